Background: an optimization exercise with open tools, aiming at small area and a short achievable clock period. Do not read the settings as production practice. At most, simulation tests tie the RTL to the original design; equivalence was not proved. The runs stand in the order in which they began. Some may have run side by side, so a run need not build on the results above it, and the first need not be the original design. The series may have gaps, and a smaller design here may also do less where the tests do not look. For runs 1, 2, 4, 6, 10, 11 and 16 to 18, only the layout was checked, not whether the RTL still works.

===== flow/run.sh =====
#!/bin/bash
# synth_recipe.tcl (not shown) runs the flow's synth.tcl, then flattens the netlist and writes it again
# the make line also repeats each setting of config.mk as NAME=value (left out here)
make -C /OpenROAD-flow-scripts/flow DESIGN_CONFIG=/design/flow/config.mk WORK_HOME=/design/flow/orfs CLKGATE_MAP_FILE= SYNTH_SCRIPT=/design/flow/synth_recipe.tcl finish

===== flow/config.mk =====
export PLATFORM = sky130hd
export DESIGN_NAME = simon_for
export DESIGN_NICKNAME = simon_for
export VERILOG_FILES = /design/flow/design.v
export SDC_FILE = /design/flow/constraint.sdc
export NUM_CORES = 4
export LEC_CHECK = 0
export CAP_MARGIN = 20
export CORE_MARGIN = 2
export CORE_UTILIZATION = 40
export PLACE_DENSITY = 0.6
export SLEW_MARGIN = 20

===== flow/constraint.sdc =====
create_clock -name core_clock -period 34.0 [get_ports {clk}]
set_input_delay 6.8000 -clock core_clock [delete_from_list [all_inputs] [get_ports {clk}]]
set_output_delay 6.8000 -clock core_clock [all_outputs]
set_load 0.01 [all_outputs]

===== flow/design.v =====
module simon_key_for(
    input[63:0] keytext,
    input clk,
    output [511:0] key_total
);
    reg [15:0] key [0:31];
    wire [15:0] c;
    wire [61:0] z;
    reg [15:0] temp0;
    reg [15:0] temp1;
    reg [15:0] temp2;
    reg [15:0] temp3;
    reg [15:0] temp4;
    reg [15:0] temp5;
    reg [15:0] temp_out;
    integer i;
    assign c  = 16'hfffc;
    assign z  = 62'b01100111000011010100100010111110110011100001101010010001011111;
    assign key_total[15:0]    = key[0];
    assign key_total[31:16]   = key[1];
    assign key_total[47:32]   = key[2];
    assign key_total[63:48]   = key[3];
    assign key_total[79:64]   = key[4];
    assign key_total[95:80]   = key[5];
    assign key_total[111:96]  = key[6];
    assign key_total[127:112] = key[7];
    assign key_total[143:128] = key[8];
    assign key_total[159:144] = key[9];
    assign key_total[175:160] = key[10];
    assign key_total[191:176] = key[11];
    assign key_total[207:192] = key[12];
    assign key_total[223:208] = key[13];
    assign key_total[239:224] = key[14];
    assign key_total[255:240] = key[15];
    assign key_total[271:256] = key[16];
    assign key_total[287:272] = key[17];
    assign key_total[303:288] = key[18];
    assign key_total[319:304] = key[19];
    assign key_total[335:320] = key[20];
    assign key_total[351:336] = key[21];
    assign key_total[367:352] = key[22];
    assign key_total[383:368] = key[23];
    assign key_total[399:384] = key[24];
    assign key_total[415:400] = key[25];
    assign key_total[431:416] = key[26];
    assign key_total[447:432] = key[27];
    assign key_total[463:448] = key[28];
    assign key_total[479:464] = key[29];
    assign key_total[495:480] = key[30];
    assign key_total[511:496] = key[31];
    always @(*)
    begin
        temp0  = keytext[15:0];
        temp1  = keytext[31:16];
        temp2  = keytext[47:32];
        temp3  = keytext[63:48];
        key[0]  = keytext[15:0];
        key[1]  = keytext[31:16];
        key[2]  = keytext[47:32];
        key[3]  = keytext[63:48];
        for(i = 4; i <= 31; i = i+1)
        begin
            temp4  = {temp3[2:0],temp3[15:3]};
            temp4  = temp4 ^ temp1;
            temp5  = temp4 ^ {temp4[0],temp4[15:1]};
            temp_out  = temp0 ^ temp5 ^ (c ^ z[i-4]);
            key[i]  = temp_out;
            temp0  = temp1;
            temp1  = temp2;
            temp2  = temp3;
            temp3  = temp_out;
        end
    end
endmodule
module simon_for(
    input[31:0] plaintext,
    input[63:0] keytext,
    input clk,
    output reg [31:0] ciphertext
);
    wire [511:0] key_total;
    reg [15:0] temp1;
    reg [15:0] temp2;
    reg [15:0] in_low;
    reg [15:0] in_high;
    wire [15:0] key [0:31];
    integer i;
    simon_key_for key_generate(
        .keytext(keytext),
        .clk(clk),
        .key_total(key_total)
    );
    assign key[0] = key_total[15:0];
    assign key[1] = key_total[31:16];
    assign key[2] = key_total[47:32];
    assign key[3] = key_total[63:48];
    assign key[4] = key_total[79:64];
    assign key[5] = key_total[95:80];
    assign key[6] = key_total[111:96];
    assign key[7] = key_total[127:112];
    assign key[8] = key_total[143:128];
    assign key[9] = key_total[159:144];
    assign key[10]= key_total[175:160];
    assign key[11]=key_total[191:176];
    assign key[12]=key_total[207:192];
    assign key[13]=key_total[223:208];
    assign key[14]=key_total[239:224];
    assign key[15]=key_total[255:240];
    assign key[16]=key_total[271:256];
    assign key[17]=key_total[287:272];
    assign key[18]=key_total[303:288];
    assign key[19]=key_total[319:304];
    assign key[20]=key_total[335:320];
    assign key[21]=key_total[351:336];
    assign key[22]=key_total[367:352];
    assign key[23]=key_total[383:368];
    assign key[24]=key_total[399:384];
    assign key[25]=key_total[415:400];
    assign key[26]=key_total[431:416];
    assign key[27]=key_total[447:432];
    assign key[28]=key_total[463:448];
    assign key[29]=key_total[479:464];
    assign key[30]=key_total[495:480];
    assign key[31]=key_total[511:496];
    always @(posedge clk)
    begin
        in_low = plaintext[15:0];
        in_high = plaintext[31:16];
        for(i=0;i<=31;i=i+1)
        begin
            temp1 = {in_high[14:0],in_high[15]}&{in_high[7:0],in_high[15:8]};
            temp2 = temp1 ^ in_low ^ {in_high[13:0],in_high[15:14]};
            in_low = in_high;
            in_high = temp2 ^ key[i];
        end
        ciphertext[15:0] = in_low;
        ciphertext[31:16] = in_high;
    end
endmodule

==> summary.md, run 1 <==
| Metric | Value |
|---|---|
| Fraction of registers with async set/reset | `0` |
| Fmax | `31.9 MHz` |
| Non-Filler Instances | `6748` |
| Max reg flops | `32` |
| Worst setup margin | `2.70 ns` |
| Number of port buffers | `128` |
| Total number of placement rows | `126` |
| Fin nets | `5309` |
| Worst slack at placement | `2.98 ns` |
| Share of layout cells above drive strength 1 | `0.102` |
| CTS Root Cell | `clkbuf_16` |
| Mux contribution to synthesized area | `0.00541` |
| EDFF count, synth | `0` |
| Register area | `641 sq um` |
| Full die area | `121000 sq um` |
| Post-synthesis compound-gate area fraction | `0.0938` |
| First-pass GRT wire length | `264000 um` |
| CP max stage delay | `0.89 ns` |
| Die height | `348 um` |
| Crit-path max FO | `12` |
| Initial antenna violation count | `0` |
| Vias | `38200` |
| Final wirelength | `183000 um` |
| Distinct cell type count after synthesis | `129` |
| Mapped Cells | `5034` |
| H-tree levels | `2` |
| Fin crit share | `0.921` |
| Detailed Routing Iterations Pass 1 | `8` |
| Setup TNS | `0 ns` |
| Final setup viols | `0` |
| Status | `complete, no violations` |
| Worst Path Required | `34.17 ns` |
| CTS clk-pin slew, worst paths | `0.05 ns` |
| Fraction of synthesized cell area in xor and xnor cells | `0.750` |
| Ranking of synthesized cells by area | `xnor2_1 35%, xnor3_1 15%, xor2_1 13%` |
| Crit path top cell by count | `xnor2_1` |
| DP Cell Count | `6741` |
| CP max stage cell | `xnor3_1` |
| WL/cell | `27.2 um` |
| DRC | `0` |
| Number of antenna-violating nets in the routed design | `0` |
| Cell taking the most area after synthesis | `xnor2_1` |
| Max-cap violations | `0` |
| Post-synthesis cell area | `47200 sq um` |
| GRT overflow | `0` |
| Initial Util | `0.402` |
| CP endpoint | `ciphertext[23]` |
| CTS Buffer Depth | `2` |
| Largest family of logic cells by synthesized area | `XOR/XNOR gates` |
| Fin crit period | `31.30 ns` |
| Fillers | `11600` |
| Crit path DAT | `31.47 ns` |
| Syn Nets | `5131` |
| Synthesis Warnings | `3` |
| Finished Core Util | `0.435` |
| Critical setup path kind | `in -> reg` |
| Simple-Gate Fraction of Synth Area | `0.127` |
| Most common cell in the synthesized netlist | `xnor2_1` |
| Mean area per synthesized cell | `9.38 sq um` |
| N_diodes | `0` |
| Seq/Total Area, Yosys | `0.0136` |
| Post-CTS setup buffers | `0` |
| Post-synthesis adder-cell area fraction | `0` |
| Num Clock Sinks | `32` |
| GR Util All Layers | `0.295` |
| Area of the multi-input gates | `46200 sq um` |
| Crit. Startpoint | `plaintext[29]` |
| Least-Margin Pin Slew | `1.21 ns` |
| Vias in the first global route | `37300` |
| #FFs+latches synth | `32` |
| Resized Gates After CTS | `0` |
| Final slew viol count | `0` |
| Pin count of the biggest net entering global routing | `16` |
| HPWL after detailed placement | `157000 um` |
| Startpoint Class | `input port` |
| Hold Path Class | `reg -> out` |
| Hold Vio Cnt, Final | `0` |
| Yosys top cell area share | `0.348` |
| Die X | `348 um` |
| Core ar. | `118000 sq um` |
| Max_slew headroom | `0.186` |
| I/O Pins | `129` |
| RSZ-0062 raised after global routing | `false` |
| CP Capture Type | `register` |
| CTS tree | `yes` |
| Primary FF master, synth | `dfxtp_1` |
| Area growth, synth to finish | `8.32%` |
| GPL Wtd Cong | `1.01` |
| Initial DRC Count | `3979` |
| Commonest cells in the synthesized netlist | `1875 x xnor2_1, 707 x xor2_1, 311 x xnor3_1, 250 x nor2_1, 175 x nand2_1` |
| Detail-routed via count per cell | `5.66` |
| CTS Buf Count | `5` |
| CTS Hold Buffers Added | `0` |
## cell usage in the layout (no fill, tap or decap), drive strengths merged, types with 19 or more instances in the layout
cell	Yosys	final
xor3	60	60
nand4	28	28
o22ai	19	19
nor2	259	259
o211ai	19	19
xnor3	335	335
nor3b	31	31
xor2	749	749
inv	47	47
a211oi	29	29
buf	40	109
and3	68	68
nand2	180	180
nor4	45	45
nand3	75	75
a21boi	21	21
a21o	31	31
nor2b	36	36
and2	79	79
a21oi	118	118
or3	33	33
o21a	21	21
o21ai	90	90
xnor2	2054	2054
or2	46	46
dfxtp	32	32
nand2b	26	26
nor3	75	75
clkdlybuf4s50	0	128
## logic make-up after synthesis
kind of cell    after synthesis
xor+xnor                   3198
simple gates               1082
mux                          24
buf+inv                     113
compound gates              585
flops                        32
## worst max-delay path, delay by kind of cell
kind / cells / cell delay, ns
AO/OA/AOI/OAI: 9 / 1.75
XOR/XNOR: 36 / 18.18
buffers and inverters: 2 / 0.67
AND/OR/NAND/NOR: 15 / 4.00
## area by class of cell
class | count | share of cell area
timing repair buffer | 237 | 0.0410
inverter | 47 | 0.00345
tap | 1536 | 0.0376
clock buffer | 7 | 0.00298
multi-input combinational | 4889 | 0.902
sequential | 32 | 0.0125
## metal layers
| layer | part of all wire | wire length (um) | vias to the layer above | track usage |
|---|---|---|---|---|
| met4 | 0.035 | 6430 | 0 | 0.0856 |
| met1 | 0.45 | 81800 | 18800 | 0.414 |
| met2 | 0.45 | 83200 | 1665 | 0.483 |
| met5 | 0 | 0 | - | 0 |
| li1 | - | - | 17400 | - |
| met3 | 0.065 | 11900 | 314 | 0.0222 |
## through the flow
| stage | hold WS [ns] | area [sq um] |
|---|---|---|
| 2_1_floorplan | 7.10 | 47200 |
| 3_3_place_gp | 7.54 | 50900 |
| 3_5_place_dp | 7.54 | 51000 |
| 4_1_cts | 7.84 | 51100 |
| 5_1_grt | 7.85 | 51100 |
| 6_report | 7.83 | 51100 |
## worst min path at each step
stage                        start              to  slack (ns)  depth (start not counted)
global route         ciphertext[7]   ciphertext[7]        7.85                          1
global placement     ciphertext[9]   ciphertext[9]        7.54                          1
floorplan            ciphertext[0]   ciphertext[0]        7.10                          0
CTS                 ciphertext[10]  ciphertext[10]        7.84                          1
detailed placement  ciphertext[12]  ciphertext[12]        7.54                          1
finish              ciphertext[29]  ciphertext[29]        7.83                          1
Power of run 1 is left out: the tool's default activity adds up to more than one toggle a clock period on the data nets, which glitch-free logic cannot reach.
==> inputs of run 2 (changes only) <==
==> flow/design.v (replaced) <==
module simon_key_for(
    input  [63:0]  keytext,
    output [511:0] key_total
);
    localparam [61:0] Z = 62'b01100111000011010100100010111110110011100001101010010001011111;
    wire [15:0] k [0:31];
    wire [15:0] m [0:31];
    assign k[0] = keytext[15:0];
    assign k[1] = keytext[31:16];
    assign k[2] = keytext[47:32];
    assign k[3] = keytext[63:48];
    genvar i;
    generate
        for (i = 0; i < 32; i = i + 1) begin : g_m
            assign m[i] = k[i] ^ {k[i][0], k[i][15:1]};
        end
        for (i = 0; i < 28; i = i + 1) begin : g_k
            wire [15:0] early = k[i] ^ m[i+1] ^ {15'h7ffe, Z[i]};
            assign k[i+4] = early ^ {m[i+3][2:0], m[i+3][15:3]};
        end
        for (i = 0; i < 32; i = i + 1) begin : g_out
            assign key_total[16*i +: 16] = k[i];
        end
    endgenerate
endmodule
module simon_for(
    input  [31:0] plaintext,
    input  [63:0] keytext,
    input         clk,
    output reg [31:0] ciphertext
);
    wire [511:0] key_total;
    simon_key_for key_generate(
        .keytext(keytext),
        .key_total(key_total)
    );
    wire [15:0] x [0:32];
    wire [15:0] y [0:32];
    assign x[0] = plaintext[31:16];
    assign y[0] = plaintext[15:0];
    genvar i;
    generate
        for (i = 0; i < 32; i = i + 1) begin : g_round
            wire [15:0] a  = {x[i][14:0], x[i][15]};
            wire [15:0] b  = {x[i][7:0], x[i][15:8]};
            wire [15:0] c  = {x[i][13:0], x[i][15:14]};
            wire [15:0] yk = y[i] ^ key_total[16*i +: 16];
            assign x[i+1] = (yk ^ c) ^ (a & b);
            assign y[i+1] = x[i];
        end
    endgenerate
    always @(posedge clk)
        ciphertext <= {x[32], y[32]};
endmodule
==> run 2 against run 1 <==
Effect of this change: worst setup slack got worse by 0.45 ns; synthesized cell count decreased by 3.7%; flip-flop and latch count unchanged; critical path depth decreased by 4; non-clock buffer count decreased by 16; wire length about the same; clock-buffer cell count decreased by 1; global-route usage increased by 1.2 points; fmax decreased by 1.4%.
==> summary.md, run 2 <==
| Metric | Value |
|---|---|
| Status | `complete, no violations` |
| Hold Vio Cnt, Final | `0` |
| Hold Crit Start | `ciphertext[8]` |
| Total number of placement rows | `123` |
| Mean area per synthesized cell | `9.37 sq um` |
| Number of antenna-violating nets in the routed design | `0` |
| Hold Path Class | `reg -> out` |
| Commonest cells after routing, fill and taps aside | `1840 x xnor2_1, 698 x xor2_1, 281 x xnor3_1` |
| Fillers | `11100` |
| RSZ-0062 raised after global routing | `false` |
| #FFs+latches synth | `32` |
| Register area | `641 sq um` |
| Distinct cell type count after synthesis | `142` |
| WL/cell | `28.2 um` |
| Commonest cells in the synthesized netlist | `1847 x xnor2_1, 700 x xor2_1, 281 x xnor3_1, 199 x nand2_1, 192 x nor2_1` |
| CTS Root Cell | `clkbuf_16` |
| Initial Util | `0.404` |
| Commonest non-fill, non-tap cell in the layout | `xnor2_1` |
| GRT overflow | `0` |
| Crit path top cell by count | `xnor2_1` |
| Worst Path Required | `34.15 ns` |
| Critical setup path kind | `in -> reg` |
| Fin crit share | `0.934` |
| I/O Pins | `129` |
| Syn Nets | `4944` |
| Pin count of the biggest net entering global routing | `14` |
| Yosys top cell area share | `0.356` |
| Area of the multi-input gates | `44400 sq um` |
| CTS tree | `yes` |
| Initial antenna violation count | `1` |
| Initial DRC Count | `4036` |
| Final wirelength | `183000 um` |
| Cell taking the most area after synthesis | `xnor2_1` |
| CTS Buffer Depth | `2` |
| Ranking of synthesized cells by area | `xnor2_1 36%, xnor3_1 14%, xor2_1 14%` |
| Fraction of registers with async set/reset | `0` |
| H-tree levels | `2` |
| Fin crit period | `31.75 ns` |
| Core ar. | `112000 sq um` |
| Detail-routed via count per cell | `5.68` |
| HPWL after detailed placement | `158000 um` |
| Setup TNS | `0 ns` |
| CP max stage cell | `xnor2_1` |
| Crit-path max FO | `11` |
| CTS clk-pin slew, worst paths | `0.05 ns` |
| First-pass GRT wire length | `262000 um` |
| Dpl cell area | `49000 sq um` |
| Hold worst-path end | `ciphertext[8]` |
| Max reg flops | `32` |
| CP max stage delay | `0.95 ns` |
| Max-cap violations | `0` |
| GR Util All Layers | `0.307` |
| Max_slew headroom | `0.173` |
| Fin nets | `5109` |
| Seq/Total Area, Yosys | `0.0141` |
| CTS Hold Buffers Added | `0` |
| Final setup viols | `0` |
| Full die area | `116000 sq um` |
| Primary FF master, synth | `dfxtp_1` |
| Fmax | `31.5 MHz` |
| GPL Wtd Cong | `1.05` |
| EDFF count, synth | `0` |
| Least-Margin Pin Slew | `1.23 ns` |
| Crit. Startpoint | `plaintext[24]` |
| Most common cell in the synthesized netlist | `xnor2_1` |
| Vias | `37000` |
| Area growth, synth to finish | `8.24%` |
| Crit path DAT | `31.90 ns` |
| Post-synthesis cell area | `45400 sq um` |
| CTS Buf Count | `5` |
| DRC | `0` |
| Final slew viol count | `0` |
| Post-CTS setup buffers | `0` |
| Mapped Cells | `4847` |
| Startpoint Class | `input port` |
| Die height | `341 um` |
| Num Clock Sinks | `32` |
| Hold path depth | `1` |
| Number of port buffers | `128` |
| CP Capture Type | `register` |
| Hold slack final | `7.83 ns` |
| Finished Cell Area | `49100 sq um` |
| Die X | `341 um` |
| Vias in the first global route | `35500` |
| Share of layout cells above drive strength 1 | `0.100` |
| Detailed Routing Iterations Pass 1 | `5` |
| Resized Gates After CTS | `0` |
| Synthesis Warnings | `2` |
-- run 2: cell count changes after synthesis, moves of 24 or more --
cell / change
nand2_1: +24
xnor3_1: -30
nand3_1: +27
nor2_1: -58
o21ai_0: -31
xnor2_1: -28
-- run 2: layer usage --
layer | global-route usage | vias to the layer above | routed length (um)
li1 | - | 16700 | -
met1 | 0.431 | 18100 | 80200
met2 | 0.485 | 1786 | 81200
met3 | 0.0324 | 354 | 13800
met4 | 0.112 | 0 | 8100
met5 | 0 | - | 0
-- run 2: how the worst max path moves through the flow --
stage,slack (ns),to
5_1_grt,1.42,ciphertext[20]
3_5_place_dp,2.55,ciphertext[20]
6_report,2.25,ciphertext[20]
2_1_floorplan,9.04,ciphertext[31]
3_3_place_gp,2.28,ciphertext[30]
4_1_cts,2.69,ciphertext[20]
-- run 2: logic make-up (layout without fill, tap and decap cells) --
kind of cell,Yosys count,count (layout),synth area share
buf+inv,99,264,0.0100
other cells,0,1,0
simple gates,1011,1011,0.121
compound gates,546,546,0.0917
flops,32,32,0.0141
mux,24,24,0.00551
xor+xnor,3135,3135,0.758
-- run 2: stage by stage --
stage	util	std cells	worst slack, ns
after floorplan	-	4847	9.04
after global placement	0.435	6505	2.28
after detailed placement	0.435	6505	2.55
after CTS	0.436	6512	2.69
after global routing	0.437	6513	1.42
final	0.437	6513	2.25
-- run 2: layout make-up --
cell class | count | area share
Clock buffer | 6 | 0.00262
Tap cell | 1500 | 0.0382
Timing Repair Buffer | 221 | 0.0403
Clock inverter | 1 | 0.000102
Multi-Input combinational cell | 4716 | 0.903
Antenna cell | 1 | 0.0000509
Inverter | 36 | 0.00275
Sequential cell | 32 | 0.0130
-- run 2: critical path, delay by kind of cell --
| family | cells | cell delay, ns |
|---|---|---|
| AO/OA/AOI/OAI | 11 | 4.13 |
| buffers and inverters | 1 | 0.65 |
| XOR/XNOR | 35 | 17.22 |
| multiplexers | 1 | 0.29 |
| AND/OR/NAND/NOR | 10 | 2.75 |
Power of run 2 is left out for the same reason.
==> inputs of run 3 (changes only) <==
==> flow/design.v (replaced) <==
module simon_xor2(input a, input b, output y);
    assign y = a ^ b;
endmodule
module simon_xnor2(input a, input b, output y);
    assign y = ~(a ^ b);
endmodule
module simon_nand2(input a, input b, output y);
    assign y = ~(a & b);
endmodule
module simon_inv(input a, output y);
    assign y = ~a;
endmodule
module simon_key_for(
    input  [63:0]  keytext,
    output [447:0] key_total    
);
    localparam [61:0] Z = 62'b01100111000011010100100010111110110011100001101010010001011111;
    wire [511:0] k;    
    wire [511:0] m;    
    assign k[63:0] = keytext;
    genvar i, j;
    generate
        for (i = 1; i < 31; i = i + 1) begin : g_m
            for (j = 0; j < 16; j = j + 1) begin : g_b
                simon_xor2 u_m(.a(k[16*i+j]), .b(k[16*i+(j+1)%16]), .y(m[16*i+j]));
            end
        end
        for (i = 0; i < 28; i = i + 1) begin : g_k
            wire [15:0] early;
            for (j = 0; j < 16; j = j + 1) begin : g_b
                if (j >= 2 || (j == 0 && Z[i])) begin : g_inv
                    simon_xnor2 u_e(.a(k[16*i+j]), .b(m[16*(i+1)+j]), .y(early[j]));
                end else begin : g_keep
                    simon_xor2 u_e(.a(k[16*i+j]), .b(m[16*(i+1)+j]), .y(early[j]));
                end
                wire kn;
                simon_xnor2 u_k(.a(early[j]), .b(m[16*(i+3)+(j+3)%16]), .y(kn));
                simon_inv   u_d(.a(kn), .y(k[16*(i+4)+j]));
            end
        end
    endgenerate
    assign key_total = k[511:64];
endmodule
module simon_for(
    input  [31:0] plaintext,
    input  [63:0] keytext,
    input         clk,
    output reg [31:0] ciphertext
);
    wire [447:0] key_total;
    wire [511:0] rk = {key_total, keytext};    
    simon_key_for key_generate(
        .keytext(keytext),
        .key_total(key_total)
    );
    wire [16*33-1:0] x;    
    assign x[15:0] = plaintext[31:16];
    wire [16*33-1:0] y = {x[16*32-1:0], plaintext[15:0]};
    genvar i, j;
    generate
        for (i = 0; i < 32; i = i + 1) begin : g_round
            wire [15:0] yk, w, n, xn;
            for (j = 0; j < 16; j = j + 1) begin : g_b
                simon_xor2  u_yk(.a(y[16*i+j]), .b(rk[16*i + j]), .y(yk[j]));
                simon_xor2  u_w (.a(yk[j]), .b(x[16*i+(j+14)%16]), .y(w[j]));
                simon_nand2 u_n (.a(x[16*i+(j+15)%16]), .b(x[16*i+(j+8)%16]), .y(n[j]));
                simon_xor2  u_x (.a(w[j]), .b(n[j]), .y(xn[j]));
                simon_inv   u_d (.a(xn[j]), .y(x[16*(i+1)+j]));
            end
        end
    endgenerate
    always @(posedge clk)
        ciphertext <= x[16*31 +: 32];
endmodule
--- a/flow/config.mk
+++ b/flow/config.mk
@@ -10,3 +10,5 @@
 export CORE_UTILIZATION = 40
 export PLACE_DENSITY = 0.6
 export SLEW_MARGIN = 20
+export SYNTH_HIERARCHICAL = 1
+export SYNTH_MINIMUM_KEEP_SIZE = 0
==> run 3 against run 2 <==
Effect of this change: highest routed layer unchanged; utilization is 0.052 points higher; cell count down 14%; still clean on timing, DRC and antenna; sequential share of layout area rose by 0.56 points; first-iteration DRC count decreased by 47%.
==> summary.md, run 3 <==
| Metric | Value |
|---|---|
| Initial Util | `0.402` |
| Fin nets | `4648` |
| Pin count of the biggest net entering global routing | `11` |
| Hold path depth | `1` |
| Crit path top cell by count | `xor2_1` |
| DRC | `0` |
| Post-synthesis cell area | `31700 sq um` |
| Max_slew headroom | `0.608` |
| Fraction of synthesized cell area in xor and xnor cells | `0.805` |
| Commonest non-fill, non-tap cell in the layout | `xor2_1` |
| Largest family of logic cells by synthesized area | `XOR/XNOR gates` |
| Mapped Cells | `4416` |
| Share of layout cells above drive strength 1 | `0.00154` |
| Detail-routed via count per cell | `4.64` |
| Mux contribution to synthesized area | `0` |
| Die height | `285 um` |
| Setup TNS | `0 ns` |
| Vias in the first global route | `26800` |
| Die X | `285 um` |
| Dpl cell area | `34300 sq um` |
| Area growth, synth to finish | `8.72%` |
| Startpoint Class | `input port` |
| I/O Pins | `129` |
| CTS Root Cell | `clkbuf_16` |
| Initial antenna violation count | `1` |
| Hold Crit Start | `ciphertext[2]` |
| Worst Path Required | `34.17 ns` |
| Fin crit period | `27.27 ns` |
| CP max stage cell | `clkdlybuf4s50_1` |
| Commonest cells after routing, fill and taps aside | `2058 x xor2_1, 960 x inv_1, 854 x xnor2_1` |
| CP Capture Type | `register` |
| Primary FF master, synth | `dfxtp_1` |
| GPL Wtd Cong | `1.03` |
| Post-synthesis compound-gate area fraction | `0` |
| Critical setup path kind | `in -> reg` |
| Syn Nets | `4513` |
| CTS clk-pin slew, worst paths | `0.05 ns` |
| Fmax | `36.7 MHz` |
| Fraction of registers with async set/reset | `0` |
| Detailed Routing Iterations Pass 1 | `5` |
| Number of antenna-violating nets in the routed design | `0` |
| HPWL after detailed placement | `101000 um` |
| Commonest cells in the synthesized netlist | `2058 x xor2_1, 960 x inv_1, 854 x xnor2_1, 512 x nand2_1, 32 x dfxtp_1` |
| Hold worst-path end | `ciphertext[2]` |
| WL/cell | `20.5 um` |
| Mean area per synthesized cell | `7.17 sq um` |
| Seq/Total Area, Yosys | `0.0202` |
| Hold Vio Cnt, Final | `0` |
| CTS Buffer Depth | `2` |
| EDFF count, synth | `0` |
| Core ar. | `78700 sq um` |
| Number of port buffers | `128` |
| Final setup viols | `0` |
| Register area | `641 sq um` |
| Final slew viol count | `0` |
| Most common cell in the synthesized netlist | `xor2_1` |
| Post-synthesis adder-cell area fraction | `0` |
| Max-cap violations | `0` |
| CTS Hold Buffers Added | `0` |
| CTS tree | `yes` |
| Resized Gates After CTS | `0` |
| Max reg flops | `32` |
| Fillers | `8243` |
| CTS Buf Count | `5` |
| Simple-Gate Fraction of Synth Area | `0.0607` |
| Num Clock Sinks | `32` |
| Ranking of synthesized cells by area | `xor2_1 57%, xnor2_1 24%, inv_1 11%` |
| Yosys top cell area share | `0.569` |
| Hold Path Class | `reg -> out` |
| Synthesis Warnings | `7` |
| Area of the multi-input gates | `27400 sq um` |
| Fin crit share | `0.802` |
| Total number of placement rows | `103` |
| #FFs+latches synth | `32` |
| Crit-path max FO | `4` |
| First-pass GRT wire length | `169000 um` |
| Vias | `26000` |
| Least-Margin Pin Slew | `0.584 ns` |
| CP max stage delay | `0.54 ns` |
| Status | `complete, no violations` |
| Initial DRC Count | `2130` |
| Post-CTS setup buffers | `0` |
| Cell taking the most area after synthesis | `xor2_1` |
| GR Util All Layers | `0.272` |
| Finished Cell Area | `34400 sq um` |
| Final wirelength | `115000 um` |
| Crit path DAT | `27.45 ns` |
| Full die area | `81400 sq um` |
| H-tree levels | `2` |
| Distinct cell type count after synthesis | `5` |
| RSZ-0062 raised after global routing | `false` |
| GRT overflow | `0` |
-- run 3: how the worst max path moves through the flow --
stage / from / to / slack [ns] / cells after the start
finish: keytext[16] / ciphertext[25] / 6.73 / 90
global route: keytext[19] / ciphertext[19] / 6.10 / 90
CTS: keytext[16] / ciphertext[25] / 7.51 / 90
detailed placement: keytext[16] / ciphertext[25] / 7.31 / 90
global placement: keytext[31] / ciphertext[25] / 7.33 / 90
floorplan: keytext[20] / ciphertext[19] / 12.72 / 89
-- run 3: layout make-up --
cell class / instances / area share
clock inverter: 2 / 0.00102
tap: 1050 / 0.0382
inverter: 960 / 0.105
sequential: 32 / 0.0186
timing repair buffer: 128 / 0.0372
multi-input combinational: 3424 / 0.797
clock buffer: 6 / 0.00374
antenna: 1 / 0.0000727
-- run 3: logic make-up (layout without fill, tap and decap cells) --
family	count (synthesis)	count (layout)
buffers and inverters	960	1096
and+or+nand+nor	512	512
xor gates and xnor gates	2912	2912
DFF	32	32
other	0	1
-- run 3: worst max-delay path: cells and delay by family --
kind / cells / cell delay, ns
xor+xnor: 60 / 13.15
buf+inv: 30 / 7.47
-- run 3: routing by layer --
metal	vias to the layer above	share of wire	GRT usage
li1	12600	-	-
met1	12300	0.42	0.343
met5	-	0	0
met4	0	0.041	0.0982
met3	222	0.051	0.0187
met2	881	0.49	0.486
-- run 3: modules after synthesis, one instance, submodules excluded, excerpt --
| module | cell area (sq um) | cells inside | copies in the design |
|---|---|---|---|
| simon_nand2 | 3.75 | 1 | 512 |
| simon_xor2 | 8.76 | 1 | 2058 |
| simon_for | 641 | 32 | 1 |
| simon_inv | 3.75 | 1 | 960 |
| simon_xnor2 | 8.76 | 1 | 854 |
-- run 3: stage by stage --
stage / util / worst slack [ns] / hold WS [ns] / instances
after floorplan: - / 12.72 / 7.10 / 4416
after global placement: 0.435 / 7.33 / 7.54 / 5594
after detailed placement: 0.435 / 7.31 / 7.53 / 5594
after CTS: 0.437 / 7.51 / 7.83 / 5602
after global routing: 0.437 / 6.10 / 7.85 / 5603
final: 0.437 / 6.73 / 7.82 / 5603
Power of run 3 is left out for the same reason.
==> inputs of run 4 (changes only) <==
--- a/flow/design.v
+++ b/flow/design.v
@@ -15,14 +15,19 @@
     output [447:0] key_total    
 );
     localparam [61:0] Z = 62'b01100111000011010100100010111110110011100001101010010001011111;
-    wire [511:0] k;    
-    wire [511:0] m;    
+    wire [511:0] k;     
+    wire [511:64] kn;   
+    wire [511:0] m;     
     assign k[63:0] = keytext;
     genvar i, j;
     generate
         for (i = 1; i < 31; i = i + 1) begin : g_m
             for (j = 0; j < 16; j = j + 1) begin : g_b
-                simon_xor2 u_m(.a(k[16*i+j]), .b(k[16*i+(j+1)%16]), .y(m[16*i+j]));
+                if (i < 4) begin : g_in
+                    simon_xor2 u_m(.a(k[16*i+j]), .b(k[16*i+(j+1)%16]), .y(m[16*i+j]));
+                end else begin : g_kn
+                    simon_xor2 u_m(.a(kn[16*i+j]), .b(kn[16*i+(j+1)%16]), .y(m[16*i+j]));
+                end
             end
         end
         for (i = 0; i < 28; i = i + 1) begin : g_k
@@ -33,9 +38,8 @@
                 end else begin : g_keep
                     simon_xor2 u_e(.a(k[16*i+j]), .b(m[16*(i+1)+j]), .y(early[j]));
                 end
-                wire kn;
-                simon_xnor2 u_k(.a(early[j]), .b(m[16*(i+3)+(j+3)%16]), .y(kn));
-                simon_inv   u_d(.a(kn), .y(k[16*(i+4)+j]));
+                simon_xnor2 u_k(.a(early[j]), .b(m[16*(i+3)+(j+3)%16]), .y(kn[16*(i+4)+j]));
+                simon_inv   u_d(.a(kn[16*(i+4)+j]), .y(k[16*(i+4)+j]));
             end
         end
     endgenerate
@@ -53,19 +57,25 @@
         .keytext(keytext),
         .key_total(key_total)
     );
-    wire [16*33-1:0] x;    
+    wire [16*33-1:0] x;     
+    wire [16*33-1:16] xn;   
     assign x[15:0] = plaintext[31:16];
     wire [16*33-1:0] y = {x[16*32-1:0], plaintext[15:0]};
     genvar i, j;
     generate
         for (i = 0; i < 32; i = i + 1) begin : g_round
-            wire [15:0] yk, w, n, xn;
+            wire [15:0] yk, w, n;
             for (j = 0; j < 16; j = j + 1) begin : g_b
                 simon_xor2  u_yk(.a(y[16*i+j]), .b(rk[16*i + j]), .y(yk[j]));
-                simon_xor2  u_w (.a(yk[j]), .b(x[16*i+(j+14)%16]), .y(w[j]));
                 simon_nand2 u_n (.a(x[16*i+(j+15)%16]), .b(x[16*i+(j+8)%16]), .y(n[j]));
-                simon_xor2  u_x (.a(w[j]), .b(n[j]), .y(xn[j]));
-                simon_inv   u_d (.a(xn[j]), .y(x[16*(i+1)+j]));
+                if (i == 0) begin : g_first
+                    simon_xor2  u_w (.a(yk[j]), .b(x[16*i+(j+14)%16]), .y(w[j]));
+                    simon_xor2  u_x (.a(w[j]), .b(n[j]), .y(xn[16*(i+1)+j]));
+                end else begin : g_next
+                    simon_xor2  u_w (.a(yk[j]), .b(xn[16*i+(j+14)%16]), .y(w[j]));
+                    simon_xnor2 u_x (.a(w[j]), .b(n[j]), .y(xn[16*(i+1)+j]));
+                end
+                simon_inv   u_d (.a(xn[16*(i+1)+j]), .y(x[16*(i+1)+j]));
             end
         end
     endgenerate
==> run 4 against run 3 <==
Effect of this change: still clean on timing, DRC and antenna; worst setup slack lost 1.5 ns; area after synthesis stayed put; flip-flop and latch count is the same; non-clock buffer count unchanged; fmax fell by 5.2%; global-route usage is 0.55 points lower; wire length decreased by 1.8%; critical path type unchanged.
==> summary.md, run 4 <==
| Metric | Value |
|---|---|
| Status | `complete, no violations` |
| Syn Nets | `4513` |
| Max-cap violations | `0` |
| Detailed Routing Iterations Pass 1 | `5` |
| Post-synthesis cell area | `31700 sq um` |
| Setup TNS | `0 ns` |
| Final setup viols | `0` |
| RSZ-0062 raised after global routing | `false` |
| Worst Path Required | `34.17 ns` |
| CTS Buf Count | `5` |
| CP Capture Type | `register` |
| Hold Path Class | `reg -> out` |
| Area of the multi-input gates | `27400 sq um` |
| CTS Hold Buffers Added | `0` |
| Primary FF master, synth | `dfxtp_1` |
| Register area | `641 sq um` |
| Fillers | `8102` |
| Commonest cells in the synthesized netlist | `1562 x xor2_1, 1350 x xnor2_1, 960 x inv_1, 512 x nand2_1, 32 x dfxtp_1` |
| CTS clk-pin slew, worst paths | `0.05 ns` |
| Share of layout cells above drive strength 1 | `0.00176` |
| Dpl cell area | `34300 sq um` |
| Full die area | `81400 sq um` |
| Die X | `285 um` |
| Mean area per synthesized cell | `7.17 sq um` |
| Most common cell in the synthesized netlist | `xor2_1` |
| Final slew viol count | `0` |
| CTS tree | `yes` |
| First-pass GRT wire length | `165000 um` |
| #FFs+latches synth | `32` |
| Fmax | `34.8 MHz` |
| Num Clock Sinks | `32` |
| Fin nets | `4648` |
| Post-CTS setup buffers | `0` |
| CP max stage cell | `clkdlybuf4s50_1` |
| WL/cell | `20.1 um` |
| I/O Pins | `129` |
| Max_slew headroom | `0.473` |
| Cell taking the most area after synthesis | `xor2_1` |
| Commonest cells after routing, fill and taps aside | `1562 x xor2_1, 1350 x xnor2_1, 960 x inv_1` |
| GR Util All Layers | `0.267` |
| Detail-routed via count per cell | `4.70` |
| Yosys top cell area share | `0.432` |
| Final wirelength | `113000 um` |
| CP max stage delay | `0.69 ns` |
| Number of antenna-violating nets in the routed design | `0` |
| CTS Root Cell | `clkbuf_16` |
| Core ar. | `78700 sq um` |
| Die height | `285 um` |
| Total number of placement rows | `103` |
| GPL Wtd Cong | `1.06` |
| Commonest non-fill, non-tap cell in the layout | `xor2_1` |
| Fin crit period | `28.77 ns` |
| Finished Cell Area | `34400 sq um` |
| CTS Buffer Depth | `2` |
| Initial antenna violation count | `4` |
| HPWL after detailed placement | `103000 um` |
| H-tree levels | `2` |
| Initial Util | `0.402` |
| Crit-path max FO | `4` |
| Crit path top cell by count | `xnor2_1` |
| Initial DRC Count | `2926` |
| Pin count of the biggest net entering global routing | `11` |
| Startpoint Class | `input port` |
| Fraction of registers with async set/reset | `0` |
| Hold slack final | `7.82 ns` |
| Crit path DAT | `28.94 ns` |
| Synthesis Warnings | `7` |
| Fin crit share | `0.846` |
| Vias in the first global route | `27000` |
| Max reg flops | `32` |
| Mapped Cells | `4416` |
| Area growth, synth to finish | `8.70%` |
| Number of port buffers | `128` |
| Vias | `26400` |
| Hold Vio Cnt, Final | `0` |
| GRT overflow | `0` |
| Critical setup path kind | `in -> reg` |
| Seq/Total Area, Yosys | `0.0202` |
| Ranking of synthesized cells by area | `xor2_1 43%, xnor2_1 37%, inv_1 11%` |
| DRC | `0` |
| EDFF count, synth | `0` |
| Resized Gates After CTS | `0` |
| Least-Margin Pin Slew | `0.785 ns` |
| Distinct cell type count after synthesis | `5` |
-- run 4: cell count changes after synthesis, sizes merged --
| cell | change |
|---|---|
| xnor2 | +496 |
| xor2 | -496 |
-- run 4: layout make-up --
type | instances | area share
flip-flops and latches | 32 | 0.0186
repair buffers | 128 | 0.0372
multi-input cells | 3424 | 0.797
inverters | 960 | 0.105
diodes | 4 | 0.000291
well taps | 1050 | 0.0382
clock buffers | 6 | 0.00403
clock inverters | 2 | 0.000291
-- run 4: Yosys stat by module, one instance, submodules excluded, a selection --
module       cells  flops+latches  copies in the design
simon_for       32             32                     1
simon_xnor2      1              0                  1350
simon_xor2       1              0                  1562
simon_inv        1              0                   960
simon_nand2      1              0                   512
-- run 4: path summary, 6_finish.rpt --
kind,start,end,slack (ns),cells after the start
max,keytext[28],ciphertext[16],5.23,64
min,ciphertext[4],ciphertext[4],7.82,1
-- run 4: critical path, delay by kind of cell --
kind,cells,cell delay [ns]
XOR/XNOR,59,20.97
buffers and inverters,4,1.03
AND/OR/NAND/NOR,1,0.09
-- run 4: kinds of logic after synthesis --
group | share of synthesized area
XOR/XNOR | 0.805
buffers and inverters | 0.114
flip-flops | 0.0202
AND/OR/NAND/NOR | 0.0607
-- run 4: per-stage QoR --
stage                     std cells  setup WS, ns  utilization
final                          5606          5.23        0.437
after floorplan                4416         13.22            -
after global placement         5594          5.80        0.435
after detailed placement       5594          6.16        0.435
after global routing           5606          5.13        0.437
after CTS                      5602          6.37        0.437
-- run 4: per-layer routing --
| metal | track usage | routed length, um | up-vias | share of wire |
|---|---|---|---|---|
| met3 | 0.0409 | 9450 | 229 | 0.084 |
| met2 | 0.430 | 49500 | 1192 | 0.44 |
| met1 | 0.365 | 50100 | 12300 | 0.44 |
| met5 | 0 | 0 | - | 0 |
| met4 | 0.0775 | 3820 | 0 | 0.034 |
| li1 | - | - | 12600 | - |
Power of run 4 is left out for the same reason.
==> inputs of run 5 (changes only) <==
==> flow/design.v: back to that of run 3 <==
--- a/flow/config.mk
+++ b/flow/config.mk
@@ -7,8 +7,8 @@
 export LEC_CHECK = 0
 export CAP_MARGIN = 20
 export CORE_MARGIN = 2
-export CORE_UTILIZATION = 40
-export PLACE_DENSITY = 0.6
+export CORE_UTILIZATION = 70
+export PLACE_DENSITY = 0.8
 export SLEW_MARGIN = 20
 export SYNTH_HIERARCHICAL = 1
 export SYNTH_MINIMUM_KEEP_SIZE = 0
==> run 5 against run 4 <==
Effect of this change: still clean; critical path depth rose by 26; hold slack improved by 0.0038 ns; die area fell by 42%; design area fell by 1.7%; fmax rose by 2.3%; sequential share of layout area barely moved; via count rose by 7.7%; worst setup slack improved by 0.65 ns; non-clock buffer count did not move; critical endpoint is now ciphertext[28]; largest cell class unchanged.
==> summary.md, run 5 <==
| Metric | Value |
|---|---|
| Num Clock Sinks | `32` |
| Primary FF master, synth | `dfxtp_1` |
| Post-CTS setup buffers | `0` |
| Initial Util | `0.713` |
| Hold path depth | `1` |
| CTS Hold Buffers Added | `0` |
| Number of antenna-violating nets in the routed design | `0` |
| Core ar. | `44400 sq um` |
| Hold Vio Cnt, Final | `0` |
| Fin nets | `4648` |
| Startpoint Class | `input port` |
| Vias in the first global route | `29000` |
| Distinct cell type count after synthesis | `5` |
| CTS Buf Count | `5` |
| Worst setup margin | `5.88 ns` |
| Full die area | `47000 sq um` |
| Setup TNS | `0 ns` |
| Final slew viol count | `0` |
| Crit-path max FO | `4` |
| Register area | `641 sq um` |
| Final wirelength | `117000 um` |
| RSZ-0062 raised after global routing | `false` |
| Die height | `217 um` |
| GRT overflow | `0` |
| DRC | `0` |
| Mean area per synthesized cell | `7.17 sq um` |
| Fraction of synthesized cell area in xor and xnor cells | `0.805` |
| Vias | `28400` |
| Fmax | `35.6 MHz` |
| Seq/Total Area, Yosys | `0.0202` |
| Mux contribution to synthesized area | `0` |
| Synthesis Warnings | `7` |
| Resized Gates After CTS | `0` |
| Area of the multi-input gates | `27400 sq um` |
| CTS tree | `yes` |
| Dpl cell area | `33700 sq um` |
| WL/cell | `22.7 um` |
| First-pass GRT wire length | `173000 um` |
| H-tree levels | `2` |
| Bufs and invs on worst path | `30` |
| Number of port buffers | `128` |
| Most common cell in the synthesized netlist | `xor2_1` |
| Commonest non-fill, non-tap cell in the layout | `xor2_1` |
| Crit path top cell by count | `xor2_1` |
| Ranking of synthesized cells by area | `xor2_1 57%, xnor2_1 24%, inv_1 11%` |
| Worst Path Required | `34.16 ns` |
| Fraction of registers with async set/reset | `0` |
| Fin crit share | `0.827` |
| Max-cap violations | `0` |
| CP Capture Type | `register` |
| Yosys top cell area share | `0.569` |
| Worst slack at placement | `7.07 ns` |
| Simple-Gate Fraction of Synth Area | `0.0607` |
| Initial antenna violation count | `0` |
| Hold worst-path end | `ciphertext[21]` |
| Mapped Cells | `4416` |
| Max reg flops | `32` |
| Post-synthesis compound-gate area fraction | `0` |
| Detailed Routing Iterations Pass 1 | `6` |
| Status | `complete, no violations` |
| Share of layout cells above drive strength 1 | `0.00154` |
| Critical setup path kind | `in -> reg` |
| Post-synthesis cell area | `31700 sq um` |
| GR Util All Layers | `0.481` |
| Least-Margin Pin Slew | `1.13 ns` |
| CP top delay family | `XOR/XNOR gates` |
| Crit path DAT | `28.29 ns` |
| Syn Nets | `4513` |
| N_diodes | `0` |
| Detail-routed via count per cell | `5.52` |
| Area growth, synth to finish | `6.90%` |
| GPL Wtd Cong | `1.13` |
| #FFs+latches synth | `32` |
| I/O Pins | `129` |
| Fin crit period | `28.12 ns` |
| Largest family of logic cells by synthesized area | `XOR/XNOR gates` |
| Fillers | `3496` |
| Commonest cells in the synthesized netlist | `2058 x xor2_1, 960 x inv_1, 854 x xnor2_1, 512 x nand2_1, 32 x dfxtp_1` |
| Hold slack final | `7.83 ns` |
| Hold Path Class | `reg -> out` |
| HPWL after detailed placement | `100000 um` |
| Finished Cell Area | `33900 sq um` |
| Final setup viols | `0` |
| Commonest cells after routing, fill and taps aside | `2058 x xor2_1, 960 x inv_1, 854 x xnor2_1` |
| Die X | `217 um` |
| CP Depth | `90` |
| CTS Buffer Depth | `2` |
| Post-synthesis adder-cell area fraction | `0` |
| CTS clk-pin slew, worst paths | `0.05 ns` |
| Hold Crit Start | `ciphertext[21]` |
| Initial DRC Count | `3326` |
| Pin count of the biggest net entering global routing | `11` |
| CP max stage delay | `0.68 ns` |
| CTS Root Cell | `clkbuf_16` |
| EDFF count, synth | `0` |
| Cell taking the most area after synthesis | `xor2_1` |
| CP max stage cell | `clkdlybuf4s50_1` |
| Total number of placement rows | `77` |
| Max_slew headroom | `0.242` |
## run 5: modules after synthesis, one instance, submodules excluded, excerpt
module       cell area (sq um)  cells inside  copies in the design
simon_nand2               3.75             1                   512
simon_for                  641            32                     1
simon_inv                 3.75             1                   960
simon_xnor2               8.76             1                   854
simon_xor2                8.76             1                  2058
## run 5: cells by family (layout without fill, tap and decap cells)
logic type    Yosys count  after routing
flops                  32             32
xor+xnor             2912           2912
buf+inv               960           1096
simple gates          512            512
## run 5: worst max-delay path by stage
stage	end	start	slack [ns]
2_1_floorplan	ciphertext[19]	keytext[20]	12.72
3_3_place_gp	ciphertext[27]	keytext[16]	7.31
3_5_place_dp	ciphertext[28]	keytext[18]	7.07
4_1_cts	ciphertext[28]	keytext[18]	7.28
5_1_grt	ciphertext[28]	keytext[16]	5.34
6_report	ciphertext[28]	keytext[18]	5.88
## run 5: metrics by stage
stage | std cells | utilization
final | 5144 | 0.762
after global routing | 5144 | 0.762
after CTS | 5144 | 0.762
after detailed placement | 5136 | 0.759
after global placement | 5136 | 0.759
after floorplan | 4416 | -
## run 5: per-layer routing
| metal | global-route usage | wire, um | vias to the layer above |
|---|---|---|---|
| met2 | 0.816 | 53500 | 1937 |
| met5 | 0 | 0 | - |
| met4 | 0.348 | 10100 | 0 |
| met1 | 0.538 | 41500 | 13200 |
| met3 | 0.0933 | 11600 | 675 |
| li1 | - | - | 12600 |
## run 5: cell type report
cell class	count	area share
clock buffer	6	0.00381
clock inverter	2	0.00103
inverter	960	0.106
multi-input combinational	3424	0.810
sequential	32	0.0189
tap	592	0.0219
timing repair buffer	128	0.0378
Power of run 5 is left out for the same reason.
==> inputs of run 6 (changes only) <==
==> flow/design.v: back to that of run 4 <==
==> run 6 against run 5 <==
Effect of this change: wire length rose by 3.7%; critical path type unchanged; clock-buffer cell count did not move; via count fell by 1.0%; utilization barely moved; die area did not move; global-route usage rose by 2.4 points; largest cell class unchanged; design area barely moved; synthesized cell count did not move; critical endpoint is now ciphertext[30]; first-iteration DRC count fell by 1.6%; sequential share of layout area barely moved.
==> summary.md, run 6 <==
| Metric | Value |
|---|---|
| Post-synthesis adder-cell area fraction | `0` |
| Post-synthesis compound-gate area fraction | `0` |
| Max-cap violations | `0` |
| GRT overflow | `0` |
| Yosys top cell area share | `0.432` |
| Ranking of synthesized cells by area | `xor2_1 43%, xnor2_1 37%, inv_1 11%` |
| Number of antenna-violating nets in the routed design | `0` |
| Worst Path Required | `34.17 ns` |
| Full die area | `47000 sq um` |
| Commonest cells in the synthesized netlist | `1562 x xor2_1, 1350 x xnor2_1, 960 x inv_1, 512 x nand2_1, 32 x dfxtp_1` |
| CTS tree | `yes` |
| Status | `complete, no violations` |
| Largest family of logic cells by synthesized area | `XOR/XNOR gates` |
| Crit path DAT | `28.85 ns` |
| Fraction of synthesized cell area in xor and xnor cells | `0.805` |
| Pin count of the biggest net entering global routing | `10` |
| Mean area per synthesized cell | `7.17 sq um` |
| GPL Wtd Cong | `1.21` |
| Total number of placement rows | `77` |
| Startpoint Class | `input port` |
| H-tree levels | `2` |
| Syn Nets | `4513` |
| DRC | `0` |
| HPWL after detailed placement | `105000 um` |
| Seq/Total Area, Yosys | `0.0202` |
| Core ar. | `44400 sq um` |
| Share of layout cells above drive strength 1 | `0.00242` |
| CP max stage delay | `0.93 ns` |
| CTS Buf Count | `5` |
| Initial antenna violation count | `1` |
| Cell taking the most area after synthesis | `xor2_1` |
| WL/cell | `23.5 um` |
| Fraction of registers with async set/reset | `0` |
| CTS Root Cell | `clkbuf_16` |
| CTS Buffer Depth | `2` |
| First-pass GRT wire length | `178000 um` |
| Crit-path max FO | `4` |
| Synthesis Warnings | `7` |
| Mux contribution to synthesized area | `0` |
| Setup TNS | `0 ns` |
| CTS clk-pin slew, worst paths | `0.05 ns` |
| Critical setup path kind | `in -> reg` |
| EDFF count, synth | `0` |
| Commonest non-fill, non-tap cell in the layout | `xor2_1` |
| #FFs+latches synth | `32` |
| Final wirelength | `121000 um` |
| Fillers | `3508` |
| Die height | `217 um` |
| Detailed Routing Iterations Pass 1 | `5` |
| Fmax | `34.9 MHz` |
| Num Clock Sinks | `32` |
| Primary FF master, synth | `dfxtp_1` |
| Fin crit period | `28.69 ns` |
| Final slew viol count | `0` |
| Max reg flops | `32` |
| Hold Path Class | `reg -> out` |
| CP max stage cell | `xor2_1` |
| Post-synthesis cell area | `31700 sq um` |
| I/O Pins | `129` |
| Distinct cell type count after synthesis | `5` |
| Fin nets | `4649` |
| Fin crit share | `0.844` |
| Initial DRC Count | `3272` |
| Simple-Gate Fraction of Synth Area | `0.0607` |
| CTS Hold Buffers Added | `0` |
| Non-Filler Instances | `5145` |
| Vias | `28100` |
| Max_slew headroom | `0.107` |
| GR Util All Layers | `0.506` |
| Most common cell in the synthesized netlist | `xor2_1` |
| Least-Margin Pin Slew | `1.33 ns` |
| Finished Core Util | `0.763` |
| Area growth, synth to finish | `6.93%` |
| DP Cell Count | `5137` |
| Vias in the first global route | `29500` |
| Final setup viols | `0` |
| Detail-routed via count per cell | `5.46` |
| RSZ-0062 raised after global routing | `false` |
| Die X | `217 um` |
| Resized Gates After CTS | `0` |
| Number of port buffers | `128` |
| Hold Vio Cnt, Final | `0` |
| Mapped Cells | `4416` |
| CP Capture Type | `register` |
| Initial Util | `0.713` |
| Post-CTS setup buffers | `0` |
| Commonest cells after routing, fill and taps aside | `1562 x xor2_1, 1346 x xnor2_1, 960 x inv_1` |
-- run 6: cell types whose count changed in the layout (fill, tap and decap cells not counted), sizes merged --
cell    before   now
buf          0     1
xor2      2058  1562
bufinv       1     0
xnor2      854  1350
diode        0     1
-- run 6: area by class of cell --
cell class | count | area [sq um] | area share
repair buffers | 129 | 1290 | 0.0381
inverters | 960 | 3600 | 0.106
flip-flops and latches | 32 | 641 | 0.0189
diodes | 1 | 2.50 | 0.0000739
well taps | 592 | 741 | 0.0219
clock buffers | 6 | 129 | 0.00381
multi-input cells | 3424 | 27500 | 0.811
clock inverters | 1 | 5.00 | 0.000148
-- run 6: worst paths after layout --
| kind | slack (ns) | endpoint | cells past startpoint | from |
|---|---|---|---|---|
| min | 7.83 | ciphertext[2] | 1 | ciphertext[2] |
| max | 5.31 | ciphertext[30] | 64 | keytext[25] |
-- run 6: per-module statistics from Yosys, one instance, submodules excluded, a selection --
module       times used  flip-flops and latches  cells
simon_xnor2        1350                       0      1
simon_inv           960                       0      1
simon_xor2         1562                       0      1
simon_nand2         512                       0      1
simon_for             1                      32     32
-- run 6: through the flow --
step                instance area, sq um  setup WS, ns  hold slack [ns]
finish                             33900          5.31             7.83
global route                       33900          5.46             7.84
CTS                                33800          6.68             7.83
detailed placement                 33700          6.58             7.54
global placement                   33700          6.47             7.53
floorplan                          31700         13.22             7.10
-- run 6: metal layers --
layer,global-route usage,routed length (um)
met5,0.0156,88
met4,0.424,12500
met3,0.160,13600
met2,0.829,53800
met1,0.528,41000
-- run 6: logic make-up (layout without fill, tap and decap cells) --
family | after synthesis | count (layout)
XOR/XNOR | 2912 | 2912
other | 0 | 1
buffers and inverters | 960 | 1096
AND/OR/NAND/NOR | 512 | 512
flip-flops | 32 | 32
-- run 6: worst max-delay path, delay by kind of cell --
kind / cells / cell delay [ns]
XOR/XNOR: 58 / 20.55
buffers and inverters: 5 / 1.38
AND/OR/NAND/NOR: 1 / 0.08
Power of run 6 is left out for the same reason.
==> inputs of run 7 (changes only) <==
==> flow/design.v: back to that of run 3 <==
==> flow/flow/run.sh (new file) <==
#!/bin/bash
# The standard layout, except that the port buffers are buf_2 cells: the default pick
# (a clkdlybuf4s50_1 delay cell) is twice the area and slow on the input paths.
set -euo pipefail
bash standard.sh "BUFFER_PORTS_ARGS=-buffer_cell sky130_fd_sc_hd__buf_2" finish > make_finish.log 2>&1
==> flow/standard.sh (new file) <==
#!/bin/bash
# synth_recipe.tcl (not shown) runs the flow's synth.tcl, then flattens the netlist and writes it again
# the make line also repeats each setting of config.mk as NAME=value (left out here)
make -C /OpenROAD-flow-scripts/flow DESIGN_CONFIG=/design/flow/config.mk WORK_HOME=/design/flow/orfs CLKGATE_MAP_FILE= SYNTH_SCRIPT=/design/flow/synth_recipe.tcl "${@:-finish}"
--- a/flow/config.mk
+++ b/flow/config.mk
@@ -7,8 +7,8 @@
 export LEC_CHECK = 0
 export CAP_MARGIN = 20
 export CORE_MARGIN = 2
-export CORE_UTILIZATION = 70
-export PLACE_DENSITY = 0.8
+export CORE_UTILIZATION = 40
+export PLACE_DENSITY = 0.6
 export SLEW_MARGIN = 20
 export SYNTH_HIERARCHICAL = 1
 export SYNTH_MINIMUM_KEEP_SIZE = 0
removed: flow/run.sh
==> run 7 against run 6 <==
Effect of this change: critical path type unchanged; hold slack lost 0.34 ns; worst setup slack improved by 2.1 ns; highest routed layer is now met4; largest cell class unchanged; synthesized cell count stayed put; still clean on timing, DRC and antenna; fmax grew 7.7%; area after synthesis stayed put; sequential share of layout area is essentially flat; critical endpoint is now ciphertext[24]; flip-flop and latch count unchanged; critical path depth increased by 26.
==> summary.md, run 7 <==
| Metric | Value |
|---|---|
| Status | `complete, no violations` |
| Hold Vio Cnt, Final | `0` |
| Hold Path Class | `reg -> out` |
| Startpoint Class | `input port` |
| Primary FF master, synth | `dfxtp_1` |
| Ranking of synthesized cells by area | `xor2_1 57%, xnor2_1 24%, inv_1 11%` |
| Syn Nets | `4513` |
| Finished Core Util | `0.429` |
| Post-synthesis cell area | `31700 sq um` |
| Detailed Routing Iterations Pass 1 | `5` |
| Post-CTS setup buffers | `0` |
| Initial Util | `0.402` |
| Resized Gates After CTS | `0` |
| Cell taking the most area after synthesis | `xor2_1` |
| CTS Hold Buffers Added | `0` |
| Crit. Startpoint | `keytext[29]` |
| Detail-routed via count per cell | `4.68` |
| Final slew viol count | `0` |
| Fin crit period | `26.63 ns` |
| EDFF count, synth | `0` |
| Initial antenna violation count | `0` |
| Least-Margin Pin Slew | `0.546 ns` |
| Max-cap violations | `0` |
| Critical setup path kind | `in -> reg` |
| #FFs+latches synth | `32` |
| HPWL after detailed placement | `99100 um` |
| I/O Pins | `129` |
| Crit path DAT | `26.80 ns` |
| Most common cell in the synthesized netlist | `xor2_1` |
| Die height | `285 um` |
| Mean area per synthesized cell | `7.17 sq um` |
| N_diodes | `0` |
| CP endpoint | `ciphertext[24]` |
| H-tree levels | `2` |
| Die X | `285 um` |
| Crit-path max FO | `4` |
| Commonest cells in the synthesized netlist | `2058 x xor2_1, 960 x inv_1, 854 x xnor2_1, 512 x nand2_1, 32 x dfxtp_1` |
| GPL Wtd Cong | `1.03` |
| CTS clk-pin slew, worst paths | `0.05 ns` |
| Core ar. | `78700 sq um` |
| Worst Path Required | `34.17 ns` |
| CTS tree | `yes` |
| Yosys top cell area share | `0.569` |
| Fin crit share | `0.783` |
| CP max stage cell | `xor2_1` |
| Total number of placement rows | `103` |
| Dpl cell area | `33600 sq um` |
| Number of port buffers | `128` |
| Number of antenna-violating nets in the routed design | `0` |
| WL/cell | `20.2 um` |
| Pin count of the biggest net entering global routing | `13` |
| Max reg flops | `32` |
| GR Util All Layers | `0.269` |
| Vias in the first global route | `26700` |
| Commonest cells after routing, fill and taps aside | `2058 x xor2_1, 960 x inv_1, 854 x xnor2_1` |
| Vias | `26200` |
| DRC | `0` |
| Synthesis Warnings | `7` |
| Full die area | `81400 sq um` |
| Area growth, synth to finish | `6.64%` |
| Commonest non-fill, non-tap cell in the layout | `xor2_1` |
| Distinct cell type count after synthesis | `5` |
| Mapped Cells | `4416` |
| Initial DRC Count | `2135` |
| Fin nets | `4648` |
| CTS Buf Count | `5` |
| Max_slew headroom | `0.633` |
| Setup TNS | `0 ns` |
| GRT overflow | `0` |
| Final wirelength | `113000 um` |
| Fmax | `37.6 MHz` |
| Finished Cell Area | `33800 sq um` |
| CP Capture Type | `register` |
| Crit path top cell by count | `xor2_1` |
| CTS Buffer Depth | `2` |
| Fraction of registers with async set/reset | `0` |
| Num Clock Sinks | `32` |
| CP max stage delay | `0.46 ns` |
| Seq/Total Area, Yosys | `0.0202` |
| Final setup viols | `0` |
| RSZ-0062 raised after global routing | `false` |
| CTS Root Cell | `clkbuf_16` |
| First-pass GRT wire length | `168000 um` |
| Share of layout cells above drive strength 1 | `0.0299` |
-- run 7: changes by cell type in the layout (fill, tap and decap cells not counted), moves of 2 or more --
| cell | previous run | this run |
|---|---|---|
| buf_2 | 0 | 128 |
| clkdlybuf4s50_1 | 128 | 0 |
| clkinvlp_4 | 0 | 2 |
| xnor2_1 | 1346 | 854 |
| xnor2_2 | 4 | 0 |
| xor2_1 | 1562 | 2058 |
-- run 7: layout make-up --
class,count,area [sq um]
tap,1050,1310
fill,8350,45000
clock buffer,5,125
multi-input combinational,3424,27400
clock inverter,3,23.8
timing repair buffer,128,641
inverter,960,3600
sequential,32,641
-- run 7: kinds of logic (layout without fill, tap and decap cells) --
family,count (synthesis),in the layout,synth area share
flip-flops,32,32,0.0202
buffers and inverters,960,1096,0.114
AND/OR/NAND/NOR,512,512,0.0607
XOR/XNOR,2912,2912,0.805
-- run 7: metal layers --
layer | up-vias | global-route usage | share of wire
met3 | 260 | 0.0214 | 0.058
met1 | 12400 | 0.337 | 0.42
met5 | - | 0 | 0
met4 | 0 | 0.107 | 0.045
li1 | 12600 | - | -
met2 | 996 | 0.473 | 0.48
-- run 7: Yosys stat by module (local to each module, per instance), a selection --
module / cell area, sq um / copies in the design / flip-flops and latches
simon_for: 641 / 1 / 32
simon_xnor2: 8.76 / 854 / 0
simon_xor2: 8.76 / 2058 / 0
simon_inv: 3.75 / 960 / 0
simon_nand2: 3.75 / 512 / 0
-- run 7: worst min-delay path by stage --
stage / startpoint / endpoint / slack [ns] / cells past startpoint
global route: ciphertext[27] / ciphertext[27] / 7.51 / 1
finish: ciphertext[27] / ciphertext[27] / 7.49 / 1
detailed placement: ciphertext[27] / ciphertext[27] / 7.19 / 1
floorplan: ciphertext[0] / ciphertext[0] / 7.10 / 0
CTS: ciphertext[27] / ciphertext[27] / 7.50 / 1
global placement: ciphertext[2] / ciphertext[2] / 7.20 / 1
-- run 7: worst max-delay path, delay by kind of cell --
family    cells  cell delay [ns]
xor+xnor     60            12.80
buf+inv      30             7.14
-- run 7: through the flow --
step | instances | worst slack [ns] | hold slack, ns
after floorplan | 4416 | 12.72 | 7.10
after global placement | 5594 | 7.71 | 7.20
after detailed placement | 5594 | 7.88 | 7.19
after CTS | 5602 | 7.99 | 7.50
after global routing | 5602 | 6.52 | 7.51
final | 5602 | 7.37 | 7.49
Power of run 7 is left out for the same reason.
==> inputs of run 8 (changes only) <==
==> flow/flow/run.sh (replaced) <==
#!/bin/bash
# The standard layout with two changes of cell choice, not of the circuit:
#  - after the standard synthesis, every inv_1 becomes an inv_2 (same area, twice the
#    drive; the inverters drive the design's fanout-4 nets);
#  - the port buffers are buf_2 cells instead of the default clkdlybuf4s50_1 delay cell,
#    which is twice the area and slow on the input paths.
set -euo pipefail
here=$(pwd)
bash standard.sh synth > make_synth.log 2>&1
ODB=$here/orfs/results/$FLOW_PLATFORM/simon_for/base/1_synth.odb \
  openroad -no_init -exit flow/swap_inv.tcl > openroad_swap_inv.log 2>&1
bash standard.sh "BUFFER_PORTS_ARGS=-buffer_cell sky130_fd_sc_hd__buf_2" finish > make_finish.log 2>&1
==> flow/flow/swap_inv.tcl (new file) <==
# swap every inv_1 for inv_2 (same area, twice the drive)
read_db $::env(ODB)
set db [ord::get_db]
set to [$db findMaster sky130_fd_sc_hd__inv_2]
set n 0
foreach inst [[ord::get_db_block] getInsts] {
  if {[[$inst getMaster] getName] eq "sky130_fd_sc_hd__inv_1"} {
    $inst swapMaster $to
    incr n
  }
}
puts "swapped $n inv_1 to inv_2"
write_db $::env(ODB)
==> run 8 against run 7 <==
Effect of this change: utilization is essentially flat; synthesized cell count is the same; highest routed layer unchanged; cell count is essentially flat; die area stayed put; still clean on timing, DRC and antenna; non-clock buffer count unchanged; critical path type unchanged; first-iteration DRC count is 12% lower; area after synthesis did not move; sequential share of layout area about the same.
==> summary.md, run 8 <==
| Metric | Value |
|---|---|
| GPL Wtd Cong | `1.04` |
| Startpoint Class | `input port` |
| WL/cell | `19.9 um` |
| Detail-routed via count per cell | `4.60` |
| CP Capture Type | `register` |
| Commonest cells after routing, fill and taps aside | `2058 x xor2_1, 960 x inv_2, 854 x xnor2_1` |
| Max_slew headroom | `0.659` |
| Mapped Cells | `4416` |
| Worst Path Required | `34.18 ns` |
| Post-synthesis cell area | `31700 sq um` |
| Number of port buffers | `128` |
| Detailed Routing Iterations Pass 1 | `5` |
| Commonest cells in the synthesized netlist | `2058 x xor2_1, 960 x inv_1, 854 x xnor2_1, 512 x nand2_1, 32 x dfxtp_1` |
| Setup TNS | `0 ns` |
| I/O Pins | `129` |
| Worst setup margin | `9.62 ns` |
| Commonest non-fill, non-tap cell in the layout | `xor2_1` |
| DRC | `0` |
| First-pass GRT wire length | `165000 um` |
| Post-CTS setup buffers | `0` |
| Mean area per synthesized cell | `7.17 sq um` |
| Crit path DAT | `24.55 ns` |
| Die X | `285 um` |
| Final slew viol count | `0` |
| Initial DRC Count | `1886` |
| GR Util All Layers | `0.266` |
| Area growth, synth to finish | `6.71%` |
| Least-Margin Pin Slew | `0.507 ns` |
| Crit-path max FO | `4` |
| Vias in the first global route | `26600` |
| Fin crit share | `0.717` |
| Fmax | `41.0 MHz` |
| Status | `complete, no violations` |
| Core ar. | `78700 sq um` |
| Initial Util | `0.402` |
| Syn Nets | `4513` |
| Fin crit period | `24.38 ns` |
| Final setup viols | `0` |
| Hold Vio Cnt, Final | `0` |
| Primary FF master, synth | `dfxtp_1` |
| Fin nets | `4648` |
| Distinct cell type count after synthesis | `5` |
| Num Clock Sinks | `32` |
| Share of layout cells above drive strength 1 | `0.241` |
| Crit path top cell by count | `xor2_1` |
| CTS Root Cell | `clkbuf_16` |
| HPWL after detailed placement | `98200 um` |
| Yosys top cell area share | `0.569` |
| EDFF count, synth | `0` |
| CTS tree | `yes` |
| Max-cap violations | `0` |
| Full die area | `81400 sq um` |
| GRT overflow | `0` |
| CTS Buf Count | `5` |
| Seq/Total Area, Yosys | `0.0202` |
| Pin count of the biggest net entering global routing | `12` |
| Fraction of registers with async set/reset | `0` |
| Ranking of synthesized cells by area | `xor2_1 57%, xnor2_1 24%, inv_1 11%` |
| Total number of placement rows | `103` |
| RSZ-0062 raised after global routing | `false` |
| CTS Buffer Depth | `2` |
| Number of antenna-violating nets in the routed design | `0` |
| Hold Path Class | `reg -> out` |
| Final wirelength | `111000 um` |
| Synthesis Warnings | `7` |
| Cell taking the most area after synthesis | `xor2_1` |
| CTS clk-pin slew, worst paths | `0.05 ns` |
| Initial antenna violation count | `1` |
| #FFs+latches synth | `32` |
| Vias | `25700` |
| Die height | `285 um` |
| Critical setup path kind | `in -> reg` |
| Most common cell in the synthesized netlist | `xor2_1` |
| Resized Gates After CTS | `0` |
| CP max stage cell | `xor2_1` |
| CTS Hold Buffers Added | `0` |
| CP max stage delay | `0.42 ns` |
| H-tree levels | `2` |
| Worst slack at placement | `9.77 ns` |
| Max reg flops | `32` |
==> run 8: cell types whose count changed in the layout (fill, tap and decap cells not counted) <==
cell	before	now
inv_1	960	0
inv_2	0	960
bufinv_16	0	1
clkinv_2	0	1
clkinv_4	1	0
clkinvlp_4	2	1
diode_2	0	1
==> run 8: Yosys stat by module, one instance, submodules excluded, excerpt <==
module / cells / times used
simon_xor2: 1 / 2058
simon_inv: 1 / 960
simon_for: 32 / 1
simon_nand2: 1 / 512
simon_xnor2: 1 / 854
==> run 8: final cells by class <==
type	count	area (sq um)
Multi-Input combinational cell	3424	27400
Timing Repair Buffer	128	641
Fill cell	8295	44900
Clock inverter	3	42.5
Sequential cell	32	641
Antenna cell	1	2.50
Tap cell	1050	1310
Clock buffer	5	125
Inverter	960	3600
==> run 8: critical path: cells and delay by family <==
family / cells / cell delay, ns
xor gates and xnor gates: 59 / 13.64
buffers and inverters: 30 / 4.04
==> run 8: final timing paths <==
kind / from / to / slack (ns) / cells after the start
max: keytext[54] / ciphertext[22] / 9.62 / 89
min: ciphertext[3] / ciphertext[3] / 7.49 / 1
==> run 8: logic make-up after synthesis <==
family / count (synthesis) / share of synthesized area
xor gates and xnor gates: 2912 / 0.805
buffers and inverters: 960 / 0.114
DFF: 32 / 0.0202
and+or+nand+nor: 512 / 0.0607
==> run 8: stage by stage <==
| step | area (sq um) | cells | utilization | hold slack, ns |
|---|---|---|---|---|
| 2_1_floorplan | 31700 | 4416 | - | 7.10 |
| 3_3_place_gp | 33600 | 5594 | 0.427 | 7.20 |
| 3_5_place_dp | 33600 | 5594 | 0.427 | 7.20 |
| 4_1_cts | 33800 | 5602 | 0.429 | 7.50 |
| 5_1_grt | 33800 | 5603 | 0.429 | 7.51 |
| 6_report | 33800 | 5603 | 0.429 | 7.49 |
==> run 8: routing by layer <==
layer | part of all wire | up-vias | wire length (um) | track usage
li1 | - | 12600 | - | -
met1 | 0.42 | 12000 | 46500 | 0.325
met2 | 0.48 | 866 | 53700 | 0.472
met3 | 0.055 | 261 | 6100 | 0.0294
met4 | 0.045 | 0 | 5000 | 0.106
met5 | 0 | - | 0 | 0
Power of run 8 is left out for the same reason.
==> inputs of run 9 (changes only) <==
==> flow/flow/run.sh (replaced) <==
#!/bin/bash
set -euo pipefail
here=$(pwd)
bash standard.sh synth > make_synth.log 2>&1
ODB=$here/orfs/results/$FLOW_PLATFORM/simon_for/base/1_synth.odb \
  openroad -no_init -exit flow/swap_inv.tcl > openroad_swap_inv.log 2>&1
bash standard.sh "BUFFER_PORTS_ARGS=-buffer_cell sky130_fd_sc_hd__buf_2" SETUP_SLACK_MARGIN=10.8 finish > make_finish.log 2>&1
==> run 9 against run 8 <==
Effect of this change: wire length is 14% higher; cell count is 8.5% higher; critical path depth is 1 higher; first-iteration DRC count is 29% higher; area after synthesis stayed put; hold slack hardly changed; die area stayed put; utilization is 14 points higher; flip-flop and latch count stayed put; fmax is 2.5% higher; non-clock buffer count is 475 higher; global-route usage is 0.21 points higher; largest cell class unchanged.
==> summary.md, run 9 <==
| Metric | Value |
|---|---|
| Share of layout cells above drive strength 1 | `0.480` |
| Number of antenna-violating nets in the routed design | `0` |
| Full die area | `81400 sq um` |
| Initial Util | `0.402` |
| GRT overflow | `0` |
| Startpoint Class | `input port` |
| Core ar. | `78700 sq um` |
| Fraction of registers with async set/reset | `0` |
| #FFs+latches synth | `32` |
| Primary FF master, synth | `dfxtp_1` |
| Crit path top cell by count | `inv_2` |
| Number of port buffers | `128` |
| CTS Buf Count | `5` |
| Crit path DAT | `23.94 ns` |
| GR Util All Layers | `0.268` |
| CP max stage cell | `xnor2_1` |
| Hold Crit Start | `ciphertext[3]` |
| Cell taking the most area after synthesis | `xor2_1` |
| CP Capture Type | `register` |
| DRC | `0` |
| Crit. Startpoint | `keytext[17]` |
| Distinct cell type count after synthesis | `5` |
| Die height | `285 um` |
| Fraction of synthesized cell area in xor and xnor cells | `0.805` |
| Vias | `29000` |
| Max reg flops | `32` |
| HPWL after detailed placement | `98200 um` |
| Detail-routed via count per cell | `4.78` |
| Final setup viols | `0` |
| Commonest cells after routing, fill and taps aside | `1282 x xor2_1, 943 x inv_2, 789 x xnor2_1` |
| Simple-Gate Fraction of Synth Area | `0.0607` |
| GPL Wtd Cong | `1.04` |
| EDFF count, synth | `0` |
| Fin crit share | `0.699` |
| Die X | `285 um` |
| Setup TNS | `0 ns` |
| Final slew viol count | `0` |
| Initial antenna violation count | `0` |
| Hold Vio Cnt, Final | `0` |
| CTS Hold Buffers Added | `0` |
| Post-synthesis compound-gate area fraction | `0` |
| Num Clock Sinks | `32` |
| H-tree levels | `2` |
| Critical setup path kind | `in -> reg` |
| Detailed Routing Iterations Pass 1 | `5` |
| Commonest cells in the synthesized netlist | `2058 x xor2_1, 960 x inv_1, 854 x xnor2_1, 512 x nand2_1, 32 x dfxtp_1` |
| Crit-path max FO | `4` |
| Max-cap violations | `0` |
| CP max stage delay | `0.28 ns` |
| I/O Pins | `129` |
| CP top delay family | `XOR/XNOR gates` |
| Mapped Cells | `4416` |
| Vias in the first global route | `26900` |
| Area growth, synth to finish | `41.5%` |
| Seq/Total Area, Yosys | `0.0202` |
| Status | `complete, no violations` |
| Post-synthesis adder-cell area fraction | `0` |
| Total number of placement rows | `103` |
| CP Depth | `90` |
| Bufs and invs on worst path | `30` |
| CTS Buffer Depth | `2` |
| Syn Nets | `4513` |
| Register area | `641 sq um` |
| Pin count of the biggest net entering global routing | `12` |
| Fillers | `6568` |
| Area of the multi-input gates | `34700 sq um` |
| WL/cell | `20.8 um` |
| N_diodes | `0` |
| Worst Path Required | `34.17 ns` |
| First-pass GRT wire length | `167000 um` |
| Synthesis Warnings | `7` |
| Hold slack final | `7.49 ns` |
| Post-synthesis cell area | `31700 sq um` |
| Largest family of logic cells by synthesized area | `XOR/XNOR gates` |
| RSZ-0062 raised after global routing | `true` |
| CTS clk-pin slew, worst paths | `0.05 ns` |
| Least-Margin Pin Slew | `0.575 ns` |
| Mean area per synthesized cell | `7.17 sq um` |
| CTS Root Cell | `clkbuf_16` |
| Yosys top cell area share | `0.569` |
| CTS tree | `yes` |
| Ranking of synthesized cells by area | `xor2_1 57%, xnor2_1 24%, inv_1 11%` |
| Hold Path Class | `reg -> out` |
| Final wirelength | `126000 um` |
| Hold path depth | `1` |
| Commonest non-fill, non-tap cell in the layout | `xor2_1` |
| Finished Core Util | `0.569` |
| Fmax | `42.1 MHz` |
| Fin crit period | `23.77 ns` |
| Mux contribution to synthesized area | `0` |
| Fin nets | `5123` |
| Max_slew headroom | `0.614` |
| Initial DRC Count | `2427` |
| Most common cell in the synthesized netlist | `xor2_1` |
## run 9: cell families after synthesis
| group | after synthesis |
|---|---|
| DFF | 32 |
| buffers and inverters | 960 |
| xor gates and xnor gates | 2912 |
| and+or+nand+nor | 512 |
## run 9: cell type report
class / instances / area share
multi-input cells: 3424 / 0.775
inverters: 960 / 0.0814
well taps: 1050 / 0.0293
clock buffers: 5 / 0.00279
repair buffers: 603 / 0.0968
flip-flops and latches: 32 / 0.0143
clock inverters: 3 / 0.000949
## run 9: worst paths after layout
| check | slack, ns | end |
|---|---|---|
| worst min-delay path | 7.49 | ciphertext[3] |
| worst max-delay path | 10.23 | ciphertext[28] |
## run 9: Yosys stat by module (local to each module, per instance), a selection
module       flip-flops and latches  cells inside  area [sq um]  copies in the design
simon_nand2                       0             1          3.75                   512
simon_inv                         0             1          3.75                   960
simon_xnor2                       0             1          8.76                   854
simon_xor2                        0             1          8.76                  2058
simon_for                        32            32           641                     1
## run 9: repair_timing
item | CTS | global route
endpoints found under the setup margin | 32 | 32
pin swaps | 2 | 681
buffers inserted | 0 | 475
gates resized for setup | 101 | 847
## run 9: through the flow
stage	instance area [sq um]	instances	setup slack, ns
after floorplan	31700	4416	13.12
final	44800	6077	10.23
after CTS	34600	5602	10.80
after global routing	44800	6077	9.85
after global placement	33600	5594	9.81
after detailed placement	33600	5594	9.77
## run 9: metal layers
layer / wire [um] / vias up / global-route usage
met1: 47300 / 14100 / 0.333
li1: - / 12900 / -
met4: 9000 / 0 / 0.101
met2: 60900 / 1502 / 0.478
met5: 0 / - / 0
met3: 9190 / 535 / 0.0214
Power of run 9 is left out for the same reason.
==> inputs of run 10 (changes only) <==
--- a/flow/design.v
+++ b/flow/design.v
@@ -53,19 +53,25 @@
         .keytext(keytext),
         .key_total(key_total)
     );
-    wire [16*33-1:0] x;    
+    wire [16*33-1:0] x;     
+    wire [16*33-1:16] xn;   
     assign x[15:0] = plaintext[31:16];
     wire [16*33-1:0] y = {x[16*32-1:0], plaintext[15:0]};
     genvar i, j;
     generate
         for (i = 0; i < 32; i = i + 1) begin : g_round
-            wire [15:0] yk, w, n, xn;
+            wire [15:0] yk, w, n;
             for (j = 0; j < 16; j = j + 1) begin : g_b
                 simon_xor2  u_yk(.a(y[16*i+j]), .b(rk[16*i + j]), .y(yk[j]));
-                simon_xor2  u_w (.a(yk[j]), .b(x[16*i+(j+14)%16]), .y(w[j]));
                 simon_nand2 u_n (.a(x[16*i+(j+15)%16]), .b(x[16*i+(j+8)%16]), .y(n[j]));
-                simon_xor2  u_x (.a(w[j]), .b(n[j]), .y(xn[j]));
-                simon_inv   u_d (.a(xn[j]), .y(x[16*(i+1)+j]));
+                if (i == 0) begin : g_first
+                    simon_xor2  u_w (.a(yk[j]), .b(x[16*i+(j+14)%16]), .y(w[j]));
+                    simon_xor2  u_x (.a(w[j]), .b(n[j]), .y(xn[16*(i+1)+j]));
+                end else begin : g_next
+                    simon_xor2  u_w (.a(yk[j]), .b(xn[16*i+(j+14)%16]), .y(w[j]));
+                    simon_xnor2 u_x (.a(w[j]), .b(n[j]), .y(xn[16*(i+1)+j]));
+                end
+                simon_inv   u_d (.a(xn[16*(i+1)+j]), .y(x[16*(i+1)+j]));
             end
         end
     endgenerate
==> flow/flow/run.sh (replaced) <==
#!/bin/bash
# The standard layout with two changes of cell choice, not of the circuit:
#  - after the standard synthesis, every inv_1 becomes an inv_2 (same area, twice the
#    drive; the inverters drive the design's fanout-4 nets);
#  - the port buffers are buf_2 cells instead of the default clkdlybuf4s50_1 delay cell,
#    which is twice the area and slow on the input paths.
set -euo pipefail
here=$(pwd)
bash standard.sh synth > make_synth.log 2>&1
ODB=$here/orfs/results/$FLOW_PLATFORM/simon_for/base/1_synth.odb \
  openroad -no_init -exit flow/swap_inv.tcl > openroad_swap_inv.log 2>&1
bash standard.sh "BUFFER_PORTS_ARGS=-buffer_cell sky130_fd_sc_hd__buf_2" finish > make_finish.log 2>&1
==> run 10 against run 9 <==
Effect of this change: non-clock buffer count down 475; design area down 25%; fmax down 3.8%; sequential share of layout area up 0.47 points; synthesized cell count unchanged; die area unchanged; cell count down 7.8%; utilization down 14 points; critical endpoint is now ciphertext[17]; highest routed layer unchanged.
==> summary.md, run 10 <==
| Metric | Value |
|---|---|
| First-pass GRT wire length | `169000 um` |
| DRC | `0` |
| CP Capture Type | `register` |
| Crit path top cell by count | `xor2_1` |
| GR Util All Layers | `0.273` |
| Die height | `285 um` |
| Seq/Total Area, Yosys | `0.0202` |
| Fmax | `40.5 MHz` |
| Max-cap violations | `0` |
| Primary FF master, synth | `dfxtp_1` |
| CTS clk-pin slew, worst paths | `0.05 ns` |
| Least-Margin Pin Slew | `0.659 ns` |
| Post-synthesis cell area | `31700 sq um` |
| Crit path DAT | `24.88 ns` |
| Max_slew headroom | `0.558` |
| Register area | `641 sq um` |
| I/O Pins | `129` |
| GPL Wtd Cong | `1.02` |
| Die X | `285 um` |
| Full die area | `81400 sq um` |
| Final wirelength | `114000 um` |
| WL/cell | `20.3 um` |
| Total number of placement rows | `103` |
| Fin crit period | `24.70 ns` |
| Number of antenna-violating nets in the routed design | `0` |
| H-tree levels | `2` |
| Yosys top cell area share | `0.432` |
| #FFs+latches synth | `32` |
| Mean area per synthesized cell | `7.17 sq um` |
| Area of the multi-input gates | `27400 sq um` |
| CP top delay family | `XOR/XNOR gates` |
| Hold Path Class | `reg -> out` |
| Vias | `25900` |
| Crit-path max FO | `4` |
| Bufs and invs on worst path | `30` |
| Fin nets | `4648` |
| Initial antenna violation count | `2` |
| Final setup viols | `0` |
| CTS Hold Buffers Added | `0` |
| Resized Gates After CTS | `0` |
| Syn Nets | `4513` |
| Commonest cells after routing, fill and taps aside | `1562 x xor2_1, 1350 x xnor2_1, 960 x inv_2` |
| CTS Buffer Depth | `2` |
| GRT overflow | `0` |
| Worst Path Required | `34.17 ns` |
| Area growth, synth to finish | `6.70%` |
| Synthesis Warnings | `7` |
| Hold Vio Cnt, Final | `0` |
| Num Clock Sinks | `32` |
| HPWL after detailed placement | `102000 um` |
| EDFF count, synth | `0` |
| Distinct cell type count after synthesis | `5` |
| Critical setup path kind | `in -> reg` |
| Final slew viol count | `0` |
| Ranking of synthesized cells by area | `xor2_1 43%, xnor2_1 37%, inv_1 11%` |
| CP max stage cell | `xor2_1` |
| Cell taking the most area after synthesis | `xor2_1` |
| Max reg flops | `32` |
| Initial DRC Count | `1642` |
| Most common cell in the synthesized netlist | `xor2_1` |
| Mapped Cells | `4416` |
| Fillers | `8273` |
| Detailed Routing Iterations Pass 1 | `5` |
| Fin crit share | `0.727` |
| Commonest cells in the synthesized netlist | `1562 x xor2_1, 1350 x xnor2_1, 960 x inv_1, 512 x nand2_1, 32 x dfxtp_1` |
| Vias in the first global route | `27500` |
| Startpoint Class | `input port` |
| Commonest non-fill, non-tap cell in the layout | `xor2_1` |
| Share of layout cells above drive strength 1 | `0.241` |
| Setup TNS | `0 ns` |
| Status | `complete, no violations` |
| CTS Buf Count | `5` |
| RSZ-0062 raised after global routing | `false` |
| Core ar. | `78700 sq um` |
| Pin count of the biggest net entering global routing | `11` |
| Post-CTS setup buffers | `0` |
| CP max stage delay | `0.36 ns` |
| Detail-routed via count per cell | `4.62` |
| Fraction of registers with async set/reset | `0` |
| Number of port buffers | `128` |
| CTS Root Cell | `clkbuf_16` |
| Initial Util | `0.402` |
| CTS tree | `yes` |
==> run 10: path summary, 6_finish.rpt <==
path	startpoint	to	slack, ns	cells past startpoint
min	ciphertext[10]	ciphertext[10]	7.49	1
max	keytext[58]	ciphertext[17]	9.30	89
==> run 10: area by class of cell <==
cell class / instances / area share
timing repair buffer: 128 / 0.0190
multi-input combinational: 3424 / 0.812
clock inverter: 2 / 0.00104
sequential: 32 / 0.0190
clock buffer: 6 / 0.00381
tap: 1050 / 0.0389
antenna: 2 / 0.000148
inverter: 960 / 0.107
==> run 10: modules after synthesis (local to each module, per instance), a selection <==
module	flip-flops and latches	cell area [sq um]	cells inside	times used
simon_nand2	0	3.75	1	512
simon_for	32	641	32	1
simon_inv	0	3.75	1	960
simon_xor2	0	8.76	1	1562
simon_xnor2	0	8.76	1	1350
==> run 10: cells by family after synthesis <==
kind of cell  synth area share
xor+xnor                 0.805
buf+inv                  0.114
simple gates            0.0607
flops                   0.0202
==> run 10: layer usage <==
| layer | GRT usage | part of all wire | up-vias |
|---|---|---|---|
| met3 | 0.0193 | 0.043 | 290 |
| met2 | 0.499 | 0.49 | 840 |
| li1 | - | - | 12700 |
| met5 | 0 | 0 | - |
| met1 | 0.326 | 0.41 | 12100 |
| met4 | 0.121 | 0.053 | 0 |
==> run 10: per-stage QoR <==
step | utilization | cell area (sq um) | hold WS, ns | setup slack, ns | std cells
floorplan | - | 31700 | 7.10 | 13.18 | 4416
global placement | 0.427 | 33600 | 7.19 | 9.34 | 5594
finish | 0.429 | 33800 | 7.49 | 9.30 | 5604
CTS | 0.429 | 33800 | 7.49 | 9.77 | 5602
detailed placement | 0.427 | 33600 | 7.20 | 9.52 | 5594
global route | 0.429 | 33800 | 7.51 | 8.39 | 5604
Power of run 10 is left out for the same reason.
==> inputs of run 11 (changes only) <==
--- a/flow/design.v
+++ b/flow/design.v
@@ -15,8 +15,11 @@
     output [447:0] key_total    
 );
     localparam [61:0] Z = 62'b01100111000011010100100010111110110011100001101010010001011111;
+    localparam [31:0] SKIP = 32'b1001_0010_0100_1001_0000_0000_0000_0000;
+    localparam [31:0] NEEDP = (SKIP >> 2) | (SKIP >> 4);
     wire [511:0] k;    
     wire [511:0] m;    
+    wire [511:0] p;    
     assign k[63:0] = keytext;
     genvar i, j;
     generate
@@ -25,17 +28,40 @@
                 simon_xor2 u_m(.a(k[16*i+j]), .b(k[16*i+(j+1)%16]), .y(m[16*i+j]));
             end
         end
+        for (i = 0; i < 32; i = i + 1) begin : g_p
+            if (NEEDP[i]) begin : g_need
+                for (j = 0; j < 16; j = j + 1) begin : g_b
+                    simon_xor2 u_p(.a(k[16*i+j]), .b(k[16*i+(j+2)%16]), .y(p[16*i+j]));
+                end
+            end else begin : g_none
+                assign p[16*i +: 16] = 16'd0;    
+            end
+        end
         for (i = 0; i < 28; i = i + 1) begin : g_k
-            wire [15:0] early;
+            wire [15:0] early, kn;
             for (j = 0; j < 16; j = j + 1) begin : g_b
                 if (j >= 2 || (j == 0 && Z[i])) begin : g_inv
                     simon_xnor2 u_e(.a(k[16*i+j]), .b(m[16*(i+1)+j]), .y(early[j]));
                 end else begin : g_keep
                     simon_xor2 u_e(.a(k[16*i+j]), .b(m[16*(i+1)+j]), .y(early[j]));
                 end
-                wire kn;
-                simon_xnor2 u_k(.a(early[j]), .b(m[16*(i+3)+(j+3)%16]), .y(kn));
-                simon_inv   u_d(.a(kn), .y(k[16*(i+4)+j]));
+                if (SKIP[i+4]) begin : g_skip
+                    localparam integer B3 = (j + 3) % 16;
+                    localparam integer B4 = (j + 4) % 16;
+                    localparam D3 = (B3 >= 2) ? 1'b1 : (B3 == 0) ? Z[i-1] : 1'b0;
+                    localparam D4 = (B4 >= 2) ? 1'b1 : (B4 == 0) ? Z[i-1] : 1'b0;
+                    wire q, e2;
+                    simon_xor2 u_q(.a(m[16*(i-1)+B3]), .b(p[16*i+B3]), .y(q));
+                    if (D3 ^ D4) begin : g_inv2
+                        simon_xnor2 u_e2(.a(early[j]), .b(q), .y(e2));
+                    end else begin : g_keep2
+                        simon_xor2  u_e2(.a(early[j]), .b(q), .y(e2));
+                    end
+                    simon_xnor2 u_k(.a(e2), .b(p[16*(i+2)+(j+6)%16]), .y(kn[j]));
+                end else begin : g_step
+                    simon_xnor2 u_k(.a(early[j]), .b(m[16*(i+3)+(j+3)%16]), .y(kn[j]));
+                end
+                simon_inv u_d(.a(kn[j]), .y(k[16*(i+4)+j]));
             end
         end
     endgenerate
==> run 11 against run 10 <==
Effect of this change: sequential share of layout area shrank 0.17 points; synthesized cell count grew 8.3%; critical path type unchanged; largest cell class unchanged; critical path depth shrank 11; cell count grew 8.4%; hold slack lost 0.0074 ns; die area grew 10%.
==> summary.md, run 11 <==
| Metric | Value |
|---|---|
| H-tree levels | `2` |
| Primary FF master, synth | `dfxtp_1` |
| Crit path DAT | `23.24 ns` |
| First-pass GRT wire length | `186000 um` |
| Total number of placement rows | `108` |
| CTS Root Cell | `clkbuf_16` |
| #FFs+latches synth | `32` |
| Hold Vio Cnt, Final | `0` |
| Setup TNS | `0 ns` |
| Largest family of logic cells by synthesized area | `XOR/XNOR gates` |
| Initial DRC Count | `2089` |
| Fin nets | `5017` |
| Status | `complete, no violations` |
| EDFF count, synth | `0` |
| Die X | `299 um` |
| Critical setup path kind | `in -> reg` |
| Fin crit period | `23.08 ns` |
| Initial Util | `0.403` |
| Worst Path Required | `34.17 ns` |
| Least-Margin Pin Slew | `0.718 ns` |
| CP max stage cell | `xor2_1` |
| Fmax | `43.3 MHz` |
| Commonest non-fill, non-tap cell in the layout | `xor2_1` |
| Resized Gates After CTS | `0` |
| Max_slew headroom | `0.518` |
| Distinct cell type count after synthesis | `5` |
| HPWL after detailed placement | `112000 um` |
| CTS tree | `yes` |
| Post-CTS setup buffers | `0` |
| DRC | `0` |
| Fin crit share | `0.679` |
| Fraction of synthesized cell area in xor and xnor cells | `0.823` |
| N_diodes | `0` |
| Number of antenna-violating nets in the routed design | `0` |
| Detail-routed via count per cell | `4.64` |
| Crit path top cell by count | `xnor2_1` |
| Mux contribution to synthesized area | `0` |
| Startpoint Class | `input port` |
| CTS Buf Count | `5` |
| Hold Crit Start | `ciphertext[13]` |
| Final wirelength | `127000 um` |
| Post-synthesis adder-cell area fraction | `0` |
| Die height | `299 um` |
| Fillers | `9158` |
| Final slew viol count | `0` |
| Yosys top cell area share | `0.481` |
| Ranking of synthesized cells by area | `xor2_1 48%, xnor2_1 34%, inv_1 10%` |
| Simple-Gate Fraction of Synth Area | `0.0551` |
| CTS Buffer Depth | `2` |
| GRT overflow | `0` |
| CP Capture Type | `register` |
| Post-synthesis compound-gate area fraction | `0` |
| Most common cell in the synthesized netlist | `xor2_1` |
| Synthesis Warnings | `7` |
| Max reg flops | `32` |
| Area growth, synth to finish | `6.48%` |
| Syn Nets | `4881` |
| Pin count of the biggest net entering global routing | `12` |
| RSZ-0062 raised after global routing | `false` |
| Final setup viols | `0` |
| WL/cell | `20.8 um` |
| CTS clk-pin slew, worst paths | `0.05 ns` |
| Mean area per synthesized cell | `7.29 sq um` |
| Commonest cells in the synthesized netlist | `1918 x xor2_1, 1362 x xnor2_1, 960 x inv_1, 512 x nand2_1, 32 x dfxtp_1` |
| Cell taking the most area after synthesis | `xor2_1` |
| Hold path depth | `1` |
| Detailed Routing Iterations Pass 1 | `5` |
| Post-synthesis cell area | `34900 sq um` |
| CTS Hold Buffers Added | `0` |
| Num Clock Sinks | `32` |
| Full die area | `89600 sq um` |
| Core ar. | `86600 sq um` |
| Share of layout cells above drive strength 1 | `0.223` |
| Hold worst-path end | `ciphertext[13]` |
| Vias | `28200` |
| Max-cap violations | `0` |
| Number of port buffers | `128` |
| Hold Path Class | `reg -> out` |
| I/O Pins | `129` |
| Initial antenna violation count | `0` |
| Crit-path max FO | `6` |
| Seq/Total Area, Yosys | `0.0184` |
| Commonest cells after routing, fill and taps aside | `1918 x xor2_1, 1362 x xnor2_1, 960 x inv_2` |
| Mapped Cells | `4784` |
| GPL Wtd Cong | `1.04` |
| Vias in the first global route | `29500` |
| CP max stage delay | `0.55 ns` |
| Fraction of registers with async set/reset | `0` |
| GR Util All Layers | `0.274` |
## run 11: changes by cell type after synthesis, sizes merged
cell,previous run,this run
xnor2,1350,1362
xor2,1562,1918
## run 11: worst max-delay path: cells and delay by family
| family | cells | cell delay, ns |
|---|---|---|
| xor gates and xnor gates | 54 | 12.89 |
| and+or+nand+nor | 4 | 0.37 |
| buffers and inverters | 20 | 3.10 |
## run 11: final cells by class
cell class	instances	area (sq um)	area share
clock buffers	5	125	0.00337
clock inverters	3	42.5	0.00114
inverters	960	3600	0.0970
multi-input cells	3792	30600	0.825
flip-flops and latches	32	641	0.0172
well taps	1155	1450	0.0389
repair buffers	129	648	0.0174
## run 11: cells by family (layout without fill, tap and decap cells)
family	Yosys count	after routing
AND/OR/NAND/NOR	512	512
flip-flops	32	32
XOR/XNOR	3280	3280
buffers and inverters	960	1097
## run 11: worst max-delay path by stage
stage                     cells past startpoint              to        start  slack [ns]
final                                        78  ciphertext[28]  keytext[17]       10.92
after CTS                                    77  ciphertext[20]  keytext[17]       11.22
after detailed placement                     77  ciphertext[20]  keytext[17]       11.02
after global placement                       78  ciphertext[19]  keytext[17]       10.97
after floorplan                              73  ciphertext[19]  keytext[16]       14.49
after global routing                         77  ciphertext[29]  keytext[17]        9.99
## run 11: Yosys stat by module (local to each module, per instance), a selection
module	cell area (sq um)	copies in the design
simon_for	641	1
simon_xnor2	8.76	1362
simon_xor2	8.76	1918
simon_inv	3.75	960
simon_nand2	3.75	512
## run 11: through the flow
stage               setup WS, ns  hold WS (ns)  area, sq um  instances   util
floorplan                  14.49          7.10        34900       4784      -
global placement           10.97          7.19        37000       6068  0.427
detailed placement         11.02          7.19        37000       6068  0.427
CTS                        11.22          7.49        37200       6076  0.429
global route                9.99          7.50        37200       6076  0.429
finish                     10.92          7.48        37200       6076  0.429
## run 11: layer usage
metal  part of all wire  track usage
met5                  0            0
met4              0.051        0.122
met1               0.41        0.328
met3              0.047       0.0194
met2               0.49        0.500
Power of run 11 is left out for the same reason.
==> inputs of run 12 (changes only) <==
==> flow/design.v: back to that of run 3 <==
--- a/flow/config.mk
+++ b/flow/config.mk
@@ -7,8 +7,8 @@
 export LEC_CHECK = 0
 export CAP_MARGIN = 20
 export CORE_MARGIN = 2
-export CORE_UTILIZATION = 40
-export PLACE_DENSITY = 0.6
+export CORE_UTILIZATION = 55
+export PLACE_DENSITY = 0.7
 export SLEW_MARGIN = 20
 export SYNTH_HIERARCHICAL = 1
 export SYNTH_MINIMUM_KEEP_SIZE = 0
==> run 12 against run 11 <==
Effect of this change: critical endpoint is now ciphertext[24]; critical path depth is 12 higher; design area is 10% lower; still clean; via count is 6.2% lower.
==> summary.md, run 12 <==
| Metric | Value |
|---|---|
| N_diodes | `0` |
| Commonest cells after routing, fill and taps aside | `2058 x xor2_1, 960 x inv_2, 854 x xnor2_1` |
| Commonest cells in the synthesized netlist | `2058 x xor2_1, 960 x inv_1, 854 x xnor2_1, 512 x nand2_1, 32 x dfxtp_1` |
| Pin count of the biggest net entering global routing | `12` |
| Resized Gates After CTS | `0` |
| Fmax | `40.2 MHz` |
| #FFs+latches synth | `32` |
| Final wirelength | `116000 um` |
| Global-route met2 utilization | `0.675` |
| Vias in the first global route | `26900` |
| RSZ-0062 raised after global routing | `false` |
| Startpoint Class | `input port` |
| Seq/Total Area, Yosys | `0.0202` |
| Initial antenna violation count | `0` |
| Mux contribution to synthesized area | `0` |
| Setup TNS | `0 ns` |
| Crit path DAT | `25.04 ns` |
| CTS tree | `yes` |
| Distinct cell type count after synthesis | `5` |
| GR Util All Layers | `0.378` |
| Full die area | `59500 sq um` |
| WL/cell | `21.9 um` |
| CP max stage delay | `0.44 ns` |
| DRC | `0` |
| Detailed Routing Iterations Pass 1 | `7` |
| HPWL after detailed placement | `101000 um` |
| Fin nets | `4648` |
| Worst slack at placement | `9.48 ns` |
| Ranking of synthesized cells by area | `xor2_1 57%, xnor2_1 24%, inv_1 11%` |
| Syn Nets | `4513` |
| CP Capture Type | `register` |
| Max reg flops | `32` |
| CTS Buffer Depth | `2` |
| CP max stage cell | `xor2_1` |
| First-pass GRT wire length | `171000 um` |
| Initial Util | `0.558` |
| H-tree levels | `2` |
| Yosys top cell area share | `0.569` |
| Post-CTS setup buffers | `0` |
| Hold Path Class | `reg -> out` |
| Die height | `244 um` |
| CTS Root Cell | `clkbuf_16` |
| Fraction of synthesized cell area in xor and xnor cells | `0.805` |
| Detail-routed via count per cell | `4.98` |
| Primary FF master, synth | `dfxtp_1` |
| Core ar. | `56700 sq um` |
| Final slew viol count | `0` |
| Max_slew headroom | `0.627` |
| Post-synthesis compound-gate area fraction | `0` |
| I/O Pins | `129` |
| Commonest non-fill, non-tap cell in the layout | `xor2_1` |
| Crit-path max FO | `4` |
| Status | `complete, no violations` |
| Least-Margin Pin Slew | `0.555 ns` |
| Total number of placement rows | `87` |
| Bufs and invs on worst path | `30` |
| Fraction of registers with async set/reset | `0` |
| Synthesis Warnings | `7` |
| Mapped Cells | `4416` |
| CTS clk-pin slew, worst paths | `0.05 ns` |
| Met3 global-route usage | `0.0374` |
| Post-synthesis adder-cell area fraction | `0` |
| Share of layout cells above drive strength 1 | `0.241` |
| Critical setup path kind | `in -> reg` |
| Fin crit period | `24.86 ns` |
| CTS Hold Buffers Added | `0` |
| CP top delay family | `XOR/XNOR gates` |
| Simple-Gate Fraction of Synth Area | `0.0607` |
| GRT overflow | `0` |
| Vias | `26500` |
| Largest family of logic cells by synthesized area | `XOR/XNOR gates` |
| Crit path top cell by count | `xor2_1` |
| GPL Wtd Cong | `1.09` |
| Number of port buffers | `128` |
| Cell taking the most area after synthesis | `xor2_1` |
| GRT met1 Usage | `0.450` |
| Die X | `244 um` |
| Worst setup margin | `9.14 ns` |
| Area growth, synth to finish | `5.54%` |
| Mean area per synthesized cell | `7.17 sq um` |
| Hold Vio Cnt, Final | `0` |
| Most common cell in the synthesized netlist | `xor2_1` |
| Post-synthesis cell area | `31700 sq um` |
| Final setup viols | `0` |
| Num Clock Sinks | `32` |
| Worst Path Required | `34.18 ns` |
| CTS Buf Count | `5` |
| Number of antenna-violating nets in the routed design | `0` |
| Busiest grt layer | `met2` |
| Fillers | `5627` |
| Fin crit share | `0.731` |
| Max-cap violations | `0` |
| Initial DRC Count | `2070` |
| EDFF count, synth | `0` |
==> run 12: cell count changes after synthesis <==
cell,delta
xnor2_1,-508
xor2_1,+140
==> run 12: final cells by class <==
type	instances	area (sq um)	area share
multi-input combinational	3424	27400	0.821
inverter	960	3600	0.108
tap	756	946	0.0283
sequential	32	641	0.0192
timing repair buffer	128	641	0.0192
clock buffer	5	125	0.00374
clock inverter	3	42.5	0.00127
==> run 12: kinds of logic after synthesis <==
logic type,after synthesis
XOR/XNOR,2912
buffers and inverters,960
AND/OR/NAND/NOR,512
flip-flops,32
==> run 12: metal layers <==
layer	wire length [um]	vias up
met5	0	-
met4	6890	0
met3	6930	334
met2	56400	1096
met1	45800	12400
li1	-	12600
==> run 12: path summary, 6_finish.rpt <==
path | from | endpoint | slack (ns) | cells after the start
worst max-delay path | keytext[28] | ciphertext[24] | 9.14 | 90
worst min-delay path | ciphertext[27] | ciphertext[27] | 7.49 | 1
==> run 12: modules after synthesis, one instance, submodules excluded, a selection <==
module       cells  cell area, sq um  flip-flops and latches  times used
simon_inv        1              3.75                       0         960
simon_nand2      1              3.75                       0         512
simon_xnor2      1              8.76                       0         854
simon_xor2       1              8.76                       0        2058
simon_for       32               641                      32           1
==> run 12: metrics by stage <==
step | util | hold slack [ns] | cells | instance area (sq um)
after floorplan | - | 7.10 | 4416 | 31700
after global placement | 0.586 | 7.20 | 5300 | 33300
after detailed placement | 0.586 | 7.19 | 5300 | 33300
after CTS | 0.589 | 7.50 | 5308 | 33400
after global routing | 0.589 | 7.51 | 5308 | 33400
final | 0.589 | 7.49 | 5308 | 33400
Power of run 12 is left out for the same reason.
==> inputs of run 13 (changes only) <==
--- a/flow/config.mk
+++ b/flow/config.mk
@@ -7,8 +7,8 @@
 export LEC_CHECK = 0
 export CAP_MARGIN = 20
 export CORE_MARGIN = 2
-export CORE_UTILIZATION = 55
-export PLACE_DENSITY = 0.7
+export CORE_UTILIZATION = 40
+export PLACE_DENSITY = 0.8
 export SLEW_MARGIN = 20
 export SYNTH_HIERARCHICAL = 1
 export SYNTH_MINIMUM_KEEP_SIZE = 0
==> run 13 against run 12 <==
Effect of this change: still clean; non-clock buffer count is the same; area after synthesis is the same; clock-buffer cell count grew 2; hold slack lost 0.0029 ns; global-route usage shrank 8.7 points.
==> summary.md, run 13 <==
| Metric | Value |
|---|---|
| Status | `complete, no violations` |
| CTS Buffer Depth | `2` |
| Vias in the first global route | `26800` |
| Yosys top cell area share | `0.569` |
| Core ar. | `78700 sq um` |
| Startpoint Class | `input port` |
| Primary FF master, synth | `dfxtp_1` |
| Setup TNS | `0 ns` |
| Num Clock Sinks | `32` |
| Post-synthesis compound-gate area fraction | `0` |
| EDFF count, synth | `0` |
| Final slew viol count | `0` |
| Most common cell in the synthesized netlist | `xor2_1` |
| Fin nets | `4648` |
| Simple-Gate Fraction of Synth Area | `0.0607` |
| Mean area per synthesized cell | `7.17 sq um` |
| DRC | `0` |
| Share of layout cells above drive strength 1 | `0.241` |
| Area of the multi-input gates | `27400 sq um` |
| Least-Margin Pin Slew | `0.664 ns` |
| Post-synthesis cell area | `31700 sq um` |
| Die X | `285 um` |
| Worst Path Required | `34.17 ns` |
| Mux contribution to synthesized area | `0` |
| Worst slack at placement | `8.67 ns` |
| Distinct cell type count after synthesis | `5` |
| Critical setup path kind | `in -> reg` |
| Post-CTS setup buffers | `0` |
| #FFs+latches synth | `32` |
| Cell taking the most area after synthesis | `xor2_1` |
| Non-Filler Instances | `5602` |
| Commonest non-fill, non-tap cell in the layout | `xor2_1` |
| CP Capture Type | `register` |
| GR Util All Layers | `0.292` |
| Fin crit share | `0.754` |
| Fillers | `8272` |
| RSZ-0062 raised after global routing | `false` |
| Fraction of registers with async set/reset | `0` |
| Synthesis Warnings | `7` |
| CTS clk-pin slew, worst paths | `0.05 ns` |
| Seq/Total Area, Yosys | `0.0202` |
| First-pass GRT wire length | `179000 um` |
| Fin crit period | `25.62 ns` |
| CTS tree | `yes` |
| Post-synthesis adder-cell area fraction | `0` |
| HPWL after detailed placement | `108000 um` |
| DP Cell Count | `5594` |
| CP max stage delay | `0.56 ns` |
| Commonest cells in the synthesized netlist | `2058 x xor2_1, 960 x inv_1, 854 x xnor2_1, 512 x nand2_1, 32 x dfxtp_1` |
| Max reg flops | `32` |
| Syn Nets | `4513` |
| Pin count of the biggest net entering global routing | `11` |
| Register area | `641 sq um` |
| Max-cap violations | `0` |
| Detail-routed via count per cell | `4.76` |
| GPL Wtd Cong | `1.06` |
| CTS Buf Count | `5` |
| Worst setup margin | `8.38 ns` |
| CTS Hold Buffers Added | `0` |
| Crit path top cell by count | `xor2_1` |
| Detailed Routing Iterations Pass 1 | `6` |
| Hold Path Class | `reg -> out` |
| N_diodes | `0` |
| Largest family of logic cells by synthesized area | `XOR/XNOR gates` |
| CTS Root Cell | `clkbuf_16` |
| Resized Gates After CTS | `0` |
| Final setup viols | `0` |
| Total number of placement rows | `103` |
| Vias | `26600` |
| Crit path DAT | `25.79 ns` |
| I/O Pins | `129` |
| H-tree levels | `2` |
| Full die area | `81400 sq um` |
| Finished Core Util | `0.429` |
| Die height | `285 um` |
| Commonest cells after routing, fill and taps aside | `2058 x xor2_1, 960 x inv_2, 854 x xnor2_1` |
| Ranking of synthesized cells by area | `xor2_1 57%, xnor2_1 24%, inv_1 11%` |
| Crit-path max FO | `4` |
| Fraction of synthesized cell area in xor and xnor cells | `0.805` |
| GRT overflow | `0` |
| Initial DRC Count | `2463` |
| Max_slew headroom | `0.554` |
| Hold Vio Cnt, Final | `0` |
| Number of port buffers | `128` |
| CP max stage cell | `xor2_1` |
| Number of antenna-violating nets in the routed design | `0` |
| Initial Util | `0.402` |
| Area growth, synth to finish | `6.65%` |
| Mapped Cells | `4416` |
| Fmax | `39.0 MHz` |
| WL/cell | `21.8 um` |
| Final wirelength | `122000 um` |
| Initial antenna violation count | `0` |
==> run 13: cell types whose count changed in the layout (fill, tap and decap cells not counted), sizes merged <==
cell | before | now
bufinv | 1 | 0
clkinv | 1 | 0
clkbuf | 5 | 7
==> run 13: path summary, 6_finish.rpt <==
kind	slack [ns]	endpoint	depth (start not counted)	startpoint
setup / recovery	8.38	ciphertext[31]	90	keytext[23]
hold / removal	7.48	ciphertext[14]	1	ciphertext[14]
==> run 13: area by class of cell <==
class | count | area share
clock buffer | 7 | 0.00422
clock inverter | 1 | 0.000222
inverter | 960 | 0.107
multi-input combinational | 3424 | 0.812
sequential | 32 | 0.0190
tap | 1050 | 0.0389
timing repair buffer | 128 | 0.0190
==> run 13: stage by stage <==
stage | hold WS, ns | instance area [sq um]
5_1_grt | 7.50 | 33800
3_3_place_gp | 7.19 | 33600
4_1_cts | 7.49 | 33800
3_5_place_dp | 7.19 | 33600
6_report | 7.48 | 33800
2_1_floorplan | 7.10 | 31700
==> run 13: cells by family (layout without fill, tap and decap cells) <==
| family | after synthesis | after routing |
|---|---|---|
| xor+xnor | 2912 | 2912 |
| buf+inv | 960 | 1096 |
| simple gates | 512 | 512 |
| flops | 32 | 32 |
==> run 13: metal layers <==
| layer | track usage | part of all wire |
|---|---|---|
| met1 | 0.379 | 0.42 |
| met2 | 0.484 | 0.45 |
| met3 | 0.0372 | 0.076 |
| met4 | 0.123 | 0.049 |
| met5 | 0 | 0 |
==> run 13: critical path, delay by kind of cell <==
kind                      cells  cell delay [ns]
buffers and inverters        30             4.16
xor gates and xnor gates     60            14.76
==> run 13: Yosys stat by module, one instance, submodules excluded, a selection <==
module | times used | cells inside | cell area (sq um)
simon_for | 1 | 32 | 641
simon_inv | 960 | 1 | 3.75
simon_nand2 | 512 | 1 | 3.75
simon_xnor2 | 854 | 1 | 8.76
simon_xor2 | 2058 | 1 | 8.76
Power of run 13 is left out for the same reason.
==> inputs of run 14 (changes only) <==
--- a/flow/config.mk
+++ b/flow/config.mk
@@ -7,8 +7,8 @@
 export LEC_CHECK = 0
 export CAP_MARGIN = 20
 export CORE_MARGIN = 2
-export CORE_UTILIZATION = 40
-export PLACE_DENSITY = 0.8
+export CORE_UTILIZATION = 25
+export PLACE_DENSITY = 0.35
 export SLEW_MARGIN = 20
 export SYNTH_HIERARCHICAL = 1
 export SYNTH_MINIMUM_KEEP_SIZE = 0
==> run 14 against run 13 <==
Effect of this change: wire length is 11% higher; sequential share of layout area hardly changed; still clean; flip-flop and latch count stayed put; area after synthesis stayed put; design area is 2.3% higher.
==> summary.md, run 14 <==
| Metric | Value |
|---|---|
| Fraction of registers with async set/reset | `0` |
| Vias in the first global route | `26700` |
| Critical setup path kind | `in -> reg` |
| Least-Margin Pin Slew | `0.576 ns` |
| WL/cell | `21.9 um` |
| Commonest cells after routing, fill and taps aside | `2058 x xor2_1, 960 x inv_2, 854 x xnor2_1` |
| #FFs+latches synth | `32` |
| Startpoint Class | `input port` |
| RSZ-0062 raised after global routing | `false` |
| Area growth, synth to finish | `9.07%` |
| Final setup viols | `0` |
| Final wirelength | `136000 um` |
| Die X | `360 um` |
| Commonest non-fill, non-tap cell in the layout | `xor2_1` |
| Detailed Routing Iterations Pass 1 | `5` |
| Die height | `360 um` |
| CTS Root Cell | `clkbuf_16` |
| Cell taking the most area after synthesis | `xor2_1` |
| CP max stage cell | `xor2_1` |
| Max reg flops | `32` |
| CP Capture Type | `register` |
| Initial DRC Count | `1424` |
| Bufs and invs on worst path | `30` |
| Num Clock Sinks | `32` |
| Mean area per synthesized cell | `7.17 sq um` |
| Fin crit period | `24.86 ns` |
| Hold slack final | `7.48 ns` |
| Initial Util | `0.252` |
| Share of layout cells above drive strength 1 | `0.241` |
| Setup TNS | `0 ns` |
| Initial antenna violation count | `0` |
| CTS Buffer Depth | `2` |
| DP Cell Count | `6194` |
| N_diodes | `0` |
| Post-synthesis cell area | `31700 sq um` |
| GRT overflow | `0` |
| Mapped Cells | `4416` |
| Seq/Total Area, Yosys | `0.0202` |
| Max-cap violations | `0` |
| CTS Hold Buffers Added | `0` |
| First-pass GRT wire length | `194000 um` |
| Status | `complete, no violations` |
| Hold Path Class | `reg -> out` |
| CP max stage delay | `0.41 ns` |
| EDFF count, synth | `0` |
| Post-CTS setup buffers | `0` |
| Detail-routed via count per cell | `4.04` |
| Ranking of synthesized cells by area | `xor2_1 57%, xnor2_1 24%, inv_1 11%` |
| Primary FF master, synth | `dfxtp_1` |
| Fmax | `40.2 MHz` |
| Fin nets | `4648` |
| HPWL after detailed placement | `121000 um` |
| GR Util All Layers | `0.204` |
| Resized Gates After CTS | `0` |
| I/O Pins | `129` |
| Full die area | `130000 sq um` |
| Final slew viol count | `0` |
| Vias | `25000` |
| CP top delay family | `XOR/XNOR gates` |
| Crit-path max FO | `4` |
| CTS Buf Count | `5` |
| DRC | `0` |
| Worst Path Required | `34.17 ns` |
| Crit path DAT | `25.03 ns` |
| GPL Wtd Cong | `0.916` |
| Crit path top cell by count | `xor2_1` |
| Hold Vio Cnt, Final | `0` |
| Most common cell in the synthesized netlist | `xor2_1` |
| Yosys top cell area share | `0.569` |
| Commonest cells in the synthesized netlist | `2058 x xor2_1, 960 x inv_1, 854 x xnor2_1, 512 x nand2_1, 32 x dfxtp_1` |
| Syn Nets | `4513` |
| Distinct cell type count after synthesis | `5` |
| CTS tree | `yes` |
| Total number of placement rows | `130` |
| Core ar. | `126000 sq um` |
| Number of antenna-violating nets in the routed design | `0` |
| Pin count of the biggest net entering global routing | `12` |
| CTS clk-pin slew, worst paths | `0.05 ns` |
| Number of port buffers | `128` |
| Max_slew headroom | `0.614` |
| Non-Filler Instances | `6202` |
| Synthesis Warnings | `7` |
| H-tree levels | `2` |
| Fin crit share | `0.731` |
[run 14: cell count changes in the layout (fill, tap and decap cells not counted), sizes merged]
| cell | previous run | this run |
|---|---|---|
| bufinv | 0 | 1 |
| clkbuf | 7 | 5 |
| clkinv | 0 | 1 |
[run 14: final timing paths]
check | start | endpoint | slack [ns] | cells after the start
max | keytext[16] | ciphertext[28] | 9.14 | 90
min | ciphertext[28] | ciphertext[28] | 7.48 | 1
[run 14: per-module statistics from Yosys, one instance, submodules excluded, excerpt]
module,cell area [sq um],copies in the design,flops+latches
simon_for,641,1,32
simon_inv,3.75,960,0
simon_xnor2,8.76,854,0
simon_xor2,8.76,2058,0
simon_nand2,3.75,512,0
[run 14: routing by layer]
metal,up-vias,global-route usage,wire [um]
li1,12600,-,-
met4,0,0.0403,2940
met5,-,0,0
met1,11900,0.266,62500
met3,123,0.00938,2910
met2,379,0.372,67600
[run 14: logic make-up (layout without fill, tap and decap cells)]
logic type,count (synthesis),in the layout,synth area share
XOR/XNOR,2912,2912,0.805
buffers and inverters,960,1096,0.114
flip-flops,32,32,0.0202
AND/OR/NAND/NOR,512,512,0.0607
[run 14: cell type report]
| type | instances | area (sq um) |
|---|---|---|
| inverters | 960 | 3600 |
| clock buffers | 5 | 125 |
| well taps | 1650 | 2060 |
| clock inverters | 3 | 42.5 |
| repair buffers | 128 | 641 |
| fillers | 14300 | 91200 |
| multi-input cells | 3424 | 27400 |
| flip-flops and latches | 32 | 641 |
[run 14: stage by stage]
stage                     cell area [sq um]   util  setup WS (ns)
after CTS                             34500  0.275           9.31
after global routing                  34500  0.275           7.89
after global placement                34400  0.273           8.95
after detailed placement              34400  0.273           9.11
after floorplan                       31700      -          13.12
final                                 34500  0.275           9.14
Power of run 14 is left out for the same reason.
==> inputs of run 15 (changes only) <==
--- a/flow/config.mk
+++ b/flow/config.mk
@@ -7,8 +7,8 @@
 export LEC_CHECK = 0
 export CAP_MARGIN = 20
 export CORE_MARGIN = 2
-export CORE_UTILIZATION = 25
-export PLACE_DENSITY = 0.35
+export CORE_UTILIZATION = 40
+export PLACE_DENSITY = 0.45
 export SLEW_MARGIN = 20
 export SYNTH_HIERARCHICAL = 1
 export SYNTH_MINIMUM_KEEP_SIZE = 0
==> run 15 against run 14 <==
Effect of this change: synthesized cell count unchanged; hold slack about the same; die area down 37%; critical path type unchanged; worst setup slack better by 0.074 ns.
==> summary.md, run 15 <==
| Metric | Value |
|---|---|
| Mapped Cells | `4416` |
| I/O Pins | `129` |
| Commonest non-fill, non-tap cell in the layout | `xor2_1` |
| Fin nets | `4648` |
| Seq/Total Area, Yosys | `0.0202` |
| Resized Gates After CTS | `0` |
| Post-synthesis compound-gate area fraction | `0` |
| Hold worst-path end | `ciphertext[14]` |
| Status | `complete, no violations` |
| CP max stage delay | `0.46 ns` |
| Vias | `25900` |
| Hold slack final | `7.49 ns` |
| Fin crit period | `24.78 ns` |
| Mean area per synthesized cell | `7.17 sq um` |
| CP Capture Type | `register` |
| Full die area | `81400 sq um` |
| Worst Path Required | `34.17 ns` |
| Met1 WL | `57200 um` |
| Non-Filler Instances | `5604` |
| Core ar. | `78700 sq um` |
| Fmax | `40.4 MHz` |
| CTS Root Cell | `clkbuf_16` |
| Critical setup path kind | `in -> reg` |
| Syn Nets | `4513` |
| Mux contribution to synthesized area | `0` |
| Final setup viols | `0` |
| Commonest cells after routing, fill and taps aside | `2058 x xor2_1, 960 x inv_2, 854 x xnor2_1` |
| Initial Util | `0.402` |
| H-tree levels | `2` |
| First-pass GRT wire length | `192000 um` |
| Pin count of the biggest net entering global routing | `11` |
| Bufs and invs on worst path | `30` |
| CTS Buf Count | `5` |
| Crit. Startpoint | `keytext[16]` |
| Num Clock Sinks | `32` |
| CTS Buffer Depth | `2` |
| Least-Margin Pin Slew | `0.719 ns` |
| Initial antenna violation count | `2` |
| Detail-routed via count per cell | `4.62` |
| Ranking of synthesized cells by area | `xor2_1 57%, xnor2_1 24%, inv_1 11%` |
| Number of antenna-violating nets in the routed design | `0` |
| Post-CTS setup buffers | `0` |
| Vias in the first global route | `27000` |
| Startpoint Class | `input port` |
| DP Cell Count | `5594` |
| Final slew viol count | `0` |
| Die height | `285 um` |
| Crit path top cell by count | `xor2_1` |
| GR Util All Layers | `0.322` |
| Hold Path Class | `reg -> out` |
| Final wirelength | `134000 um` |
| Area growth, synth to finish | `6.70%` |
| Detailed Routing Iterations Pass 1 | `5` |
| Max reg flops | `32` |
| Top Layer Used | `met4` |
| Fraction of synthesized cell area in xor and xnor cells | `0.805` |
| Max-cap violations | `0` |
| EDFF count, synth | `0` |
| Die X | `285 um` |
| Yosys top cell area share | `0.569` |
| Commonest cells in the synthesized netlist | `2058 x xor2_1, 960 x inv_1, 854 x xnor2_1, 512 x nand2_1, 32 x dfxtp_1` |
| CTS Hold Buffers Added | `0` |
| Setup TNS | `0 ns` |
| Hold Crit Start | `ciphertext[14]` |
| Total number of placement rows | `103` |
| #FFs+latches synth | `32` |
| WL/cell | `23.8 um` |
| Most common cell in the synthesized netlist | `xor2_1` |
| Hold Vio Cnt, Final | `0` |
| Post-synthesis cell area | `31700 sq um` |
| Initial DRC Count | `1818` |
| Post-synthesis adder-cell area fraction | `0` |
| Worst slack at placement | `9.39 ns` |
| Largest family of logic cells by synthesized area | `XOR/XNOR gates` |
| Simple-Gate Fraction of Synth Area | `0.0607` |
| CTS clk-pin slew, worst paths | `0.05 ns` |
| RSZ-0062 raised after global routing | `false` |
| GRT overflow | `0` |
| DRC | `0` |
| Number of port buffers | `128` |
| HPWL after detailed placement | `118000 um` |
| CP top delay family | `XOR/XNOR gates` |
| Worst setup margin | `9.22 ns` |
| Distinct cell type count after synthesis | `5` |
| Primary FF master, synth | `dfxtp_1` |
| Share of layout cells above drive strength 1 | `0.241` |
| Crit path DAT | `24.96 ns` |
| GPL Wtd Cong | `1.00` |
| Hold path depth | `1` |
| Cell taking the most area after synthesis | `xor2_1` |
| CP max stage cell | `xor2_1` |
| Metal3 WL | `5540 um` |
| Synthesis Warnings | `7` |
| Fin crit share | `0.729` |
| CTS tree | `yes` |
| Crit-path max FO | `4` |
| Met2 wire length | `66100 um` |
| Max_slew headroom | `0.517` |
| Fraction of registers with async set/reset | `0` |
## run 15: cell type report
class | count | area, sq um
Antenna cell | 2 | 5.00
Clock buffer | 6 | 129
Clock inverter | 2 | 35.0
Fill cell | 8580 | 44900
Inverter | 960 | 3600
Multi-Input combinational cell | 3424 | 27400
Sequential cell | 32 | 641
Tap cell | 1050 | 1310
Timing Repair Buffer | 128 | 641
## run 15: worst max-delay path by stage
| stage | end | slack (ns) | cells after the start |
|---|---|---|---|
| 6_report | ciphertext[27] | 9.22 | 90 |
| 5_1_grt | ciphertext[26] | 8.29 | 90 |
| 3_3_place_gp | ciphertext[26] | 9.11 | 90 |
| 2_1_floorplan | ciphertext[19] | 13.12 | 89 |
| 3_5_place_dp | ciphertext[30] | 9.39 | 90 |
| 4_1_cts | ciphertext[30] | 9.61 | 90 |
## run 15: kinds of logic after synthesis
kind of cell / count (synthesis)
xor gates and xnor gates: 2912
buffers and inverters: 960
and+or+nand+nor: 512
DFF: 32
## run 15: Yosys stat by module, one instance, submodules excluded, excerpt
module / cell area (sq um) / times used
simon_for: 641 / 1
simon_xnor2: 8.76 / 854
simon_xor2: 8.76 / 2058
simon_inv: 3.75 / 960
simon_nand2: 3.75 / 512
## run 15: layer usage
metal | vias up | global-route usage
met4 | 0 | 0.0954
li1 | 12600 | -
met3 | 179 | 0.0250
met5 | - | 0
met2 | 666 | 0.582
met1 | 12400 | 0.405
## run 15: metrics by stage
| step | utilization | instance area [sq um] |
|---|---|---|
| 6_report | 0.429 | 33800 |
| 5_1_grt | 0.429 | 33800 |
| 4_1_cts | 0.429 | 33800 |
| 3_5_place_dp | 0.427 | 33600 |
| 3_3_place_gp | 0.427 | 33600 |
| 2_1_floorplan | - | 31700 |
Power of run 15 is left out for the same reason.
==> inputs of run 16 (changes only) <==
--- a/flow/design.v
+++ b/flow/design.v
@@ -12,10 +12,11 @@
 endmodule
 module simon_key_for(
     input  [63:0]  keytext,
-    output [447:0] key_total    
+    output [431:0] key_total,   
+    output [15:0]  key31_n      
 );
     localparam [61:0] Z = 62'b01100111000011010100100010111110110011100001101010010001011111;
-    wire [511:0] k;    
+    wire [495:0] k;    
     wire [511:0] m;    
     assign k[63:0] = keytext;
     genvar i, j;
@@ -35,11 +36,15 @@
                 end
                 wire kn;
                 simon_xnor2 u_k(.a(early[j]), .b(m[16*(i+3)+(j+3)%16]), .y(kn));
-                simon_inv   u_d(.a(kn), .y(k[16*(i+4)+j]));
+                if (i < 27) begin : g_drive
+                    simon_inv u_d(.a(kn), .y(k[16*(i+4)+j]));
+                end else begin : g_last
+                    assign key31_n[j] = kn;
+                end
             end
         end
     endgenerate
-    assign key_total = k[511:64];
+    assign key_total = k[495:64];
 endmodule
 module simon_for(
     input  [31:0] plaintext,
@@ -47,11 +52,13 @@
     input         clk,
     output reg [31:0] ciphertext
 );
-    wire [447:0] key_total;
-    wire [511:0] rk = {key_total, keytext};    
+    wire [431:0] key_total;
+    wire [15:0]  key31_n;
+    wire [495:0] rk = {key_total, keytext};    
     simon_key_for key_generate(
         .keytext(keytext),
-        .key_total(key_total)
+        .key_total(key_total),
+        .key31_n(key31_n)
     );
     wire [16*33-1:0] x;    
     assign x[15:0] = plaintext[31:16];
@@ -59,13 +66,21 @@
     genvar i, j;
     generate
         for (i = 0; i < 32; i = i + 1) begin : g_round
-            wire [15:0] yk, w, n, xn;
+            wire [15:0] yk, w, n, xn;    
             for (j = 0; j < 16; j = j + 1) begin : g_b
-                simon_xor2  u_yk(.a(y[16*i+j]), .b(rk[16*i + j]), .y(yk[j]));
+                if (i < 31) begin : g_mid
+                    simon_xor2  u_yk(.a(y[16*i+j]), .b(rk[16*i + j]), .y(yk[j]));
+                end else begin : g_last
+                    simon_xnor2 u_yk(.a(y[16*i+j]), .b(key31_n[j]), .y(yk[j]));
+                end
                 simon_xor2  u_w (.a(yk[j]), .b(x[16*i+(j+14)%16]), .y(w[j]));
                 simon_nand2 u_n (.a(x[16*i+(j+15)%16]), .b(x[16*i+(j+8)%16]), .y(n[j]));
-                simon_xor2  u_x (.a(w[j]), .b(n[j]), .y(xn[j]));
-                simon_inv   u_d (.a(xn[j]), .y(x[16*(i+1)+j]));
+                if (i < 31) begin : g_drive
+                    simon_xor2  u_x (.a(w[j]), .b(n[j]), .y(xn[j]));
+                    simon_inv   u_d (.a(xn[j]), .y(x[16*(i+1)+j]));
+                end else begin : g_last_x
+                    simon_xnor2 u_x (.a(w[j]), .b(n[j]), .y(x[16*(i+1)+j]));
+                end
             end
         end
     endgenerate
--- a/flow/config.mk
+++ b/flow/config.mk
@@ -8,7 +8,7 @@
 export CAP_MARGIN = 20
 export CORE_MARGIN = 2
 export CORE_UTILIZATION = 40
-export PLACE_DENSITY = 0.45
+export PLACE_DENSITY = 0.6
 export SLEW_MARGIN = 20
 export SYNTH_HIERARCHICAL = 1
 export SYNTH_MINIMUM_KEEP_SIZE = 0
==> run 16 against run 15 <==
Effect of this change: clock-buffer cell count decreased by 1; still clean on timing, DRC and antenna; fmax decreased by 0.24%; worst setup slack got worse by 0.060 ns; area after synthesis unchanged; via count decreased by 0.39%; wire length decreased by 16%.
==> summary.md, run 16 <==
| Metric | Value |
|---|---|
| Total number of placement rows | `103` |
| Die X | `285 um` |
| Max-cap violations | `0` |
| Most common cell in the synthesized netlist | `xor2_1` |
| CTS Buffer Depth | `2` |
| Final setup viols | `0` |
| #FFs+latches synth | `32` |
| GRT overflow | `0` |
| Share of layout cells above drive strength 1 | `0.235` |
| Final slew viol count | `0` |
| Vias in the first global route | `26700` |
| WL/cell | `20.1 um` |
| Commonest cells in the synthesized netlist | `2026 x xor2_1, 928 x inv_1, 886 x xnor2_1, 512 x nand2_1, 32 x dfxtp_1` |
| Crit path top cell by count | `xor2_1` |
| CP top delay family | `XOR/XNOR gates` |
| Mapped Cells | `4400` |
| Post-CTS setup buffers | `0` |
| Num Clock Sinks | `32` |
| Number of port buffers | `128` |
| Register area | `641 sq um` |
| Die height | `285 um` |
| Status | `complete, no violations` |
| Setup TNS | `0 ns` |
| Bufs and invs on worst path | `29` |
| Full die area | `81400 sq um` |
| I/O Pins | `129` |
| Synthesis Warnings | `7` |
| CTS tree | `yes` |
| Fillers | `8294` |
| Final wirelength | `112000 um` |
| Fraction of registers with async set/reset | `0` |
| Detail-routed via count per cell | `4.63` |
| CP max stage delay | `0.38 ns` |
| Post-synthesis cell area | `31700 sq um` |
| Detailed Routing Iterations Pass 1 | `6` |
| CTS clk-pin slew, worst paths | `0.05 ns` |
| EDFF count, synth | `0` |
| H-tree levels | `2` |
| Initial antenna violation count | `2` |
| GR Util All Layers | `0.267` |
| Max reg flops | `32` |
| CTS Root Cell | `clkbuf_16` |
| Syn Nets | `4497` |
| Cell taking the most area after synthesis | `xor2_1` |
| Ranking of synthesized cells by area | `xor2_1 56%, xnor2_1 25%, inv_1 11%` |
| Seq/Total Area, Yosys | `0.0202` |
| DP Cell Count | `5562` |
| Fmax | `40.3 MHz` |
| Area growth, synth to finish | `6.26%` |
| Area of the multi-input gates | `27400 sq um` |
| Crit-path max FO | `4` |
| Crit. Startpoint | `keytext[20]` |
| Fin crit period | `24.84 ns` |
| Finished Core Util | `0.427` |
| CTS Buf Count | `5` |
| Core ar. | `78700 sq um` |
| Hold Vio Cnt, Final | `0` |
| CTS Hold Buffers Added | `0` |
| Resized Gates After CTS | `0` |
| Fin crit share | `0.731` |
| Least-Margin Pin Slew | `0.574 ns` |
| Vias | `25800` |
| CP Capture Type | `register` |
| Max_slew headroom | `0.615` |
| Yosys top cell area share | `0.560` |
| Fin nets | `4616` |
| RSZ-0062 raised after global routing | `false` |
| Mean area per synthesized cell | `7.20 sq um` |
| First-pass GRT wire length | `166000 um` |
| Pin count of the biggest net entering global routing | `12` |
| GPL Wtd Cong | `1.02` |
| Hold Path Class | `reg -> out` |
| Number of antenna-violating nets in the routed design | `0` |
| Hold worst-path end | `ciphertext[2]` |
| Critical setup path kind | `in -> reg` |
| Crit path DAT | `25.00 ns` |
| Commonest non-fill, non-tap cell in the layout | `xor2_1` |
| Startpoint Class | `input port` |
| Commonest cells after routing, fill and taps aside | `2026 x xor2_1, 928 x inv_2, 886 x xnor2_1` |
| Distinct cell type count after synthesis | `6` |
| CP max stage cell | `xnor2_1` |
| Non-Filler Instances | `5572` |
| HPWL after detailed placement | `98700 um` |
| Initial Util | `0.402` |
| Initial DRC Count | `1732` |
| Worst Path Required | `34.15 ns` |
| Hold path depth | `1` |
| Hold Crit Start | `ciphertext[2]` |
| Primary FF master, synth | `dfxtp_1` |
| DRC | `0` |
run 16: changes by cell type after synthesis, sizes merged:
| cell | previous run | this run |
|---|---|---|
| xor2 | 2058 | 2026 |
| inv | 960 | 928 |
| buf | 0 | 16 |
| xnor2 | 854 | 886 |
run 16: per-module statistics from Yosys (local to each module, per instance):
module         cells  times used  cell area [sq um]
simon_xor2         1        2026               8.76
simon_key_for     16           1                120
simon_inv          1         928               3.75
simon_nand2        1         512               3.75
simon_for         32           1                641
simon_xnor2        1         886               8.76
run 16: cell families after synthesis:
logic type / share of synthesized area
XOR/XNOR: 0.805
buffers and inverters: 0.114
AND/OR/NAND/NOR: 0.0607
flip-flops: 0.0202
run 16: how the worst max path moves through the flow:
stage / to / slack (ns) / cells after the start
global route: ciphertext[22] / 8.34 / 89
detailed placement: ciphertext[22] / 9.56 / 89
finish: ciphertext[22] / 9.16 / 89
CTS: ciphertext[22] / 9.75 / 89
global placement: ciphertext[22] / 9.42 / 89
floorplan: ciphertext[19] / 13.21 / 88
run 16: stage by stage:
stage / cell area (sq um) / hold slack (ns) / setup WS [ns]
floorplan: 31700 / 7.10 / 13.21
global placement: 33500 / 7.19 / 9.42
detailed placement: 33500 / 7.20 / 9.56
CTS: 33600 / 7.49 / 9.75
global route: 33700 / 7.50 / 8.34
finish: 33700 / 7.48 / 9.16
run 16: layout make-up:
type | instances | share of cell area
multi-input cells | 3424 | 0.815
inverters | 928 | 0.104
well taps | 1050 | 0.0390
flip-flops and latches | 32 | 0.0190
repair buffers | 128 | 0.0190
clock buffers | 5 | 0.00372
clock inverters | 3 | 0.000558
diodes | 2 | 0.000149
run 16: routing by layer:
| layer | track usage | vias up | wire, um |
|---|---|---|---|
| met5 | 0 | - | 0 |
| met4 | 0.114 | 0 | 5540 |
| met3 | 0.0197 | 276 | 5350 |
| met2 | 0.488 | 905 | 55500 |
| met1 | 0.318 | 12000 | 45500 |
| li1 | - | 12600 | - |
Power of run 16 is left out for the same reason.
==> inputs of run 17 (changes only) <==
==> flow/flow/run.sh (replaced) <==
#!/bin/bash
# The standard layout with these changes of how it is made, not of the circuit:
#  - after the standard synthesis, every inv_1 becomes an inv_2 (same area, twice the
#    drive; the inverters drive the design's fanout-4 nets);
#  - the port buffers are buf_2 cells instead of the default clkdlybuf4s50_1 delay cell,
#    which is twice the area and slow on the input paths;
#  - timing-driven global placement reweights the critical nets more often, more
#    strongly and for more of them (the key schedule's chain and the last rounds).
set -euo pipefail
here=$(pwd)
bash standard.sh synth > make_synth.log 2>&1
ODB=$here/orfs/results/$FLOW_PLATFORM/simon_for/base/1_synth.odb \
  openroad -no_init -exit flow/swap_inv.tcl > openroad_swap_inv.log 2>&1
bash standard.sh "BUFFER_PORTS_ARGS=-buffer_cell sky130_fd_sc_hd__buf_2" \
  "GLOBAL_PLACEMENT_ARGS=-timing_driven_net_reweight_overflow {80 70 60 50 40 30 20} -timing_driven_net_weight_max 5 -timing_driven_nets_percentage 30" \
  finish > make_finish.log 2>&1
==> run 17 against run 16 <==
Effect of this change: still clean on timing, DRC and antenna; die area unchanged; non-clock buffer count is the same; first-iteration DRC count grew 23%; utilization about the same; highest routed layer is now met5.
==> summary.md, run 17 <==
| Metric | Value |
|---|---|
| Fillers | `8356` |
| CP max stage delay | `0.41 ns` |
| HPWL after detailed placement | `105000 um` |
| GRT overflow | `0` |
| RSZ-0062 raised after global routing | `false` |
| Share of layout cells above drive strength 1 | `0.235` |
| CTS tree | `yes` |
| GR Util All Layers | `0.289` |
| Fin nets | `4616` |
| Detailed Routing Iterations Pass 1 | `7` |
| Initial Util | `0.402` |
| #FFs+latches synth | `32` |
| CP Capture Type | `register` |
| Hold Path Class | `reg -> out` |
| Cell taking the most area after synthesis | `xor2_1` |
| Least-Margin Pin Slew | `0.648 ns` |
| Primary FF master, synth | `dfxtp_1` |
| Hold Vio Cnt, Final | `0` |
| CTS Hold Buffers Added | `0` |
| Final wirelength | `121000 um` |
| Core ar. | `78700 sq um` |
| Met3 global-route usage | `0.0326` |
| Startpoint Class | `input port` |
| I/O Pins | `129` |
| Mapped Cells | `4400` |
| Initial DRC Count | `2133` |
| DRC | `0` |
| EDFF count, synth | `0` |
| Vias in the first global route | `27300` |
| Seq/Total Area, Yosys | `0.0202` |
| Mean area per synthesized cell | `7.20 sq um` |
| Most common cell in the synthesized netlist | `xor2_1` |
| Crit-path max FO | `4` |
| First-pass GRT wire length | `178000 um` |
| Busiest grt layer | `met2` |
| Fin crit period | `25.19 ns` |
| CP top delay family | `XOR/XNOR gates` |
| CTS Buffer Depth | `2` |
| Commonest cells in the synthesized netlist | `2026 x xor2_1, 928 x inv_1, 886 x xnor2_1, 512 x nand2_1, 32 x dfxtp_1` |
| GPL Wtd Cong | `1.07` |
| GRT met1 Usage | `0.356` |
| Area growth, synth to finish | `6.30%` |
| Yosys top cell area share | `0.560` |
| Setup TNS | `0 ns` |
| Initial antenna violation count | `3` |
| Syn Nets | `4497` |
| Fmax | `39.7 MHz` |
| Bufs and invs on worst path | `29` |
| WL/cell | `21.7 um` |
| Commonest cells after routing, fill and taps aside | `2026 x xor2_1, 928 x inv_2, 886 x xnor2_1` |
| Die height | `285 um` |
| Fin crit share | `0.741` |
| Max reg flops | `32` |
| Distinct cell type count after synthesis | `6` |
| Number of port buffers | `128` |
| CP max stage cell | `xor2_1` |
| Fraction of registers with async set/reset | `0` |
| Final slew viol count | `0` |
| Die X | `285 um` |
| CTS Root Cell | `clkbuf_16` |
| Worst Path Required | `34.16 ns` |
| Total number of placement rows | `103` |
| Crit path top cell by count | `xor2_1` |
| Max-cap violations | `0` |
| Ranking of synthesized cells by area | `xor2_1 56%, xnor2_1 25%, inv_1 11%` |
| Global-route met2 utilization | `0.499` |
| Synthesis Warnings | `7` |
| Resized Gates After CTS | `0` |
| Crit path DAT | `25.35 ns` |
| Max_slew headroom | `0.565` |
| Post-synthesis cell area | `31700 sq um` |
| CTS clk-pin slew, worst paths | `0.05 ns` |
| CTS Buf Count | `5` |
| Commonest non-fill, non-tap cell in the layout | `xor2_1` |
| Post-CTS setup buffers | `0` |
| Full die area | `81400 sq um` |
| Pin count of the biggest net entering global routing | `10` |
| Detail-routed via count per cell | `4.76` |
| Final setup viols | `0` |
| Critical setup path kind | `in -> reg` |
| H-tree levels | `2` |
| Status | `complete, no violations` |
| Num Clock Sinks | `32` |
| Number of antenna-violating nets in the routed design | `0` |
| Vias | `26500` |
run 17: final timing paths:
| path | from | to | slack (ns) | cells after the start |
|---|---|---|---|---|
| worst max-delay path | keytext[27] | ciphertext[16] | 8.81 | 89 |
| worst min-delay path | ciphertext[7] | ciphertext[7] | 7.48 | 1 |
run 17: area by class of cell:
type                       count  area, sq um  share of cell area
sequential                    32          641              0.0190
tap                         1050         1310              0.0390
multi-input combinational   3424        27400               0.815
inverter                     928         3480               0.103
timing repair buffer         128          641              0.0190
clock buffer                   7          153             0.00453
antenna                        3         7.51            0.000223
run 17: logic make-up after synthesis:
kind of cell  share of synthesized area
xor+xnor                          0.805
buf+inv                           0.114
flops                            0.0202
simple gates                     0.0607
run 17: stage by stage:
stage / cell area, sq um / hold WS, ns / util / instances / worst slack (ns)
after floorplan: 31700 / 7.10 / - / 4400 / 13.21
after global placement: 33500 / 7.20 / 0.426 / 5562 / 8.69
after detailed placement: 33500 / 7.19 / 0.426 / 5562 / 9.20
after CTS: 33700 / 7.49 / 0.427 / 5569 / 9.39
after global routing: 33700 / 7.50 / 0.428 / 5571 / 8.11
final: 33700 / 7.48 / 0.428 / 5572 / 8.81
run 17: metal layers:
layer  vias to the layer above  wire (um)
li1                      12600          -
met1                     12600      49900
met2                      1041      57000
met3                       336       7310
met4                         2       6630
met5                         -         16
run 17: modules after synthesis, one instance, submodules excluded:
module / flip-flops and latches / cells / cell area, sq um
simon_xnor2: 0 / 1 / 8.76
simon_for: 32 / 32 / 641
simon_xor2: 0 / 1 / 8.76
simon_key_for: 0 / 16 / 120
simon_inv: 0 / 1 / 3.75
simon_nand2: 0 / 1 / 3.75
Power of run 17 is left out for the same reason.
==> inputs of run 18 (changes only) <==
--- a/flow/flow/run.sh
+++ b/flow/flow/run.sh
@@ -12,5 +12,5 @@
 ODB=$here/orfs/results/$FLOW_PLATFORM/simon_for/base/1_synth.odb \
   openroad -no_init -exit flow/swap_inv.tcl > openroad_swap_inv.log 2>&1
 bash standard.sh "BUFFER_PORTS_ARGS=-buffer_cell sky130_fd_sc_hd__buf_2" \
-  "GLOBAL_PLACEMENT_ARGS=-timing_driven_net_reweight_overflow {80 70 60 50 40 30 20} -timing_driven_net_weight_max 5 -timing_driven_nets_percentage 30" \
+  "GLOBAL_PLACEMENT_ARGS=-timing_driven_net_reweight_overflow {79 64 49 29 21 15} -timing_driven_net_weight_max 3 -timing_driven_nets_percentage 20" \
   finish > make_finish.log 2>&1
==> run 18 against run 17 <==
Effect of this change: wire length is 5.5% lower; critical endpoint is now ciphertext[24]; hold slack better by 0.0088 ns; fmax is 3.1% higher; non-clock buffer count stayed put; global-route usage is 1.6 points lower; cell count hardly changed; utilization hardly changed.
==> summary.md, run 18 <==
| Metric | Value |
|---|---|
| Detail-routed via count per cell | `4.68` |
| Fin nets | `4616` |
| Vias in the first global route | `27000` |
| Total number of placement rows | `103` |
| Status | `complete, no violations` |
| Cell taking the most area after synthesis | `xor2_1` |
| First-pass GRT wire length | `170000 um` |
| Finished Core Util | `0.428` |
| Fraction of registers with async set/reset | `0` |
| CTS clk-pin slew, worst paths | `0.05 ns` |
| Post-synthesis compound-gate area fraction | `0` |
| Primary FF master, synth | `dfxtp_1` |
| GRT overflow | `0` |
| Crit path DAT | `24.60 ns` |
| Number of port buffers | `128` |
| Fin crit period | `24.43 ns` |
| WL/cell | `20.5 um` |
| Max_slew headroom | `0.630` |
| HPWL after detailed placement | `100000 um` |
| CTS Buffer Depth | `2` |
| GR Util All Layers | `0.273` |
| Area growth, synth to finish | `6.34%` |
| GPL Wtd Cong | `1.03` |
| Final slew viol count | `0` |
| #FFs+latches synth | `32` |
| Yosys top cell area share | `0.560` |
| CP max stage delay | `0.40 ns` |
| Detailed Routing Iterations Pass 1 | `5` |
| Final wirelength | `114000 um` |
| Post-CTS setup buffers | `0` |
| Initial DRC Count | `1942` |
| CTS tree | `yes` |
| Max-cap violations | `0` |
| Post-synthesis cell area | `31700 sq um` |
| Hold Path Class | `reg -> out` |
| Commonest non-fill, non-tap cell in the layout | `xor2_1` |
| Die X | `285 um` |
| I/O Pins | `129` |
| Resized Gates After CTS | `0` |
| EDFF count, synth | `0` |
| Setup TNS | `0 ns` |
| RSZ-0062 raised after global routing | `false` |
| Fmax | `40.9 MHz` |
| Initial Util | `0.402` |
| Worst Path Required | `34.17 ns` |
| Number of antenna-violating nets in the routed design | `0` |
| Simple-Gate Fraction of Synth Area | `0.0607` |
| Mapped Cells | `4400` |
| Commonest cells after routing, fill and taps aside | `2026 x xor2_1, 928 x inv_2, 886 x xnor2_1` |
| CP max stage cell | `xor2_1` |
| Crit path top cell by count | `xor2_1` |
| Crit-path max FO | `4` |
| Mean area per synthesized cell | `7.20 sq um` |
| Synthesis Warnings | `7` |
| Full die area | `81400 sq um` |
| Largest family of logic cells by synthesized area | `XOR/XNOR gates` |
| Post-synthesis adder-cell area fraction | `0` |
| H-tree levels | `2` |
| Die height | `285 um` |
| Commonest cells in the synthesized netlist | `2026 x xor2_1, 928 x inv_1, 886 x xnor2_1, 512 x nand2_1, 32 x dfxtp_1` |
| Vias | `26100` |
| Pin count of the biggest net entering global routing | `11` |
| Mux contribution to synthesized area | `0` |
| Final setup viols | `0` |
| Fin crit share | `0.719` |
| Least-Margin Pin Slew | `0.551 ns` |
| Distinct cell type count after synthesis | `6` |
| Initial antenna violation count | `4` |
| CTS Hold Buffers Added | `0` |
| CTS Root Cell | `clkbuf_16` |
| Startpoint Class | `input port` |
| Core ar. | `78700 sq um` |
| Ranking of synthesized cells by area | `xor2_1 56%, xnor2_1 25%, inv_1 11%` |
| Most common cell in the synthesized netlist | `xor2_1` |
| Num Clock Sinks | `32` |
| Max reg flops | `32` |
| Fraction of synthesized cell area in xor and xnor cells | `0.805` |
| CTS Buf Count | `5` |
| DRC | `0` |
| CP Capture Type | `register` |
| Seq/Total Area, Yosys | `0.0202` |
| Critical setup path kind | `in -> reg` |
| Share of layout cells above drive strength 1 | `0.235` |
| Syn Nets | `4497` |
| Hold Vio Cnt, Final | `0` |
[run 18: metrics by stage]
stage               cells  hold WS, ns  setup slack (ns)  instance area, sq um
floorplan            4400         7.10             13.21                 31700
global placement     5562         7.20              9.80                 33500
detailed placement   5562         7.20              9.86                 33500
CTS                  5570         7.50             10.08                 33700
global route         5574         7.50              8.72                 33700
finish               5574         7.49              9.57                 33700
[run 18: cell type report]
cell class,instances,area [sq um]
Inverter,928,3480
Sequential cell,32,641
Timing Repair Buffer,128,641
Fill cell,8346,45100
Multi-Input combinational cell,3424,27400
Clock inverter,2,35.0
Clock buffer,6,129
Antenna cell,4,10.0
Tap cell,1050,1310
[run 18: kinds of logic after synthesis]
family	count (synthesis)
and+or+nand+nor	512
DFF	32
xor gates and xnor gates	2912
buffers and inverters	944
[run 18: routing by layer]
metal	up-vias	wire length, um	GRT usage
met5	-	0	0
li1	12600	-	-
met2	964	55500	0.487
met3	260	5590	0.0172
met4	0	5220	0.108
met1	12300	48000	0.341
[run 18: critical path, delay by kind of cell]
kind,cells,cell delay (ns)
buffers and inverters,29,4.24
xor gates and xnor gates,60,13.48
[run 18: final timing paths]
path                  cells after the start  slack (ns)             end      startpoint
worst max-delay path                     89        9.57  ciphertext[24]     keytext[29]
worst min-delay path                      1        7.49  ciphertext[16]  ciphertext[16]
[run 18: Yosys stat by module, one instance, submodules excluded]
module         flops+latches  cells inside  times used  cell area [sq um]
simon_for                 32            32           1                641
simon_key_for              0            16           1                120
simon_xnor2                0             1         886               8.76
simon_xor2                 0             1        2026               8.76
simon_inv                  0             1         928               3.75
simon_nand2                0             1         512               3.75
Power of run 18 is left out for the same reason.

-- port drivers added, routing unchanged --
Ports are ideal in the flow. The routed layouts listed here were re-timed in OpenROAD. Step 1: set_driving_cell puts a clkbuf_16 on clk and a buf_2 on each other input, an assumption about the parent block. Step 2 adds t to the input delays and takes it off the output delays; t is the mean of the earliest and latest rising clock arrival at the registers after step 1. Input paths then give back, and output paths get back, about the clock's delay inside the block. Slacks: ideal / step 1 / step 2; pairs: ideal / step 1.
run | t (ns) | slack for setup (ns) | hold WS [ns] | clock arrival spread, ns | worst data-port slew with drivers (ns)
run 1 | 0.305 | 2.696 / 2.696 / 2.391 | 7.830 / 7.862 / 7.557 | 0.004 / 0.003 | 0.06
run 2 | 0.309 | 2.248 / 2.256 / 1.947 | 7.834 / 7.871 / 7.562 | 0.006 / 0.006 | 0.07
run 3 | 0.308 | 6.726 / 6.719 / 6.411 | 7.823 / 7.855 / 7.546 | 0.007 / 0.007 | 0.08
run 4 | 0.300 | 5.232 / 5.238 / 4.938 | 7.823 / 7.852 / 7.552 | 0.004 / 0.005 | 0.08
run 5 | 0.300 | 5.878 / 5.881 / 5.580 | 7.826 / 7.855 / 7.555 | 0.003 / 0.003 | 0.05
run 6 | 0.309 | 5.314 / 5.312 / 5.003 | 7.826 / 7.857 / 7.548 | 0.007 / 0.006 | 0.06
run 7 | 0.309 | 7.373 / 7.385 / 7.076 | 7.487 / 7.519 / 7.210 | 0.003 / 0.002 | 0.06
run 8 | 0.305 | 9.621 / 9.630 / 9.325 | 7.489 / 7.518 / 7.213 | 0.003 / 0.003 | 0.07
run 9 | 0.306 | 10.226 / 10.230 / 9.924 | 7.489 / 7.519 / 7.213 | 0.003 / 0.003 | 0.07
run 10 | 0.306 | 9.296 / 9.307 / 9.001 | 7.488 / 7.519 / 7.213 | 0.004 / 0.003 | 0.07
run 11 | 0.298 | 10.925 / 10.925 / 10.627 | 7.480 / 7.508 / 7.210 | 0.004 / 0.004 | 0.06
run 12 | 0.306 | 9.136 / 9.145 / 8.839 | 7.487 / 7.517 / 7.211 | 0.004 / 0.004 | 0.05
run 13 | 0.307 | 8.379 / 8.392 / 8.085 | 7.484 / 7.520 / 7.212 | 0.002 / 0.003 | 0.05
run 14 | 0.312 | 9.143 / 9.146 / 8.834 | 7.485 / 7.522 / 7.210 | 0.006 / 0.006 | 0.06
run 15 | 0.312 | 9.217 / 9.232 / 8.920 | 7.485 / 7.522 / 7.210 | 0.005 / 0.005 | 0.07
run 16 | 0.298 | 9.157 / 9.164 / 8.866 | 7.479 / 7.507 / 7.209 | 0.008 / 0.008 | 0.08
run 17 | 0.309 | 8.805 / 8.807 / 8.498 | 7.483 / 7.522 / 7.212 | 0.005 / 0.005 | 0.08
run 18 | 0.311 | 9.570 / 9.570 / 9.258 | 7.491 / 7.523 / 7.212 | 0.003 / 0.003 | 0.08
After both steps every run listed still meets setup and hold. The setup slack of run 3, which loses most, moves by -0.007 ns with the drivers and by -0.315 ns with both steps.
